This design comes from an exercise in tuning for small area on the open sky130 flow, not from production work.
RTL that was checked went through simulation tests only; none was proved equivalent to the original.
The runs stand in the order in which they began. Some may have run side by side, so a run need not build on the results above it, and the first need not be the original design.
Not every run is shown, and edits may drop behaviour that the tests do not exercise.
For run 1, only the layout was checked, not whether the RTL still works.

**flow/config.mk**
```make
export PLATFORM = sky130hd
export DESIGN_NAME = cpu
export DESIGN_NICKNAME = cpu
export VERILOG_FILES = /design/flow/design.v
export SDC_FILE = /design/flow/constraint.sdc
export NUM_CORES = 4
export LEC_CHECK = 0
export CAP_MARGIN = 20
export CORE_MARGIN = 2
export CORE_UTILIZATION = 40
export SLEW_MARGIN = 20
```
**flow/run.sh**
```bash
#!/bin/bash
# synth_recipe.tcl (not shown) runs the flow's synth.tcl, then flattens the netlist and writes it again
# the make line also repeats each setting of config.mk as NAME=value (left out here)
make -C /OpenROAD-flow-scripts/flow DESIGN_CONFIG=/design/flow/config.mk WORK_HOME=/design/flow/orfs CLKGATE_MAP_FILE= SYNTH_SCRIPT=/design/flow/synth_recipe.tcl finish
```
**flow/constraint.sdc**
```tcl
create_clock -name core_clock -period 140.0 [get_ports {clk}]
set_input_delay 28.0000 -clock core_clock [delete_from_list [all_inputs] [get_ports {clk}]]
set_output_delay 28.0000 -clock core_clock [all_outputs]
set_load 0.01 [all_outputs]
```
**flow/design.v**
```verilog
module register (
    input wire [15:0] d,
    output reg [15:0] q,
    input wire clk, ie, rst
);
always @(posedge clk, posedge rst) begin
    if (rst)
        q <= 0;
    else if (ie)
        q <= d;
end
endmodule
module alu (
    input wire [15:0] a_in,
    input wire [15:0] b_in,
    output wire [15:0] out,
    input wire [3:0] mode,
    input wire carry_in,
    output reg [4:0] flags
);
reg [16:0] outc;
assign out = outc[15:0];
always @(*) begin
    case (mode) 
        4'b0000: outc <= a_in + b_in + carry_in;  
        4'b0001: outc <= a_in - b_in  - carry_in;  
        4'b0010: outc <= a_in & b_in;  
        4'b0011: outc <= a_in | b_in;  
        4'b0100: outc <= a_in ^ b_in;  
        4'b0101: outc <= a_in << b_in;  
        4'b0110: outc <= a_in >> b_in;  
        4'b0111: outc <= a_in * b_in;  
        4'b1000: outc <= (b_in == 16'b0) ? 17'h0FFFF : a_in / b_in;  
        4'b1001: outc <= a_in;  
        default: outc <= b_in;  
    endcase
    flags[0] <= ~(|outc[15:0]);  
    flags[1] <= (~(|mode[3:1])) & outc[16];  
    flags[2] <= outc[15];  
    flags[3] <= (((a_in[15]^b_in[15])^(~mode[0]))&((b_in[15]^outc[15])^mode[0]));  
    flags[4] <= ^outc[15:0];  
end
endmodule
module pc (
    input wire [15:0] in,
    output reg [15:0] out,
    input wire clk, inc, ie, irq, rst,
    output reg [15:0] saved_pc
);
wire [15:0] inmux;
always @(posedge clk, posedge rst) begin
    if(rst) begin
        out = 16'b0;
        saved_pc = 16'b0;
    end else begin
        if (ie)
            out = in;
        if (inc)
            out = out + 16'b1;
        if (irq & (ie | inc)) begin
            saved_pc = out;
            out = 16'b1;
        end
    end
end
endmodule
module decoder (
    input wire [15:0] instr,
    output reg pc_inc, pc_ie, reg_in_mux_ctl, alu_r_mux_ctl, alu_cin, ram_write, ram_read, alu_flags_ie, reg_sr_in, sr_ie, sr_pc_over, ram_read_done, pc_sr_ie, irq_instr,
    output reg [3:0] alu_mode, reg_l_ctl, reg_r_ctl,
    output reg [7:0] gp_reg_ie,
    input wire mem_busy, mem_ready,
    input wire [4:0] flags
);
wire [6:0] opcode = instr[6:0];
wire [2:0] tg_reg = instr[9:7];
wire [2:0] fo_reg = instr[12:10];
wire [2:0] so_reg = instr[15:13];
reg jmp_en;
always @(*) begin
    pc_inc <= 1;
    {pc_ie, reg_in_mux_ctl, alu_r_mux_ctl, alu_cin, alu_mode, reg_l_ctl, reg_r_ctl, gp_reg_ie, ram_write, ram_read, alu_flags_ie, reg_sr_in, sr_ie, sr_pc_over, pc_sr_ie, irq_instr} <= 0;
    ram_read_done <= 0;
    case (opcode)
        7'b0000001: begin  
            alu_mode            <= 4'b1001;
            gp_reg_ie[tg_reg]   <= 1'b1;
            reg_l_ctl           <= fo_reg;
        end
        7'b0000010: begin  
            if(mem_busy) begin
                pc_inc          <= 1'b0;
					 alu_mode        <= 4'b1010; 
                alu_r_mux_ctl   <= 1'b1;
            end else if (mem_ready) begin
                alu_mode        <= 4'b1010;
                alu_r_mux_ctl   <= 1'b1;
                reg_in_mux_ctl  <= 1'b1;
                gp_reg_ie[tg_reg]<= 1'b1;
                ram_read_done   <= 1'b1;
            end else begin
                alu_mode        <= 4'b1010;
                alu_r_mux_ctl   <= 1'b1;
                reg_in_mux_ctl  <= 1'b1;
                ram_read        <= 1'b1;
                pc_inc          <= 1'b0;
            end
        end
        7'b0000011: begin  
            if(mem_busy) begin
                pc_inc          <= 1'b0;
					 alu_mode        <= 4'b0000;
                reg_l_ctl       <= fo_reg;
                alu_r_mux_ctl   <= 1'b1;
            end else if (mem_ready) begin
                alu_mode        <= 4'b0000;
                reg_l_ctl       <= fo_reg;
                alu_r_mux_ctl   <= 1'b1;
                reg_in_mux_ctl  <= 1'b1;
                gp_reg_ie[tg_reg]<= 1'b1;
                ram_read_done   <= 1'b1;
            end else begin    
                alu_mode        <= 4'b0000;
                reg_l_ctl       <= fo_reg;
                alu_r_mux_ctl   <= 1'b1;
                reg_in_mux_ctl  <= 1'b1;
                ram_read        <= 1'b1;
                pc_inc          <= 1'b0;
            end
        end
        7'b0000100: begin  
            alu_mode            <= 4'b1010;
            alu_r_mux_ctl       <= 1'b1;
            gp_reg_ie[tg_reg]   <= 1'b1;
        end
        7'b0000101: begin  
            if(mem_busy) begin
                pc_inc          <= 1'b0;
					 alu_mode        <= 4'b1010;
                alu_r_mux_ctl   <= 1'b1;
                reg_r_ctl       <= fo_reg;
            end else begin
                alu_mode        <= 4'b1010;
                alu_r_mux_ctl   <= 1'b1;
                reg_r_ctl       <= fo_reg;
                ram_write       <= 1'b1;
            end
        end
        7'b0000110: begin  
            if(mem_busy) begin
                pc_inc          <= 1'b0;
                alu_r_mux_ctl   <= 1'b1;
                reg_l_ctl       <= so_reg;
                alu_mode        <= 4'b0000;
                reg_r_ctl       <= fo_reg;
            end else begin
                alu_mode        <= 4'b0000;
                alu_r_mux_ctl   <= 1'b1;
                reg_r_ctl       <= fo_reg;
                reg_l_ctl       <= so_reg;
                ram_write       <= 1'b1;           
            end
        end
        7'b0000111: begin  
            alu_mode            <= 4'b0000;
            reg_l_ctl           <= fo_reg;
            reg_r_ctl           <= so_reg;
            gp_reg_ie[tg_reg]   <= 1'b1;
            alu_flags_ie        <= 1'b1;
        end
        7'b0001000: begin  
            alu_mode            <= 4'b0000;
            reg_l_ctl           <= fo_reg;
            alu_r_mux_ctl       <= 1'b1;
            gp_reg_ie[tg_reg]   <= 1'b1;
            alu_flags_ie        <= 1'b1;
        end
        7'b0001001: begin  
            alu_mode            <= 4'b0000;
            reg_l_ctl           <= fo_reg;
            reg_r_ctl           <= so_reg;
            alu_cin             <= flags[1];
            gp_reg_ie[tg_reg]   <= 1'b1;
            alu_flags_ie        <= 1'b1;
        end
        7'b0001010: begin  
            alu_mode            <= 4'b0001;
            reg_l_ctl           <= fo_reg;
            reg_r_ctl           <= so_reg;
            gp_reg_ie[tg_reg]   <= 1'b1;
            alu_flags_ie        <= 1'b1;
        end
        7'b0001011: begin  
            alu_mode            <= 4'b0001;
            reg_l_ctl           <= fo_reg;
            reg_r_ctl           <= so_reg;
            alu_cin             <= flags[1];
            gp_reg_ie[tg_reg]   <= 1'b1;
            alu_flags_ie        <= 1'b1;
        end
        7'b0001100: begin  
            alu_mode            <= 4'b0001;
            reg_l_ctl           <= fo_reg;
            reg_r_ctl           <= so_reg;
            alu_flags_ie        <= 1'b1;
        end
        7'b0001101: begin  
            alu_mode            <= 4'b0001;
            alu_r_mux_ctl       <= 1'b1;
            reg_l_ctl           <= fo_reg;
            alu_flags_ie        <= 1'b1;
        end
        7'b0001110: begin  
            alu_mode            <= 4'b1010;
            alu_r_mux_ctl       <= 1'b1;
            pc_ie               <= jmp_en;
            pc_inc              <= ~jmp_en;
        end
        7'b0001111: begin  
            alu_mode            <= 4'b1010;
            alu_r_mux_ctl       <= 1'b1;
            pc_ie               <= 1'b1;
            pc_inc              <= 1'b0;
            reg_sr_in           <= 1'b1;
            gp_reg_ie[tg_reg]   <= 1'b1;
            sr_pc_over          <= 1'b1;
        end
        7'b0010000: begin  
            reg_sr_in           <= 1'b1;
            gp_reg_ie[tg_reg]   <= 1'b1;
        end
        7'b0010001: begin  
            alu_mode            <= 4'b1010;
            reg_r_ctl           <= fo_reg;
            sr_ie               <= 1'b1;
        end
        7'b0010010: begin  
            pc_inc              <= 1'b1;
            irq_instr           <= 1'b1;
        end
        7'b0010011: begin  
            alu_mode            <= 4'b0010;
            reg_l_ctl           <= fo_reg;
            reg_r_ctl           <= so_reg;
            gp_reg_ie[tg_reg]   <= 1'b1;
            alu_flags_ie        <= 1'b1;
        end
        7'b0010100: begin  
            alu_mode            <= 4'b0011;
            reg_l_ctl           <= fo_reg;
            reg_r_ctl           <= so_reg;
            gp_reg_ie[tg_reg]   <= 1'b1;
            alu_flags_ie        <= 1'b1;
        end
        7'b0010101: begin  
            alu_mode            <= 4'b0100;
            reg_l_ctl           <= fo_reg;
            reg_r_ctl           <= so_reg;
            gp_reg_ie[tg_reg]   <= 1'b1;
            alu_flags_ie        <= 1'b1;
        end
        7'b0010110: begin  
            alu_mode            <= 4'b0010;
            reg_l_ctl           <= fo_reg;
            alu_r_mux_ctl       <= 1'b1;
            gp_reg_ie[tg_reg]   <= 1'b1;
            alu_flags_ie        <= 1'b1;
        end
        7'b0010111: begin  
            alu_mode            <= 4'b0011;
            reg_l_ctl           <= fo_reg;
            alu_r_mux_ctl       <= 1'b1;
            gp_reg_ie[tg_reg]   <= 1'b1;
            alu_flags_ie        <= 1'b1;
        end
        7'b0011000: begin  
            alu_mode            <= 4'b0100;
            reg_l_ctl           <= fo_reg;
            alu_r_mux_ctl       <= 1'b1;
            gp_reg_ie[tg_reg]   <= 1'b1;
            alu_flags_ie        <= 1'b1;
        end
        7'b0011001: begin  
            alu_mode            <= 4'b0101;
            reg_l_ctl           <= fo_reg;
            reg_r_ctl           <= so_reg;
            gp_reg_ie[tg_reg]   <= 1'b1;
            alu_flags_ie        <= 1'b1;
        end
        7'b0011010: begin  
            alu_mode            <= 4'b0110;
            reg_l_ctl           <= fo_reg;
            reg_r_ctl           <= so_reg;
            gp_reg_ie[tg_reg]   <= 1'b1;
            alu_flags_ie        <= 1'b1;
        end
        7'b0011011: begin  
            alu_mode            <= 4'b0010;
            reg_l_ctl           <= fo_reg;
            alu_r_mux_ctl       <= 1'b1;
            alu_flags_ie        <= 1'b1;
        end
        7'b0011100: begin  
            alu_mode            <= 4'b0111;
            reg_l_ctl           <= fo_reg;
            reg_r_ctl           <= so_reg;
            gp_reg_ie[tg_reg]   <= 1'b1;
            alu_flags_ie        <= 1'b1;
        end
        7'b0011101: begin  
            alu_mode            <= 4'b1000;
            reg_l_ctl           <= fo_reg;
            reg_r_ctl           <= so_reg;
            gp_reg_ie[tg_reg]   <= 1'b1;
            alu_flags_ie        <= 1'b1;
        end
        7'b0011110: begin  
            pc_sr_ie            <= 1'b1;
            pc_ie               <= 1'b1;
            pc_inc              <= 1'b0;
        end
        default:   
            pc_inc              <= 1'b1;
    endcase
end
always @(*) begin
        case (instr[10:7])
        4'b0001:  
            jmp_en <= flags[1];
        4'b0010:  
            jmp_en <= flags[0];
        4'b0011:  
            jmp_en <= flags[2];
        4'b0100:  
            jmp_en <= ~(flags[2] | flags[0]);
        4'b0101:  
            jmp_en <= flags[0] | flags[2];
        4'b0110:  
            jmp_en <= ~flags[2];
        4'b0111:  
            jmp_en <= ~flags[0];
        4'b1000: jmp_en <= flags[3];
        4'b1001: jmp_en <= flags[3];
        default:  
            jmp_en <= 1; 
    endcase
end
endmodule
module fetch(
    input wire clk,
    input wire [15:0] pc_in,
    input wire [31:0] ram_data,
    input wire ram_busy, ram_cack, ram_data_ready,
    output reg ram_read,
    output reg [31:0] instr_out,
    output reg [15:0] ram_addr,
    output reg ram_addr_ovr,
    output reg pc_hold,
    input wire flag_boot_mode,
    input wire rst,
    input wire irq_in, irq_en,
    output reg irq_p,
    input wire [7:0] pc_page_in
);
reg [1:0] state;
reg c_acked;
reg [15:0] prev_pc;
reg [31:0] pref_instr;
reg [7:0] prev_pc_page, saved_pc_page;
reg prev_irq;
wire prefetch_ok = instr_out[6:0] != 7'h02 && instr_out[6:0] != 7'h03 && instr_out[6:0] != 7'h05 && instr_out[6:0] != 7'h06;
wire prefetch_ok_ramd = ram_data[6:0] != 7'h02 && ram_data[6:0] != 7'h03 && ram_data[6:0] != 7'h05 && ram_data[6:0] != 7'h06;
wire prefetch_ok_pref = pref_instr[6:0] != 7'h02 && pref_instr[6:0] != 7'h03 && pref_instr[6:0] != 7'h05 && pref_instr[6:0] != 7'h06;
always @(negedge clk, posedge rst) begin
    if(rst) begin
        ram_read <= 1'b0;
        instr_out <= 31'b0;
        ram_addr <= 16'b0;
        ram_addr_ovr <= 1'b0;
        pc_hold <= 1'b0;
        state <= 2'b0;
        prev_pc <= 16'hFFFF;
        c_acked <= 1'b0;
        irq_p <= 1'b0;
        prev_irq <= 1'b0;
        prev_pc_page <= 8'b0;
        saved_pc_page <= 8'b0;
    end else begin
        if(~flag_boot_mode) begin
            if(pc_in != prev_pc || pc_page_in != prev_pc_page) begin
                pc_hold <= 1'b1;
                instr_out <= 32'b0;  
            end
            case(state)
                2'b0: begin   
                    if((pc_in != prev_pc || pc_page_in != prev_pc_page || pc_hold) && ~ram_busy) begin  
                        ram_read <= 1'b1;
                        ram_addr_ovr <= 1'b1;
                        ram_addr <= pc_in;  
                        state <= 2'b1;  
                        saved_pc_page <= pc_page_in;
                    end else if(prefetch_ok) begin  
                        ram_read <= 1'b1;
                        ram_addr_ovr <= 1'b1;
                        state <= 2'b10;
                        ram_addr <= pc_in+16'b1;
                        saved_pc_page <= pc_page_in;
                    end
                end
                2'b1: begin  
                    if(~ram_cack && ~c_acked) begin  
                        ram_read <= 1'b1;
                        ram_addr_ovr <= 1'b1;
                    end else begin
                        ram_read <= 1'b0;
                        c_acked <= 1'b1;
                        if(ram_data_ready) begin  
                            ram_read <= 1'b0;
                            c_acked <= 1'b0;
                            pc_hold <= 1'b0;
                            instr_out <= ram_data;  
                            if(prefetch_ok_ramd) begin   
                                ram_read <= 1'b1;
                                ram_addr_ovr <= 1'b1;
                                state <= 2'b10;
                                ram_addr <= pc_in+16'b1;
                                saved_pc_page <= pc_page_in;
                            end else begin  
                                ram_addr_ovr <= 1'b0;
                                state <= 2'b0;
                            end
                        end else begin  
                            ram_addr_ovr <= 1'b1;
                        end
                    end
                end
                2'b10: begin  
                    if(~ram_cack && ~c_acked) begin  
                        ram_read <= 1'b1;
                        ram_addr_ovr <= 1'b1;
                        ram_read <= 1'b1;
                    end else begin
                        ram_read <= 1'b0;
                        c_acked <= 1'b1;
                        if(ram_data_ready && (pc_in != prev_pc || pc_hold || pc_page_in != prev_pc_page)) begin  
                            if(pc_in == ram_addr && pc_page_in == saved_pc_page) begin  
                                ram_addr_ovr <= 1'b0;
                                c_acked <= 1'b0;
                                pc_hold <= 1'b0; 
                                instr_out <= ram_data;
                                if(prefetch_ok_ramd) begin   
                                    ram_read <= 1'b1;
                                    ram_addr_ovr <= 1'b1;
                                    state <= 2'b10;
                                    ram_addr <= pc_in+16'b1;
                                    saved_pc_page <= pc_page_in;
                                end else begin  
                                    ram_addr_ovr <= 1'b0;
                                    state <= 2'b0;
                                end
                            end else begin  
                                c_acked <= 1'b0;
                                ram_read <= 1'b1;
                                ram_addr_ovr <= 1'b1;
                                ram_addr <= pc_in;
                                saved_pc_page <= pc_page_in;
                                state <= 2'b1;
                            end
                        end else if(ram_data_ready) begin  
                            c_acked <= 1'b0;
                            pref_instr <= ram_data;
                            state <= 2'b11;
                        end else begin  
                            ram_addr_ovr <= 1'b1;
                        end
                    end
                end
                2'b11: begin  
                    if(pc_in != prev_pc || pc_hold || pc_page_in != prev_pc_page ) begin  
                        if(pc_in == ram_addr && pc_page_in == saved_pc_page) begin  
                            c_acked <= 1'b0;
                            pc_hold <= 1'b0; 
                            instr_out <= pref_instr;
                            if(prefetch_ok_pref) begin   
                                ram_read <= 1'b1;
                                ram_addr_ovr <= 1'b1;
                                state <= 2'b10;
                                ram_addr <= pc_in+16'b1;
                                saved_pc_page <= pc_page_in;
                            end else begin  
                                ram_addr_ovr <= 1'b0;
                                state <= 2'b0;
                            end
                        end else begin  
                            ram_read <= 1'b1;
                            ram_addr_ovr <= 1'b1;
                            ram_addr <= pc_in;
                            saved_pc_page <= pc_page_in;
                            state <= 2'b1;
                        end
                    end
                end
            endcase
        end
        if(irq_in != prev_irq && irq_in == 1'b1 && irq_en)
            irq_p <= 1'b1;
        if(pc_in == 16'b1 && pc_page_in == 8'b0 && irq_p)
            irq_p <= 1'b0;
        prev_pc <= pc_in;
        prev_pc_page <= pc_page_in;
        prev_irq <= irq_in;
    end
end
endmodule
module sregs(
    input wire clk,
    input wire rst,
    input wire sr_ie,
    input wire [15:0] sr_sel, sr_in,
    input wire [6:0] instr_op,
    output reg [15:0] sr_out,
    output wire boot_mode, instr_mem_over,
    input wire irq_in, irq_instr,
    input wire [15:0] pc_in,
    output wire irq_en,
    input wire out_addr_ovr, pc_ie, pc_inc,
    input wire [4:0] alu_flags_in,
    output reg [4:0] alu_flags,
    input wire alu_flags_ie,
    input wire [15:0] saved_pc,
    input wire [15:0] addr_in,
    output reg [19:0] addr_out,
    input wire [15:0] prog_in,
    output reg [19:0] prog_out,
    output reg [7:0] prog_page_out
);
reg [3:0] rt_mode;  
reg [1:0] jtr_mode, jtr_mode_buff;  
reg [15:0] irq_pc;  
reg [3:0] irq_flags;  
reg prev_irq;
reg [15:0] virt_scratch_reg;  
reg [7:0] mem_page [15:0];  
reg [7:0] prog_page [15:0];
integer pi;
always @(posedge clk, posedge rst) begin
    if(rst) begin
        rt_mode <= 4'b0001;
        jtr_mode <= 2'b01; jtr_mode_buff <= 2'b01; 
        prev_irq <= 1'b0; irq_pc <= 16'b0;
        alu_flags <= 5'b0;
        irq_flags <= 4'b0;
        virt_scratch_reg <= 16'b0;
        for (pi = 0; pi < 16; pi = pi + 1) begin
            mem_page[pi] <= 8'b0;
            prog_page[pi] <= 8'b0;
        end
    end else begin
        if(sr_ie) begin
            case(sr_sel)
                16'b1: begin
                    if(rt_mode[0]) begin  
                        rt_mode <= sr_in[3:0];
                    end
                end
                16'b10:
                    jtr_mode_buff <= sr_in[1:0];
                16'b11:
                    irq_pc <= sr_in;
                16'b100:
                    alu_flags <= sr_in[4:0];
                16'b110:
                    virt_scratch_reg <= sr_in;
                default: begin end
            endcase
            if(sr_sel >= 16'b10000 && sr_sel <= 16'b11111 && rt_mode[0]) begin
                mem_page[sr_sel-16'b10000] <= sr_in[7:0];
            end
            if(sr_sel >= 16'b100000 && sr_sel <= 16'b101111 && rt_mode[0]) begin
                prog_page[sr_sel-16'b100000] <= sr_in[7:0];
            end
        end
        if ((instr_op == 7'b0001110 || instr_op == 7'b0001111 || instr_op == 7'b0011110 || (instr_op == 7'b0010001 && sr_sel == 16'b0)) && (pc_ie|pc_inc)) begin
            jtr_mode <= jtr_mode_buff;
        end
        if(out_addr_ovr) begin
            rt_mode[2] <= 1'b1;
        end
        if(irq_in & rt_mode[2] & (pc_ie|pc_inc)) begin
            irq_flags[3:0] <= {irq_instr, rt_mode[0], jtr_mode[1], rt_mode[3]};
            rt_mode[0] <= 1'b1;  
            rt_mode[3] <= 1'b0;
            jtr_mode[1] <= 1'b0;
            jtr_mode_buff[1] <= 1'b0;  
            rt_mode[2] <= 1'b0;
        end
        if(alu_flags_ie)
            alu_flags <= alu_flags_in;
        prev_irq <= irq_in;
    end
end
assign boot_mode = jtr_mode[0];
assign instr_mem_over = rt_mode[1];
assign irq_en = rt_mode[2];
always @(*) begin
    if(~out_addr_ovr) begin
        case (sr_sel)
            16'b1: sr_out = rt_mode;
            16'b10: sr_out = jtr_mode;
            16'b11: sr_out = saved_pc;
            16'b100: sr_out = alu_flags;
            16'b101: sr_out = irq_flags;
            16'b110: sr_out = virt_scratch_reg;
            default: sr_out = 16'b0;
        endcase
    end else begin
        sr_out = irq_pc;
    end
    if(~rt_mode[3]) 
        addr_out = {4'b0, addr_in};
    else
        addr_out = {mem_page[addr_in[15:12]], addr_in[11:0]};
    if(~jtr_mode[1])  begin
        prog_out = {4'b0, prog_in};
        prog_page_out = prog_in[15:12];
    end else begin
        prog_out = {prog_page[prog_in[15:12]], prog_in[11:0]};
        prog_page_out = prog_page[prog_in[15:12]];
    end
end
endmodule
module cpu (
    input wire clk, rst,
    output wire [19:0] e_addr_bus,
    output wire [15:0] e_prog_addr, e_data,
    input wire [15:0] e_mem_bus, 
    input wire [31:0] e_instr,
    input wire [31:0] e_sdram_instr,
    input wire e_mem_busy, e_mem_ready, e_mem_cack,
    input wire irq_in,
    output wire ram_read_out, ram_write, ram_instr_access, ram_read_done,
    output wire [7:0] e_reg_leds,
    output wire [3:0] e_pc_leds
);
wire [15:0] reg_l_bus, reg_r_bus;
wire [15:0] alu_bus, mem_bus;
wire [31:0] instr_bus;
wire [15:0] reg_in_mux;
wire [15:0] alu_r_mux;
wire [15:0] spec_reg_out_mod;
wire [4:0] alu_flags_out, alu_flags_f;
wire [7:0] prog_page;
wire [15:0] prog_addr, spec_reg_out, saved_pc;
wire [15:0] fetch_addr;
wire [19:0] alu_bus_paged, fetch_addr_paged;
wire [31:0] fetch_instr_bus;
wire pc_inc, pc_ie, reg_in_mux_ctl, alu_r_mux_ctl, alu_cin, alu_flags_ie, reg_sr_in, sr_ie, sr_pc_over, ram_read, irq_instr;
wire [3:0] alu_mode, reg_l_ctl, reg_r_ctl;
wire [7:0] gp_reg_ie;
wire fetch_ram_read, fetch_wait, fetch_addr_mux, irq_p, irq_en, pc_sr_ie;
wire flag_boot_mode, flag_instr_mem_over;
wire [15:0] gp_reg_out [7:0];
genvar i;
generate
    for (i=0; i<8; i = i+1) begin : gp_regs
        register gp_reg(reg_in_mux, gp_reg_out[i], clk, gp_reg_ie[i], rst);
    end
endgenerate
alu alu(reg_l_bus, alu_r_mux, alu_bus, alu_mode, alu_cin, alu_flags_f);
pc pc((pc_sr_ie ? spec_reg_out : alu_bus), prog_addr, clk, pc_inc & (~fetch_wait | flag_boot_mode), (pc_ie | (sr_ie & instr_bus[31:16] == 16'b0)) & (~fetch_wait | flag_boot_mode), (irq_p|irq_instr), rst, saved_pc);
decoder decoder(instr_bus[15:0], pc_inc, pc_ie, reg_in_mux_ctl, alu_r_mux_ctl, alu_cin,
    ram_write, ram_read, alu_flags_ie, reg_sr_in, sr_ie, sr_pc_over, ram_read_done, pc_sr_ie, irq_instr, alu_mode, reg_l_ctl, reg_r_ctl, gp_reg_ie,
    e_mem_busy, e_mem_ready, alu_flags_out);
fetch fetch(clk, prog_addr, e_sdram_instr, e_mem_busy, e_mem_cack, e_mem_ready, fetch_ram_read, fetch_instr_bus, fetch_addr, fetch_addr_mux, fetch_wait, flag_boot_mode, rst, irq_in, irq_en, irq_p, prog_page);
sregs sregs(clk, rst, sr_ie, instr_bus[31:16], alu_bus, instr_bus[6:0], spec_reg_out_mod, flag_boot_mode, flag_instr_mem_over, irq_p|irq_instr, irq_instr, prog_addr, irq_en, pc_sr_ie, ((pc_ie | (sr_ie & instr_bus[31:16] == 16'b0)) & (~fetch_wait | flag_boot_mode)), pc_inc & (~fetch_wait | flag_boot_mode),
    alu_flags_f, alu_flags_out, alu_flags_ie, saved_pc, alu_bus, alu_bus_paged, fetch_addr, fetch_addr_paged, prog_page);
assign reg_in_mux = (reg_in_mux_ctl | reg_sr_in ? (reg_sr_in ? spec_reg_out : mem_bus) : alu_bus);
assign alu_r_mux = (alu_r_mux_ctl ? instr_bus[31:16] : reg_r_bus);
assign reg_l_bus = gp_reg_out[reg_l_ctl];
assign reg_r_bus = gp_reg_out[reg_r_ctl];
assign spec_reg_out = (((instr_bus[31:16] == 16'b0 || sr_pc_over) && ~pc_sr_ie) ? prog_addr : spec_reg_out_mod);
assign e_addr_bus = (fetch_addr_mux ?  fetch_addr_paged : alu_bus_paged);
assign instr_bus = (flag_boot_mode ? e_instr : fetch_instr_bus);
assign e_prog_addr = prog_addr;
assign e_data = reg_r_bus;
assign mem_bus = e_mem_bus;
assign e_reg_leds = gp_reg_out[0][7:0];
assign e_pc_leds = prog_addr[3:0];
assign ram_read_out = ram_read | fetch_ram_read;
assign ram_instr_access = fetch_addr_mux | flag_instr_mem_over;
endmodule
```
==> impl_metrics.toml, run 1 <==
[timing]
clock_skew_ns = 0.08440
fin_setup_tns_ns = 0
slew_viol_final = 0
setup_violations = 0
relSlewSlack = 0.1122
whs_ns = 0.4516
hold_viol = 0
tightest_slew_ns = 1.332

[yosys]
syn-num-nets = 6342
yosys_register_bits = 585
async_reset_ff_frac = 0.9453
ys.warnings.count = 9
syn-cell-area_mm2 = 0.04806
ys_seq_area_frac = 0.3085
syn-instance-count = 5870
synth.distinct_cells = 125
synth_flop_cell = "dfrtp_1"
synth-edff-count = 32
syn_avg_cell_area_um2 = 8.187

[placement]
numPortBuffers = 153
post-dp-hpwl_um = 149100
place_area_mm2 = 0.05166
gp_routability_congestion = 1.080

[cells_and_area]
design_area_mm2 = 0.05503
layout_commonest_cell = "nand2_1"
drive_above_1_share = 0.1144
final_cell_mix = "nand2_1 (888), o21ai_0 (568), dfrtp_1 (462)"
nNetsFinal = 6485
utilization = 0.4605
largestRegisters = "gp_regs.gp_reg.q (128), sregs.mem_page (128), sregs.prog_page (128)"
area_growth_pct = 14.52
diodes = 0

[global_route]
grt_overflow = 0
grt_max_degree = 147
top_usage_layer = "met2"
use_met3 = 0.08732
track_usage = 0.3267
antenna_found_initial = 3
first_global_vias = 45490
grt_first_pass_wirelength_um = 302500
grtUsageMet1 = 0.4256
use_met2 = 0.4918

[clock_tree]
clockBufferDepth = 3
clkSlewWorstSetupHoldPaths_ns = 0.05
cts-root-buf = "clkbuf_16"
clock_sinks = 585
clock_latency_ns = 0.68
cts_max_level = 3
cts_tree = "built"
cts-buffers-inserted = 68

[critical_path]
cpMostUsedCell = "o21a_1"
slowest_stage = "clkdlybuf4s50_1"
crit_fanout = 19
slowest_delay_ns = 0.52
cp_data_required_time_ns = 112.00
end_kind = "output pin"
start_kind = "flop"
arrival_ns = 109.48
path_class = "reg2out"

[route]
routed_via_density = 6.284
vias = 48240
drt_iter0_markers = 6086
ant_nets = 0
routed_wl_um = 205900
wl_per_cell_um = 26.82
drcViolationCount = 0
dr.pass1.iters = 10

[floorplanning]
core_region_area_mm2 = 0.1195
die_area_mm2 = 0.1229
die_y_um = 350.6
start_util = 0.4022
placementRows = 127
ios = 154
die_x_um = 350.6

[flow_run]
drv_cap = 0

[hold_path]
hold_class = "reg2reg"

[status]
status = "no timing/DRC/antenna violations"
[routing by layer]
layer  part of all wire  wire (µm)
met5            0.00013         26
met2               0.43      87560
met3               0.11      22600
met4              0.065      13380
met1               0.40      82320
[metrics by stage]
stage / std cells / setup WS, ns
floorplan: 5870 / 3.037
global placement: 7444 / 0.9398
detailed placement: 7447 / -0.2580
CTS: 7618 / 0.1144
global route: 7677 / -0.1303
finish: 7677 / 2.516
[critical path, delay by kind of cell (launching register included)]
kind                       cells  cell delay, ns
AOI/OAI and AO/OA            114           22.11
and+or+nand+nor               42            7.35
adders and majority gates     15            4.50
buffers and inverters         12            2.42
muxes                          7            1.99
DFF                            1            0.47
[area by class of cell]
cell class | instances | area, µm²
well taps | 1612 | 2017
inverters | 296 | 1124
flip-flops and latches | 585 | 14830
clock inverters | 80 | 539.3
clock buffers | 90 | 1938
fillers | 11900 | 64460
multi-input cells | 4598 | 31060
repair buffers | 416 | 3526
[kinds of logic after synthesis]
group / Yosys count / synth area share
flip-flops: 585 / 0.3085
AO/OA/AOI/OAI: 1908 / 0.2666
XOR/XNOR: 151 / 0.02752
multiplexers: 160 / 0.03705
buffers and inverters: 689 / 0.05803
adder cells (fa/ha/maj): 386 / 0.1158
other: 1 / 0.00007803
AND/OR/NAND/NOR: 1990 / 0.1864
[path summary, 6_finish.rpt]
| path | startpoint | to | slack [ns] | cells after the start |
|---|---|---|---|---|
| worst max-delay path | fetch.instr_out[0]$_DFFE_NP0N_ | e_addr_bus[0] | 2.52 | 190 |
| worst min-delay path | fetch.ram_read$_DFFE_NP0P_ | fetch.ram_read$_DFFE_NP0P_ | 0.45 | 2 |
| worst max register to register | fetch.instr_out[0]$_DFFE_NP0N_ | sregs.alu_flags[4]$_DFFE_PP0P_ | 30.07 | 194 |
| worst min register to register | fetch.ram_read$_DFFE_NP0P_ | fetch.ram_read$_DFFE_NP0P_ | 0.45 | 2 |
| max in group asynchronous | rst | fetch.instr_out[22]$_DFFE_NP0N_ | 40.72 | 3 |
| min in group asynchronous | rst | pc.out[4]$_DFF_PP0_ | 28.10 | 2 |
[timing repair]
item                       in CTS  in global routing
cloned                          0                  2
hold buffers                    0                  0
resized for setup              12                 83
setup endpoints to repair       1                  2
setup buffers                   2                 55
pin swaps                       1                 16
[cell usage after synthesis (all sizes together), types with 34 or more instances]
library cell  instances  share of area
fa                   98          0.041
a21o                 57         0.0089
a31oi                72         0.0098
xor2                 84          0.015
inv                 291          0.023
a21oi               351          0.037
o21a                 96          0.015
o22ai                35         0.0047
nand3               148          0.016
a221oi               69          0.014
a21boi               36         0.0057
nor2                455          0.036
nand2b               41         0.0053
a222oi               34         0.0071
nand2               895          0.070
xnor2                67          0.012
nor4                 37         0.0056
nor3                132          0.014
a211oi               58         0.0099
o21ai               606          0.064
dfrtn                72          0.037
dfrtp               462           0.24
mux2                 80          0.019
a22oi                79          0.012
ha                  288          0.075
nand4                39         0.0053
or3                  36         0.0047
a22o                 44         0.0080
o211ai               60         0.0095
buf                 104          0.012
clkbuf              288          0.022
o221ai               45         0.0086
and3                 56         0.0073
mux2i                74          0.015
and2                 36         0.0047
Power of run 1 is not shown: default switching activity piles up to over one toggle a cycle in this logic, so the estimate is an artifact.
==> inputs of run 2 (changes only) <==
==> flow/design.v (replaced) <==
module regfile (
    input wire clk, rst,
    input wire [15:0] d,
    input wire [7:0] we,
    input wire [2:0] l_sel, r_sel,
    output wire [15:0] l_out, r_out,
    output wire [7:0] leds
);
reg [127:0] r;
genvar i;
generate
    for (i = 0; i < 8; i = i + 1) begin : gp
        always @(posedge clk)
            if (rst | we[i])
                r[16*i +: 16] <= d & {16{~rst}};
    end
endgenerate
assign l_out = r[16*l_sel +: 16] & {16{~rst}};
assign r_out = r[16*r_sel +: 16] & {16{~rst}};
assign leds = r[7:0] & {8{~rst}};
endmodule
module fadd (
    input wire a, b, c,
    output wire s, co
);
assign s  = a ^ b ^ c;
assign co = (a & b) | (c & (a ^ b));
endmodule
module alu (
    input wire [15:0] a_in,
    input wire [15:0] b_in,
    output wire [15:0] out,
    input wire c_add, c_sub, c_and, c_or, c_xor, c_shl, c_shr, c_mul, c_div, c_pa, c_pb,
    input wire carry_in,
    output wire [4:0] flags
);
wire [16:0] ac;
wire [15:0] as;
assign ac[0] = carry_in ^ c_sub;
genvar k, s;
generate
    for (k = 0; k < 16; k = k + 1) begin : addc
        fadd f(a_in[k], b_in[k] ^ c_sub, ac[k], as[k], ac[k+1]);
    end
endgenerate
wire carry_out = ac[16] ^ c_sub;
wire dv = c_div | c_shr;
wire sh = c_shl | c_shr;
wire [15:0] oh = 16'b1 << b_in[3:0];
wire big = |b_in[15:4];
wire [15:0] y = sh ? oh : b_in;
wire [255:0] rr;    
wire [255:0] sm;    
wire [271:0] cc;    
wire [15:0] q;      
wire [16:0] hz;     
assign hz[16] = 1'b1;
generate
    for (k = 15; k >= 0; k = k - 1) begin : hzc
        assign hz[k] = hz[k+1] & ~y[k];
    end
    for (s = 0; s < 16; s = s + 1) begin : st
        wire [s:0] l;
        if (s == 0) begin : l0
            assign l = dv & a_in[15];
        end else begin : ln
            assign l = {rr[16*(s-1) +: s], dv & a_in[15-s]};
        end
        assign cc[17*s] = dv;
        for (k = 0; k <= s; k = k + 1) begin : cl
            wire yy = dv ? ~y[k] : (a_in[k] & y[15-s]);
            fadd f(l[k], yy, cc[17*s+k], sm[16*s+k], cc[17*s+k+1]);
        end
        assign q[s] = cc[17*s+s+1] & hz[s+1];
        if (s < 15) begin : mx
            assign rr[16*s +: s+1] = (dv & ~q[s]) ? l : sm[16*s +: s+1];
        end
    end
endgenerate
wire [15:0] prod = sm[240 +: 16];
wire [15:0] quot;
generate
    for (k = 0; k < 16; k = k + 1) begin : qr
        assign quot[15-k] = q[k];
    end
endgenerate
wire g3 = c_and | c_or | c_pa | c_pb;
wire g2 = c_or | c_xor | c_pa;
wire g1 = c_or | c_xor | c_pb;
wire [15:0] lu = (a_in & b_in & {16{g3}}) | (a_in & ~b_in & {16{g2}}) | (~a_in & b_in & {16{g1}});
wire sel_p = c_mul | (c_shl & ~big);
wire sel_q = c_div | (c_shr & ~big);
wire sel_a = c_add | c_sub;
assign out = lu | (as & {16{sel_a}}) | (prod & {16{sel_p}}) | (quot & {16{sel_q}});
wire m0 = c_sub | c_or | c_shl | c_mul | c_pa;
assign flags[0] = ~(|out);
assign flags[1] = sel_a & carry_out;
assign flags[2] = out[15];
assign flags[3] = ((a_in[15] ^ b_in[15]) ^ ~m0) & ((b_in[15] ^ out[15]) ^ m0);
assign flags[4] = ^out;
endmodule
module pc (
    input wire [15:0] in,
    output reg [15:0] out,
    input wire clk, inc, ie, irq, rst,
    output reg [15:0] saved_pc,
    output reg chg           
);
wire [15:0] t1 = ie ? in : out;
wire [15:0] t2 = inc ? t1 + 16'b1 : t1;
wire take = irq & (ie | inc);
wire [15:0] nx = take ? 16'b1 : t2;
always @(posedge clk, posedge rst) begin
    if (rst) begin
        out <= 16'b0;
        chg <= 1'b1;
    end else begin
        out <= nx;
        chg <= nx != out;
    end
end
always @(posedge clk) begin
    if (rst)
        saved_pc <= 16'b0;
    else if (take)
        saved_pc <= t2;
end
endmodule
module decoder (
    input wire [15:0] instr,
    output wire pc_inc, pc_ie, reg_in_mux_ctl, alu_r_mux_ctl, alu_cin, ram_write, ram_read,
    output wire alu_flags_ie, reg_sr_in, sr_ie, sr_pc_over, ram_read_done, pc_sr_ie, irq_instr, jtr_op,
    output wire c_add, c_sub, c_and, c_or, c_xor, c_shl, c_shr, c_mul, c_div, c_pa, c_pb,
    output wire [2:0] reg_l_ctl, reg_r_ctl,
    output wire [7:0] gp_reg_ie,
    input wire mem_busy, mem_ready,
    input wire [4:0] flags
);
wire [6:0] op = instr[6:0];
wire [2:0] tg = instr[9:7];
wire [2:0] fo = instr[12:10];
wire [2:0] so = instr[15:13];
wire o_mov = op == 7'h01, o_ldd = op == 7'h02, o_ldo = op == 7'h03, o_ldi = op == 7'h04;
wire o_std = op == 7'h05, o_sto = op == 7'h06, o_add = op == 7'h07, o_adi = op == 7'h08;
wire o_adc = op == 7'h09, o_sub = op == 7'h0A, o_suc = op == 7'h0B, o_cmp = op == 7'h0C;
wire o_cmi = op == 7'h0D, o_jmp = op == 7'h0E, o_jal = op == 7'h0F, o_srl = op == 7'h10;
wire o_srs = op == 7'h11, o_sys = op == 7'h12, o_and = op == 7'h13, o_orr = op == 7'h14;
wire o_xor = op == 7'h15, o_ani = op == 7'h16, o_ori = op == 7'h17, o_xoi = op == 7'h18;
wire o_shl = op == 7'h19, o_shr = op == 7'h1A, o_cai = op == 7'h1B, o_mul = op == 7'h1C;
wire o_div = op == 7'h1D, o_irt = op == 7'h1E;
reg jmp_en;
always @(*) begin
    case (instr[10:7])
        4'b0001: jmp_en = flags[1];
        4'b0010: jmp_en = flags[0];
        4'b0011: jmp_en = flags[2];
        4'b0100: jmp_en = ~(flags[2] | flags[0]);
        4'b0101: jmp_en = flags[0] | flags[2];
        4'b0110: jmp_en = ~flags[2];
        4'b0111: jmp_en = ~flags[0];
        4'b1000: jmp_en = flags[3];
        4'b1001: jmp_en = flags[3];
        default: jmp_en = 1'b1;
    endcase
end
wire ld = o_ldd | o_ldo;
wire st = o_std | o_sto;
wire ld_wait = ld & ~mem_busy & ~mem_ready;
assign pc_inc = ~((ld & (mem_busy | ~mem_ready)) | (st & mem_busy) | (o_jmp & jmp_en) | o_jal | o_irt);
assign pc_ie = (o_jmp & jmp_en) | o_jal | o_irt;
assign reg_in_mux_ctl = ld & ~mem_busy;
assign ram_read_done = ld & ~mem_busy & mem_ready;
assign ram_read = ld_wait;
assign ram_write = st & ~mem_busy;
assign alu_r_mux_ctl = ld | o_ldi | st | o_adi | o_cmi | o_jmp | o_jal | o_ani | o_ori | o_xoi | o_cai;
assign alu_cin = (o_adc | o_suc) & flags[1];
assign alu_flags_ie = o_add | o_adi | o_adc | o_sub | o_suc | o_cmp | o_cmi | o_and | o_orr | o_xor
                    | o_ani | o_ori | o_xoi | o_shl | o_shr | o_cai | o_mul | o_div;
assign reg_sr_in = o_jal | o_srl;
assign sr_ie = o_srs;
assign sr_pc_over = o_jal;
assign pc_sr_ie = o_irt;
assign irq_instr = o_sys;
assign jtr_op = o_jmp | o_jal | o_irt;
assign c_sub = o_sub | o_suc | o_cmp | o_cmi;
assign c_and = o_and | o_ani | o_cai;
assign c_or  = o_orr | o_ori;
assign c_xor = o_xor | o_xoi;
assign c_shl = o_shl;
assign c_shr = o_shr;
assign c_mul = o_mul;
assign c_div = o_div;
assign c_pa  = o_mov;
assign c_pb  = o_ldd | o_ldi | o_std | o_jmp | o_jal | o_srs;
assign c_add = ~(c_sub | c_and | c_or | c_xor | c_shl | c_shr | c_mul | c_div | c_pa | c_pb);
wire l_fo = o_mov | o_ldo | o_add | o_adi | o_adc | o_sub | o_suc | o_cmp | o_cmi | o_and | o_orr | o_xor
          | o_ani | o_ori | o_xoi | o_shl | o_shr | o_cai | o_mul | o_div;
assign reg_l_ctl = l_fo ? fo : o_sto ? so : 3'b0;
wire r_so = o_add | o_adc | o_sub | o_suc | o_cmp | o_and | o_orr | o_xor | o_shl | o_shr | o_mul | o_div;
assign reg_r_ctl = r_so ? so : (o_std | o_sto | o_srs) ? fo : 3'b0;
wire we = o_mov | (ld & ~mem_busy & mem_ready) | o_ldi | o_add | o_adi | o_adc | o_sub | o_suc
        | o_jal | o_srl | o_and | o_orr | o_xor | o_ani | o_ori | o_xoi | o_shl | o_shr | o_mul | o_div;
assign gp_reg_ie = {8{we}} & (8'b1 << tg);
endmodule
module fetch (
    input wire clk,
    input wire [15:0] pc_in,
    input wire pc_chg,               
    input wire [31:0] ram_data,
    input wire ram_busy, ram_cack, ram_data_ready,
    output reg ram_read,
    output reg [31:0] instr_out,
    output wire [15:0] ram_addr,
    output reg ram_addr_ovr,
    output reg pc_hold,
    input wire flag_boot_mode,
    input wire rst,
    input wire irq_in, irq_en,
    output reg irq_p,
    input wire [7:0] pc_page_in
);
reg [1:0] state;
reg c_acked;
reg [31:0] pref_instr;
reg [7:0] prev_pc_page, saved_pc_page;
reg prev_irq;
reg [3:0] ra_hi;
reg [11:0] ra_lo;
assign ram_addr = {ra_hi, ra_lo};
function pok(input [6:0] o);
    pok = o != 7'h02 && o != 7'h03 && o != 7'h05 && o != 7'h06;
endfunction
wire chg = pc_chg | (pc_page_in != prev_pc_page);
wire hit = pc_in == ram_addr && pc_page_in == saved_pc_page;
wire [15:0] pc_nx = pc_in + 16'b1;
reg n_rd, n_ovr, n_hold, n_ack, ld_addr, ld_pref;
reg [1:0] n_state;
reg [15:0] n_addr;
reg [1:0] isel;   
always @(*) begin
    n_rd = ram_read; n_ovr = ram_addr_ovr; n_hold = pc_hold; n_ack = c_acked;
    n_state = state; ld_addr = 1'b0; n_addr = pc_in; ld_pref = 1'b0;
    isel = 2'd0;
    if (chg) begin
        n_hold = 1'b1;
        isel = 2'd1;
    end
    case (state)
        2'd0: begin
            if ((chg | pc_hold) & ~ram_busy) begin
                n_rd = 1'b1; n_ovr = 1'b1; ld_addr = 1'b1; n_addr = pc_in; n_state = 2'd1;
            end else if (pok(instr_out[6:0])) begin
                n_rd = 1'b1; n_ovr = 1'b1; ld_addr = 1'b1; n_addr = pc_nx; n_state = 2'd2;
            end
        end
        2'd1: begin
            if (~ram_cack & ~c_acked) begin
                n_rd = 1'b1; n_ovr = 1'b1;
            end else begin
                n_rd = 1'b0; n_ack = 1'b1;
                if (ram_data_ready) begin
                    n_ack = 1'b0; n_hold = 1'b0; isel = 2'd2;
                    if (pok(ram_data[6:0])) begin
                        n_rd = 1'b1; n_ovr = 1'b1; ld_addr = 1'b1; n_addr = pc_nx; n_state = 2'd2;
                    end else begin
                        n_ovr = 1'b0; n_state = 2'd0;
                    end
                end else
                    n_ovr = 1'b1;
            end
        end
        2'd2: begin
            if (~ram_cack & ~c_acked) begin
                n_rd = 1'b1; n_ovr = 1'b1;
            end else begin
                n_rd = 1'b0; n_ack = 1'b1;
                if (ram_data_ready & (chg | pc_hold)) begin
                    n_ack = 1'b0;
                    if (hit) begin
                        n_ovr = 1'b0; n_hold = 1'b0; isel = 2'd2;
                        if (pok(ram_data[6:0])) begin
                            n_rd = 1'b1; n_ovr = 1'b1; ld_addr = 1'b1; n_addr = pc_nx; n_state = 2'd2;
                        end else begin
                            n_ovr = 1'b0; n_state = 2'd0;
                        end
                    end else begin
                        n_rd = 1'b1; n_ovr = 1'b1; ld_addr = 1'b1; n_addr = pc_in; n_state = 2'd1;
                    end
                end else if (ram_data_ready) begin
                    n_ack = 1'b0; ld_pref = 1'b1; n_state = 2'd3;
                end else
                    n_ovr = 1'b1;
            end
        end
        2'd3: begin
            if (chg | pc_hold) begin
                if (hit) begin
                    n_ack = 1'b0; n_hold = 1'b0; isel = 2'd3;
                    if (pok(pref_instr[6:0])) begin
                        n_rd = 1'b1; n_ovr = 1'b1; ld_addr = 1'b1; n_addr = pc_nx; n_state = 2'd2;
                    end else begin
                        n_ovr = 1'b0; n_state = 2'd0;
                    end
                end else begin
                    n_rd = 1'b1; n_ovr = 1'b1; ld_addr = 1'b1; n_addr = pc_in; n_state = 2'd1;
                end
            end
        end
    endcase
end
wire run = ~flag_boot_mode;
always @(negedge clk, posedge rst) begin
    if (rst) begin
        ram_read <= 1'b0;
        instr_out <= 32'b0;
        ra_hi <= 4'b0;
        ram_addr_ovr <= 1'b0;
        pc_hold <= 1'b0;
        state <= 2'b0;
        c_acked <= 1'b0;
        irq_p <= 1'b0;
        prev_irq <= 1'b0;
    end else begin
        if (run) begin
            ram_read <= n_rd;
            ram_addr_ovr <= n_ovr;
            pc_hold <= n_hold;
            c_acked <= n_ack;
            state <= n_state;
            if (ld_addr)
                ra_hi <= n_addr[15:12];
            case (isel)
                2'd1: instr_out <= 32'b0;
                2'd2: instr_out <= ram_data;
                2'd3: instr_out <= pref_instr;
                default: ;
            endcase
        end
        if (pc_in == 16'b1 && pc_page_in == 8'b0 && irq_p)
            irq_p <= 1'b0;
        else if (irq_in & ~prev_irq & irq_en)
            irq_p <= 1'b1;
        prev_irq <= irq_in;
    end
end
always @(negedge clk) begin
    if (run & ld_addr) begin
        ra_lo <= n_addr[11:0];
        saved_pc_page <= pc_page_in;
    end
    if (run & ld_pref)
        pref_instr <= ram_data;
    prev_pc_page <= pc_page_in;
end
endmodule
module sregs (
    input wire clk,
    input wire rst,
    input wire sr_ie,
    input wire [15:0] sr_sel, sr_in,
    input wire jtr_op,
    output wire [15:0] sr_out,       
    output wire boot_mode, instr_mem_over,
    input wire irq_in, irq_instr,
    output wire irq_en,
    input wire out_addr_ovr, pc_move,
    input wire [4:0] alu_flags_in,
    output reg [4:0] alu_flags,
    input wire alu_flags_ie,
    input wire [15:0] saved_pc,
    output reg [15:0] irq_pc,
    input wire [15:0] addr_in,
    output wire [19:0] addr_out,
    input wire [15:0] prog_in,
    output wire [19:0] prog_out,
    output wire [7:0] prog_page_out
);
reg [3:0] rt_mode;
reg [1:0] jtr_mode, jtr_mode_buff;
reg [3:0] irq_flags;
reg [15:0] virt_scratch_reg;
reg [127:0] mem_page, prog_page;
wire hi0 = sr_sel[15:3] == 13'b0;
wire s1 = hi0 & sr_sel[2:0] == 3'd1;
wire s2 = hi0 & sr_sel[2:0] == 3'd2;
wire s3 = hi0 & sr_sel[2:0] == 3'd3;
wire s4 = hi0 & sr_sel[2:0] == 3'd4;
wire s5 = hi0 & sr_sel[2:0] == 3'd5;
wire s6 = hi0 & sr_sel[2:0] == 3'd6;
wire sel0 = hi0 & sr_sel[2:0] == 3'd0;
wire irq_take = irq_in & rt_mode[2] & pc_move;
always @(posedge clk, posedge rst) begin
    if (rst) begin
        rt_mode <= 4'b0001;
        jtr_mode <= 2'b01;
        jtr_mode_buff <= 2'b01;
        alu_flags <= 5'b0;
    end else begin
        if (sr_ie & s1 & rt_mode[0])
            rt_mode <= sr_in[3:0];
        if (sr_ie & s2)
            jtr_mode_buff <= sr_in[1:0];
        if ((jtr_op | (sr_ie & sel0)) & pc_move)
            jtr_mode <= jtr_mode_buff;
        if (out_addr_ovr)
            rt_mode[2] <= 1'b1;
        if (irq_take) begin
            rt_mode[0] <= 1'b1;
            rt_mode[3] <= 1'b0;
            jtr_mode[1] <= 1'b0;
            jtr_mode_buff[1] <= 1'b0;
            rt_mode[2] <= 1'b0;
        end
        if (alu_flags_ie)
            alu_flags <= alu_flags_in;
        else if (sr_ie & s4)
            alu_flags <= sr_in[4:0];
    end
end
always @(posedge clk) begin
    if (rst) begin
        irq_pc <= 16'b0;
        virt_scratch_reg <= 16'b0;
        irq_flags <= 4'b0;
    end else begin
        if (sr_ie & s3)
            irq_pc <= sr_in;
        if (sr_ie & s6)
            virt_scratch_reg <= sr_in;
        if (irq_take)
            irq_flags <= {irq_instr, rt_mode[0], jtr_mode[1], rt_mode[3]};
    end
end
wire mp_wr = sr_ie & rt_mode[0] & (sr_sel[15:4] == 12'd1);
wire pp_wr = sr_ie & rt_mode[0] & (sr_sel[15:4] == 12'd2);
wire [7:0] pdin = sr_in[7:0] & {8{~rst}};
genvar i;
generate
    for (i = 0; i < 16; i = i + 1) begin : pt
        always @(posedge clk)
            if (rst | (mp_wr & sr_sel[3:0] == i))
                mem_page[8*i +: 8] <= pdin;
        always @(posedge clk)
            if (rst | (pp_wr & sr_sel[3:0] == i))
                prog_page[8*i +: 8] <= pdin;
    end
endgenerate
assign boot_mode = jtr_mode[0];
assign instr_mem_over = rt_mode[1];
assign irq_en = rt_mode[2];
assign sr_out = ({16{s1}} & {12'b0, rt_mode})
              | ({16{s2}} & {14'b0, jtr_mode})
              | ({16{s3}} & saved_pc)
              | ({16{s4}} & {11'b0, alu_flags})
              | ({16{s5}} & {12'b0, irq_flags})
              | ({16{s6}} & virt_scratch_reg);
wire [7:0] mp = mem_page[8*addr_in[15:12] +: 8];
wire [7:0] pp = prog_page[8*prog_in[15:12] +: 8];
assign addr_out = rt_mode[3] ? {mp, addr_in[11:0]} : {4'b0, addr_in};
assign prog_page_out = jtr_mode[1] ? pp : {4'b0, prog_in[15:12]};
assign prog_out = {prog_page_out, prog_in[11:0]};
endmodule
module cpu (
    input wire clk, rst,
    output wire [19:0] e_addr_bus,
    output wire [15:0] e_prog_addr, e_data,
    input wire [15:0] e_mem_bus,
    input wire [31:0] e_instr,
    input wire [31:0] e_sdram_instr,
    input wire e_mem_busy, e_mem_ready, e_mem_cack,
    input wire irq_in,
    output wire ram_read_out, ram_write, ram_instr_access, ram_read_done,
    output wire [7:0] e_reg_leds,
    output wire [3:0] e_pc_leds
);
wire [15:0] reg_l_bus, reg_r_bus, alu_bus, alu_r_mux, reg_in_mux, spec_reg_out, sr_out;
wire [15:0] prog_addr, saved_pc, irq_pc, fetch_addr;
wire [31:0] instr_bus, fetch_instr_bus;
wire [19:0] alu_bus_paged, fetch_addr_paged;
wire [7:0] prog_page;
wire [4:0] alu_flags_f, alu_flags_out;
wire [2:0] reg_l_ctl, reg_r_ctl;
wire [7:0] gp_reg_ie;
wire pc_inc, pc_ie, reg_in_mux_ctl, alu_r_mux_ctl, alu_cin, alu_flags_ie, reg_sr_in, sr_ie, sr_pc_over, ram_read, irq_instr, pc_sr_ie, jtr_op;
wire c_add, c_sub, c_and, c_or, c_xor, c_shl, c_shr, c_mul, c_div, c_pa, c_pb;
wire fetch_ram_read, fetch_wait, fetch_addr_mux, irq_p, irq_en, pc_chg;
wire flag_boot_mode, flag_instr_mem_over;
wire sel0 = instr_bus[31:16] == 16'b0;
wire adv = ~fetch_wait | flag_boot_mode;
wire pc_ie_g = (pc_ie | (sr_ie & sel0)) & adv;
wire pc_inc_g = pc_inc & adv;
regfile gp(clk, rst, reg_in_mux, gp_reg_ie, reg_l_ctl, reg_r_ctl, reg_l_bus, reg_r_bus, e_reg_leds);
alu alu(reg_l_bus, alu_r_mux, alu_bus, c_add, c_sub, c_and, c_or, c_xor, c_shl, c_shr, c_mul, c_div, c_pa, c_pb,
    alu_cin, alu_flags_f);
pc pc(pc_sr_ie ? irq_pc : alu_r_mux, prog_addr, clk, pc_inc_g, pc_ie_g, irq_p | irq_instr, rst, saved_pc, pc_chg);
decoder decoder(instr_bus[15:0], pc_inc, pc_ie, reg_in_mux_ctl, alu_r_mux_ctl, alu_cin, ram_write, ram_read,
    alu_flags_ie, reg_sr_in, sr_ie, sr_pc_over, ram_read_done, pc_sr_ie, irq_instr, jtr_op,
    c_add, c_sub, c_and, c_or, c_xor, c_shl, c_shr, c_mul, c_div, c_pa, c_pb,
    reg_l_ctl, reg_r_ctl, gp_reg_ie, e_mem_busy, e_mem_ready, alu_flags_out);
fetch fetch(clk, prog_addr, pc_chg, e_sdram_instr, e_mem_busy, e_mem_cack, e_mem_ready, fetch_ram_read, fetch_instr_bus,
    fetch_addr, fetch_addr_mux, fetch_wait, flag_boot_mode, rst, irq_in, irq_en, irq_p, prog_page);
sregs sregs(clk, rst, sr_ie, instr_bus[31:16], reg_r_bus, jtr_op, sr_out, flag_boot_mode, flag_instr_mem_over,
    irq_p | irq_instr, irq_instr, irq_en, pc_sr_ie, pc_ie_g | pc_inc_g,
    alu_flags_f, alu_flags_out, alu_flags_ie, saved_pc, irq_pc,
    alu_bus, alu_bus_paged, fetch_addr, fetch_addr_paged, prog_page);
assign spec_reg_out = (sel0 | sr_pc_over) ? prog_addr : sr_out;
assign reg_in_mux = reg_sr_in ? spec_reg_out : reg_in_mux_ctl ? e_mem_bus : alu_bus;
assign alu_r_mux = alu_r_mux_ctl ? instr_bus[31:16] : reg_r_bus;
assign e_addr_bus = fetch_addr_mux ? fetch_addr_paged : alu_bus_paged;
assign instr_bus = flag_boot_mode ? e_instr : fetch_instr_bus;
assign e_prog_addr = prog_addr;
assign e_data = reg_r_bus;
assign e_pc_leds = prog_addr[3:0];
assign ram_read_out = ram_read | fetch_ram_read;
assign ram_instr_access = fetch_addr_mux | flag_instr_mem_over;
endmodule
--- a/flow/config.mk
+++ b/flow/config.mk
@@ -7,2 +7,3 @@
 export LEC_CHECK = 0
+export ABC_AREA = 1
 export CAP_MARGIN = 20
==> impl_metrics.toml, run 2 <==
[floorplanning]
die_y_um = 309.0
die_area_mm2 = 0.09547
start_util = 0.4047
ios = 154
die_x_um = 309.0
placementRows = 111
core_region_area_mm2 = 0.09194

[timing]
relSlewSlack = 0.2674
rsz0062_at_grt = "yes"
hold_viol = 0
clock_skew_ns = 0.07007
slew_viol_final = 0
setup_violations = 20
whs_ns = 0.4650
tightest_slew_ns = 1.092
worst_slack_ns = -7.280

[route]
routed_wl_um = 146700
drt_iter0_markers = 3971
drcViolationCount = 0
ant_nets = 0
dr.pass1.iters = 6
vias = 36020
wl_per_cell_um = 22.91
routed_via_density = 5.624

[global_route]
use_met3 = 0.06851
track_usage = 0.3013
top_usage_layer = "met2"
grt_max_degree = 79
first_global_vias = 33970
grtUsageMet1 = 0.4236
antenna_found_initial = 2
grt_first_pass_wirelength_um = 216100
grt_overflow = 0
use_met2 = 0.4516

[yosys]
synth_top_area_cell = "edfxtp_1"
synth_top_area_frac = 0.3519
synth_area_leaders = "edfxtp_1 (35%), nand2_1 (8.2%), fa_1 (8.1%), o21ai_0 (6.6%), nor2_1 (4.6%)"
synth_flop_cell = "edfxtp_1"
ys.warnings.count = 5
syn-instance-count = 4358
synth-edff-count = 436
synth_most_common_cell = "nand2_1"
syn-cell-area_mm2 = 0.03721
synth.distinct_cells = 80
syn_avg_cell_area_um2 = 8.537
async_reset_ff_frac = 0.1298
yosys_register_bits = 570
syn-num-nets = 4614
ys_seq_area_frac = 0.4341
synth.top_cells.by_count = "nand2_1 (817), o21ai_0 (489), nor2_1 (451), edfxtp_1 (436), inv_1 (406)"

[cells_and_area]
final_cell_mix = "nand2_1 (761), buf_4 (652), o21ai_0 (442)"
nNetsFinal = 5362
largestRegisters = "gp.r (128), sregs.mem_page (128), sregs.prog_page (128)"
drive_above_1_share = 0.2681
area_growth_pct = 31.24
layout_commonest_cell = "nand2_1"

[clock_tree]
clock_sinks = 570
cts_tree = "built"
clkSlewWorstSetupHoldPaths_ns = 0.04
cts_max_level = 2
cts-root-buf = "clkbuf_16"
cts-buffers-inserted = 61
clockBufferDepth = 3
clock_latency_ns = 0.68

[placement]
gp_routability_congestion = 0.9989
post-dp-hpwl_um = 107500
numPortBuffers = 153

[critical_path]
cpMostUsedCell = "fa_2"
r2r_slack_ns = 20.23
arrival_ns = 119.28
path_class = "reg2out"
crit_fanout = 11
cp_num_buf_inv = 66
start_kind = "flop"
critPathTopFamily = "adder cells"
end_kind = "output pin"
cp_data_required_time_ns = 112.00
slowest_delay_ns = 0.54
slowest_stage = "fa_2"

[flow_run]
drv_cap = 0

[status]
status = "finished with violations"
so_faults = "setup timing"

[hold_path]
hold_class = "reg2reg"
-- run 2: area by class of cell --
class	count	area, µm²
sequential	570	16150
fill	8670	43110
inverter	448	1739
clock buffer	74	1658
antenna	2	5.005
timing repair buffer	858	7174
tap	1243	1555
clock inverter	102	691.9
multi-input combinational	3107	19860
-- run 2: through the flow --
step | TNS, ns | util | worst slack, ns | instance area, µm² | instances
final | -105.85 | 0.5311 | -7.280 | 48830 | 6404
after global routing | -137.55 | 0.5311 | -8.936 | 48830 | 6403
after CTS | -101.50 | 0.5237 | -7.047 | 48150 | 6373
after detailed placement | -107.56 | 0.4853 | -7.371 | 44620 | 6126
after global placement | -94.75 | 0.4850 | -6.670 | 44590 | 6124
after floorplan | -70.75 | - | -5.547 | 37820 | 4358
-- run 2: what timing repair did --
action | 4_1_cts | 5_1_grt
setup buffers | 68 | 25
pin swaps | 33 | 63
gates cloned | 4 | 1
hold buffers | 0 | 0
gates resized for setup | 232 | 144
endpoints found under the setup margin | 20 | 20
-- run 2: path summary, 6_finish.rpt --
path                                                     start  depth (start not counted)                         endpoint
worst max register to register  fetch.instr_out[4]$_DFFE_NP0P_                        270   sregs.alu_flags[4]$_DFFE_PP0P_
min in group asynchronous                                  rst                          3             pc.out[13]$_DFF_PP0_
worst min register to register  fetch.pref_instr[13]$_DFFE_NP_                          2  fetch.instr_out[13]$_DFFE_NP0P_
max in group asynchronous                                  rst                          4  fetch.instr_out[11]$_DFFE_NP0P_
worst min-delay path            fetch.pref_instr[13]$_DFFE_NP_                          2  fetch.instr_out[13]$_DFFE_NP0P_
worst max-delay path            fetch.instr_out[4]$_DFFE_NP0P_                        264                   e_addr_bus[13]
-- run 2: logic make-up (layout without fill, tap and decap cells) --
| logic type | after synthesis | in the layout | share of synthesized area |
|---|---|---|---|
| buffers and inverters | 683 | 1482 | 0.07402 |
| AOI/OAI and AO/OA | 1071 | 1072 | 0.1704 |
| DFF | 570 | 570 | 0.4341 |
| adders and majority gates | 170 | 170 | 0.08764 |
| muxes | 26 | 26 | 0.007466 |
| and+or+nand+nor | 1761 | 1762 | 0.2083 |
| xor gates and xnor gates | 77 | 77 | 0.01813 |
| other | 0 | 2 | 0 |
-- run 2: worst register-to-register path, delay by kind of cell, from the launching register on --
family / cells / cell delay (ns)
buffers and inverters: 68 / 4.19
AO/OA/AOI/OAI: 20 / 2.02
adder cells (fa/ha/maj): 122 / 36.76
XOR/XNOR: 5 / 0.95
flip-flops: 1 / 0.43
AND/OR/NAND/NOR: 55 / 5.31
-- run 2: routing by layer --
layer | routed length [µm] | vias up | part of all wire
met5 | 0 | - | 0
met4 | 6411 | 0 | 0.044
met3 | 15530 | 335 | 0.11
met2 | 63800 | 1879 | 0.43
met1 | 60960 | 17330 | 0.42
li1 | - | 16480 | -
Power of run 2 is left out for the same reason.
==> inputs of run 3 (changes only) <==
--- a/flow/config.mk
+++ b/flow/config.mk
@@ -8,5 +8,6 @@
 export ABC_AREA = 1
-export CAP_MARGIN = 20
+export CAP_MARGIN = 0
 export CORE_MARGIN = 2
-export CORE_UTILIZATION = 40
-export SLEW_MARGIN = 20
+export CORE_UTILIZATION = 60
+export PLACE_DENSITY = 0.7
+export SLEW_MARGIN = 0
==> impl_metrics.toml, run 3 <==
[critical_path]
r2r_slack_ns = 20.26
crit_fanout = 11
end_kind = "output pin"
start_kind = "flop"
slowest_stage = "fa_1"
cpMostUsedCell = "fa_2"
cp_data_required_time_ns = 112.00
arrival_ns = 119.65
path_class = "reg2out"
slowest_delay_ns = 0.50

[floorplanning]
placementRows = 91
die_y_um = 253.0
die_x_um = 253.0
start_util = 0.6051
ios = 154
core_region_area_mm2 = 0.06148
die_area_mm2 = 0.06402

[yosys]
syn_avg_cell_area_um2 = 8.537
syn-num-nets = 4614
synth_top_area_cell = "edfxtp_1"
synth.distinct_cells = 80
ys.warnings.count = 5
synth-edff-count = 436
ys_seq_area_frac = 0.4341
synth.top_cells.by_count = "nand2_1 (817), o21ai_0 (489), nor2_1 (451), edfxtp_1 (436), inv_1 (406)"
synth_area_leaders = "edfxtp_1 (35%), nand2_1 (8.2%), fa_1 (8.1%), o21ai_0 (6.6%), nor2_1 (4.6%)"
synth_top_area_frac = 0.3519
yosys_register_bits = 570
synth_most_common_cell = "nand2_1"
syn-cell-area_mm2 = 0.03721
synth_flop_cell = "edfxtp_1"
async_reset_ff_frac = 0.1298
syn-instance-count = 4358

[global_route]
grt_overflow = 0
antenna_found_initial = 2
first_global_vias = 35320
track_usage = 0.4446
grt_max_degree = 89
grt_first_pass_wirelength_um = 213000

[route]
routed_wl_um = 144700
drcViolationCount = 0
drt_iter0_markers = 5535
ant_nets = 0
vias = 37340
routed_via_density = 6.334
dr.pass1.iters = 6
wl_per_cell_um = 24.55

[cells_and_area]
area_growth_pct = 27.49
drive_above_1_share = 0.2515
largestRegisters = "gp.r (128), sregs.mem_page (128), sregs.prog_page (128)"
final_cell_mix = "nand2_1 (760), buf_4 (626), o21ai_0 (460)"
diodes = 0
nNetsFinal = 5314
utilization = 0.7715
design_area_mm2 = 0.04743
register_area_mm2 = 0.01615
fill_cells = 4368
layout_commonest_cell = "nand2_1"
multi_input_area_mm2 = 0.01960

[clock_tree]
clkSlewWorstSetupHoldPaths_ns = 0.05
cts-root-buf = "clkbuf_16"
clock_latency_ns = 0.67
clock_sinks = 570
cts_tree = "built"
holdBufCountCts = 0
cts-buffers-inserted = 58
clockBufferDepth = 3
cts_max_level = 2

[timing]
tightest_slew_ns = 1.365
rsz0062_at_grt = "yes"
clock_skew_ns = 0.09485
worst_slack_ns = -7.655
slew_viol_final = 0
relSlewSlack = 0.08443
hold_viol = 0
setup_violations = 20

[flow_run]
drv_cap = 0

[placement]
place_area_mm2 = 0.04389
numPortBuffers = 153
dp_slack_ns = -7.593
post-dp-hpwl_um = 104400
gp_routability_congestion = 1.086

[status]
so_faults = "setup timing"
status = "finished with violations"

[hold_path]
hold_class = "reg2reg"
## run 3: final timing paths
kind | start | to | cells after the start
setup reg to reg | fetch.instr_out[5]$_DFFE_NP0P_ | sregs.alu_flags[4]$_DFFE_PP0P_ | 268
min in group asynchronous | rst | pc.out[10]$_DFF_PP0_ | 3
setup / recovery | fetch.instr_out[5]$_DFFE_NP0P_ | e_addr_bus[14] | 264
hold reg to reg | fetch.instr_out[18]$_DFFE_NP0P_ | fetch.instr_out[18]$_DFFE_NP0P_ | 1
max in group asynchronous | rst | fetch.instr_out[13]$_DFFE_NP0P_ | 4
hold / removal | fetch.instr_out[18]$_DFFE_NP0P_ | fetch.instr_out[18]$_DFFE_NP0P_ | 1
## run 3: critical path, delay by kind of cell (launching register included)
kind / cells / cell delay, ns
AOI/OAI and AO/OA: 22 / 2.59
xor gates and xnor gates: 1 / 0.13
adders and majority gates: 119 / 35.66
buffers and inverters: 68 / 5.06
DFF: 1 / 0.45
and+or+nand+nor: 54 / 5.14
## run 3: layout make-up
| cell class | count | share of cell area |
|---|---|---|
| inverters | 448 | 0.03667 |
| well taps | 790 | 0.02084 |
| clock buffers | 71 | 0.03250 |
| flip-flops and latches | 570 | 0.3405 |
| multi-input cells | 3107 | 0.4132 |
| repair buffers | 813 | 0.1439 |
| clock inverters | 96 | 0.01237 |
## run 3: stage by stage
| step | hold slack, ns | TNS, ns | std cells |
|---|---|---|---|
| floorplan | 0.4126 | -70.75 | 4358 |
| global placement | 0.4153 | -96.10 | 5652 |
| detailed placement | 0.4306 | -113.11 | 5652 |
| CTS | 0.4514 | -108.42 | 5862 |
| global route | 0.4644 | -146.00 | 5895 |
| finish | 0.4560 | -111.79 | 5895 |
## run 3: logic make-up after synthesis
kind of cell	synth area share
and+or+nand+nor	0.2083
buffers and inverters	0.07402
xor gates and xnor gates	0.01813
adders and majority gates	0.08764
muxes	0.007466
DFF	0.4341
AOI/OAI and AO/OA	0.1704
## run 3: routing by layer
metal	GRT usage	part of all wire	vias up	wire (µm)
met3	0.1008	0.13	578	18490
met5	0	0.000076	-	11
met4	0.2536	0.068	2	9798
met2	0.6827	0.44	2739	64380
met1	0.5834	0.36	17620	52070
li1	-	-	16400	-
## run 3: what timing repair did
action,4_1_cts,5_1_grt
pin swaps,45,51
endpoints found under the setup margin,20,20
cloned,7,2
setup buffers,37,31
resized for setup,171,111
Power of run 3 is left out for the same reason.
==> inputs of run 4 (changes only) <==
--- a/flow/design.v
+++ b/flow/design.v
@@ -39,3 +39,3 @@
 assign ac[0] = carry_in ^ c_sub;
-genvar k, s;
+genvar k;
 generate
@@ -51,6 +51,2 @@
 wire [15:0] y = sh ? oh : b_in;
-wire [255:0] rr;    
-wire [255:0] sm;    
-wire [271:0] cc;    
-wire [15:0] q;      
 wire [16:0] hz;     
@@ -61,21 +57,429 @@
     end
-    for (s = 0; s < 16; s = s + 1) begin : st
-        wire [s:0] l;
-        if (s == 0) begin : l0
-            assign l = dv & a_in[15];
-        end else begin : ln
-            assign l = {rr[16*(s-1) +: s], dv & a_in[15-s]};
-        end
-        assign cc[17*s] = dv;
-        for (k = 0; k <= s; k = k + 1) begin : cl
-            wire yy = dv ? ~y[k] : (a_in[k] & y[15-s]);
-            fadd f(l[k], yy, cc[17*s+k], sm[16*s+k], cc[17*s+k+1]);
-        end
-        assign q[s] = cc[17*s+s+1] & hz[s+1];
-        if (s < 15) begin : mx
-            assign rr[16*s +: s+1] = (dv & ~q[s]) ? l : sm[16*s +: s+1];
-        end
-    end
 endgenerate
-wire [15:0] prod = sm[240 +: 16];
+wire [15:0] q;      
+wire [0:0] l0, y0, s0, r0, g0, p0;
+wire [1:0] c0;
+assign l0 = dv & a_in[15];
+assign y0 = dv ? ~y[0:0] : (a_in[0:0] & {1{y[15]}});
+assign g0 = l0 & y0;
+assign p0 = l0 | y0;
+assign c0[0] = dv;
+fadd f0_0(l0[0], y0[0], c0[0], s0[0], c0[1]);
+assign q[0] = c0[1] & hz[1];
+assign r0 = (dv & ~q[0]) ? l0 : s0;
+wire [1:0] l1, y1, s1, r1, g1, p1;
+wire [2:0] c1;
+assign l1 = {r0[0:0], dv & a_in[14]};
+assign y1 = dv ? ~y[1:0] : (a_in[1:0] & {2{y[14]}});
+assign g1 = l1 & y1;
+assign p1 = l1 | y1;
+assign c1[0] = dv;
+wire m1_1;
+fadd f1_0(l1[0], y1[0], c1[0], s1[0], m1_1);
+fadd f1_1(l1[1], y1[1], m1_1, s1[1], c1[2]);
+assign q[1] = c1[2] & hz[2];
+assign r1 = (dv & ~q[1]) ? l1 : s1;
+wire [2:0] l2, y2, s2, r2, g2, p2;
+wire [3:0] c2;
+assign l2 = {r1[1:0], dv & a_in[13]};
+assign y2 = dv ? ~y[2:0] : (a_in[2:0] & {3{y[13]}});
+assign g2 = l2 & y2;
+assign p2 = l2 | y2;
+assign c2[0] = dv;
+wire m2_1;
+fadd f2_0(l2[0], y2[0], c2[0], s2[0], m2_1);
+wire m2_2;
+fadd f2_1(l2[1], y2[1], m2_1, s2[1], m2_2);
+fadd f2_2(l2[2], y2[2], m2_2, s2[2], c2[3]);
+assign q[2] = c2[3] & hz[3];
+assign r2 = (dv & ~q[2]) ? l2 : s2;
+wire [3:0] l3, y3, s3, r3, g3, p3;
+wire [4:0] c3;
+assign l3 = {r2[2:0], dv & a_in[12]};
+assign y3 = dv ? ~y[3:0] : (a_in[3:0] & {4{y[12]}});
+assign g3 = l3 & y3;
+assign p3 = l3 | y3;
+assign c3[0] = dv;
+wire m3_1;
+fadd f3_0(l3[0], y3[0], c3[0], s3[0], m3_1);
+wire m3_2;
+fadd f3_1(l3[1], y3[1], m3_1, s3[1], m3_2);
+wire m3_3;
+fadd f3_2(l3[2], y3[2], m3_2, s3[2], m3_3);
+fadd f3_3(l3[3], y3[3], m3_3, s3[3], c3[4]);
+assign q[3] = c3[4] & hz[4];
+assign r3 = (dv & ~q[3]) ? l3 : s3;
+wire [4:0] l4, y4, s4, r4, g4, p4;
+wire [5:0] c4;
+assign l4 = {r3[3:0], dv & a_in[11]};
+assign y4 = dv ? ~y[4:0] : (a_in[4:0] & {5{y[11]}});
+assign g4 = l4 & y4;
+assign p4 = l4 | y4;
+assign c4[0] = dv;
+wire m4_1;
+fadd f4_0(l4[0], y4[0], c4[0], s4[0], m4_1);
+wire m4_2;
+fadd f4_1(l4[1], y4[1], m4_1, s4[1], m4_2);
+wire m4_3;
+fadd f4_2(l4[2], y4[2], m4_2, s4[2], m4_3);
+fadd f4_3(l4[3], y4[3], m4_3, s4[3], c4[4]);
+fadd f4_4(l4[4], y4[4], c4[4], s4[4], c4[5]);
+assign q[4] = c4[5] & hz[5];
+assign r4 = (dv & ~q[4]) ? l4 : s4;
+wire [5:0] l5, y5, s5, r5, g5, p5;
+wire [6:0] c5;
+assign l5 = {r4[4:0], dv & a_in[10]};
+assign y5 = dv ? ~y[5:0] : (a_in[5:0] & {6{y[10]}});
+assign g5 = l5 & y5;
+assign p5 = l5 | y5;
+assign c5[0] = dv;
+wire m5_1;
+fadd f5_0(l5[0], y5[0], c5[0], s5[0], m5_1);
+wire m5_2;
+fadd f5_1(l5[1], y5[1], m5_1, s5[1], m5_2);
+wire m5_3;
+fadd f5_2(l5[2], y5[2], m5_2, s5[2], m5_3);
+fadd f5_3(l5[3], y5[3], m5_3, s5[3], c5[4]);
+wire m5_5;
+fadd f5_4(l5[4], y5[4], c5[4], s5[4], m5_5);
+fadd f5_5(l5[5], y5[5], m5_5, s5[5], c5[6]);
+assign q[5] = c5[6] & hz[6];
+assign r5 = (dv & ~q[5]) ? l5 : s5;
+wire [6:0] l6, y6, s6, r6, g6, p6;
+wire [7:0] c6;
+assign l6 = {r5[5:0], dv & a_in[9]};
+assign y6 = dv ? ~y[6:0] : (a_in[6:0] & {7{y[9]}});
+assign g6 = l6 & y6;
+assign p6 = l6 | y6;
+assign c6[0] = dv;
+wire m6_1;
+fadd f6_0(l6[0], y6[0], c6[0], s6[0], m6_1);
+wire m6_2;
+fadd f6_1(l6[1], y6[1], m6_1, s6[1], m6_2);
+wire m6_3;
+fadd f6_2(l6[2], y6[2], m6_2, s6[2], m6_3);
+fadd f6_3(l6[3], y6[3], m6_3, s6[3], c6[4]);
+wire m6_5;
+fadd f6_4(l6[4], y6[4], c6[4], s6[4], m6_5);
+wire m6_6;
+fadd f6_5(l6[5], y6[5], m6_5, s6[5], m6_6);
+fadd f6_6(l6[6], y6[6], m6_6, s6[6], c6[7]);
+assign q[6] = c6[7] & hz[7];
+assign r6 = (dv & ~q[6]) ? l6 : s6;
+wire [7:0] l7, y7, s7, r7, g7, p7;
+wire [8:0] c7;
+assign l7 = {r6[6:0], dv & a_in[8]};
+assign y7 = dv ? ~y[7:0] : (a_in[7:0] & {8{y[8]}});
+assign g7 = l7 & y7;
+assign p7 = l7 | y7;
+assign c7[0] = dv;
+wire m7_1;
+fadd f7_0(l7[0], y7[0], c7[0], s7[0], m7_1);
+wire m7_2;
+fadd f7_1(l7[1], y7[1], m7_1, s7[1], m7_2);
+wire m7_3;
+fadd f7_2(l7[2], y7[2], m7_2, s7[2], m7_3);
+wire m7_4;
+fadd f7_3(l7[3], y7[3], m7_3, s7[3], m7_4);
+assign c7[4] = (g7[0] & p7[1] & p7[2] & p7[3]) | (g7[1] & p7[2] & p7[3]) | (g7[2] & p7[3]) | (g7[3]) | (p7[0] & p7[1] & p7[2] & p7[3] & c7[0]);
+wire m7_5;
+fadd f7_4(l7[4], y7[4], c7[4], s7[4], m7_5);
+wire m7_6;
+fadd f7_5(l7[5], y7[5], m7_5, s7[5], m7_6);
+wire m7_7;
+fadd f7_6(l7[6], y7[6], m7_6, s7[6], m7_7);
+wire m7_8;
+fadd f7_7(l7[7], y7[7], m7_7, s7[7], m7_8);
+assign c7[8] = (g7[4] & p7[5] & p7[6] & p7[7]) | (g7[5] & p7[6] & p7[7]) | (g7[6] & p7[7]) | (g7[7]) | (p7[4] & p7[5] & p7[6] & p7[7] & c7[4]);
+assign q[7] = c7[8] & hz[8];
+assign r7 = (dv & ~q[7]) ? l7 : s7;
+wire [8:0] l8, y8, s8, r8, g8, p8;
+wire [9:0] c8;
+assign l8 = {r7[7:0], dv & a_in[7]};
+assign y8 = dv ? ~y[8:0] : (a_in[8:0] & {9{y[7]}});
+assign g8 = l8 & y8;
+assign p8 = l8 | y8;
+assign c8[0] = dv;
+wire m8_1;
+fadd f8_0(l8[0], y8[0], c8[0], s8[0], m8_1);
+wire m8_2;
+fadd f8_1(l8[1], y8[1], m8_1, s8[1], m8_2);
+wire m8_3;
+fadd f8_2(l8[2], y8[2], m8_2, s8[2], m8_3);
+wire m8_4;
+fadd f8_3(l8[3], y8[3], m8_3, s8[3], m8_4);
+assign c8[4] = (g8[0] & p8[1] & p8[2] & p8[3]) | (g8[1] & p8[2] & p8[3]) | (g8[2] & p8[3]) | (g8[3]) | (p8[0] & p8[1] & p8[2] & p8[3] & c8[0]);
+wire m8_5;
+fadd f8_4(l8[4], y8[4], c8[4], s8[4], m8_5);
+wire m8_6;
+fadd f8_5(l8[5], y8[5], m8_5, s8[5], m8_6);
+wire m8_7;
+fadd f8_6(l8[6], y8[6], m8_6, s8[6], m8_7);
+wire m8_8;
+fadd f8_7(l8[7], y8[7], m8_7, s8[7], m8_8);
+assign c8[8] = (g8[4] & p8[5] & p8[6] & p8[7]) | (g8[5] & p8[6] & p8[7]) | (g8[6] & p8[7]) | (g8[7]) | (p8[4] & p8[5] & p8[6] & p8[7] & c8[4]);
+fadd f8_8(l8[8], y8[8], c8[8], s8[8], c8[9]);
+assign q[8] = c8[9] & hz[9];
+assign r8 = (dv & ~q[8]) ? l8 : s8;
+wire [9:0] l9, y9, s9, r9, g9, p9;
+wire [10:0] c9;
+assign l9 = {r8[8:0], dv & a_in[6]};
+assign y9 = dv ? ~y[9:0] : (a_in[9:0] & {10{y[6]}});
+assign g9 = l9 & y9;
+assign p9 = l9 | y9;
+assign c9[0] = dv;
+wire m9_1;
+fadd f9_0(l9[0], y9[0], c9[0], s9[0], m9_1);
+wire m9_2;
+fadd f9_1(l9[1], y9[1], m9_1, s9[1], m9_2);
+wire m9_3;
+fadd f9_2(l9[2], y9[2], m9_2, s9[2], m9_3);
+wire m9_4;
+fadd f9_3(l9[3], y9[3], m9_3, s9[3], m9_4);
+assign c9[4] = (g9[0] & p9[1] & p9[2] & p9[3]) | (g9[1] & p9[2] & p9[3]) | (g9[2] & p9[3]) | (g9[3]) | (p9[0] & p9[1] & p9[2] & p9[3] & c9[0]);
+wire m9_5;
+fadd f9_4(l9[4], y9[4], c9[4], s9[4], m9_5);
+wire m9_6;
+fadd f9_5(l9[5], y9[5], m9_5, s9[5], m9_6);
+wire m9_7;
+fadd f9_6(l9[6], y9[6], m9_6, s9[6], m9_7);
+wire m9_8;
+fadd f9_7(l9[7], y9[7], m9_7, s9[7], m9_8);
+assign c9[8] = (g9[4] & p9[5] & p9[6] & p9[7]) | (g9[5] & p9[6] & p9[7]) | (g9[6] & p9[7]) | (g9[7]) | (p9[4] & p9[5] & p9[6] & p9[7] & c9[4]);
+wire m9_9;
+fadd f9_8(l9[8], y9[8], c9[8], s9[8], m9_9);
+fadd f9_9(l9[9], y9[9], m9_9, s9[9], c9[10]);
+assign q[9] = c9[10] & hz[10];
+assign r9 = (dv & ~q[9]) ? l9 : s9;
+wire [10:0] l10, y10, s10, r10, g10, p10;
+wire [11:0] c10;
+assign l10 = {r9[9:0], dv & a_in[5]};
+assign y10 = dv ? ~y[10:0] : (a_in[10:0] & {11{y[5]}});
+assign g10 = l10 & y10;
+assign p10 = l10 | y10;
+assign c10[0] = dv;
+wire m10_1;
+fadd f10_0(l10[0], y10[0], c10[0], s10[0], m10_1);
+wire m10_2;
+fadd f10_1(l10[1], y10[1], m10_1, s10[1], m10_2);
+wire m10_3;
+fadd f10_2(l10[2], y10[2], m10_2, s10[2], m10_3);
+wire m10_4;
+fadd f10_3(l10[3], y10[3], m10_3, s10[3], m10_4);
+assign c10[4] = (g10[0] & p10[1] & p10[2] & p10[3]) | (g10[1] & p10[2] & p10[3]) | (g10[2] & p10[3]) | (g10[3]) | (p10[0] & p10[1] & p10[2] & p10[3] & c10[0]);
+wire m10_5;
+fadd f10_4(l10[4], y10[4], c10[4], s10[4], m10_5);
+wire m10_6;
+fadd f10_5(l10[5], y10[5], m10_5, s10[5], m10_6);
+wire m10_7;
+fadd f10_6(l10[6], y10[6], m10_6, s10[6], m10_7);
+wire m10_8;
+fadd f10_7(l10[7], y10[7], m10_7, s10[7], m10_8);
+assign c10[8] = (g10[4] & p10[5] & p10[6] & p10[7]) | (g10[5] & p10[6] & p10[7]) | (g10[6] & p10[7]) | (g10[7]) | (p10[4] & p10[5] & p10[6] & p10[7] & c10[4]);
+wire m10_9;
+fadd f10_8(l10[8], y10[8], c10[8], s10[8], m10_9);
+wire m10_10;
+fadd f10_9(l10[9], y10[9], m10_9, s10[9], m10_10);
+fadd f10_10(l10[10], y10[10], m10_10, s10[10], c10[11]);
+assign q[10] = c10[11] & hz[11];
+assign r10 = (dv & ~q[10]) ? l10 : s10;
+wire [11:0] l11, y11, s11, r11, g11, p11;
+wire [12:0] c11;
+assign l11 = {r10[10:0], dv & a_in[4]};
+assign y11 = dv ? ~y[11:0] : (a_in[11:0] & {12{y[4]}});
+assign g11 = l11 & y11;
+assign p11 = l11 | y11;
+assign c11[0] = dv;
+wire m11_1;
+fadd f11_0(l11[0], y11[0], c11[0], s11[0], m11_1);
+wire m11_2;
+fadd f11_1(l11[1], y11[1], m11_1, s11[1], m11_2);
+wire m11_3;
+fadd f11_2(l11[2], y11[2], m11_2, s11[2], m11_3);
+wire m11_4;
+fadd f11_3(l11[3], y11[3], m11_3, s11[3], m11_4);
+assign c11[4] = (g11[0] & p11[1] & p11[2] & p11[3]) | (g11[1] & p11[2] & p11[3]) | (g11[2] & p11[3]) | (g11[3]) | (p11[0] & p11[1] & p11[2] & p11[3] & c11[0]);
+wire m11_5;
+fadd f11_4(l11[4], y11[4], c11[4], s11[4], m11_5);
+wire m11_6;
+fadd f11_5(l11[5], y11[5], m11_5, s11[5], m11_6);
+wire m11_7;
+fadd f11_6(l11[6], y11[6], m11_6, s11[6], m11_7);
+wire m11_8;
+fadd f11_7(l11[7], y11[7], m11_7, s11[7], m11_8);
+assign c11[8] = (g11[4] & p11[5] & p11[6] & p11[7]) | (g11[5] & p11[6] & p11[7]) | (g11[6] & p11[7]) | (g11[7]) | (p11[4] & p11[5] & p11[6] & p11[7] & c11[4]);
+wire m11_9;
+fadd f11_8(l11[8], y11[8], c11[8], s11[8], m11_9);
+wire m11_10;
+fadd f11_9(l11[9], y11[9], m11_9, s11[9], m11_10);
+wire m11_11;
+fadd f11_10(l11[10], y11[10], m11_10, s11[10], m11_11);
+wire m11_12;
+fadd f11_11(l11[11], y11[11], m11_11, s11[11], m11_12);
+assign c11[12] = (g11[8] & p11[9] & p11[10] & p11[11]) | (g11[9] & p11[10] & p11[11]) | (g11[10] & p11[11]) | (g11[11]) | (p11[8] & p11[9] & p11[10] & p11[11] & c11[8]);
+assign q[11] = c11[12] & hz[12];
+assign r11 = (dv & ~q[11]) ? l11 : s11;
+wire [12:0] l12, y12, s12, r12, g12, p12;
+wire [13:0] c12;
+assign l12 = {r11[11:0], dv & a_in[3]};
+assign y12 = dv ? ~y[12:0] : (a_in[12:0] & {13{y[3]}});
+assign g12 = l12 & y12;
+assign p12 = l12 | y12;
+assign c12[0] = dv;
+wire m12_1;
+fadd f12_0(l12[0], y12[0], c12[0], s12[0], m12_1);
+wire m12_2;
+fadd f12_1(l12[1], y12[1], m12_1, s12[1], m12_2);
+wire m12_3;
+fadd f12_2(l12[2], y12[2], m12_2, s12[2], m12_3);
+wire m12_4;
+fadd f12_3(l12[3], y12[3], m12_3, s12[3], m12_4);
+assign c12[4] = (g12[0] & p12[1] & p12[2] & p12[3]) | (g12[1] & p12[2] & p12[3]) | (g12[2] & p12[3]) | (g12[3]) | (p12[0] & p12[1] & p12[2] & p12[3] & c12[0]);
+wire m12_5;
+fadd f12_4(l12[4], y12[4], c12[4], s12[4], m12_5);
+wire m12_6;
+fadd f12_5(l12[5], y12[5], m12_5, s12[5], m12_6);
+wire m12_7;
+fadd f12_6(l12[6], y12[6], m12_6, s12[6], m12_7);
+wire m12_8;
+fadd f12_7(l12[7], y12[7], m12_7, s12[7], m12_8);
+assign c12[8] = (g12[4] & p12[5] & p12[6] & p12[7]) | (g12[5] & p12[6] & p12[7]) | (g12[6] & p12[7]) | (g12[7]) | (p12[4] & p12[5] & p12[6] & p12[7] & c12[4]);
+wire m12_9;
+fadd f12_8(l12[8], y12[8], c12[8], s12[8], m12_9);
+wire m12_10;
+fadd f12_9(l12[9], y12[9], m12_9, s12[9], m12_10);
+wire m12_11;
+fadd f12_10(l12[10], y12[10], m12_10, s12[10], m12_11);
+wire m12_12;
+fadd f12_11(l12[11], y12[11], m12_11, s12[11], m12_12);
+assign c12[12] = (g12[8] & p12[9] & p12[10] & p12[11]) | (g12[9] & p12[10] & p12[11]) | (g12[10] & p12[11]) | (g12[11]) | (p12[8] & p12[9] & p12[10] & p12[11] & c12[8]);
+fadd f12_12(l12[12], y12[12], c12[12], s12[12], c12[13]);
+assign q[12] = c12[13] & hz[13];
+assign r12 = (dv & ~q[12]) ? l12 : s12;
+wire [13:0] l13, y13, s13, r13, g13, p13;
+wire [14:0] c13;
+assign l13 = {r12[12:0], dv & a_in[2]};
+assign y13 = dv ? ~y[13:0] : (a_in[13:0] & {14{y[2]}});
+assign g13 = l13 & y13;
+assign p13 = l13 | y13;
+assign c13[0] = dv;
+wire m13_1;
+fadd f13_0(l13[0], y13[0], c13[0], s13[0], m13_1);
+wire m13_2;
+fadd f13_1(l13[1], y13[1], m13_1, s13[1], m13_2);
+wire m13_3;
+fadd f13_2(l13[2], y13[2], m13_2, s13[2], m13_3);
+wire m13_4;
+fadd f13_3(l13[3], y13[3], m13_3, s13[3], m13_4);
+assign c13[4] = (g13[0] & p13[1] & p13[2] & p13[3]) | (g13[1] & p13[2] & p13[3]) | (g13[2] & p13[3]) | (g13[3]) | (p13[0] & p13[1] & p13[2] & p13[3] & c13[0]);
+wire m13_5;
+fadd f13_4(l13[4], y13[4], c13[4], s13[4], m13_5);
+wire m13_6;
+fadd f13_5(l13[5], y13[5], m13_5, s13[5], m13_6);
+wire m13_7;
+fadd f13_6(l13[6], y13[6], m13_6, s13[6], m13_7);
+wire m13_8;
+fadd f13_7(l13[7], y13[7], m13_7, s13[7], m13_8);
+assign c13[8] = (g13[4] & p13[5] & p13[6] & p13[7]) | (g13[5] & p13[6] & p13[7]) | (g13[6] & p13[7]) | (g13[7]) | (p13[4] & p13[5] & p13[6] & p13[7] & c13[4]);
+wire m13_9;
+fadd f13_8(l13[8], y13[8], c13[8], s13[8], m13_9);
+wire m13_10;
+fadd f13_9(l13[9], y13[9], m13_9, s13[9], m13_10);
+wire m13_11;
+fadd f13_10(l13[10], y13[10], m13_10, s13[10], m13_11);
+wire m13_12;
+fadd f13_11(l13[11], y13[11], m13_11, s13[11], m13_12);
+assign c13[12] = (g13[8] & p13[9] & p13[10] & p13[11]) | (g13[9] & p13[10] & p13[11]) | (g13[10] & p13[11]) | (g13[11]) | (p13[8] & p13[9] & p13[10] & p13[11] & c13[8]);
+wire m13_13;
+fadd f13_12(l13[12], y13[12], c13[12], s13[12], m13_13);
+fadd f13_13(l13[13], y13[13], m13_13, s13[13], c13[14]);
+assign q[13] = c13[14] & hz[14];
+assign r13 = (dv & ~q[13]) ? l13 : s13;
+wire [14:0] l14, y14, s14, r14, g14, p14;
+wire [15:0] c14;
+assign l14 = {r13[13:0], dv & a_in[1]};
+assign y14 = dv ? ~y[14:0] : (a_in[14:0] & {15{y[1]}});
+assign g14 = l14 & y14;
+assign p14 = l14 | y14;
+assign c14[0] = dv;
+wire m14_1;
+fadd f14_0(l14[0], y14[0], c14[0], s14[0], m14_1);
+wire m14_2;
+fadd f14_1(l14[1], y14[1], m14_1, s14[1], m14_2);
+wire m14_3;
+fadd f14_2(l14[2], y14[2], m14_2, s14[2], m14_3);
+wire m14_4;
+fadd f14_3(l14[3], y14[3], m14_3, s14[3], m14_4);
+assign c14[4] = (g14[0] & p14[1] & p14[2] & p14[3]) | (g14[1] & p14[2] & p14[3]) | (g14[2] & p14[3]) | (g14[3]) | (p14[0] & p14[1] & p14[2] & p14[3] & c14[0]);
+wire m14_5;
+fadd f14_4(l14[4], y14[4], c14[4], s14[4], m14_5);
+wire m14_6;
+fadd f14_5(l14[5], y14[5], m14_5, s14[5], m14_6);
+wire m14_7;
+fadd f14_6(l14[6], y14[6], m14_6, s14[6], m14_7);
+wire m14_8;
+fadd f14_7(l14[7], y14[7], m14_7, s14[7], m14_8);
+assign c14[8] = (g14[4] & p14[5] & p14[6] & p14[7]) | (g14[5] & p14[6] & p14[7]) | (g14[6] & p14[7]) | (g14[7]) | (p14[4] & p14[5] & p14[6] & p14[7] & c14[4]);
+wire m14_9;
+fadd f14_8(l14[8], y14[8], c14[8], s14[8], m14_9);
+wire m14_10;
+fadd f14_9(l14[9], y14[9], m14_9, s14[9], m14_10);
+wire m14_11;
+fadd f14_10(l14[10], y14[10], m14_10, s14[10], m14_11);
+wire m14_12;
+fadd f14_11(l14[11], y14[11], m14_11, s14[11], m14_12);
+assign c14[12] = (g14[8] & p14[9] & p14[10] & p14[11]) | (g14[9] & p14[10] & p14[11]) | (g14[10] & p14[11]) | (g14[11]) | (p14[8] & p14[9] & p14[10] & p14[11] & c14[8]);
+wire m14_13;
+fadd f14_12(l14[12], y14[12], c14[12], s14[12], m14_13);
+wire m14_14;
+fadd f14_13(l14[13], y14[13], m14_13, s14[13], m14_14);
+fadd f14_14(l14[14], y14[14], m14_14, s14[14], c14[15]);
+assign q[14] = c14[15] & hz[15];
+assign r14 = (dv & ~q[14]) ? l14 : s14;
+wire [15:0] l15, y15, s15, r15, g15, p15;
+wire [16:0] c15;
+assign l15 = {r14[14:0], dv & a_in[0]};
+assign y15 = dv ? ~y[15:0] : (a_in[15:0] & {16{y[0]}});
+assign g15 = l15 & y15;
+assign p15 = l15 | y15;
+assign c15[0] = dv;
+wire m15_1;
+fadd f15_0(l15[0], y15[0], c15[0], s15[0], m15_1);
+wire m15_2;
+fadd f15_1(l15[1], y15[1], m15_1, s15[1], m15_2);
+wire m15_3;
+fadd f15_2(l15[2], y15[2], m15_2, s15[2], m15_3);
+wire m15_4;
+fadd f15_3(l15[3], y15[3], m15_3, s15[3], m15_4);
+assign c15[4] = (g15[0] & p15[1] & p15[2] & p15[3]) | (g15[1] & p15[2] & p15[3]) | (g15[2] & p15[3]) | (g15[3]) | (p15[0] & p15[1] & p15[2] & p15[3] & c15[0]);
+wire m15_5;
+fadd f15_4(l15[4], y15[4], c15[4], s15[4], m15_5);
+wire m15_6;
+fadd f15_5(l15[5], y15[5], m15_5, s15[5], m15_6);
+wire m15_7;
+fadd f15_6(l15[6], y15[6], m15_6, s15[6], m15_7);
+wire m15_8;
+fadd f15_7(l15[7], y15[7], m15_7, s15[7], m15_8);
+assign c15[8] = (g15[4] & p15[5] & p15[6] & p15[7]) | (g15[5] & p15[6] & p15[7]) | (g15[6] & p15[7]) | (g15[7]) | (p15[4] & p15[5] & p15[6] & p15[7] & c15[4]);
+wire m15_9;
+fadd f15_8(l15[8], y15[8], c15[8], s15[8], m15_9);
+wire m15_10;
+fadd f15_9(l15[9], y15[9], m15_9, s15[9], m15_10);
+wire m15_11;
+fadd f15_10(l15[10], y15[10], m15_10, s15[10], m15_11);
+wire m15_12;
+fadd f15_11(l15[11], y15[11], m15_11, s15[11], m15_12);
+assign c15[12] = (g15[8] & p15[9] & p15[10] & p15[11]) | (g15[9] & p15[10] & p15[11]) | (g15[10] & p15[11]) | (g15[11]) | (p15[8] & p15[9] & p15[10] & p15[11] & c15[8]);
+wire m15_13;
+fadd f15_12(l15[12], y15[12], c15[12], s15[12], m15_13);
+wire m15_14;
+fadd f15_13(l15[13], y15[13], m15_13, s15[13], m15_14);
+wire m15_15;
+fadd f15_14(l15[14], y15[14], m15_14, s15[14], m15_15);
+wire m15_16;
+fadd f15_15(l15[15], y15[15], m15_15, s15[15], m15_16);
+assign c15[16] = (g15[12] & p15[13] & p15[14] & p15[15]) | (g15[13] & p15[14] & p15[15]) | (g15[14] & p15[15]) | (g15[15]) | (p15[12] & p15[13] & p15[14] & p15[15] & c15[12]);
+assign q[15] = c15[16];
+assign r15 = s15;
+wire [15:0] prod = r15;
 wire [15:0] quot;
@@ -86,6 +490,6 @@
 endgenerate
-wire g3 = c_and | c_or | c_pa | c_pb;
-wire g2 = c_or | c_xor | c_pa;
-wire g1 = c_or | c_xor | c_pb;
-wire [15:0] lu = (a_in & b_in & {16{g3}}) | (a_in & ~b_in & {16{g2}}) | (~a_in & b_in & {16{g1}});
+wire lg3 = c_and | c_or | c_pa | c_pb;
+wire lg2 = c_or | c_xor | c_pa;
+wire lg1 = c_or | c_xor | c_pb;
+wire [15:0] lu = (a_in & b_in & {16{lg3}}) | (a_in & ~b_in & {16{lg2}}) | (~a_in & b_in & {16{lg1}});
 wire sel_p = c_mul | (c_shl & ~big);
--- a/flow/config.mk
+++ b/flow/config.mk
@@ -8,6 +8,5 @@
 export ABC_AREA = 1
-export CAP_MARGIN = 0
+export CAP_MARGIN = 20
 export CORE_MARGIN = 2
-export CORE_UTILIZATION = 60
-export PLACE_DENSITY = 0.7
-export SLEW_MARGIN = 0
+export CORE_UTILIZATION = 40
+export SLEW_MARGIN = 20
==> impl_metrics.toml, run 4 <==
[placement]
gp_routability_congestion = 0.9871
numPortBuffers = 153
post-dp-hpwl_um = 109100

[yosys]
synth.top_cells.by_count = "nand2_1 (752), inv_1 (694), o21ai_0 (618), nor2_1 (439), edfxtp_1 (436)"
synth_most_common_cell = "nand2_1"
syn_avg_cell_area_um2 = 8.292
yosys_register_bits = 570
synth_area_leaders = "edfxtp_1 (32%), o21ai_0 (7.6%), nand2_1 (7.0%), ha_1 (6.5%), inv_1 (6.4%)"
syn-cell-area_mm2 = 0.04061
synth-edff-count = 436
syn-num-nets = 5321
synth_top_area_cell = "edfxtp_1"
synth_top_area_frac = 0.3224
async_reset_ff_frac = 0.1298
ys_seq_area_frac = 0.3977
synth.distinct_cells = 78
ys.warnings.count = 5
synth_flop_cell = "edfxtp_1"
syn-instance-count = 4897

[global_route]
antenna_found_initial = 3
use_met3 = 0.03912
use_met2 = 0.4809
grt_max_degree = 109
grt_first_pass_wirelength_um = 222000
first_global_vias = 34880
grtUsageMet1 = 0.3619
grt_overflow = 0
top_usage_layer = "met2"
track_usage = 0.2834

[cells_and_area]
final_cell_mix = "inv_1 (742), nand2_1 (737), o21ai_0 (593)"
drive_above_1_share = 0.09904
largestRegisters = "gp.r (128), sregs.mem_page (128), sregs.prog_page (128)"
nNetsFinal = 5505
layout_commonest_cell = "inv_1"
area_growth_pct = 15.05

[critical_path]
arrival_ns = 108.95
cp_data_required_time_ns = 112.00
end_kind = "output pin"
slowest_stage = "clkdlybuf4s50_1"
start_kind = "flop"
slowest_delay_ns = 0.58
cp_num_buf_inv = 56
path_class = "reg2out"
critPathTopFamily = "adder cells"
crit_fanout = 45

[timing]
relSlewSlack = 0.2274
tightest_slew_ns = 1.152
whs_ns = 0.4389
setup_violations = 0
hold_viol = 0
slew_viol_final = 0
clock_skew_ns = 0.09819

[route]
routed_wl_um = 149900
wl_per_cell_um = 23.11
drt_iter0_markers = 3793
dr.pass1.iters = 6
routed_via_density = 5.578
vias = 36200
ant_nets = 0
drcViolationCount = 0

[hold_path]
hold_class = "reg2reg"

[clock_tree]
clockBufferDepth = 3
clock_latency_ns = 0.69
clock_sinks = 570
cts-root-buf = "clkbuf_16"
clkSlewWorstSetupHoldPaths_ns = 0.05
holdBufCountCts = 0
cts_tree = "built"
cts_max_level = 2
cts-buffers-inserted = 59

[floorplanning]
die_x_um = 322.6
core_region_area_mm2 = 0.1003
placementRows = 116
die_y_um = 322.6
start_util = 0.4049
ios = 154
die_area_mm2 = 0.1041

[flow_run]
drv_cap = 0

[status]
status = "no timing/DRC/antenna violations"
run 4: cell types whose count changed after synthesis, moves of 19 or more:
cell / before / now
inv_1: 406 / 694
ha_1: 19 / 211
o21ai_0: 489 / 618
nand2_1: 817 / 752
o211ai_1: 65 / 102
o311ai_0: 38 / 5
fa_1: 151 / 127
xnor2_1: 18 / 40
a31oi_1: 50 / 31
run 4: per-layer routing:
layer	vias to the layer above	share of wire
met2	1571	0.48
met4	2	0.046
li1	16870	-
met5	-	0.000087
met1	17450	0.40
met3	310	0.074
run 4: kinds of logic after synthesis:
logic type	after synthesis	share of synthesized area
and+or+nand+nor	1660	0.1775
AOI/OAI and AO/OA	1250	0.1806
buffers and inverters	974	0.09355
DFF	570	0.3977
adders and majority gates	338	0.1276
xor gates and xnor gates	95	0.02049
muxes	10	0.002465
run 4: per-stage QoR:
stage	cells	cell area, µm²	TNS [ns]	setup WS, ns	util
global placement	6291	43870	0	1.702	0.4374
detailed placement	6292	43890	0	0.9850	0.4376
CTS	6460	46090	0	0.2238	0.4596
finish	6489	46710	0	3.055	0.4658
global route	6487	46710	-0.3571	-0.1392	0.4657
floorplan	4897	40610	0	6.565	-
run 4: worst min-delay path, stage by stage, from the launching register on:
cell,delay [ns]
dfrtn_1,0.41
nand2_1,0.06
nand2_1,0.06
run 4: area by class of cell:
cell class                      count  area, µm²
Antenna cell                        3      7.507
Clock buffer                       65       1499
Clock inverter                    104      706.9
Fill cell                        9827      53580
Inverter                          735       2803
Multi-Input combinational cell   3357      21150
Sequential cell                   570      16150
Tap cell                         1357       1698
Timing Repair Buffer              298       2700
run 4: worst paths after layout:
kind	from	endpoint	slack, ns	cells after the start
min in group asynchronous	rst	sregs.jtr_mode_buff[1]$_DFFE_PP0P_	28.25	3
worst min-delay path	fetch.instr_out[18]$_DFFE_NP0P_	fetch.instr_out[18]$_DFFE_NP0P_	0.44	2
max in group asynchronous	rst	fetch.instr_out[12]$_DFFE_NP0P_	40.47	4
worst max-delay path	fetch.instr_out[4]$_DFFE_NP0P_	e_addr_bus[12]	3.05	218
worst min register to register	fetch.instr_out[18]$_DFFE_NP0P_	fetch.instr_out[18]$_DFFE_NP0P_	0.44	2
worst max register to register	fetch.instr_out[4]$_DFFE_NP0P_	gp.r[63]$_DFFE_PP_	31.32	216
run 4: repair_timing:
item | CTS | global route
gates resized for setup | 0 | 101
endpoints found under the setup margin | 0 | 20
endpoints found under the hold margin | 0 | 0
buffers inserted | 0 | 22
Power of run 4 is left out for the same reason.
==> inputs of run 5 (changes only) <==
--- a/flow/design.v
+++ b/flow/design.v
@@ -90,5 +90,4 @@
 fadd f2_0(l2[0], y2[0], c2[0], s2[0], m2_1);
-wire m2_2;
-fadd f2_1(l2[1], y2[1], m2_1, s2[1], m2_2);
-fadd f2_2(l2[2], y2[2], m2_2, s2[2], c2[3]);
+fadd f2_1(l2[1], y2[1], m2_1, s2[1], c2[2]);
+fadd f2_2(l2[2], y2[2], c2[2], s2[2], c2[3]);
 assign q[2] = c2[3] & hz[3];
@@ -106,5 +105,8 @@
 fadd f3_1(l3[1], y3[1], m3_1, s3[1], m3_2);
+assign c3[2] = (g3[0] & p3[1]) | (g3[1]) | (p3[0] & p3[1] & c3[0]);
 wire m3_3;
-fadd f3_2(l3[2], y3[2], m3_2, s3[2], m3_3);
-fadd f3_3(l3[3], y3[3], m3_3, s3[3], c3[4]);
+fadd f3_2(l3[2], y3[2], c3[2], s3[2], m3_3);
+wire m3_4;
+fadd f3_3(l3[3], y3[3], m3_3, s3[3], m3_4);
+assign c3[4] = (g3[2] & p3[3]) | (g3[3]) | (p3[2] & p3[3] & c3[2]);
 assign q[3] = c3[4] & hz[4];
@@ -122,5 +124,8 @@
 fadd f4_1(l4[1], y4[1], m4_1, s4[1], m4_2);
+assign c4[2] = (g4[0] & p4[1]) | (g4[1]) | (p4[0] & p4[1] & c4[0]);
 wire m4_3;
-fadd f4_2(l4[2], y4[2], m4_2, s4[2], m4_3);
-fadd f4_3(l4[3], y4[3], m4_3, s4[3], c4[4]);
+fadd f4_2(l4[2], y4[2], c4[2], s4[2], m4_3);
+wire m4_4;
+fadd f4_3(l4[3], y4[3], m4_3, s4[3], m4_4);
+assign c4[4] = (g4[2] & p4[3]) | (g4[3]) | (p4[2] & p4[3] & c4[2]);
 fadd f4_4(l4[4], y4[4], c4[4], s4[4], c4[5]);
@@ -139,8 +144,13 @@
 fadd f5_1(l5[1], y5[1], m5_1, s5[1], m5_2);
+assign c5[2] = (g5[0] & p5[1]) | (g5[1]) | (p5[0] & p5[1] & c5[0]);
 wire m5_3;
-fadd f5_2(l5[2], y5[2], m5_2, s5[2], m5_3);
-fadd f5_3(l5[3], y5[3], m5_3, s5[3], c5[4]);
+fadd f5_2(l5[2], y5[2], c5[2], s5[2], m5_3);
+wire m5_4;
+fadd f5_3(l5[3], y5[3], m5_3, s5[3], m5_4);
+assign c5[4] = (g5[2] & p5[3]) | (g5[3]) | (p5[2] & p5[3] & c5[2]);
 wire m5_5;
 fadd f5_4(l5[4], y5[4], c5[4], s5[4], m5_5);
-fadd f5_5(l5[5], y5[5], m5_5, s5[5], c5[6]);
+wire m5_6;
+fadd f5_5(l5[5], y5[5], m5_5, s5[5], m5_6);
+assign c5[6] = (g5[4] & p5[5]) | (g5[5]) | (p5[4] & p5[5] & c5[4]);
 assign q[5] = c5[6] & hz[6];
@@ -158,5 +168,8 @@
 fadd f6_1(l6[1], y6[1], m6_1, s6[1], m6_2);
+assign c6[2] = (g6[0] & p6[1]) | (g6[1]) | (p6[0] & p6[1] & c6[0]);
 wire m6_3;
-fadd f6_2(l6[2], y6[2], m6_2, s6[2], m6_3);
-fadd f6_3(l6[3], y6[3], m6_3, s6[3], c6[4]);
+fadd f6_2(l6[2], y6[2], c6[2], s6[2], m6_3);
+wire m6_4;
+fadd f6_3(l6[3], y6[3], m6_3, s6[3], m6_4);
+assign c6[4] = (g6[2] & p6[3]) | (g6[3]) | (p6[2] & p6[3] & c6[2]);
 wire m6_5;
@@ -165,3 +178,4 @@
 fadd f6_5(l6[5], y6[5], m6_5, s6[5], m6_6);
-fadd f6_6(l6[6], y6[6], m6_6, s6[6], c6[7]);
+assign c6[6] = (g6[4] & p6[5]) | (g6[5]) | (p6[4] & p6[5] & c6[4]);
+fadd f6_6(l6[6], y6[6], c6[6], s6[6], c6[7]);
 assign q[6] = c6[7] & hz[7];
@@ -179,7 +193,8 @@
 fadd f7_1(l7[1], y7[1], m7_1, s7[1], m7_2);
+assign c7[2] = (g7[0] & p7[1]) | (g7[1]) | (p7[0] & p7[1] & c7[0]);
 wire m7_3;
-fadd f7_2(l7[2], y7[2], m7_2, s7[2], m7_3);
+fadd f7_2(l7[2], y7[2], c7[2], s7[2], m7_3);
 wire m7_4;
 fadd f7_3(l7[3], y7[3], m7_3, s7[3], m7_4);
-assign c7[4] = (g7[0] & p7[1] & p7[2] & p7[3]) | (g7[1] & p7[2] & p7[3]) | (g7[2] & p7[3]) | (g7[3]) | (p7[0] & p7[1] & p7[2] & p7[3] & c7[0]);
+assign c7[4] = (g7[2] & p7[3]) | (g7[3]) | (p7[2] & p7[3] & c7[2]);
 wire m7_5;
@@ -188,7 +203,8 @@
 fadd f7_5(l7[5], y7[5], m7_5, s7[5], m7_6);
+assign c7[6] = (g7[4] & p7[5]) | (g7[5]) | (p7[4] & p7[5] & c7[4]);
 wire m7_7;
-fadd f7_6(l7[6], y7[6], m7_6, s7[6], m7_7);
+fadd f7_6(l7[6], y7[6], c7[6], s7[6], m7_7);
 wire m7_8;
 fadd f7_7(l7[7], y7[7], m7_7, s7[7], m7_8);
-assign c7[8] = (g7[4] & p7[5] & p7[6] & p7[7]) | (g7[5] & p7[6] & p7[7]) | (g7[6] & p7[7]) | (g7[7]) | (p7[4] & p7[5] & p7[6] & p7[7] & c7[4]);
+assign c7[8] = (g7[6] & p7[7]) | (g7[7]) | (p7[6] & p7[7] & c7[6]);
 assign q[7] = c7[8] & hz[8];
@@ -206,7 +222,8 @@
 fadd f8_1(l8[1], y8[1], m8_1, s8[1], m8_2);
+assign c8[2] = (g8[0] & p8[1]) | (g8[1]) | (p8[0] & p8[1] & c8[0]);
 wire m8_3;
-fadd f8_2(l8[2], y8[2], m8_2, s8[2], m8_3);
+fadd f8_2(l8[2], y8[2], c8[2], s8[2], m8_3);
 wire m8_4;
 fadd f8_3(l8[3], y8[3], m8_3, s8[3], m8_4);
-assign c8[4] = (g8[0] & p8[1] & p8[2] & p8[3]) | (g8[1] & p8[2] & p8[3]) | (g8[2] & p8[3]) | (g8[3]) | (p8[0] & p8[1] & p8[2] & p8[3] & c8[0]);
+assign c8[4] = (g8[2] & p8[3]) | (g8[3]) | (p8[2] & p8[3] & c8[2]);
 wire m8_5;
@@ -215,7 +232,8 @@
 fadd f8_5(l8[5], y8[5], m8_5, s8[5], m8_6);
+assign c8[6] = (g8[4] & p8[5]) | (g8[5]) | (p8[4] & p8[5] & c8[4]);
 wire m8_7;
-fadd f8_6(l8[6], y8[6], m8_6, s8[6], m8_7);
+fadd f8_6(l8[6], y8[6], c8[6], s8[6], m8_7);
 wire m8_8;
 fadd f8_7(l8[7], y8[7], m8_7, s8[7], m8_8);
-assign c8[8] = (g8[4] & p8[5] & p8[6] & p8[7]) | (g8[5] & p8[6] & p8[7]) | (g8[6] & p8[7]) | (g8[7]) | (p8[4] & p8[5] & p8[6] & p8[7] & c8[4]);
+assign c8[8] = (g8[6] & p8[7]) | (g8[7]) | (p8[6] & p8[7] & c8[6]);
 fadd f8_8(l8[8], y8[8], c8[8], s8[8], c8[9]);
@@ -234,7 +252,8 @@
 fadd f9_1(l9[1], y9[1], m9_1, s9[1], m9_2);
+assign c9[2] = (g9[0] & p9[1]) | (g9[1]) | (p9[0] & p9[1] & c9[0]);
 wire m9_3;
-fadd f9_2(l9[2], y9[2], m9_2, s9[2], m9_3);
+fadd f9_2(l9[2], y9[2], c9[2], s9[2], m9_3);
 wire m9_4;
 fadd f9_3(l9[3], y9[3], m9_3, s9[3], m9_4);
-assign c9[4] = (g9[0] & p9[1] & p9[2] & p9[3]) | (g9[1] & p9[2] & p9[3]) | (g9[2] & p9[3]) | (g9[3]) | (p9[0] & p9[1] & p9[2] & p9[3] & c9[0]);
+assign c9[4] = (g9[2] & p9[3]) | (g9[3]) | (p9[2] & p9[3] & c9[2]);
 wire m9_5;
@@ -243,10 +262,13 @@
 fadd f9_5(l9[5], y9[5], m9_5, s9[5], m9_6);
+assign c9[6] = (g9[4] & p9[5]) | (g9[5]) | (p9[4] & p9[5] & c9[4]);
 wire m9_7;
-fadd f9_6(l9[6], y9[6], m9_6, s9[6], m9_7);
+fadd f9_6(l9[6], y9[6], c9[6], s9[6], m9_7);
 wire m9_8;
 fadd f9_7(l9[7], y9[7], m9_7, s9[7], m9_8);
-assign c9[8] = (g9[4] & p9[5] & p9[6] & p9[7]) | (g9[5] & p9[6] & p9[7]) | (g9[6] & p9[7]) | (g9[7]) | (p9[4] & p9[5] & p9[6] & p9[7] & c9[4]);
+assign c9[8] = (g9[6] & p9[7]) | (g9[7]) | (p9[6] & p9[7] & c9[6]);
 wire m9_9;
 fadd f9_8(l9[8], y9[8], c9[8], s9[8], m9_9);
-fadd f9_9(l9[9], y9[9], m9_9, s9[9], c9[10]);
+wire m9_10;
+fadd f9_9(l9[9], y9[9], m9_9, s9[9], m9_10);
+assign c9[10] = (g9[8] & p9[9]) | (g9[9]) | (p9[8] & p9[9] & c9[8]);
 assign q[9] = c9[10] & hz[10];
@@ -264,7 +286,8 @@
 fadd f10_1(l10[1], y10[1], m10_1, s10[1], m10_2);
+assign c10[2] = (g10[0] & p10[1]) | (g10[1]) | (p10[0] & p10[1] & c10[0]);
 wire m10_3;
-fadd f10_2(l10[2], y10[2], m10_2, s10[2], m10_3);
+fadd f10_2(l10[2], y10[2], c10[2], s10[2], m10_3);
 wire m10_4;
 fadd f10_3(l10[3], y10[3], m10_3, s10[3], m10_4);
-assign c10[4] = (g10[0] & p10[1] & p10[2] & p10[3]) | (g10[1] & p10[2] & p10[3]) | (g10[2] & p10[3]) | (g10[3]) | (p10[0] & p10[1] & p10[2] & p10[3] & c10[0]);
+assign c10[4] = (g10[2] & p10[3]) | (g10[3]) | (p10[2] & p10[3] & c10[2]);
 wire m10_5;
@@ -273,7 +296,8 @@
 fadd f10_5(l10[5], y10[5], m10_5, s10[5], m10_6);
+assign c10[6] = (g10[4] & p10[5]) | (g10[5]) | (p10[4] & p10[5] & c10[4]);
 wire m10_7;
-fadd f10_6(l10[6], y10[6], m10_6, s10[6], m10_7);
+fadd f10_6(l10[6], y10[6], c10[6], s10[6], m10_7);
 wire m10_8;
 fadd f10_7(l10[7], y10[7], m10_7, s10[7], m10_8);
-assign c10[8] = (g10[4] & p10[5] & p10[6] & p10[7]) | (g10[5] & p10[6] & p10[7]) | (g10[6] & p10[7]) | (g10[7]) | (p10[4] & p10[5] & p10[6] & p10[7] & c10[4]);
+assign c10[8] = (g10[6] & p10[7]) | (g10[7]) | (p10[6] & p10[7] & c10[6]);
 wire m10_9;
@@ -282,3 +306,4 @@
 fadd f10_9(l10[9], y10[9], m10_9, s10[9], m10_10);
-fadd f10_10(l10[10], y10[10], m10_10, s10[10], c10[11]);
+assign c10[10] = (g10[8] & p10[9]) | (g10[9]) | (p10[8] & p10[9] & c10[8]);
+fadd f10_10(l10[10], y10[10], c10[10], s10[10], c10[11]);
 assign q[10] = c10[11] & hz[11];
@@ -296,7 +321,8 @@
 fadd f11_1(l11[1], y11[1], m11_1, s11[1], m11_2);
+assign c11[2] = (g11[0] & p11[1]) | (g11[1]) | (p11[0] & p11[1] & c11[0]);
 wire m11_3;
-fadd f11_2(l11[2], y11[2], m11_2, s11[2], m11_3);
+fadd f11_2(l11[2], y11[2], c11[2], s11[2], m11_3);
 wire m11_4;
 fadd f11_3(l11[3], y11[3], m11_3, s11[3], m11_4);
-assign c11[4] = (g11[0] & p11[1] & p11[2] & p11[3]) | (g11[1] & p11[2] & p11[3]) | (g11[2] & p11[3]) | (g11[3]) | (p11[0] & p11[1] & p11[2] & p11[3] & c11[0]);
+assign c11[4] = (g11[2] & p11[3]) | (g11[3]) | (p11[2] & p11[3] & c11[2]);
 wire m11_5;
@@ -305,7 +331,8 @@
 fadd f11_5(l11[5], y11[5], m11_5, s11[5], m11_6);
+assign c11[6] = (g11[4] & p11[5]) | (g11[5]) | (p11[4] & p11[5] & c11[4]);
 wire m11_7;
-fadd f11_6(l11[6], y11[6], m11_6, s11[6], m11_7);
+fadd f11_6(l11[6], y11[6], c11[6], s11[6], m11_7);
 wire m11_8;
 fadd f11_7(l11[7], y11[7], m11_7, s11[7], m11_8);
-assign c11[8] = (g11[4] & p11[5] & p11[6] & p11[7]) | (g11[5] & p11[6] & p11[7]) | (g11[6] & p11[7]) | (g11[7]) | (p11[4] & p11[5] & p11[6] & p11[7] & c11[4]);
+assign c11[8] = (g11[6] & p11[7]) | (g11[7]) | (p11[6] & p11[7] & c11[6]);
 wire m11_9;
@@ -314,7 +341,8 @@
 fadd f11_9(l11[9], y11[9], m11_9, s11[9], m11_10);
+assign c11[10] = (g11[8] & p11[9]) | (g11[9]) | (p11[8] & p11[9] & c11[8]);
 wire m11_11;
-fadd f11_10(l11[10], y11[10], m11_10, s11[10], m11_11);
+fadd f11_10(l11[10], y11[10], c11[10], s11[10], m11_11);
 wire m11_12;
 fadd f11_11(l11[11], y11[11], m11_11, s11[11], m11_12);
-assign c11[12] = (g11[8] & p11[9] & p11[10] & p11[11]) | (g11[9] & p11[10] & p11[11]) | (g11[10] & p11[11]) | (g11[11]) | (p11[8] & p11[9] & p11[10] & p11[11] & c11[8]);
+assign c11[12] = (g11[10] & p11[11]) | (g11[11]) | (p11[10] & p11[11] & c11[10]);
 assign q[11] = c11[12] & hz[12];
@@ -332,7 +360,8 @@
 fadd f12_1(l12[1], y12[1], m12_1, s12[1], m12_2);
+assign c12[2] = (g12[0] & p12[1]) | (g12[1]) | (p12[0] & p12[1] & c12[0]);
 wire m12_3;
-fadd f12_2(l12[2], y12[2], m12_2, s12[2], m12_3);
+fadd f12_2(l12[2], y12[2], c12[2], s12[2], m12_3);
 wire m12_4;
 fadd f12_3(l12[3], y12[3], m12_3, s12[3], m12_4);
-assign c12[4] = (g12[0] & p12[1] & p12[2] & p12[3]) | (g12[1] & p12[2] & p12[3]) | (g12[2] & p12[3]) | (g12[3]) | (p12[0] & p12[1] & p12[2] & p12[3] & c12[0]);
+assign c12[4] = (g12[2] & p12[3]) | (g12[3]) | (p12[2] & p12[3] & c12[2]);
 wire m12_5;
@@ -341,7 +370,8 @@
 fadd f12_5(l12[5], y12[5], m12_5, s12[5], m12_6);
+assign c12[6] = (g12[4] & p12[5]) | (g12[5]) | (p12[4] & p12[5] & c12[4]);
 wire m12_7;
-fadd f12_6(l12[6], y12[6], m12_6, s12[6], m12_7);
+fadd f12_6(l12[6], y12[6], c12[6], s12[6], m12_7);
 wire m12_8;
 fadd f12_7(l12[7], y12[7], m12_7, s12[7], m12_8);
-assign c12[8] = (g12[4] & p12[5] & p12[6] & p12[7]) | (g12[5] & p12[6] & p12[7]) | (g12[6] & p12[7]) | (g12[7]) | (p12[4] & p12[5] & p12[6] & p12[7] & c12[4]);
+assign c12[8] = (g12[6] & p12[7]) | (g12[7]) | (p12[6] & p12[7] & c12[6]);
 wire m12_9;
@@ -350,7 +380,8 @@
 fadd f12_9(l12[9], y12[9], m12_9, s12[9], m12_10);
+assign c12[10] = (g12[8] & p12[9]) | (g12[9]) | (p12[8] & p12[9] & c12[8]);
 wire m12_11;
-fadd f12_10(l12[10], y12[10], m12_10, s12[10], m12_11);
+fadd f12_10(l12[10], y12[10], c12[10], s12[10], m12_11);
 wire m12_12;
 fadd f12_11(l12[11], y12[11], m12_11, s12[11], m12_12);
-assign c12[12] = (g12[8] & p12[9] & p12[10] & p12[11]) | (g12[9] & p12[10] & p12[11]) | (g12[10] & p12[11]) | (g12[11]) | (p12[8] & p12[9] & p12[10] & p12[11] & c12[8]);
+assign c12[12] = (g12[10] & p12[11]) | (g12[11]) | (p12[10] & p12[11] & c12[10]);
 fadd f12_12(l12[12], y12[12], c12[12], s12[12], c12[13]);
@@ -369,7 +400,8 @@
 fadd f13_1(l13[1], y13[1], m13_1, s13[1], m13_2);
+assign c13[2] = (g13[0] & p13[1]) | (g13[1]) | (p13[0] & p13[1] & c13[0]);
 wire m13_3;
-fadd f13_2(l13[2], y13[2], m13_2, s13[2], m13_3);
+fadd f13_2(l13[2], y13[2], c13[2], s13[2], m13_3);
 wire m13_4;
 fadd f13_3(l13[3], y13[3], m13_3, s13[3], m13_4);
-assign c13[4] = (g13[0] & p13[1] & p13[2] & p13[3]) | (g13[1] & p13[2] & p13[3]) | (g13[2] & p13[3]) | (g13[3]) | (p13[0] & p13[1] & p13[2] & p13[3] & c13[0]);
+assign c13[4] = (g13[2] & p13[3]) | (g13[3]) | (p13[2] & p13[3] & c13[2]);
 wire m13_5;
@@ -378,7 +410,8 @@
 fadd f13_5(l13[5], y13[5], m13_5, s13[5], m13_6);
+assign c13[6] = (g13[4] & p13[5]) | (g13[5]) | (p13[4] & p13[5] & c13[4]);
 wire m13_7;
-fadd f13_6(l13[6], y13[6], m13_6, s13[6], m13_7);
+fadd f13_6(l13[6], y13[6], c13[6], s13[6], m13_7);
 wire m13_8;
 fadd f13_7(l13[7], y13[7], m13_7, s13[7], m13_8);
-assign c13[8] = (g13[4] & p13[5] & p13[6] & p13[7]) | (g13[5] & p13[6] & p13[7]) | (g13[6] & p13[7]) | (g13[7]) | (p13[4] & p13[5] & p13[6] & p13[7] & c13[4]);
+assign c13[8] = (g13[6] & p13[7]) | (g13[7]) | (p13[6] & p13[7] & c13[6]);
 wire m13_9;
@@ -387,10 +420,13 @@
 fadd f13_9(l13[9], y13[9], m13_9, s13[9], m13_10);
+assign c13[10] = (g13[8] & p13[9]) | (g13[9]) | (p13[8] & p13[9] & c13[8]);
 wire m13_11;
-fadd f13_10(l13[10], y13[10], m13_10, s13[10], m13_11);
+fadd f13_10(l13[10], y13[10], c13[10], s13[10], m13_11);
 wire m13_12;
 fadd f13_11(l13[11], y13[11], m13_11, s13[11], m13_12);
-assign c13[12] = (g13[8] & p13[9] & p13[10] & p13[11]) | (g13[9] & p13[10] & p13[11]) | (g13[10] & p13[11]) | (g13[11]) | (p13[8] & p13[9] & p13[10] & p13[11] & c13[8]);
+assign c13[12] = (g13[10] & p13[11]) | (g13[11]) | (p13[10] & p13[11] & c13[10]);
 wire m13_13;
 fadd f13_12(l13[12], y13[12], c13[12], s13[12], m13_13);
-fadd f13_13(l13[13], y13[13], m13_13, s13[13], c13[14]);
+wire m13_14;
+fadd f13_13(l13[13], y13[13], m13_13, s13[13], m13_14);
+assign c13[14] = (g13[12] & p13[13]) | (g13[13]) | (p13[12] & p13[13] & c13[12]);
 assign q[13] = c13[14] & hz[14];
@@ -408,7 +444,8 @@
 fadd f14_1(l14[1], y14[1], m14_1, s14[1], m14_2);
+assign c14[2] = (g14[0] & p14[1]) | (g14[1]) | (p14[0] & p14[1] & c14[0]);
 wire m14_3;
-fadd f14_2(l14[2], y14[2], m14_2, s14[2], m14_3);
+fadd f14_2(l14[2], y14[2], c14[2], s14[2], m14_3);
 wire m14_4;
 fadd f14_3(l14[3], y14[3], m14_3, s14[3], m14_4);
-assign c14[4] = (g14[0] & p14[1] & p14[2] & p14[3]) | (g14[1] & p14[2] & p14[3]) | (g14[2] & p14[3]) | (g14[3]) | (p14[0] & p14[1] & p14[2] & p14[3] & c14[0]);
+assign c14[4] = (g14[2] & p14[3]) | (g14[3]) | (p14[2] & p14[3] & c14[2]);
 wire m14_5;
@@ -417,7 +454,8 @@
 fadd f14_5(l14[5], y14[5], m14_5, s14[5], m14_6);
+assign c14[6] = (g14[4] & p14[5]) | (g14[5]) | (p14[4] & p14[5] & c14[4]);
 wire m14_7;
-fadd f14_6(l14[6], y14[6], m14_6, s14[6], m14_7);
+fadd f14_6(l14[6], y14[6], c14[6], s14[6], m14_7);
 wire m14_8;
 fadd f14_7(l14[7], y14[7], m14_7, s14[7], m14_8);
-assign c14[8] = (g14[4] & p14[5] & p14[6] & p14[7]) | (g14[5] & p14[6] & p14[7]) | (g14[6] & p14[7]) | (g14[7]) | (p14[4] & p14[5] & p14[6] & p14[7] & c14[4]);
+assign c14[8] = (g14[6] & p14[7]) | (g14[7]) | (p14[6] & p14[7] & c14[6]);
 wire m14_9;
@@ -426,7 +464,8 @@
 fadd f14_9(l14[9], y14[9], m14_9, s14[9], m14_10);
+assign c14[10] = (g14[8] & p14[9]) | (g14[9]) | (p14[8] & p14[9] & c14[8]);
 wire m14_11;
-fadd f14_10(l14[10], y14[10], m14_10, s14[10], m14_11);
+fadd f14_10(l14[10], y14[10], c14[10], s14[10], m14_11);
 wire m14_12;
 fadd f14_11(l14[11], y14[11], m14_11, s14[11], m14_12);
-assign c14[12] = (g14[8] & p14[9] & p14[10] & p14[11]) | (g14[9] & p14[10] & p14[11]) | (g14[10] & p14[11]) | (g14[11]) | (p14[8] & p14[9] & p14[10] & p14[11] & c14[8]);
+assign c14[12] = (g14[10] & p14[11]) | (g14[11]) | (p14[10] & p14[11] & c14[10]);
 wire m14_13;
@@ -435,3 +474,4 @@
 fadd f14_13(l14[13], y14[13], m14_13, s14[13], m14_14);
-fadd f14_14(l14[14], y14[14], m14_14, s14[14], c14[15]);
+assign c14[14] = (g14[12] & p14[13]) | (g14[13]) | (p14[12] & p14[13] & c14[12]);
+fadd f14_14(l14[14], y14[14], c14[14], s14[14], c14[15]);
 assign q[14] = c14[15] & hz[15];
@@ -449,7 +489,8 @@
 fadd f15_1(l15[1], y15[1], m15_1, s15[1], m15_2);
+assign c15[2] = (g15[0] & p15[1]) | (g15[1]) | (p15[0] & p15[1] & c15[0]);
 wire m15_3;
-fadd f15_2(l15[2], y15[2], m15_2, s15[2], m15_3);
+fadd f15_2(l15[2], y15[2], c15[2], s15[2], m15_3);
 wire m15_4;
 fadd f15_3(l15[3], y15[3], m15_3, s15[3], m15_4);
-assign c15[4] = (g15[0] & p15[1] & p15[2] & p15[3]) | (g15[1] & p15[2] & p15[3]) | (g15[2] & p15[3]) | (g15[3]) | (p15[0] & p15[1] & p15[2] & p15[3] & c15[0]);
+assign c15[4] = (g15[2] & p15[3]) | (g15[3]) | (p15[2] & p15[3] & c15[2]);
 wire m15_5;
@@ -458,7 +499,8 @@
 fadd f15_5(l15[5], y15[5], m15_5, s15[5], m15_6);
+assign c15[6] = (g15[4] & p15[5]) | (g15[5]) | (p15[4] & p15[5] & c15[4]);
 wire m15_7;
-fadd f15_6(l15[6], y15[6], m15_6, s15[6], m15_7);
+fadd f15_6(l15[6], y15[6], c15[6], s15[6], m15_7);
 wire m15_8;
 fadd f15_7(l15[7], y15[7], m15_7, s15[7], m15_8);
-assign c15[8] = (g15[4] & p15[5] & p15[6] & p15[7]) | (g15[5] & p15[6] & p15[7]) | (g15[6] & p15[7]) | (g15[7]) | (p15[4] & p15[5] & p15[6] & p15[7] & c15[4]);
+assign c15[8] = (g15[6] & p15[7]) | (g15[7]) | (p15[6] & p15[7] & c15[6]);
 wire m15_9;
@@ -467,7 +509,8 @@
 fadd f15_9(l15[9], y15[9], m15_9, s15[9], m15_10);
+assign c15[10] = (g15[8] & p15[9]) | (g15[9]) | (p15[8] & p15[9] & c15[8]);
 wire m15_11;
-fadd f15_10(l15[10], y15[10], m15_10, s15[10], m15_11);
+fadd f15_10(l15[10], y15[10], c15[10], s15[10], m15_11);
 wire m15_12;
 fadd f15_11(l15[11], y15[11], m15_11, s15[11], m15_12);
-assign c15[12] = (g15[8] & p15[9] & p15[10] & p15[11]) | (g15[9] & p15[10] & p15[11]) | (g15[10] & p15[11]) | (g15[11]) | (p15[8] & p15[9] & p15[10] & p15[11] & c15[8]);
+assign c15[12] = (g15[10] & p15[11]) | (g15[11]) | (p15[10] & p15[11] & c15[10]);
 wire m15_13;
@@ -476,7 +519,8 @@
 fadd f15_13(l15[13], y15[13], m15_13, s15[13], m15_14);
+assign c15[14] = (g15[12] & p15[13]) | (g15[13]) | (p15[12] & p15[13] & c15[12]);
 wire m15_15;
-fadd f15_14(l15[14], y15[14], m15_14, s15[14], m15_15);
+fadd f15_14(l15[14], y15[14], c15[14], s15[14], m15_15);
 wire m15_16;
 fadd f15_15(l15[15], y15[15], m15_15, s15[15], m15_16);
-assign c15[16] = (g15[12] & p15[13] & p15[14] & p15[15]) | (g15[13] & p15[14] & p15[15]) | (g15[14] & p15[15]) | (g15[15]) | (p15[12] & p15[13] & p15[14] & p15[15] & c15[12]);
+assign c15[16] = (g15[14] & p15[15]) | (g15[15]) | (p15[14] & p15[15] & c15[14]);
 assign q[15] = c15[16];
==> flow/flow/run.sh (new file) <==
#!/bin/bash
# Own layout flow: the standard ORFS flow, except that
#  - ABC maps the logic with an area-oriented script, then resizes for delay (flow/amap.abc),
#  - ports are buffered with the smallest buffer,
#  - CTS inserts no dummy loads,
#  - half-adder cells are not used (synthesis keeps full adders only).
# Every tool's output goes to a log in this folder (make_*.log) and under orfs/logs.
set -euo pipefail
W=$(pwd)
# synthesis script: the standard flow's, with the ABC mapping script replaced
{
  head -n 1 synth_recipe.tcl
  cat <<'T'
proc abc {args} {
  set i [lsearch -exact $args -script]
  if { $i >= 0 } { set args [lreplace $args [expr {$i+1}] [expr {$i+1}] $::env(MY_ABC_SCRIPT)] }
  yosys abc {*}$args
}
T
  tail -n +2 synth_recipe.tcl
} > my_synth.tcl
sed -e "s#SYNTH_SCRIPT=[^ ]*#SYNTH_SCRIPT=$W/my_synth.tcl#" \
    -e 's#CLKGATE_MAP_FILE= #CLKGATE_MAP_FILE= "DONT_USE_CELLS=${DU_LIST}" #' standard.sh > my_standard.sh
export MY_ABC_SCRIPT=$W/flow/amap.abc
export BUFFER_PORTS_ARGS="-buffer_cell sky130_fd_sc_hd__buf_1"
export CTS_ARGS="-sink_clustering_enable -repair_clock_nets -dont_use_dummy_load"
# the platform's don't-use cells, and the half adders
DU_LIST=$(sed -n '/^export DONT_USE_CELLS/,/^$/p' "$FLOW_HOME/platforms/$FLOW_PLATFORM/config.mk" \
  | sed -e 's/export DONT_USE_CELLS += //' -e 's/\\//' | tr -s ' \n' '  ')
export DU_LIST="$DU_LIST sky130_fd_sc_hd__ha_1 sky130_fd_sc_hd__ha_2 sky130_fd_sc_hd__ha_4"
bash my_standard.sh "${1:-finish}" > make_${1:-finish}.log 2>&1
[ -n "${1:-}" ] || test -f out/final.def
==> flow/flow/amap.abc (new file) <==
strash
dch -f
amap
topo
stime -c
buffer -c
upsize -c
dnsize -c
==> flow/standard.sh (new file) <==
#!/bin/bash
# synth_recipe.tcl (not shown) runs the flow's synth.tcl, then flattens the netlist and writes it again
# the make line also repeats each setting of config.mk as NAME=value (left out here)
make -C /OpenROAD-flow-scripts/flow DESIGN_CONFIG=/design/flow/config.mk WORK_HOME=/design/flow/orfs CLKGATE_MAP_FILE= SYNTH_SCRIPT=/design/flow/synth_recipe.tcl "${@:-finish}"
--- a/flow/config.mk
+++ b/flow/config.mk
@@ -8,2 +8,3 @@
 export ABC_AREA = 1
+export ABC_CLOCK_PERIOD_IN_PS = 36000
 export CAP_MARGIN = 20
removed: flow/run.sh
==> impl_metrics.toml, run 5 <==
[critical_path]
crit_fanout = 16
slowest_stage = "fa_1"
r2r_slack_ns = 31.09
cp.depth = 229
start_kind = "flop"
cp_data_required_time_ns = 112.00
critPathTopFamily = "compound AO/OA/AOI/OAI gates"
cpMostUsedCell = "o21ai_0"
cp_num_buf_inv = 25
r2r_end = "sregs.alu_flags[4]$_DFFE_PP0P_"
path_class = "reg2out"
arrival_ns = 109.15
slowest_delay_ns = 0.50
reg2reg_depth = 234
end_kind = "output pin"
rr_startpoint = "fetch.instr_out[2]$_DFFE_NP0P_"

[floorplanning]
ios = 154
core_region_area_mm2 = 0.08555
placementRows = 107
die_area_mm2 = 0.08899
die_y_um = 298.3
die_x_um = 298.3
start_util = 0.4050

[route]
drcViolationCount = 0
routed_wl_um = 135500
dr.pass1.iters = 7
vias = 32940
ant_nets = 0
drt_iter0_markers = 4577
wl_per_cell_um = 26.73
routed_via_density = 6.497

[global_route]
use_met3 = 0.05724
grt_max_degree = 93
use_met2 = 0.4310
grt_first_pass_wirelength_um = 197500
top_usage_layer = "met2"
antenna_found_initial = 3
grt_overflow = 0
grtUsageMet1 = 0.4213
track_usage = 0.2906
first_global_vias = 30300

[yosys]
async_reset_ff_frac = 0.1298
synth.distinct_cells = 92
synth-edff-count = 436
synth_top_area_frac = 0.3779
synth_top_area_cell = "edfxtp_1"
synth_area_leaders = "edfxtp_1 (38%), o22ai_1 (9.2%), fa_1 (5.2%), o21ai_0 (4.4%), nor2_1 (4.3%)"
syn-cell-area_mm2 = 0.03465
synth_top_family_by_area = "compound AO/OA/AOI/OAI gates"
ys.warnings.count = 5
syn_avg_cell_area_um2 = 9.534
yosys_register_bits = 570
synth.top_cells.by_count = "o22ai_1 (508), edfxtp_1 (436), nor2_1 (397), o21ai_0 (307), inv_1 (226)"
synth-simple-area-share = 0.1170
ys_seq_area_frac = 0.4661
muxShareOfSynthArea = 0
synth_most_common_cell = "o22ai_1"
synth_compound_area_frac = 0.3053
syn-instance-count = 3634
yosys.area_share.adder = 0.05200
synth_flop_cell = "edfxtp_1"
synth_xor_area_frac = 0.0007583
syn-num-nets = 3810

[clock_tree]
cts_tree = "built"
clkSlewWorstSetupHoldPaths_ns = 0.04
clockBufferDepth = 3
clock_sinks = 570
cts-root-buf = "clkbuf_16"
holdBufCountCts = 0
cts_max_level = 2
cts-buffers-inserted = 59
clock_latency_ns = 0.68

[placement]
numPortBuffers = 153
placed_cells = 4893
gp_routability_congestion = 1.013
post-dp-hpwl_um = 95340

[timing]
hold_viol = 0
tightest_slew_ns = 1.124
relSlewSlack = 0.2491
slew_viol_final = 0
clock_skew_ns = 0.1137
fin_setup_tns_ns = 0
setup_violations = 0

[cells_and_area]
layout_commonest_cell = "o22ai_1"
area_growth_pct = 15.22
final_cell_mix = "o22ai_1 (490), edfxtp_1 (436), nor2_1 (379)"
instances_no_fill = 5070
nNetsFinal = 4103
utilization = 0.4666
largestRegisters = "gp.r (128), sregs.mem_page (128), sregs.prog_page (128)"
drive_above_1_share = 0.1414

[flow_run]
drv_cap = 0

[hold_path]
whs_path_depth = 2
hold_start = "fetch.instr_out[13]$_DFFE_NP0P_"
hold_class = "reg2reg"
holdPathEnd = "fetch.instr_out[13]$_DFFE_NP0P_"

[status]
status = "no timing/DRC/antenna violations"
-- run 5: cell count changes after synthesis, sizes merged, moves of 54 or more --
| cell | previous run | this run |
|---|---|---|
| o211ai | 105 | 5 |
| o21ai | 680 | 348 |
| nand2 | 794 | 225 |
| xor2 | 55 | 1 |
| inv | 724 | 255 |
| ha | 211 | 0 |
| o22ai | 71 | 532 |
| a22oi | 14 | 86 |
| nand3 | 248 | 27 |
-- run 5: per-layer routing --
metal	part of all wire	up-vias	wire length, µm
li1	-	14650	-
met1	0.41	15980	55470
met2	0.43	1981	58850
met3	0.12	320	15600
met4	0.041	4	5569
met5	0.00015	-	21
-- run 5: cells by family (layout without fill, tap and decap cells) --
family,after synthesis,in the layout
compound gates,1576,1576
simple gates,893,893
flops,570,570
buf+inv,502,793
fa+ha+maj,90,90
xor+xnor,3,3
other cells,0,1
-- run 5: cell type report --
class                           instances  area [µm²]
Fill cell                            8163       45630
Clock inverter                         60       225.2
Inverter                              274        1076
Multi-Input combinational cell       2562       17000
Timing Repair Buffer                  400        2557
Antenna cell                            1       2.502
Clock buffer                           59        1476
Tap cell                             1144        1431
Sequential cell                       570       16150
-- run 5: repair_timing --
| action | in CTS | in global routing |
|---|---|---|
| setup endpoints to repair | 5 | 20 |
| buffers inserted | 0 | 52 |
| gates cloned | 0 | 5 |
| pin swaps | 0 | 32 |
| gates resized for setup | 7 | 94 |
-- run 5: worst max path at each step --
stage	end	startpoint
floorplan	e_addr_bus[14]	fetch.instr_out[3]$_DFFE_NP0P_
global placement	e_addr_bus[15]	fetch.instr_out[2]$_DFFE_NP0P_
detailed placement	e_addr_bus[15]	fetch.instr_out[2]$_DFFE_NP0P_
CTS	e_addr_bus[15]	fetch.instr_out[2]$_DFFE_NP0P_
global route	e_addr_bus[13]	fetch.instr_out[2]$_DFFE_NP0P_
finish	e_addr_bus[15]	fetch.instr_out[2]$_DFFE_NP0P_
-- run 5: tightest hold or removal path, delay by kind of cell (launching register included) --
| kind | cells | cell delay, ns |
|---|---|---|
| flops | 1 | 0.41 |
| compound gates | 1 | 0.06 |
| simple gates | 1 | 0.05 |
-- run 5: stage by stage --
| step | area [µm²] | hold slack [ns] | setup slack [ns] |
|---|---|---|---|
| detailed placement | 37270 | 0.4275 | -0.1441 |
| global placement | 37260 | 0.4101 | 0.6756 |
| finish | 39920 | 0.4377 | 2.848 |
| floorplan | 34650 | 0.4006 | 5.687 |
| global route | 39920 | 0.4658 | -0.3082 |
| CTS | 39000 | 0.4377 | 0.01663 |
Power of run 5 is left out for the same reason.
==> inputs of run 6 (changes only) <==
--- a/flow/design.v
+++ b/flow/design.v
@@ -770,2 +770,6 @@
         prev_irq <= 1'b0;
+        ra_lo <= 12'b0;
+        saved_pc_page <= 8'b0;
+        pref_instr <= 32'b0;
+        prev_pc_page <= 8'b0;
     end else begin
@@ -777,4 +781,9 @@
             state <= n_state;
-            if (ld_addr)
+            if (ld_addr) begin
                 ra_hi <= n_addr[15:12];
+                ra_lo <= n_addr[11:0];
+                saved_pc_page <= pc_page_in;
+            end
+            if (ld_pref)
+                pref_instr <= ram_data;
             case (isel)
@@ -791,13 +800,5 @@
         prev_irq <= irq_in;
+        prev_pc_page <= pc_page_in;
     end
 end
-always @(negedge clk) begin
-    if (run & ld_addr) begin
-        ra_lo <= n_addr[11:0];
-        saved_pc_page <= pc_page_in;
-    end
-    if (run & ld_pref)
-        pref_instr <= ram_data;
-    prev_pc_page <= pc_page_in;
-end
 endmodule
--- a/flow/flow/run.sh
+++ b/flow/flow/run.sh
@@ -4,3 +4,3 @@
 #  - ports are buffered with the smallest buffer,
-#  - CTS inserts no dummy loads,
+#  - CTS inserts no dummy loads and uses the smaller clock buffers,
 #  - half-adder cells are not used (synthesis keeps full adders only).
@@ -25,3 +25,3 @@
 export BUFFER_PORTS_ARGS="-buffer_cell sky130_fd_sc_hd__buf_1"
-export CTS_ARGS="-sink_clustering_enable -repair_clock_nets -dont_use_dummy_load"
+export CTS_ARGS="-sink_clustering_enable -repair_clock_nets -dont_use_dummy_load -buf_list {sky130_fd_sc_hd__clkbuf_4 sky130_fd_sc_hd__clkbuf_8}"
 # the platform's don't-use cells, and the half adders
--- a/flow/config.mk
+++ b/flow/config.mk
@@ -11,3 +11,3 @@
 export CORE_MARGIN = 2
-export CORE_UTILIZATION = 40
+export CORE_UTILIZATION = 55
 export SLEW_MARGIN = 20
==> impl_metrics.toml, run 6 <==
[floorplanning]
ios = 154
die_x_um = 259.5
die_y_um = 259.5
core_region_area_mm2 = 0.06446
die_area_mm2 = 0.06732
placementRows = 93
start_util = 0.5568

[placement]
dp_slack_ns = -1.325
gp_routability_congestion = 1.009
post-dp-hpwl_um = 97710
numPortBuffers = 153

[cells_and_area]
layout_commonest_cell = "o22ai_1"
drive_above_1_share = 0.1534
register_area_mm2 = 0.01593
utilization = 0.6142
area_growth_pct = 10.31
multi_input_area_mm2 = 0.01795
nNetsFinal = 4149
largestRegisters = "gp.r (128), sregs.mem_page (128), sregs.prog_page (128)"
final_cell_mix = "o22ai_1 (464), nor2_1 (401), edfxtp_1 (384)"
fill_cells = 5510

[critical_path]
slowest_stage = "fa_1"
cpMostUsedCell = "o21ai_0"
arrival_ns = 109.96
slowest_delay_ns = 0.46
crit_fanout = 32
cp_data_required_time_ns = 112.00
start_kind = "flop"
path_class = "reg2out"
end_kind = "output pin"

[yosys]
async_reset_ff_frac = 0.2351
syn-num-nets = 3961
synth.top_cells.by_count = "o22ai_1 (479), nor2_1 (414), edfxtp_1 (384), o21ai_0 (356), inv_1 (260)"
yosys_register_bits = 570
ys_seq_area_frac = 0.4438
synth_top_area_cell = "edfxtp_1"
syn_avg_cell_area_um2 = 9.484
synth_flop_cell = "edfxtp_1"
synth.distinct_cells = 114
syn-cell-area_mm2 = 0.03590
syn-instance-count = 3785
synth_top_area_frac = 0.3212
synth-edff-count = 384
synth_area_leaders = "edfxtp_1 (32%), o22ai_1 (8.3%), dfrtn_1 (7.3%), fa_1 (5.0%), o21ai_0 (5.0%)"
ys.warnings.count = 5
synth_most_common_cell = "o22ai_1"

[global_route]
track_usage = 0.3982
grt_first_pass_wirelength_um = 202400
grt_max_degree = 107
grt_overflow = 0
antenna_found_initial = 6
first_global_vias = 32240

[timing]
clock_skew_ns = 0.1864
fin_setup_tns_ns = 0
hold_viol = 0
setup_violations = 0
slew_viol_final = 0
tightest_slew_ns = 1.286
relSlewSlack = 0.1428
worst_slack_ns = 2.037

[route]
routed_wl_um = 139600
wl_per_cell_um = 28.89
routed_via_density = 7.193
ant_nets = 0
drt_iter0_markers = 5760
drcViolationCount = 0
vias = 34760
dr.pass1.iters = 6

[clock_tree]
cts_max_level = 3
cts-buffers-inserted = 93
clock_latency_ns = 0.75
clockBufferDepth = 3
cts_tree = "built"
clkSlewWorstSetupHoldPaths_ns = 0.04
cts-root-buf = "clkbuf_8"
clock_sinks = 570
holdBufCountCts = 0

[flow_run]
drv_cap = 0

[hold_path]
hold_class = "reg2reg"

[status]
status = "no timing/DRC/antenna violations"
run 6: cell count changes after synthesis, moves of 16 or more:
cell,delta
o21ai_0,+49
clkbuf_8,+17
and2b_2,+17
dfrtn_1,+60
o22ai_1,-29
o22ai_2,+16
edfxtp_1,-52
a21oi_1,+20
nor2_1,+17
o22a_1,+19
inv_1,+34
run 6: per-stage QoR:
stage          instance area (µm²)  hold slack [ns]  cells
6_report                     39600           0.4322   4833
3_3_place_gp                 37380           0.4234   4682
5_1_grt                      39590           0.4584   4831
4_1_cts                      38780           0.4316   4777
3_5_place_dp                 37410           0.4318   4683
2_1_floorplan                35900           0.4113   3785
run 6: final cells by class:
class,instances,share of cell area
sequential,570,0.4023
multi-input combinational,2666,0.4534
inverter,300,0.03122
antenna,7,0.0004424
timing repair buffer,340,0.05283
clock buffer,93,0.03233
timing repair inverter,2,0.0004424
tap,855,0.02702
run 6: cell families (layout without fill, tap and decap cells):
| family | after synthesis | in the layout | synth area share |
|---|---|---|---|
| xor+xnor | 4 | 4 | 0.0009762 |
| buf+inv | 550 | 735 | 0.07093 |
| fa+ha+maj | 90 | 90 | 0.05019 |
| simple gates | 909 | 910 | 0.1175 |
| compound gates | 1662 | 1662 | 0.3166 |
| flops | 570 | 570 | 0.4438 |
| other cells | 0 | 7 | 0 |
run 6: what timing repair did:
| item | in CTS | in global routing |
|---|---|---|
| setup buffers | 1 | 44 |
| gates cloned | 0 | 5 |
| gates resized for setup | 18 | 76 |
| setup endpoints to repair | 9 | 19 |
| pin swaps | 1 | 21 |
run 6: final timing paths:
check | startpoint | to | slack, ns | cells after the start
hold / removal | fetch.instr_out[19]$_DFFE_NP0P_ | fetch.instr_out[19]$_DFFE_NP0P_ | 0.43 | 2
setup reg to reg | fetch.instr_out[2]$_DFFE_NP0P_ | sregs.alu_flags[4]$_DFFE_PP0P_ | 29.70 | 224
max in group asynchronous | rst | fetch.pref_instr[0]$_DFFE_NP0P_ | 39.91 | 5
setup / recovery | fetch.instr_out[2]$_DFFE_NP0P_ | e_addr_bus[17] | 2.04 | 220
min in group asynchronous | rst | pc.out[1]$_DFF_PP0_ | 27.93 | 3
hold reg to reg | fetch.instr_out[19]$_DFFE_NP0P_ | fetch.instr_out[19]$_DFFE_NP0P_ | 0.43 | 2
run 6: worst max-delay path: cells and delay by family, from the launching register on:
kind | cells | cell delay, ns
compound gates | 129 | 22.22
simple gates | 49 | 7.87
buf+inv | 32 | 4.95
fa+ha+maj | 10 | 3.85
flops | 1 | 0.39
run 6: routing by layer:
layer / vias up / global-route usage / routed length (µm)
met5: - / 0 / 13
met4: 2 / 0.1746 / 7272
met3: 487 / 0.1122 / 18500
met2: 2681 / 0.5846 / 60130
met1: 16690 / 0.5514 / 53700
li1: 14900 / - / -
Power of run 6 is left out for the same reason.
==> inputs of run 7 (changes only) <==
--- a/flow/design.v
+++ b/flow/design.v
@@ -17,4 +17,15 @@
 endgenerate
-assign l_out = r[16*l_sel +: 16] & {16{~rst}};
-assign r_out = r[16*r_sel +: 16] & {16{~rst}};
+wire [7:0] ls = (8'b1 << l_sel) & {8{~rst}};
+wire [7:0] rs = (8'b1 << r_sel) & {8{~rst}};
+reg [15:0] lo, ro;
+integer j;
+always @(*) begin
+    lo = 16'b0; ro = 16'b0;
+    for (j = 0; j < 8; j = j + 1) begin
+        lo = lo | (r[16*j +: 16] & {16{ls[j]}});
+        ro = ro | (r[16*j +: 16] & {16{rs[j]}});
+    end
+end
+assign l_out = lo;
+assign r_out = ro;
 assign leds = r[7:0] & {8{~rst}};
@@ -52,8 +63,33 @@
 wire [16:0] hz;     
-assign hz[16] = 1'b1;
+wire [3:0] gz;      
+wire [16:0] hl;     
 generate
-    for (k = 15; k >= 0; k = k - 1) begin : hzc
-        assign hz[k] = hz[k+1] & ~y[k];
+    for (k = 0; k < 4; k = k + 1) begin : gzc
+        assign gz[k] = ~|y[4*k+3:4*k];
+    end
+    for (k = 15; k >= 0; k = k - 1) begin : hlc
+        if (k % 4 == 3) begin : t
+            assign hl[k] = ~y[k];
+        end else begin : c
+            assign hl[k] = hl[k+1] & ~y[k];
+        end
     end
 endgenerate
+assign hz[16] = 1'b1;
+assign hz[15] = hl[15];
+assign hz[14] = hl[14];
+assign hz[13] = hl[13];
+assign hz[12] = hl[12];
+assign hz[11] = hl[11] & gz[3];
+assign hz[10] = hl[10] & gz[3];
+assign hz[9]  = hl[9]  & gz[3];
+assign hz[8]  = hl[8]  & gz[3];
+assign hz[7]  = hl[7]  & gz[3] & gz[2];
+assign hz[6]  = hl[6]  & gz[3] & gz[2];
+assign hz[5]  = hl[5]  & gz[3] & gz[2];
+assign hz[4]  = hl[4]  & gz[3] & gz[2];
+assign hz[3]  = hl[3]  & gz[3] & gz[2] & gz[1];
+assign hz[2]  = hl[2]  & gz[3] & gz[2] & gz[1];
+assign hz[1]  = hl[1]  & gz[3] & gz[2] & gz[1];
+assign hz[0]  = hl[0]  & gz[3] & gz[2] & gz[1];
 wire [15:0] q;      
--- a/flow/config.mk
+++ b/flow/config.mk
@@ -9,5 +9,6 @@
 export ABC_CLOCK_PERIOD_IN_PS = 36000
-export CAP_MARGIN = 20
+export CAP_MARGIN = 0
 export CORE_MARGIN = 2
 export CORE_UTILIZATION = 55
-export SLEW_MARGIN = 20
+export GPL_TIMING_DRIVEN = 0
+export SLEW_MARGIN = 0
==> impl_metrics.toml, run 7 <==
[status]
status = "finished with violations"
so_faults = "capacitance limit, slew limit"

[global_route]
first_global_vias = 31170
grt_max_degree = 60
grt_overflow = 0
grt_first_pass_wirelength_um = 199500
track_usage = 0.4020
antenna_found_initial = 6

[floorplanning]
ios = 154
die_x_um = 256.8
core_region_area_mm2 = 0.06308
start_util = 0.5572
die_area_mm2 = 0.06595
placementRows = 92
die_y_um = 256.8

[cells_and_area]
design_area_mm2 = 0.03983
largestRegisters = "gp.r (128), sregs.mem_page (128), sregs.prog_page (128)"
area_growth_pct = 13.31
utilization = 0.6314
drive_above_1_share = 0.1252
fill_cells = 5628
nNetsFinal = 4352
final_cell_mix = "nor2_1 (411), edfxtp_1 (384), o22ai_1 (372)"
layout_commonest_cell = "nor2_1"

[timing]
relSlewSlack = -0.05979
tightest_slew_ns = 1.575
setup_violations = 0
slew_viol_final = 5
clock_skew_ns = 0.1230
hold_viol = 0

[yosys]
async_reset_ff_frac = 0.2351
synth_top_area_cell = "edfxtp_1"
syn-num-nets = 4023
synth.distinct_cells = 90
syn_avg_cell_area_um2 = 9.133
yosys_register_bits = 570
synth_area_leaders = "edfxtp_1 (33%), dfrtn_1 (7.4%), o22ai_1 (7.2%), fa_1 (5.0%), o21ai_0 (4.8%)"
synth_flop_cell = "edfxtp_1"
syn-cell-area_mm2 = 0.03515
synth_most_common_cell = "nor2_1"
synth-edff-count = 384
syn-instance-count = 3849
ys.warnings.count = 5
synth_top_area_frac = 0.3280
synth.top_cells.by_count = "nor2_1 (422), o22ai_1 (404), edfxtp_1 (384), inv_1 (379), o21ai_0 (337)"
ys_seq_area_frac = 0.4532

[placement]
gp_routability_congestion = 1.033
place_area_mm2 = 0.03725
post-dp-hpwl_um = 100700
numPortBuffers = 153

[clock_tree]
clockBufferDepth = 3
cts-buffers-inserted = 95
clkSlewWorstSetupHoldPaths_ns = 0.04
holdBufCountCts = 0
clock_latency_ns = 0.70
cts_max_level = 3
cts-root-buf = "clkbuf_8"
clock_sinks = 570
cts_tree = "built"

[critical_path]
end_kind = "output pin"
slowest_stage = "nor4_4"
path_class = "reg2out"
cp_data_required_time_ns = 112.00
crit_fanout = 10
critPathTopFamily = "compound AO/OA/AOI/OAI gates"
cp_num_buf_inv = 29
arrival_ns = 109.98
start_kind = "flop"
reg2reg_depth = 226
slowest_delay_ns = 0.46
cpMostUsedCell = "o22ai_2"
cp.depth = 223

[route]
routed_wl_um = 136600
drcViolationCount = 0
dr.pass1.iters = 9
ant_nets = 0
vias = 34570
drt_iter0_markers = 5291
routed_via_density = 6.877
wl_per_cell_um = 27.17

[flow_run]
drv_cap = 1

[hold_path]
hold_class = "reg2reg"
whs_path_depth = 2
run 7: cell type report:
class	count	area [µm²]	share of cell area
multi-input combinational	2615	17590	0.4416
sequential	570	15930	0.4000
inverter	419	1583	0.03974
clock buffer	95	1308	0.03283
timing repair buffer	233	1290	0.03239
tap	846	1059	0.02658
buffer	244	1057	0.02655
antenna	5	12.51	0.0003141
run 7: cells by family (layout without fill, tap and decap cells):
group                      after synthesis  in the layout  share of synthesized area
AOI/OAI and AO/OA                     1548           1548                     0.2948
xor gates and xnor gates                 3              3                  0.0007476
adders and majority gates               88             88                    0.05012
buffers and inverters                  664            991                    0.07311
DFF                                    570            570                     0.4532
other                                    0              5                          0
and+or+nand+nor                        976            976                     0.1280
run 7: metrics by stage:
stage	std cells	hold slack, ns	worst slack, ns	TNS [ns]
2_1_floorplan	3849	0.4107	8.118	0
3_3_place_gp	4848	0.4240	-3.507	-38.96
3_5_place_dp	4881	0.4301	-3.578	-34.59
4_1_cts	4985	0.4319	0.01121	0
5_1_grt	5025	0.4420	-0.2512	-1.647
6_report	5027	0.4287	2.020	0
run 7: what timing repair did:
action / CTS / global route
resized for setup: 78 / 144
hold endpoints to repair: 0 / 0
setup buffers: 9 / 36
endpoints found under the setup margin: 20 / 20
pin swaps: 6 / 27
run 7: path summary, 6_finish.rpt:
check                      slack [ns]                                  to                             from
max in group asynchronous       40.69          fetch.ra_hi[2]$_DFFE_NP0P_                              rst
hold / removal                   0.43     fetch.instr_out[15]$_DFFE_NP0P_  fetch.instr_out[15]$_DFFE_NP0P_
min in group asynchronous       28.63  sregs.jtr_mode_buff[1]$_DFFE_PP0P_                              rst
setup reg to reg                30.21      sregs.alu_flags[4]$_DFFE_PP0P_   fetch.instr_out[0]$_DFFE_NP0P_
hold reg to reg                  0.43     fetch.instr_out[15]$_DFFE_NP0P_  fetch.instr_out[15]$_DFFE_NP0P_
setup / recovery                 2.02                      e_addr_bus[14]   fetch.instr_out[0]$_DFFE_NP0P_
run 7: worst reg2reg max path: cells and delay by family (launching register included):
family / cells / cell delay [ns]
DFF: 1 / 0.41
buffers and inverters: 26 / 4.09
adders and majority gates: 8 / 2.78
AOI/OAI and AO/OA: 121 / 21.12
and+or+nand+nor: 70 / 11.04
xor gates and xnor gates: 1 / 0.19
run 7: per-layer routing:
| metal | global-route usage | vias up | wire [µm] |
|---|---|---|---|
| met4 | 0.1563 | 0 | 5961 |
| met2 | 0.5697 | 2654 | 57150 |
| met1 | 0.5863 | 16390 | 53850 |
| li1 | - | 15120 | - |
| met5 | 0 | - | 0 |
| met3 | 0.1076 | 405 | 19630 |
Power of run 7 is left out for the same reason.
==> inputs of run 8 (changes only) <==
--- a/flow/design.v
+++ b/flow/design.v
@@ -17,15 +17,4 @@
 endgenerate
-wire [7:0] ls = (8'b1 << l_sel) & {8{~rst}};
-wire [7:0] rs = (8'b1 << r_sel) & {8{~rst}};
-reg [15:0] lo, ro;
-integer j;
-always @(*) begin
-    lo = 16'b0; ro = 16'b0;
-    for (j = 0; j < 8; j = j + 1) begin
-        lo = lo | (r[16*j +: 16] & {16{ls[j]}});
-        ro = ro | (r[16*j +: 16] & {16{rs[j]}});
-    end
-end
-assign l_out = lo;
-assign r_out = ro;
+assign l_out = r[16*l_sel +: 16] & {16{~rst}};
+assign r_out = r[16*r_sel +: 16] & {16{~rst}};
 assign leds = r[7:0] & {8{~rst}};
@@ -806,6 +795,2 @@
         prev_irq <= 1'b0;
-        ra_lo <= 12'b0;
-        saved_pc_page <= 8'b0;
-        pref_instr <= 32'b0;
-        prev_pc_page <= 8'b0;
     end else begin
@@ -817,9 +802,4 @@
             state <= n_state;
-            if (ld_addr) begin
+            if (ld_addr)
                 ra_hi <= n_addr[15:12];
-                ra_lo <= n_addr[11:0];
-                saved_pc_page <= pc_page_in;
-            end
-            if (ld_pref)
-                pref_instr <= ram_data;
             case (isel)
@@ -836,5 +816,13 @@
         prev_irq <= irq_in;
-        prev_pc_page <= pc_page_in;
     end
 end
+always @(negedge clk) begin
+    if (run & ld_addr) begin
+        ra_lo <= n_addr[11:0];
+        saved_pc_page <= pc_page_in;
+    end
+    if (run & ld_pref)
+        pref_instr <= ram_data;
+    prev_pc_page <= pc_page_in;
+end
 endmodule
--- a/flow/config.mk
+++ b/flow/config.mk
@@ -9,6 +9,5 @@
 export ABC_CLOCK_PERIOD_IN_PS = 36000
-export CAP_MARGIN = 0
+export CAP_MARGIN = 20
 export CORE_MARGIN = 2
 export CORE_UTILIZATION = 55
-export GPL_TIMING_DRIVEN = 0
-export SLEW_MARGIN = 0
+export SLEW_MARGIN = 20
==> impl_metrics.toml, run 8 <==
[route]
vias = 33620
routed_via_density = 7.098
dr.pass1.iters = 7
wl_per_cell_um = 27.62
drt_iter0_markers = 4713
drcViolationCount = 0
dr_wl_met2_um = 56830
highest_layer = "met4"
routed_wl_um = 130800
wl_met3_um = 16430
ant_nets = 0
wl_met1_um = 50690

[critical_path]
crit_fanout = 64
reg2reg_depth = 229
slowest_stage = "dfrtn_1"
slowest_delay_ns = 0.52
cpMostUsedCell = "o22ai_2"
crit_start = "fetch.instr_out[2]$_DFFE_NP0P_"
rr_startpoint = "fetch.instr_out[2]$_DFFE_NP0P_"
end_kind = "output pin"
crit_path_end = "e_addr_bus[16]"
r2r_slack_ns = 30.70
path_class = "reg2out"
arrival_ns = 109.63
cp_data_required_time_ns = 112.00
start_kind = "flop"
r2r_end = "sregs.alu_flags[4]$_DFFE_PP0P_"

[cells_and_area]
instances_no_fill = 4737
largestRegisters = "gp.r (128), sregs.mem_page (128), sregs.prog_page (128)"
fill_cells = 5258
area_growth_pct = 11.79
drive_above_1_share = 0.1278
final_cell_mix = "o22ai_1 (486), edfxtp_1 (436), nor2_1 (398)"
multi_input_area_mm2 = 0.01694
layout_commonest_cell = "o22ai_1"
nNetsFinal = 4073
register_area_mm2 = 0.01615

[flow_run]
drv_cap = 0

[hold_path]
hold_class = "reg2reg"
whs_path_depth = 2
hold_start = "fetch.instr_out[15]$_DFFE_NP0P_"

[yosys]
syn-instance-count = 3657
synth.distinct_cells = 93
synth_area_leaders = "edfxtp_1 (38%), o22ai_1 (9.1%), fa_1 (5.1%), o21ai_0 (4.5%), nor2_1 (4.5%)"
synth.top_cells.by_count = "o22ai_1 (503), edfxtp_1 (436), nor2_1 (413), o21ai_0 (313), inv_1 (232)"
muxShareOfSynthArea = 0
ys.warnings.count = 5
yosys.area_share.adder = 0.05091
synth_xor_area_frac = 0.0005062
synth-simple-area-share = 0.1208
syn-num-nets = 3831
synth_compound_area_frac = 0.3021
syn-cell-area_mm2 = 0.03460
syn_avg_cell_area_um2 = 9.463
synth_flop_cell = "edfxtp_1"
synth_most_common_cell = "o22ai_1"
async_reset_ff_frac = 0.1298
synth_top_area_cell = "edfxtp_1"
yosys_register_bits = 570
synth-edff-count = 436
ys_seq_area_frac = 0.4667
synth_top_area_frac = 0.3783
synth_top_family_by_area = "compound AO/OA/AOI/OAI gates"

[timing]
clock_skew_ns = 0.1376
tightest_slew_ns = 1.119
whs_ns = 0.4304
slew_viol_final = 0
hold_viol = 0
relSlewSlack = 0.2485
setup_violations = 0
fin_setup_tns_ns = 0

[placement]
numPortBuffers = 153
post-dp-hpwl_um = 91330
placed_cells = 4541
gp_routability_congestion = 1.005

[global_route]
grt_overflow = 0
grt_max_degree = 79
first_global_vias = 31570
grt_first_pass_wirelength_um = 191900
track_usage = 0.3931
antenna_found_initial = 1

[floorplanning]
die_x_um = 254.8
start_util = 0.5587
ios = 154
placementRows = 91
core_region_area_mm2 = 0.06194
die_y_um = 254.8
die_area_mm2 = 0.06494

[clock_tree]
holdBufCountCts = 0
clockBufferDepth = 3
clock_latency_ns = 0.71
cts_tree = "built"
cts-root-buf = "clkbuf_8"
clock_sinks = 570
clkSlewWorstSetupHoldPaths_ns = 0.04
cts_max_level = 3
cts-buffers-inserted = 94

[status]
status = "no timing/DRC/antenna violations"
[run 8: cell type report]
| cell class | instances | area share |
|---|---|---|
| Sequential cell | 570 | 0.4175 |
| Timing Repair Buffer | 318 | 0.04991 |
| Antenna cell | 3 | 0.0001941 |
| Clock buffer | 94 | 0.03344 |
| Multi-Input combinational cell | 2579 | 0.4379 |
| Inverter | 276 | 0.02820 |
| Tap cell | 837 | 0.02707 |
| Clock inverter | 60 | 0.005822 |
[run 8: logic make-up (layout without fill, tap and decap cells)]
family | Yosys count | after routing
compound gates | 1566 | 1566
simple gates | 922 | 923
flops | 570 | 570
buf+inv | 509 | 748
fa+ha+maj | 88 | 88
xor+xnor | 2 | 2
other cells | 0 | 3
[run 8: timing repair]
action	in CTS	in global routing
resized for setup	5	101
hold endpoints to repair	0	0
endpoints found under the setup margin	8	20
gates cloned	0	2
pin swaps	0	21
buffers inserted	0	37
[run 8: worst min path at each step]
stage / slack [ns] / end
finish: 0.43 / fetch.instr_out[15]$_DFFE_NP0P_
global route: 0.45 / fetch.instr_out[20]$_DFFE_NP0P_
CTS: 0.43 / fetch.instr_out[15]$_DFFE_NP0P_
detailed placement: 0.43 / fetch.instr_out[29]$_DFFE_NP0P_
global placement: 0.41 / fetch.instr_out[28]$_DFFE_NP0P_
floorplan: 0.40 / fetch.instr_out[22]$_DFFE_NP0P_
[run 8: stage by stage]
stage               utilization  instance area (µm²)  worst slack (ns)
finish                   0.6246                38680             2.375
global route             0.6245                38680           -0.3581
CTS                      0.6111                37850           0.06598
detailed placement       0.5864                36320           -0.2659
global placement         0.5860                36290             1.617
floorplan                     -                34600             7.812
[run 8: critical path: cells and delay by family, from the launching register on]
kind                     cells  cell delay (ns)
AO/OA/AOI/OAI              126            21.22
adder cells (fa/ha/maj)      8             2.60
flip-flops                   1             0.52
AND/OR/NAND/NOR             62             9.95
buffers and inverters       30             4.63
[run 8: layer usage]
layer  GRT usage  vias up
li1            -    14590
met1      0.5400    16150
met2      0.5846     2400
met3      0.1015      473
met4      0.1840        0
met5           0        -
Power of run 8 is left out for the same reason.
==> inputs of run 9 (changes only) <==
--- a/flow/flow/run.sh
+++ b/flow/flow/run.sh
@@ -25,3 +25,3 @@
 export BUFFER_PORTS_ARGS="-buffer_cell sky130_fd_sc_hd__buf_1"
-export CTS_ARGS="-sink_clustering_enable -repair_clock_nets -dont_use_dummy_load -buf_list {sky130_fd_sc_hd__clkbuf_4 sky130_fd_sc_hd__clkbuf_8}"
+export CTS_ARGS="-sink_clustering_enable -repair_clock_nets -dont_use_dummy_load -buf_list {sky130_fd_sc_hd__clkbuf_4}"
 # the platform's don't-use cells, and the half adders
--- a/flow/config.mk
+++ b/flow/config.mk
@@ -11,3 +11,3 @@
 export CORE_MARGIN = 2
-export CORE_UTILIZATION = 55
+export CORE_UTILIZATION = 65
 export SLEW_MARGIN = 20
==> impl_metrics.toml, run 9 <==
[floorplanning]
die_area_mm2 = 0.05510
die_x_um = 234.7
die_y_um = 234.7
core_region_area_mm2 = 0.05255
start_util = 0.6585
placementRows = 84
ios = 154

[global_route]
track_usage = 0.4525
grt_max_degree = 83
grt_first_pass_wirelength_um = 192300
first_global_vias = 33000
grt_overflow = 0
antenna_found_initial = 2

[placement]
numPortBuffers = 153
post-dp-hpwl_um = 89020
gp_routability_congestion = 1.056
dp_slack_ns = -0.7100

[clock_tree]
clockBufferDepth = 3
clkSlewWorstSetupHoldPaths_ns = 0.04
cts_max_level = 4
clock_sinks = 570
cts-buffers-inserted = 146
cts-root-buf = "clkbuf_4"
holdBufCountCts = 0
clock_latency_ns = 0.99
cts_tree = "built"

[yosys]
synth.top_cells.by_count = "o22ai_1 (503), edfxtp_1 (436), nor2_1 (413), o21ai_0 (313), inv_1 (232)"
syn-num-nets = 3831
ys_seq_area_frac = 0.4667
syn-instance-count = 3657
syn_avg_cell_area_um2 = 9.463
yosys_register_bits = 570
ys.warnings.count = 5
async_reset_ff_frac = 0.1298
synth_area_leaders = "edfxtp_1 (38%), o22ai_1 (9.1%), fa_1 (5.1%), o21ai_0 (4.5%), nor2_1 (4.5%)"
syn-cell-area_mm2 = 0.03460
synth_flop_cell = "edfxtp_1"
synth-edff-count = 436
synth_most_common_cell = "o22ai_1"
synth_top_area_frac = 0.3783
synth_top_area_cell = "edfxtp_1"
synth.distinct_cells = 93

[critical_path]
r2r_slack_ns = 30.36
slowest_delay_ns = 0.53
reg2reg_depth = 226
crit_path_end = "e_addr_bus[13]"
cpMostUsedCell = "o22ai_1"
rr_startpoint = "fetch.instr_out[2]$_DFFE_NP0P_"
arrival_ns = 109.99
slowest_stage = "dfrtn_1"
path_class = "reg2out"
crit_start = "fetch.instr_out[2]$_DFFE_NP0P_"
crit_fanout = 51
end_kind = "output pin"
r2r_end = "sregs.alu_flags[4]$_DFFE_PP0P_"
start_kind = "flop"
cp_data_required_time_ns = 112.00

[timing]
worst_slack_ns = 2.013
slew_viol_final = 0
tightest_slew_ns = 1.224
whs_ns = 0.4319
hold_viol = 0
fin_setup_tns_ns = 0
clock_skew_ns = 0.2226
setup_violations = 0
relSlewSlack = 0.1779

[cells_and_area]
area_growth_pct = 11.04
final_cell_mix = "o22ai_1 (485), edfxtp_1 (436), nor2_1 (394)"
layout_commonest_cell = "o22ai_1"
drive_above_1_share = 0.1445
largestRegisters = "gp.r (128), sregs.mem_page (128), sregs.prog_page (128)"
utilization = 0.7312
nNetsFinal = 4134

[route]
routed_wl_um = 130700
dr.pass1.iters = 10
ant_nets = 0
drcViolationCount = 0
routed_via_density = 7.577
wl_per_cell_um = 28.11
drt_iter0_markers = 6431
vias = 35220

[status]
status = "no timing/DRC/antenna violations"

[flow_run]
drv_cap = 0

[hold_path]
hold_class = "reg2reg"
[run 9: cell counts after synthesis]
Identical to the previous run, type by type.
[run 9: worst min-delay path by stage]
stage | cells after the start | to | slack [ns] | from
after detailed placement | 2 | fetch.instr_out[25]$_DFFE_NP0P_ | 0.42 | fetch.pref_instr[25]$_DFFE_NP_
final | 2 | fetch.instr_out[10]$_DFFE_NP0P_ | 0.43 | fetch.instr_out[10]$_DFFE_NP0P_
after global placement | 2 | fetch.instr_out[18]$_DFFE_NP0P_ | 0.42 | fetch.pref_instr[18]$_DFFE_NP_
after floorplan | 2 | fetch.instr_out[22]$_DFFE_NP0P_ | 0.40 | fetch.pref_instr[22]$_DFFE_NP_
after CTS | 2 | fetch.instr_out[19]$_DFFE_NP0P_ | 0.43 | fetch.instr_out[19]$_DFFE_NP0P_
after global routing | 2 | fetch.instr_out[21]$_DFFE_NP0P_ | 0.46 | fetch.instr_out[21]$_DFFE_NP0P_
[run 9: metal layers]
layer | track usage | share of wire
met2 | 0.6682 | 0.43
met3 | 0.1494 | 0.16
met4 | 0.2424 | 0.065
met1 | 0.5945 | 0.35
met5 | 0 | 0.00014
[run 9: cells by family after synthesis]
kind of cell / count (synthesis) / synth area share
XOR/XNOR: 2 / 0.0005063
flip-flops: 570 / 0.4667
buffers and inverters: 509 / 0.05894
AO/OA/AOI/OAI: 1566 / 0.3021
AND/OR/NAND/NOR: 922 / 0.1208
adder cells (fa/ha/maj): 88 / 0.05091
[run 9: per-stage QoR]
| step | std cells | area (µm²) |
|---|---|---|
| CTS | 4591 | 37470 |
| floorplan | 3657 | 34600 |
| detailed placement | 4384 | 36060 |
| finish | 4648 | 38420 |
| global route | 4647 | 38420 |
| global placement | 4382 | 36040 |
[run 9: final cells by class]
class | count | area [µm²]
Antenna cell | 2 | 5.005
Clock buffer | 146 | 1096
Clock inverter | 60 | 225.2
Fill cell | 3799 | 14130
Inverter | 276 | 1089
Multi-Input combinational cell | 2579 | 17040
Sequential cell | 570 | 16150
Tap cell | 688 | 860.8
Timing Repair Buffer | 324 | 1938
Timing Repair inverter | 3 | 20.02
[run 9: critical path, delay by kind of cell, from the launching register on]
kind,cells,cell delay [ns]
compound gates,118,20.83
fa+ha+maj,8,2.36
simple gates,63,10.44
buf+inv,32,4.88
flops,1,0.53
[run 9: repair_timing]
action	CTS	global route
endpoints found under the setup margin	8	20
pin swaps	0	26
setup buffers	0	52
cloned	2	3
gates resized for setup	18	108
Power of run 9 is left out for the same reason.
==> inputs of run 10 (changes only) <==
--- a/flow/flow/run.sh
+++ b/flow/flow/run.sh
@@ -25,3 +25,3 @@
 export BUFFER_PORTS_ARGS="-buffer_cell sky130_fd_sc_hd__buf_1"
-export CTS_ARGS="-sink_clustering_enable -repair_clock_nets -dont_use_dummy_load -buf_list {sky130_fd_sc_hd__clkbuf_4}"
+export CTS_ARGS="-sink_clustering_enable -repair_clock_nets -dont_use_dummy_load -buf_list {sky130_fd_sc_hd__clkbuf_4 sky130_fd_sc_hd__clkbuf_8}"
 # the platform's don't-use cells, and the half adders
--- a/flow/config.mk
+++ b/flow/config.mk
@@ -11,3 +11,4 @@
 export CORE_MARGIN = 2
-export CORE_UTILIZATION = 65
+export CORE_UTILIZATION = 55
+export PLACE_DENSITY = 0.75
 export SLEW_MARGIN = 20
==> impl_metrics.toml, run 10 <==
[status]
status = "no timing/DRC/antenna violations"

[cells_and_area]
largestRegisters = "gp.r (128), sregs.mem_page (128), sregs.prog_page (128)"
final_cell_mix = "o22ai_1 (481), edfxtp_1 (436), nor2_1 (399)"
area_growth_pct = 11.34
layout_commonest_cell = "o22ai_1"
instances_no_fill = 4720
nNetsFinal = 4056
fill_cells = 5252
drive_above_1_share = 0.1237

[yosys]
synth.top_cells.by_count = "o22ai_1 (503), edfxtp_1 (436), nor2_1 (413), o21ai_0 (313), inv_1 (232)"
async_reset_ff_frac = 0.1298
synth_flop_cell = "edfxtp_1"
synth-edff-count = 436
ys_seq_area_frac = 0.4667
syn_avg_cell_area_um2 = 9.463
syn-instance-count = 3657
syn-num-nets = 3831
synth.distinct_cells = 93
ys.warnings.count = 5
syn-cell-area_mm2 = 0.03460
yosys_register_bits = 570
synth_top_area_cell = "edfxtp_1"
synth_top_area_frac = 0.3783
synth_most_common_cell = "o22ai_1"
synth_area_leaders = "edfxtp_1 (38%), o22ai_1 (9.1%), fa_1 (5.1%), o21ai_0 (4.5%), nor2_1 (4.5%)"

[critical_path]
r2r_end = "sregs.alu_flags[4]$_DFFE_PP0P_"
crit_path_end = "e_addr_bus[12]"
crit_start = "fetch.instr_out[2]$_DFFE_NP0P_"
crit_fanout = 49
cp_data_required_time_ns = 112.00
slowest_delay_ns = 0.59
reg2reg_depth = 220
r2r_slack_ns = 30.90
arrival_ns = 109.49
path_class = "reg2out"
end_kind = "output pin"
cp.depth = 216
cp_num_buf_inv = 29
start_kind = "flop"
rr_startpoint = "fetch.instr_out[2]$_DFFE_NP0P_"
cpMostUsedCell = "o22ai_1"
critPathTopFamily = "compound AO/OA/AOI/OAI gates"
slowest_stage = "fa_2"

[floorplanning]
die_x_um = 254.8
ios = 154
die_y_um = 254.8
die_area_mm2 = 0.06494
start_util = 0.5587
placementRows = 91
core_region_area_mm2 = 0.06194

[placement]
gp_routability_congestion = 1.091
placed_cells = 4525
numPortBuffers = 153
post-dp-hpwl_um = 87800

[timing]
relSlewSlack = 0.2091
clock_skew_ns = 0.1055
tightest_slew_ns = 1.177
setup_violations = 0
fin_setup_tns_ns = 0
slew_viol_final = 0
hold_viol = 0

[global_route]
grt_max_degree = 122
grt_first_pass_wirelength_um = 187000
track_usage = 0.3830
grt_overflow = 0
antenna_found_initial = 5
first_global_vias = 30740

[hold_path]
hold_class = "reg2reg"

[clock_tree]
clockBufferDepth = 3
cts-buffers-inserted = 92
cts_max_level = 3
clock_sinks = 570
clkSlewWorstSetupHoldPaths_ns = 0.04
clock_latency_ns = 0.70
cts_tree = "built"
cts-root-buf = "clkbuf_8"

[route]
dr.pass1.iters = 9
drt_iter0_markers = 5409
wl_per_cell_um = 26.95
ant_nets = 0
vias = 33360
drcViolationCount = 0
routed_via_density = 7.068
routed_wl_um = 127200

[flow_run]
drv_cap = 0
[run 10: cell families after synthesis]
family	after synthesis	share of synthesized area
compound gates	1566	0.3021
simple gates	922	0.1208
flops	570	0.4667
buf+inv	509	0.05894
fa+ha+maj	88	0.05091
xor+xnor	2	0.0005063
[run 10: timing repair]
action                                  4_1_cts  5_1_grt
gates resized for setup                       7       90
cloned                                        1        1
endpoints found under the setup margin        8       20
buffers inserted                              0       38
hold buffers                                  0        0
pin swaps                                     1       19
[run 10: per-layer routing]
metal | track usage | part of all wire | up-vias
met3 | 0.09621 | 0.13 | 507
met2 | 0.5616 | 0.43 | 2462
met1 | 0.5223 | 0.38 | 15810
met5 | 0 | 0.00022 | -
met4 | 0.2114 | 0.061 | 4
li1 | - | - | 14580
[run 10: worst min-delay path, delay by kind of cell, from the launching register on]
| family | cells | cell delay, ns |
|---|---|---|
| AO/OA/AOI/OAI | 1 | 0.06 |
| AND/OR/NAND/NOR | 1 | 0.05 |
| flip-flops | 1 | 0.40 |
[run 10: worst min-delay path by stage]
stage | slack, ns | depth (start not counted) | startpoint | endpoint
floorplan | 0.40 | 2 | fetch.pref_instr[22]$_DFFE_NP_ | fetch.instr_out[22]$_DFFE_NP0P_
global placement | 0.41 | 2 | fetch.pref_instr[23]$_DFFE_NP_ | fetch.instr_out[23]$_DFFE_NP0P_
detailed placement | 0.42 | 2 | fetch.pref_instr[25]$_DFFE_NP_ | fetch.instr_out[25]$_DFFE_NP0P_
CTS | 0.44 | 2 | fetch.instr_out[10]$_DFFE_NP0P_ | fetch.instr_out[10]$_DFFE_NP0P_
global route | 0.45 | 2 | fetch.instr_out[10]$_DFFE_NP0P_ | fetch.instr_out[10]$_DFFE_NP0P_
finish | 0.43 | 2 | fetch.instr_out[10]$_DFFE_NP0P_ | fetch.instr_out[10]$_DFFE_NP0P_
[run 10: metrics by stage]
| stage | utilization | setup WS, ns | cell area [µm²] | hold slack (ns) |
|---|---|---|---|---|
| floorplan | - | 7.812 | 34600 | 0.4006 |
| global placement | 0.5843 | 1.539 | 36190 | 0.4092 |
| detailed placement | 0.5845 | 0.08252 | 36200 | 0.4211 |
| CTS | 0.6092 | 0.1451 | 37740 | 0.4354 |
| global route | 0.6219 | -0.3859 | 38520 | 0.4453 |
| finish | 0.6220 | 2.512 | 38530 | 0.4349 |
[run 10: final cells by class]
type / instances / area [µm²] / share of cell area
antenna: 3 / 7.507 / 0.0001949
clock buffer: 92 / 1266 / 0.03287
clock inverter: 60 / 225.2 / 0.005846
inverter: 276 / 1077 / 0.02796
multi-input combinational: 2580 / 17010 / 0.4415
sequential: 570 / 16150 / 0.4192
tap: 837 / 1047 / 0.02718
timing repair buffer: 302 / 1743 / 0.04524
Power of run 10 is left out for the same reason.
==> inputs of run 11 (changes only) <==
--- a/flow/flow/run.sh
+++ b/flow/flow/run.sh
@@ -5,3 +5,4 @@
 #  - CTS inserts no dummy loads and uses the smaller clock buffers,
-#  - half-adder cells are not used (synthesis keeps full adders only).
+#  - half-adder cells are not used (synthesis keeps full adders only),
+#  - after global routing, cells off the critical paths are downsized (RECOVER_POWER).
 # Every tool's output goes to a log in this folder (make_*.log) and under orfs/logs.
@@ -22,6 +23,6 @@
 sed -e "s#SYNTH_SCRIPT=[^ ]*#SYNTH_SCRIPT=$W/my_synth.tcl#" \
-    -e 's#CLKGATE_MAP_FILE= #CLKGATE_MAP_FILE= "DONT_USE_CELLS=${DU_LIST}" #' standard.sh > my_standard.sh
+    -e 's#CLKGATE_MAP_FILE= #CLKGATE_MAP_FILE= "DONT_USE_CELLS=${DU_LIST}" RECOVER_POWER=100 #' standard.sh > my_standard.sh
 export MY_ABC_SCRIPT=$W/flow/amap.abc
 export BUFFER_PORTS_ARGS="-buffer_cell sky130_fd_sc_hd__buf_1"
-export CTS_ARGS="-sink_clustering_enable -repair_clock_nets -dont_use_dummy_load -buf_list {sky130_fd_sc_hd__clkbuf_4 sky130_fd_sc_hd__clkbuf_8}"
+export CTS_ARGS="-sink_clustering_enable -repair_clock_nets -dont_use_dummy_load -buf_list {sky130_fd_sc_hd__clkbuf_4}"
 # the platform's don't-use cells, and the half adders
--- a/flow/config.mk
+++ b/flow/config.mk
@@ -11,4 +11,3 @@
 export CORE_MARGIN = 2
-export CORE_UTILIZATION = 55
-export PLACE_DENSITY = 0.75
+export CORE_UTILIZATION = 65
 export SLEW_MARGIN = 20
==> impl_metrics.toml, run 11 <==
[status]
status = "finished with violations"
so_faults = "capacitance limit, slew limit"

[cells_and_area]
multi_input_area_mm2 = 0.01704
drive_above_1_share = 0.1352
nNetsFinal = 4134
design_area_mm2 = 0.03829
utilization = 0.7286
fill_cells = 3846
area_growth_pct = 10.64
register_area_mm2 = 0.01615
layout_commonest_cell = "o22ai_1"
final_cell_mix = "o22ai_1 (485), edfxtp_1 (436), nor2_1 (394)"
largestRegisters = "gp.r (128), sregs.mem_page (128), sregs.prog_page (128)"

[clock_tree]
clock_sinks = 570
cts-buffers-inserted = 146
clockBufferDepth = 3
cts_max_level = 4
cts_tree = "built"
clkSlewWorstSetupHoldPaths_ns = 0.04
clock_latency_ns = 0.98
cts-root-buf = "clkbuf_4"

[timing]
tightest_slew_ns = 3.395
setup_violations = 0
fin_setup_tns_ns = 0
clock_skew_ns = 0.2114
hold_viol = 0
slew_viol_final = 147
relSlewSlack = -1.264

[route]
routed_via_density = 7.563
dr.pass1.iters = 9
drcViolationCount = 0
vias = 35150
wl_per_cell_um = 28.12
drt_iter0_markers = 6514
ant_nets = 0
routed_wl_um = 130700

[global_route]
grt_overflow = 0
track_usage = 0.4525
grt_max_degree = 83
grt_first_pass_wirelength_um = 192300
antenna_found_initial = 2
first_global_vias = 33000

[yosys]
synth_top_area_cell = "edfxtp_1"
ys.warnings.count = 5
synth_flop_cell = "edfxtp_1"
synth_area_leaders = "edfxtp_1 (38%), o22ai_1 (9.1%), fa_1 (5.1%), o21ai_0 (4.5%), nor2_1 (4.5%)"
synth-edff-count = 436
synth_most_common_cell = "o22ai_1"
syn_avg_cell_area_um2 = 9.463
syn-num-nets = 3831
synth_top_area_frac = 0.3783
syn-instance-count = 3657
yosys_register_bits = 570
ys_seq_area_frac = 0.4667
synth.distinct_cells = 93
synth.top_cells.by_count = "o22ai_1 (503), edfxtp_1 (436), nor2_1 (413), o21ai_0 (313), inv_1 (232)"
async_reset_ff_frac = 0.1298
syn-cell-area_mm2 = 0.03460

[placement]
numPortBuffers = 153
gp_routability_congestion = 1.056
place_area_mm2 = 0.03606
post-dp-hpwl_um = 89020

[floorplanning]
core_region_area_mm2 = 0.05255
die_area_mm2 = 0.05510
die_x_um = 234.7
start_util = 0.6585
ios = 154
placementRows = 84
die_y_um = 234.7

[critical_path]
arrival_ns = 110.00
start_kind = "flop"
slowest_delay_ns = 0.53
cpMostUsedCell = "o21ai_0"
cp_data_required_time_ns = 112.00
crit_fanout = 21
end_kind = "output pin"
path_class = "reg2out"
slowest_stage = "dfrtn_1"

[hold_path]
hold_class = "reg2reg"

[flow_run]
drv_cap = 2
[run 11: cell type report]
| type | count | area share |
|---|---|---|
| clock inverter | 60 | 0.005882 |
| timing repair buffer | 324 | 0.04706 |
| clock buffer | 146 | 0.02863 |
| sequential | 570 | 0.4218 |
| tap | 688 | 0.02248 |
| timing repair inverter | 3 | 0.0005229 |
| antenna | 2 | 0.0001307 |
| multi-input combinational | 2579 | 0.4450 |
| inverter | 276 | 0.02843 |
[run 11: repair_timing]
| action | 4_1_cts | 5_1_grt |
|---|---|---|
| setup buffers | 0 | 52 |
| cloned | 2 | 3 |
| resized for setup | 18 | 108 |
| endpoints found under the setup margin | 8 | 20 |
| pin swaps | 0 | 26 |
| hold buffers | 0 | 0 |
[run 11: final timing paths]
check / startpoint / endpoint / slack (ns) / depth (start not counted)
worst max-delay path: fetch.instr_out[2]$_DFFE_NP0P_ / e_addr_bus[18] / 2.00 / 224
worst min-delay path: fetch.instr_out[10]$_DFFE_NP0P_ / fetch.instr_out[10]$_DFFE_NP0P_ / 0.43 / 2
worst max register to register: fetch.instr_out[2]$_DFFE_NP0P_ / sregs.alu_flags[4]$_DFFE_PP0P_ / 30.34 / 226
worst min register to register: fetch.instr_out[10]$_DFFE_NP0P_ / fetch.instr_out[10]$_DFFE_NP0P_ / 0.43 / 2
max in group asynchronous: rst / fetch.irq_p$_DFFE_NP0P_ / 36.91 / 4
min in group asynchronous: rst / pc.out[12]$_DFF_PP0_ / 28.67 / 3
[run 11: through the flow]
step	cells	setup WS [ns]	hold slack, ns
6_report	4648	1.997	0.4302
5_1_grt	4647	-0.5664	0.4593
4_1_cts	4591	0.01885	0.4317
3_5_place_dp	4384	-0.7100	0.4207
3_3_place_gp	4382	1.303	0.4162
2_1_floorplan	3657	7.812	0.4006
[run 11: logic make-up after synthesis]
group	count (synthesis)	share of synthesized area
compound gates	1566	0.3021
buf+inv	509	0.05894
flops	570	0.4667
xor+xnor	2	0.0005063
fa+ha+maj	88	0.05091
simple gates	922	0.1208
[run 11: worst max-delay path, delay by kind of cell, from the launching register on]
kind / cells / cell delay, ns
fa+ha+maj: 8 / 2.57
compound gates: 121 / 21.11
buf+inv: 32 / 4.72
simple gates: 63 / 10.13
flops: 1 / 0.53
[run 11: routing by layer]
metal,global-route usage,part of all wire,vias to the layer above
li1,-,-,14770
met4,0.2424,0.068,0
met5,0,0,-
met2,0.6682,0.43,3313
met1,0.5945,0.34,16300
met3,0.1494,0.16,770
Power of run 11 is left out for the same reason.
==> inputs of run 12 (changes only) <==
--- a/flow/flow/run.sh
+++ b/flow/flow/run.sh
@@ -5,4 +5,3 @@
 #  - CTS inserts no dummy loads and uses the smaller clock buffers,
-#  - half-adder cells are not used (synthesis keeps full adders only),
-#  - after global routing, cells off the critical paths are downsized (RECOVER_POWER).
+#  - half-adder cells are not used (synthesis keeps full adders only).
 # Every tool's output goes to a log in this folder (make_*.log) and under orfs/logs.
@@ -23,3 +22,3 @@
 sed -e "s#SYNTH_SCRIPT=[^ ]*#SYNTH_SCRIPT=$W/my_synth.tcl#" \
-    -e 's#CLKGATE_MAP_FILE= #CLKGATE_MAP_FILE= "DONT_USE_CELLS=${DU_LIST}" RECOVER_POWER=100 #' standard.sh > my_standard.sh
+    -e 's#CLKGATE_MAP_FILE= #CLKGATE_MAP_FILE= "DONT_USE_CELLS=${DU_LIST}" #' standard.sh > my_standard.sh
 export MY_ABC_SCRIPT=$W/flow/amap.abc
--- a/flow/config.mk
+++ b/flow/config.mk
@@ -11,3 +11,4 @@
 export CORE_MARGIN = 2
-export CORE_UTILIZATION = 65
+export CORE_UTILIZATION = 55
+export PLACE_DENSITY = 0.75
 export SLEW_MARGIN = 20
==> impl_metrics.toml, run 12 <==
[status]
status = "no timing/DRC/antenna violations"

[global_route]
grt_max_degree = 122
track_usage = 0.3859
grt_overflow = 0
first_global_vias = 31230
antenna_found_initial = 6
grt_first_pass_wirelength_um = 187800

[yosys]
synth-edff-count = 436
ys_seq_area_frac = 0.4667
syn-cell-area_mm2 = 0.03460
syn-instance-count = 3657
ys.warnings.count = 5
syn-num-nets = 3831
synth_top_area_frac = 0.3783
yosys_register_bits = 570
synth_area_leaders = "edfxtp_1 (38%), o22ai_1 (9.1%), fa_1 (5.1%), o21ai_0 (4.5%), nor2_1 (4.5%)"
syn_avg_cell_area_um2 = 9.463
synth.top_cells.by_count = "o22ai_1 (503), edfxtp_1 (436), nor2_1 (413), o21ai_0 (313), inv_1 (232)"
synth.distinct_cells = 93
synth_top_area_cell = "edfxtp_1"
synth_most_common_cell = "o22ai_1"
async_reset_ff_frac = 0.1298
synth_flop_cell = "edfxtp_1"

[route]
wl_met3_um = 17320
routed_wl_um = 127800
highest_layer = "met5"
vias = 33720
routed_via_density = 7.057
ant_nets = 0
drcViolationCount = 0
dr_wl_met2_um = 55140
wl_per_cell_um = 26.75
drt_iter0_markers = 5481
wl_met1_um = 47720
dr.pass1.iters = 9

[clock_tree]
cts_max_level = 4
cts-root-buf = "clkbuf_4"
cts-buffers-inserted = 147
cts_tree = "built"
clockBufferDepth = 3
clock_latency_ns = 0.98
clkSlewWorstSetupHoldPaths_ns = 0.05
clock_sinks = 570

[critical_path]
start_kind = "flop"
cpMostUsedCell = "o22ai_1"
cp_num_buf_inv = 27
path_class = "reg2out"
slowest_stage = "fa_2"
critPathTopFamily = "compound AO/OA/AOI/OAI gates"
arrival_ns = 109.59
end_kind = "output pin"
crit_fanout = 49
slowest_delay_ns = 0.58
cp_data_required_time_ns = 112.00
r2r_slack_ns = 31.14

[timing]
hold_viol = 0
setup_violations = 0
whs_ns = 0.4305
slew_viol_final = 0
tightest_slew_ns = 1.185
clock_skew_ns = 0.1916
relSlewSlack = 0.2037

[placement]
post-dp-hpwl_um = 87800
numPortBuffers = 153
gp_routability_congestion = 1.091

[floorplanning]
die_y_um = 254.8
die_x_um = 254.8
die_area_mm2 = 0.06494
ios = 154
core_region_area_mm2 = 0.06194
start_util = 0.5587
placementRows = 91

[cells_and_area]
utilization = 0.6194
drive_above_1_share = 0.1355
largestRegisters = "gp.r (128), sregs.mem_page (128), sregs.prog_page (128)"
fill_cells = 5326
layout_commonest_cell = "o22ai_1"
final_cell_mix = "o22ai_1 (483), edfxtp_1 (436), nor2_1 (398)"
area_growth_pct = 10.88
nNetsFinal = 4110

[hold_path]
hold_class = "reg2reg"

[flow_run]
drv_cap = 0
-- run 12: changes by cell type in the layout (fill, tap and decap cells not counted), moves of 4 or more --
cell and delta:
clkinvlp_4 -4, o21ai_1 +6, nor2_2 -5, buf_4 +17, nor2_1 +4, diode_2 +5, clkbuf_1 -37, o21ai_0 -9
-- run 12: kinds of logic after synthesis --
group / count (synthesis) / synth area share
compound gates: 1566 / 0.3021
xor+xnor: 2 / 0.0005063
fa+ha+maj: 88 / 0.05091
buf+inv: 509 / 0.05894
flops: 570 / 0.4667
simple gates: 922 / 0.1208
-- run 12: area by class of cell --
class / instances / area [µm²] / share of cell area
clock buffer: 147 / 1104 / 0.02876
sequential: 570 / 16150 / 0.4209
clock inverter: 60 / 225.2 / 0.005870
multi-input combinational: 2579 / 16990 / 0.4427
inverter: 276 / 1077 / 0.02808
timing repair buffer: 302 / 1762 / 0.04592
tap: 837 / 1047 / 0.02729
antenna: 7 / 17.52 / 0.0004565
-- run 12: metrics by stage --
| step | worst slack, ns | instances | TNS (ns) | cell area [µm²] |
|---|---|---|---|---|
| 2_1_floorplan | 7.812 | 3657 | 0 | 34600 |
| 3_3_place_gp | 1.539 | 4524 | 0 | 36190 |
| 3_5_place_dp | 0.08252 | 4525 | 0 | 36200 |
| 4_1_cts | 0.1414 | 4732 | 0 | 37580 |
| 5_1_grt | -0.3967 | 4774 | -1.835 | 38360 |
| 6_report | 2.409 | 4778 | 0 | 38370 |
-- run 12: final timing paths --
check | from | to | depth (start not counted)
min in group asynchronous | rst | pc.out[0]$_DFF_PP0_ | 2
worst max register to register | fetch.instr_out[3]$_DFFE_NP0P_ | sregs.alu_flags[4]$_DFFE_PP0P_ | 223
worst min-delay path | fetch.instr_out[10]$_DFFE_NP0P_ | fetch.instr_out[10]$_DFFE_NP0P_ | 2
worst max-delay path | fetch.instr_out[3]$_DFFE_NP0P_ | e_addr_bus[13] | 218
max in group asynchronous | rst | fetch.instr_out[12]$_DFFE_NP0P_ | 3
worst min register to register | fetch.instr_out[10]$_DFFE_NP0P_ | fetch.instr_out[10]$_DFFE_NP0P_ | 2
-- run 12: timing repair --
item / in CTS / in global routing
hold buffers: 0 / 0
gates cloned: 1 / 0
buffers inserted: 0 / 37
setup endpoints to repair: 8 / 20
gates resized for setup: 8 / 91
pin swaps: 1 / 21
-- run 12: metal layers --
layer | track usage | vias up
li1 | - | 14700
met1 | 0.5162 | 15910
met2 | 0.5648 | 2613
met3 | 0.1084 | 494
met4 | 0.2216 | 4
met5 | 0 | -
-- run 12: worst register-to-register path: cells and delay by family, from the launching register on --
| kind | cells | cell delay [ns] |
|---|---|---|
| and+or+nand+nor | 65 | 10.78 |
| adders and majority gates | 8 | 2.59 |
| buffers and inverters | 24 | 3.78 |
| DFF | 1 | 0.46 |
| AOI/OAI and AO/OA | 126 | 21.19 |
Power of run 12 is left out for the same reason.
==> inputs of run 13 (changes only) <==
--- a/flow/flow/run.sh
+++ b/flow/flow/run.sh
@@ -25,3 +25,3 @@
 export BUFFER_PORTS_ARGS="-buffer_cell sky130_fd_sc_hd__buf_1"
-export CTS_ARGS="-sink_clustering_enable -repair_clock_nets -dont_use_dummy_load -buf_list {sky130_fd_sc_hd__clkbuf_4}"
+export CTS_ARGS="-sink_clustering_enable -repair_clock_nets -dont_use_dummy_load -buf_list {sky130_fd_sc_hd__clkbuf_8} -sink_clustering_size 12 -sink_clustering_max_diameter 80"
 # the platform's don't-use cells, and the half adders
==> impl_metrics.toml, run 13 <==
[floorplanning]
die_x_um = 254.8
die_y_um = 254.8
core_region_area_mm2 = 0.06194
die_area_mm2 = 0.06494
start_util = 0.5587
placementRows = 91
ios = 154

[global_route]
first_global_vias = 30390
grt_overflow = 0
antenna_found_initial = 4
track_usage = 0.3796
grt_max_degree = 122
grt_first_pass_wirelength_um = 186000

[yosys]
syn-num-nets = 3831
synth_top_area_frac = 0.3783
synth.distinct_cells = 93
synth-edff-count = 436
ys.warnings.count = 5
synth_area_leaders = "edfxtp_1 (38%), o22ai_1 (9.1%), fa_1 (5.1%), o21ai_0 (4.5%), nor2_1 (4.5%)"
synth.top_cells.by_count = "o22ai_1 (503), edfxtp_1 (436), nor2_1 (413), o21ai_0 (313), inv_1 (232)"
synth_most_common_cell = "o22ai_1"
yosys_register_bits = 570
syn_avg_cell_area_um2 = 9.463
ys_seq_area_frac = 0.4667
syn-cell-area_mm2 = 0.03460
async_reset_ff_frac = 0.1298
syn-instance-count = 3657
synth_flop_cell = "edfxtp_1"
synth_top_area_cell = "edfxtp_1"

[clock_tree]
cts_max_level = 2
holdBufCountCts = 0
cts-root-buf = "clkbuf_8"
clock_latency_ns = 0.70
cts_tree = "built"
clock_sinks = 570
cts-buffers-inserted = 54
clkSlewWorstSetupHoldPaths_ns = 0.05
clockBufferDepth = 3

[cells_and_area]
layout_commonest_cell = "o22ai_1"
fill_cells = 5338
multi_input_area_mm2 = 0.01696
area_growth_pct = 9.748
largestRegisters = "gp.r (128), sregs.mem_page (128), sregs.prog_page (128)"
final_cell_mix = "o22ai_1 (486), edfxtp_1 (436), nor2_1 (397)"
utilization = 0.6131
drive_above_1_share = 0.1147
register_area_mm2 = 0.01615
nNetsFinal = 4020

[critical_path]
critPathTopFamily = "compound AO/OA/AOI/OAI gates"
arrival_ns = 109.30
cp_num_buf_inv = 27
slowest_delay_ns = 0.57
start_kind = "flop"
cpMostUsedCell = "o22ai_1"
crit_fanout = 64
end_kind = "output pin"
cp_data_required_time_ns = 112.00
slowest_stage = "fa_2"
path_class = "reg2out"
cp.depth = 215
reg2reg_depth = 220

[timing]
setup_violations = 0
slew_viol_final = 0
tightest_slew_ns = 1.200
relSlewSlack = 0.1941
clock_skew_ns = 0.1029
hold_viol = 0

[hold_path]
whs_path_depth = 2
hold_class = "reg2reg"

[route]
dr.pass1.iters = 9
routed_via_density = 7.089
wl_per_cell_um = 27.04
vias = 33200
routed_wl_um = 126600
drt_iter0_markers = 5277
ant_nets = 0
drcViolationCount = 0

[placement]
post-dp-hpwl_um = 87800
numPortBuffers = 153
gp_routability_congestion = 1.091

[status]
status = "no timing/DRC/antenna violations"

[flow_run]
drv_cap = 0
[run 13: cell counts after synthesis]
Identical to the previous run, type by type.
[run 13: path summary, 6_finish.rpt]
| kind | from | endpoint | slack (ns) |
|---|---|---|---|
| max reg2reg | fetch.instr_out[3]$_DFFE_NP0P_ | sregs.alu_flags[4]$_DFFE_PP0P_ | 31.29 |
| max in group asynchronous | rst | fetch.instr_out[29]$_DFFE_NP0P_ | 41.17 |
| min in group asynchronous | rst | pc.out[5]$_DFF_PP0_ | 27.52 |
| max | fetch.instr_out[3]$_DFFE_NP0P_ | e_addr_bus[13] | 2.70 |
| min reg2reg | fetch.instr_out[10]$_DFFE_NP0P_ | fetch.instr_out[10]$_DFFE_NP0P_ | 0.43 |
| min | fetch.instr_out[10]$_DFFE_NP0P_ | fetch.instr_out[10]$_DFFE_NP0P_ | 0.43 |
[run 13: final cells by class]
cell class                      count  area share
Timing Repair Buffer              305     0.04659
Tap cell                          837     0.02758
Sequential cell                   570      0.4253
Multi-Input combinational cell   2579      0.4466
Clock buffer                       54     0.01957
Inverter                          276     0.02830
Clock inverter                     60    0.005930
Antenna cell                        2   0.0001318
[run 13: worst min-delay path: stages, from the launching register on]
cell     delay, ns
dfrtn_1       0.41
nand2_1       0.05
o21ai_0       0.06
[run 13: repair_timing]
action,4_1_cts,5_1_grt
pin swaps,1,19
cloned,1,0
buffers inserted,0,41
endpoints found under the setup margin,8,20
resized for setup,3,91
[run 13: metal layers]
layer,track usage,share of wire
met5,0,0
met3,0.08726,0.13
met4,0.1970,0.062
met2,0.5644,0.43
met1,0.5214,0.38
[run 13: metrics by stage]
| step | hold WS [ns] | cells | TNS [ns] | cell area (µm²) | setup WS, ns |
|---|---|---|---|---|---|
| 6_report | 0.4311 | 4683 | 0 | 37980 | 2.695 |
| 2_1_floorplan | 0.4006 | 3657 | 0 | 34600 | 7.812 |
| 5_1_grt | 0.4458 | 4682 | -1.384 | 37980 | -0.2230 |
| 3_5_place_dp | 0.4211 | 4525 | 0 | 36200 | 0.08252 |
| 4_1_cts | 0.4358 | 4639 | 0 | 37190 | 0.02863 |
| 3_3_place_gp | 0.4092 | 4524 | 0 | 36190 | 1.539 |
[run 13: logic make-up (layout without fill, tap and decap cells)]
| family | Yosys count | in the layout | share of synthesized area |
|---|---|---|---|
| AOI/OAI and AO/OA | 1566 | 1567 | 0.3021 |
| adders and majority gates | 88 | 88 | 0.05091 |
| buffers and inverters | 509 | 695 | 0.05894 |
| xor gates and xnor gates | 2 | 2 | 0.0005063 |
| other | 0 | 2 | 0 |
| DFF | 570 | 570 | 0.4667 |
| and+or+nand+nor | 922 | 922 | 0.1208 |
Power of run 13 is left out for the same reason.
==> inputs of run 14 (changes only) <==
--- a/flow/config.mk
+++ b/flow/config.mk
@@ -12,3 +12,3 @@
 export CORE_UTILIZATION = 55
-export PLACE_DENSITY = 0.75
+export PLACE_DENSITY = 0.85
 export SLEW_MARGIN = 20
==> impl_metrics.toml, run 14 <==
[global_route]
grt_max_degree = 78
track_usage = 0.3720
grt_first_pass_wirelength_um = 183900
first_global_vias = 31020
antenna_found_initial = 3
grt_overflow = 0

[route]
drcViolationCount = 0
vias = 33550
drt_iter0_markers = 5917
ant_nets = 0
routed_wl_um = 124100
routed_via_density = 7.194
wl_per_cell_um = 26.61
dr.pass1.iters = 9

[critical_path]
arrival_ns = 109.55
slowest_stage = "nor4_1"
r2r_slack_ns = 30.79
cp_data_required_time_ns = 112.00
end_kind = "output pin"
cpMostUsedCell = "o22ai_1"
start_kind = "flop"
cp_num_buf_inv = 30
slowest_delay_ns = 0.86
path_class = "reg2out"
critPathTopFamily = "compound AO/OA/AOI/OAI gates"
crit_fanout = 53

[clock_tree]
clockBufferDepth = 3
cts-root-buf = "clkbuf_8"
cts-buffers-inserted = 54
cts_tree = "built"
clock_sinks = 570
clock_latency_ns = 0.69
clkSlewWorstSetupHoldPaths_ns = 0.06
cts_max_level = 2

[floorplanning]
start_util = 0.5587
die_area_mm2 = 0.06494
ios = 154
placementRows = 91
die_y_um = 254.8
core_region_area_mm2 = 0.06194
die_x_um = 254.8

[timing]
clock_skew_ns = 0.1015
whs_ns = 0.4343
relSlewSlack = 0.1548
hold_viol = 0
slew_viol_final = 0
setup_violations = 0
tightest_slew_ns = 1.263

[cells_and_area]
design_area_mm2 = 0.03782
utilization = 0.6106
layout_commonest_cell = "o22ai_1"
area_growth_pct = 9.285
largestRegisters = "gp.r (128), sregs.mem_page (128), sregs.prog_page (128)"
drive_above_1_share = 0.1103
nNetsFinal = 4002
final_cell_mix = "o22ai_1 (487), edfxtp_1 (436), nor2_1 (394)"

[yosys]
syn-num-nets = 3831
synth_area_leaders = "edfxtp_1 (38%), o22ai_1 (9.1%), fa_1 (5.1%), o21ai_0 (4.5%), nor2_1 (4.5%)"
synth-edff-count = 436
syn-instance-count = 3657
ys_seq_area_frac = 0.4667
synth.distinct_cells = 93
async_reset_ff_frac = 0.1298
synth_most_common_cell = "o22ai_1"
syn_avg_cell_area_um2 = 9.463
ys.warnings.count = 5
synth_flop_cell = "edfxtp_1"
synth_top_area_frac = 0.3783
synth_top_area_cell = "edfxtp_1"
synth.top_cells.by_count = "o22ai_1 (503), edfxtp_1 (436), nor2_1 (413), o21ai_0 (313), inv_1 (232)"
syn-cell-area_mm2 = 0.03460
yosys_register_bits = 570

[hold_path]
hold_class = "reg2reg"

[status]
status = "no timing/DRC/antenna violations"

[flow_run]
drv_cap = 0

[placement]
place_area_mm2 = 0.03614
numPortBuffers = 153
gp_routability_congestion = 1.080
post-dp-hpwl_um = 86970
[run 14: final cells by class]
type,count,area [µm²]
Sequential cell,570,16150
Fill cell,5126,24120
Antenna cell,1,2.502
Clock buffer,54,743.2
Multi-Input combinational cell,2578,16920
Tap cell,837,1047
Timing Repair inverter,2,10.01
Timing Repair Buffer,286,1630
Clock inverter,60,225.2
Inverter,276,1085
[run 14: worst register-to-register path: cells and delay by family, from the launching register on]
kind	cells	cell delay (ns)
adders and majority gates	9	3.04
and+or+nand+nor	59	9.17
buffers and inverters	26	5.11
DFF	1	0.51
AOI/OAI and AO/OA	128	21.36
[run 14: path summary, 6_finish.rpt]
path | startpoint | end | depth (start not counted)
worst max-delay path | fetch.instr_out[5]$_DFFE_NP0P_ | e_addr_bus[14] | 217
worst min-delay path | fetch.instr_out[9]$_DFFE_NP0P_ | fetch.instr_out[9]$_DFFE_NP0P_ | 2
worst max register to register | fetch.instr_out[5]$_DFFE_NP0P_ | sregs.alu_flags[4]$_DFFE_PP0P_ | 222
worst min register to register | fetch.instr_out[9]$_DFFE_NP0P_ | fetch.instr_out[9]$_DFFE_NP0P_ | 2
max in group asynchronous | rst | fetch.ra_hi[1]$_DFFE_NP0P_ | 4
min in group asynchronous | rst | pc.out[12]$_DFF_PP0_ | 3
[run 14: logic make-up after synthesis]
family	Yosys count	share of synthesized area
AO/OA/AOI/OAI	1566	0.3021
AND/OR/NAND/NOR	922	0.1208
flip-flops	570	0.4667
buffers and inverters	509	0.05894
adder cells (fa/ha/maj)	88	0.05091
XOR/XNOR	2	0.0005063
[run 14: per-stage QoR]
stage	instances	setup WS [ns]	setup TNS, ns
after floorplan	3657	7.812	0
after global placement	4519	1.216	0
after detailed placement	4519	-0.2594	-0.7982
after CTS	4632	0.009337	0
after global routing	4664	-0.2261	-1.272
final	4664	2.447	0
[run 14: metal layers]
metal	vias to the layer above	GRT usage	routed length (µm)
met4	4	0.1967	7352
met2	2853	0.5609	53880
met1	15740	0.4954	44690
met3	516	0.09733	18180
met5	-	0	22
li1	14440	-	-
[run 14: repair_timing]
| item | 4_1_cts | 5_1_grt |
|---|---|---|
| setup endpoints to repair | 8 | 20 |
| buffers inserted | 0 | 29 |
| hold buffers | 0 | 0 |
| pin swaps | 0 | 13 |
| resized for setup | 4 | 94 |
| gates cloned | 0 | 2 |
Power of run 14 is left out for the same reason.
==> inputs of run 15 (changes only) <==
--- a/flow/design.v
+++ b/flow/design.v
@@ -684,3 +684,3 @@
     output reg ram_read,
-    output reg [31:0] instr_out,
+    output wire [31:0] instr_out,    
     output wire [15:0] ram_addr,
@@ -694,5 +694,10 @@
 );
+function [4:0] opcode(input [6:0] o);
+    opcode = (o[6:5] == 2'b00 && o[4:0] != 5'h1F) ? o[4:0] : 5'h00;
+endfunction
 reg [1:0] state;
 reg c_acked;
-reg [31:0] pref_instr;
+reg [29:0] instr_q, pref_instr;
+assign instr_out = {instr_q[29:5], 2'b00, instr_q[4:0]};
+wire [29:0] ram_word = {ram_data[31:7], opcode(ram_data[6:0])};
 reg [7:0] prev_pc_page, saved_pc_page;
@@ -702,4 +707,4 @@
 assign ram_addr = {ra_hi, ra_lo};
-function pok(input [6:0] o);
-    pok = o != 7'h02 && o != 7'h03 && o != 7'h05 && o != 7'h06;
+function pok(input [4:0] o);
+    pok = o != 5'h02 && o != 5'h03 && o != 5'h05 && o != 5'h06;
 endfunction
@@ -724,3 +729,3 @@
                 n_rd = 1'b1; n_ovr = 1'b1; ld_addr = 1'b1; n_addr = pc_in; n_state = 2'd1;
-            end else if (pok(instr_out[6:0])) begin
+            end else if (pok(instr_q[4:0])) begin
                 n_rd = 1'b1; n_ovr = 1'b1; ld_addr = 1'b1; n_addr = pc_nx; n_state = 2'd2;
@@ -735,3 +740,3 @@
                     n_ack = 1'b0; n_hold = 1'b0; isel = 2'd2;
-                    if (pok(ram_data[6:0])) begin
+                    if (pok(ram_word[4:0])) begin
                         n_rd = 1'b1; n_ovr = 1'b1; ld_addr = 1'b1; n_addr = pc_nx; n_state = 2'd2;
@@ -753,3 +758,3 @@
                         n_ovr = 1'b0; n_hold = 1'b0; isel = 2'd2;
-                        if (pok(ram_data[6:0])) begin
+                        if (pok(ram_word[4:0])) begin
                             n_rd = 1'b1; n_ovr = 1'b1; ld_addr = 1'b1; n_addr = pc_nx; n_state = 2'd2;
@@ -771,3 +776,3 @@
                     n_ack = 1'b0; n_hold = 1'b0; isel = 2'd3;
-                    if (pok(pref_instr[6:0])) begin
+                    if (pok(pref_instr[4:0])) begin
                         n_rd = 1'b1; n_ovr = 1'b1; ld_addr = 1'b1; n_addr = pc_nx; n_state = 2'd2;
@@ -787,3 +792,3 @@
         ram_read <= 1'b0;
-        instr_out <= 32'b0;
+        instr_q <= 30'b0;
         ra_hi <= 4'b0;
@@ -805,5 +810,5 @@
             case (isel)
-                2'd1: instr_out <= 32'b0;
-                2'd2: instr_out <= ram_data;
-                2'd3: instr_out <= pref_instr;
+                2'd1: instr_q <= 30'b0;
+                2'd2: instr_q <= ram_word;
+                2'd3: instr_q <= pref_instr;
                 default: ;
@@ -824,3 +829,3 @@
     if (run & ld_pref)
-        pref_instr <= ram_data;
+        pref_instr <= ram_word;
     prev_pc_page <= pc_page_in;
@@ -948,2 +953,5 @@
 );
+function [4:0] opcode(input [6:0] o);
+    opcode = (o[6:5] == 2'b00 && o[4:0] != 5'h1F) ? o[4:0] : 5'h00;
+endfunction
 wire [15:0] reg_l_bus, reg_r_bus, alu_bus, alu_r_mux, reg_in_mux, spec_reg_out, sr_out;
@@ -982,3 +990,3 @@
 assign e_addr_bus = fetch_addr_mux ? fetch_addr_paged : alu_bus_paged;
-assign instr_bus = flag_boot_mode ? e_instr : fetch_instr_bus;
+assign instr_bus = flag_boot_mode ? {e_instr[31:7], 2'b00, opcode(e_instr[6:0])} : fetch_instr_bus;
 assign e_prog_addr = prog_addr;
--- a/flow/config.mk
+++ b/flow/config.mk
@@ -12,3 +12,3 @@
 export CORE_UTILIZATION = 55
-export PLACE_DENSITY = 0.85
+export PLACE_DENSITY = 0.75
 export SLEW_MARGIN = 20
==> impl_metrics.toml, run 15 <==
[route]
wl_per_cell_um = 26.84
routed_wl_um = 125600
routed_via_density = 7.068
dr.pass1.iters = 10
drt_iter0_markers = 5463
vias = 33080
drcViolationCount = 0
ant_nets = 0

[critical_path]
arrival_ns = 109.27
end_kind = "output pin"
cp_data_required_time_ns = 112.00
slowest_stage = "o221ai_2"
path_class = "reg2out"
critPathTopFamily = "compound AO/OA/AOI/OAI gates"
cp_num_buf_inv = 28
slowest_delay_ns = 0.46
start_kind = "flop"
crit_fanout = 17
cpMostUsedCell = "o21ai_0"

[floorplanning]
die_y_um = 254.9
die_area_mm2 = 0.06499
placementRows = 91
ios = 154
die_x_um = 254.9
core_region_area_mm2 = 0.06194
start_util = 0.5591

[global_route]
grt_max_degree = 71
grtUsageMet1 = 0.5383
grt_overflow = 0
grt_first_pass_wirelength_um = 184300
use_met2 = 0.5395
first_global_vias = 29940
use_met3 = 0.08207
track_usage = 0.3762
top_usage_layer = "met2"
antenna_found_initial = 2

[yosys]
synth_area_leaders = "edfxtp_1 (38%), o22ai_1 (8.5%), fa_1 (5.1%), o21ai_0 (5.1%), nor2_1 (4.2%)"
synth-edff-count = 434
synth_flop_cell = "edfxtp_1"
yosys_register_bits = 566
ys_seq_area_frac = 0.4632
syn-instance-count = 3658
ys.warnings.count = 6
synth_top_area_cell = "edfxtp_1"
synth_most_common_cell = "o22ai_1"
synth.distinct_cells = 101
async_reset_ff_frac = 0.1272
syn-cell-area_mm2 = 0.03463
synth_top_area_frac = 0.3763
syn_avg_cell_area_um2 = 9.467
synth.top_cells.by_count = "o22ai_1 (468), edfxtp_1 (434), nor2_1 (383), o21ai_0 (350), inv_1 (239)"
syn-num-nets = 3832

[clock_tree]
cts_tree = "built"
holdBufCountCts = 0
cts-buffers-inserted = 54
cts_max_level = 2
clock_sinks = 566
clock_latency_ns = 0.74
clockBufferDepth = 3
clkSlewWorstSetupHoldPaths_ns = 0.06
cts-root-buf = "clkbuf_8"

[cells_and_area]
layout_commonest_cell = "o22ai_1"
drive_above_1_share = 0.1177
nNetsFinal = 4017
area_growth_pct = 9.722
final_cell_mix = "o22ai_1 (455), edfxtp_1 (434), nor2_1 (372)"
largestRegisters = "gp.r (128), sregs.mem_page (128), sregs.prog_page (128)"
utilization = 0.6135

[placement]
gp_routability_congestion = 1.016
dp_slack_ns = 0.08110
post-dp-hpwl_um = 88300
numPortBuffers = 153

[timing]
setup_violations = 0
slew_viol_final = 0
worst_slack_ns = 2.731
relSlewSlack = 0.1641
clock_skew_ns = 0.1504
tightest_slew_ns = 1.246
hold_viol = 0

[flow_run]
drv_cap = 0

[status]
status = "no timing/DRC/antenna violations"

[hold_path]
hold_class = "reg2reg"
-- run 15: cell types whose count changed in the layout (fill, tap and decap cells not counted), moves of 12 or more --
cell,change
a21oi_1,+29
a221oi_1,-19
buf_4,+12
nor2_1,-22
nor2b_1,+13
o21ai_0,+38
o21ai_1,-16
o221ai_1,+13
o22ai_1,-32
-- run 15: what timing repair did --
item	4_1_cts	5_1_grt
resized for setup	4	77
cloned	0	2
setup endpoints to repair	8	20
hold endpoints to repair	0	0
pin swaps	0	11
setup buffers	0	24
-- run 15: area by class of cell --
cell class / count / area, µm²
multi-input combinational: 2576 / 17070
timing repair inverter: 1 / 8.758
clock buffer: 54 / 743.2
timing repair buffer: 300 / 1748
clock inverter: 58 / 217.7
antenna: 2 / 5.005
fill: 5252 / 23940
sequential: 566 / 16040
tap: 837 / 1047
inverter: 286 / 1119
-- run 15: worst paths after layout --
check,from,endpoint,slack [ns],cells after the start
worst max-delay path,fetch.instr_q[0]$_DFFE_NP0P_,e_addr_bus[13],2.73,216
worst min-delay path,fetch.instr_q[20]$_DFFE_NP0P_,fetch.instr_q[20]$_DFFE_NP0P_,0.43,2
worst max register to register,fetch.instr_q[0]$_DFFE_NP0P_,sregs.alu_flags[4]$_DFFE_PP0P_,30.66,223
worst min register to register,fetch.instr_q[20]$_DFFE_NP0P_,fetch.instr_q[20]$_DFFE_NP0P_,0.43,2
max in group asynchronous,rst,fetch.instr_q[1]$_DFFE_NP0P_,41.05,4
min in group asynchronous,rst,pc.out[10]$_DFF_PP0_,27.69,3
-- run 15: cell families after synthesis --
kind of cell	Yosys count	share of synthesized area
AO/OA/AOI/OAI	1592	0.3090
XOR/XNOR	3	0.0007588
AND/OR/NAND/NOR	892	0.1173
flip-flops	566	0.4632
adder cells (fa/ha/maj)	88	0.05087
buffers and inverters	517	0.05882
-- run 15: routing by layer --
metal	part of all wire	wire (µm)
met1	0.39	49400
met2	0.42	53090
met3	0.13	15930
met4	0.057	7181
met5	0	0
-- run 15: through the flow --
step	area, µm²	setup TNS [ns]	cells	hold WS (ns)
2_1_floorplan	34630	0	3658	0.3826
3_3_place_gp	36370	0	4538	0.3940
3_5_place_dp	36390	0	4539	0.4058
4_1_cts	37360	0	4650	0.4317
5_1_grt	38000	-0.6981	4680	0.4632
6_report	38000	0	4680	0.4273
-- run 15: worst reg2reg max path: cells and delay by family, from the launching register on --
| family | cells | cell delay (ns) |
|---|---|---|
| compound gates | 118 | 21.60 |
| fa+ha+maj | 8 | 2.63 |
| simple gates | 71 | 10.05 |
| buf+inv | 26 | 4.62 |
| flops | 1 | 0.40 |
Power of run 15 is left out for the same reason.
==> inputs of run 16 (changes only) <==
==> flow/design.v: back to that of run 8 <==
--- a/flow/config.mk
+++ b/flow/config.mk
@@ -12,3 +12,3 @@
 export CORE_UTILIZATION = 55
-export PLACE_DENSITY = 0.75
+export PLACE_DENSITY = 0.95
 export SLEW_MARGIN = 20
==> impl_metrics.toml, run 16 <==
[critical_path]
start_kind = "flop"
crit_fanout = 39
cp_data_required_time_ns = 112.00
arrival_ns = 109.62
slowest_delay_ns = 0.77
slowest_stage = "o22ai_1"
end_kind = "output pin"
cpMostUsedCell = "o22ai_1"
path_class = "reg2out"

[yosys]
syn_avg_cell_area_um2 = 9.463
synth.top_cells.by_count = "o22ai_1 (503), edfxtp_1 (436), nor2_1 (413), o21ai_0 (313), inv_1 (232)"
async_reset_ff_frac = 0.1298
yosys_register_bits = 570
synth_top_family_by_area = "compound AO/OA/AOI/OAI gates"
synth_top_area_cell = "edfxtp_1"
synth_most_common_cell = "o22ai_1"
synth_compound_area_frac = 0.3021
synth_area_leaders = "edfxtp_1 (38%), o22ai_1 (9.1%), fa_1 (5.1%), o21ai_0 (4.5%), nor2_1 (4.5%)"
synth_flop_cell = "edfxtp_1"
syn-instance-count = 3657
synth.distinct_cells = 93
synth-edff-count = 436
yosys.area_share.adder = 0.05091
syn-cell-area_mm2 = 0.03460
muxShareOfSynthArea = 0
ys.warnings.count = 5
synth_xor_area_frac = 0.0005062
ys_seq_area_frac = 0.4667
synth-simple-area-share = 0.1208
syn-num-nets = 3831
synth_top_area_frac = 0.3783

[placement]
numPortBuffers = 153
post-dp-hpwl_um = 84470
gp_routability_congestion = 1.074

[cells_and_area]
fill_cells = 4901
nNetsFinal = 4024
utilization = 0.6118
drive_above_1_share = 0.1130
largestRegisters = "gp.r (128), sregs.mem_page (128), sregs.prog_page (128)"
layout_commonest_cell = "o22ai_1"
final_cell_mix = "o22ai_1 (491), edfxtp_1 (436), nor2_1 (398)"
area_growth_pct = 9.509

[clock_tree]
holdBufCountCts = 0
cts_tree = "built"
cts-buffers-inserted = 53
cts_max_level = 2
cts-root-buf = "clkbuf_8"
clock_sinks = 570
clock_latency_ns = 0.68
clkSlewWorstSetupHoldPaths_ns = 0.06
clockBufferDepth = 3

[hold_path]
hold_class = "reg2reg"

[floorplanning]
die_x_um = 254.8
core_region_area_mm2 = 0.06194
ios = 154
die_y_um = 254.8
die_area_mm2 = 0.06494
placementRows = 91
start_util = 0.5587

[timing]
tightest_slew_ns = 1.258
hold_viol = 0
clock_skew_ns = 0.1071
setup_violations = 0
relSlewSlack = 0.1610
slew_viol_final = 0

[global_route]
track_usage = 0.3661
grt_first_pass_wirelength_um = 182800
grt_overflow = 0
grt_max_degree = 98
antenna_found_initial = 6
first_global_vias = 31320

[route]
dr.pass1.iters = 10
drt_iter0_markers = 7255
routed_wl_um = 124300
vias = 34460
drcViolationCount = 0
wl_per_cell_um = 26.52
ant_nets = 0
routed_via_density = 7.350

[flow_run]
drv_cap = 0

[status]
status = "no timing/DRC/antenna violations"
## run 16: layout make-up
cell class | count | area, µm² | share of cell area
Sequential cell | 570 | 16150 | 0.4262
Timing Repair Buffer | 310 | 1808 | 0.04771
Clock inverter | 60 | 225.2 | 0.005943
Tap cell | 837 | 1047 | 0.02764
Inverter | 276 | 1080 | 0.02849
Clock buffer | 53 | 729.5 | 0.01925
Multi-Input combinational cell | 2579 | 16850 | 0.4446
Antenna cell | 3 | 7.507 | 0.0001981
## run 16: timing repair
| item | in CTS | in global routing |
|---|---|---|
| pin swaps | 0 | 21 |
| gates cloned | 0 | 2 |
| gates resized for setup | 2 | 76 |
| setup endpoints to repair | 4 | 20 |
| setup buffers | 0 | 54 |
## run 16: worst paths after layout
path / cells after the start / slack, ns / endpoint / startpoint
worst max-delay path: 218 / 2.38 / e_addr_bus[13] / fetch.instr_out[2]$_DFFE_NP0P_
worst min-delay path: 2 / 0.44 / fetch.instr_out[9]$_DFFE_NP0P_ / fetch.instr_out[9]$_DFFE_NP0P_
worst max register to register: 223 / 30.69 / sregs.alu_flags[4]$_DFFE_PP0P_ / fetch.instr_out[2]$_DFFE_NP0P_
worst min register to register: 2 / 0.44 / fetch.instr_out[9]$_DFFE_NP0P_ / fetch.instr_out[9]$_DFFE_NP0P_
max in group asynchronous: 4 / 40.73 / fetch.ram_addr_ovr$_DFFE_NP0P_ / rst
min in group asynchronous: 3 / 27.98 / pc.out[9]$_DFF_PP0_ / rst
## run 16: logic make-up after synthesis
logic type | after synthesis
AOI/OAI and AO/OA | 1566
xor gates and xnor gates | 2
adders and majority gates | 88
buffers and inverters | 509
DFF | 570
and+or+nand+nor | 922
## run 16: worst max-delay path: cells and delay by family, from the launching register on
kind	cells	cell delay (ns)
and+or+nand+nor	62	10.21
buffers and inverters	24	3.93
AOI/OAI and AO/OA	124	21.85
DFF	1	0.50
adders and majority gates	8	2.55
## run 16: layer usage
metal / wire [µm] / global-route usage / up-vias
li1: - / - / 14500
met1: 42000 / 0.4741 / 15830
met4: 9015 / 0.1948 / 6
met3: 20820 / 0.1197 / 758
met5: 54 / 0.003759 / -
met2: 52440 / 0.5477 / 3370
## run 16: per-stage QoR
step	setup TNS [ns]	std cells	setup WS (ns)	cell area, µm²	hold WS (ns)
2_1_floorplan	0	3657	7.812	34600	0.4006
3_3_place_gp	0	4515	1.700	36110	0.4084
3_5_place_dp	0	4516	0.3299	36110	0.4244
4_1_cts	0	4628	0.2844	37070	0.4409
5_1_grt	-5.962	4686	-0.8035	37890	0.4682
6_report	0	4688	2.383	37900	0.4399
Power of run 16 is left out for the same reason.
==> inputs of run 17 (changes only) <==
--- a/flow/config.mk
+++ b/flow/config.mk
@@ -11,4 +11,4 @@
 export CORE_MARGIN = 2
-export CORE_UTILIZATION = 55
-export PLACE_DENSITY = 0.95
+export CORE_UTILIZATION = 62
+export PLACE_DENSITY = 0.85
 export SLEW_MARGIN = 20
==> impl_metrics.toml, run 17 <==
[status]
status = "no timing/DRC/antenna violations"

[global_route]
grt_first_pass_wirelength_um = 180800
track_usage = 0.4147
grt_max_degree = 77
antenna_found_initial = 3
first_global_vias = 30730
grt_overflow = 0

[cells_and_area]
nNetsFinal = 4007
layout_commonest_cell = "o22ai_1"
multi_input_area_mm2 = 0.01699
drive_above_1_share = 0.1141
fill_cells = 4281
register_area_mm2 = 0.01615
final_cell_mix = "o22ai_1 (487), edfxtp_1 (436), nor2_1 (396)"
area_growth_pct = 9.387
largestRegisters = "gp.r (128), sregs.mem_page (128), sregs.prog_page (128)"

[route]
drt_iter0_markers = 5658
dr.pass1.iters = 9
wl_per_cell_um = 26.68
drcViolationCount = 0
routed_via_density = 7.290
ant_nets = 0
routed_wl_um = 122200
vias = 33390

[timing]
tightest_slew_ns = 1.300
hold_viol = 0
slew_viol_final = 0
setup_violations = 0
relSlewSlack = 0.1265
clock_skew_ns = 0.09719
fin_setup_tns_ns = 0

[yosys]
synth.distinct_cells = 93
synth_top_area_cell = "edfxtp_1"
synth_most_common_cell = "o22ai_1"
synth_area_leaders = "edfxtp_1 (38%), o22ai_1 (9.1%), fa_1 (5.1%), o21ai_0 (4.5%), nor2_1 (4.5%)"
yosys_register_bits = 570
synth.top_cells.by_count = "o22ai_1 (503), edfxtp_1 (436), nor2_1 (413), o21ai_0 (313), inv_1 (232)"
syn_avg_cell_area_um2 = 9.463
ys.warnings.count = 5
ys_seq_area_frac = 0.4667
synth_top_area_frac = 0.3783
syn-instance-count = 3657
async_reset_ff_frac = 0.1298
synth_flop_cell = "edfxtp_1"
syn-num-nets = 3831
syn-cell-area_mm2 = 0.03460
synth-edff-count = 436

[critical_path]
slowest_stage = "a221oi_2"
cp_data_required_time_ns = 112.00
arrival_ns = 109.39
crit_fanout = 66
start_kind = "flop"
end_kind = "output pin"
slowest_delay_ns = 0.59
path_class = "reg2out"

[clock_tree]
clkSlewWorstSetupHoldPaths_ns = 0.06
cts_max_level = 2
clockBufferDepth = 3
clock_sinks = 570
cts-root-buf = "clkbuf_8"
clock_latency_ns = 0.70
holdBufCountCts = 0
cts_tree = "built"
cts-buffers-inserted = 54

[floorplanning]
die_y_um = 240.3
placementRows = 86
core_region_area_mm2 = 0.05509
ios = 154
die_x_um = 240.3
start_util = 0.6281
die_area_mm2 = 0.05772

[hold_path]
hold_class = "reg2reg"

[placement]
gp_routability_congestion = 1.077
numPortBuffers = 153
post-dp-hpwl_um = 84430

[flow_run]
drv_cap = 0
-- run 17: changes by cell type in the layout (fill, tap and decap cells not counted), moves of 4 or more --
cell and change:
buf_4 -20, o21ai_0 +4, o22ai_1 -4, nor3_2 +5
o21ai_1 -6, nor3_1 -5
-- run 17: layout make-up --
cell class	instances	share of cell area
antenna	1	0.00006611
clock buffer	54	0.01963
clock inverter	60	0.005950
inverter	276	0.02866
multi-input combinational	2579	0.4488
sequential	570	0.4267
tap	748	0.02472
timing repair buffer	291	0.04532
timing repair inverter	1	0.0001322
-- run 17: critical path: cells and delay by family, from the launching register on --
family                     cells  cell delay, ns
AOI/OAI and AO/OA            120           20.96
and+or+nand+nor               61            9.18
buffers and inverters         26            4.97
adders and majority gates      9            3.11
DFF                            1            0.40
-- run 17: logic make-up (layout without fill, tap and decap cells) --
family | after synthesis | count (layout) | share of synthesized area
simple gates | 922 | 922 | 0.1208
other cells | 0 | 1 | 0
flops | 570 | 570 | 0.4667
buf+inv | 509 | 682 | 0.05894
xor+xnor | 2 | 2 | 0.0005063
fa+ha+maj | 88 | 88 | 0.05091
compound gates | 1566 | 1567 | 0.3021
-- run 17: final timing paths --
kind	slack, ns	cells after the start	from	end
min in group asynchronous	28.62	4	rst	pc.out[4]$_DFF_PP0_
min	0.43	2	fetch.instr_out[20]$_DFFE_NP0P_	fetch.instr_out[20]$_DFFE_NP0P_
max in group asynchronous	40.85	4	rst	fetch.ra_hi[3]$_DFFE_NP0P_
max reg2reg	30.90	222	fetch.instr_out[2]$_DFFE_NP0P_	sregs.alu_flags[4]$_DFFE_PP0P_
min reg2reg	0.43	2	fetch.instr_out[20]$_DFFE_NP0P_	fetch.instr_out[20]$_DFFE_NP0P_
max	2.61	216	fetch.instr_out[2]$_DFFE_NP0P_	e_addr_bus[17]
-- run 17: timing repair --
action / in CTS / in global routing
endpoints found under the setup margin: 8 / 20
pin swaps: 1 / 16
buffers inserted: 0 / 29
gates cloned: 1 / 3
gates resized for setup: 11 / 98
-- run 17: stage by stage --
step	std cells	utilization	instance area (µm²)	hold WS [ns]	worst slack, ns
3_3_place_gp	4433	0.6547	36070	0.4076	0.9700
5_1_grt	4580	0.6871	37850	0.4686	-0.07662
2_1_floorplan	3657	-	34600	0.4006	7.812
6_report	4580	0.6871	37850	0.4294	2.606
3_5_place_dp	4433	0.6548	36070	0.4233	-0.6731
4_1_cts	4547	0.6734	37100	0.4322	0.007354
-- run 17: layer usage --
| layer | routed length [µm] | GRT usage | vias to the layer above |
|---|---|---|---|
| li1 | - | - | 14440 |
| met1 | 43330 | 0.5563 | 15550 |
| met2 | 52280 | 0.6068 | 2891 |
| met3 | 18540 | 0.1152 | 508 |
| met4 | 8027 | 0.2390 | 0 |
| met5 | 0 | 0 | - |
Power of run 17 is left out for the same reason.
==> inputs of run 18 (changes only) <==
--- a/flow/flow/run.sh
+++ b/flow/flow/run.sh
@@ -25,3 +25,3 @@
 export BUFFER_PORTS_ARGS="-buffer_cell sky130_fd_sc_hd__buf_1"
-export CTS_ARGS="-sink_clustering_enable -repair_clock_nets -dont_use_dummy_load -buf_list {sky130_fd_sc_hd__clkbuf_8} -sink_clustering_size 12 -sink_clustering_max_diameter 80"
+export CTS_ARGS="-sink_clustering_enable -repair_clock_nets -dont_use_dummy_load -buf_list {sky130_fd_sc_hd__clkbuf_8} -sink_clustering_size 14 -sink_clustering_max_diameter 90"
 # the platform's don't-use cells, and the half adders
--- a/flow/config.mk
+++ b/flow/config.mk
@@ -11,3 +11,3 @@
 export CORE_MARGIN = 2
-export CORE_UTILIZATION = 62
+export CORE_UTILIZATION = 55
 export PLACE_DENSITY = 0.85
==> impl_metrics.toml, run 18 <==
[status]
status = "no timing/DRC/antenna violations"

[floorplanning]
ios = 154
die_x_um = 254.8
die_y_um = 254.8
start_util = 0.5587
placementRows = 91
core_region_area_mm2 = 0.06194
die_area_mm2 = 0.06494

[yosys]
ys.warnings.count = 5
synth-edff-count = 436
synth_top_area_frac = 0.3783
synth.top_cells.by_count = "o22ai_1 (503), edfxtp_1 (436), nor2_1 (413), o21ai_0 (313), inv_1 (232)"
synth_flop_cell = "edfxtp_1"
ys_seq_area_frac = 0.4667
yosys_register_bits = 570
synth.distinct_cells = 93
synth_top_area_cell = "edfxtp_1"
syn-cell-area_mm2 = 0.03460
async_reset_ff_frac = 0.1298
syn-instance-count = 3657
syn_avg_cell_area_um2 = 9.463
synth_area_leaders = "edfxtp_1 (38%), o22ai_1 (9.1%), fa_1 (5.1%), o21ai_0 (4.5%), nor2_1 (4.5%)"
synth_most_common_cell = "o22ai_1"
syn-num-nets = 3831

[critical_path]
r2r_slack_ns = 30.88
end_kind = "output pin"
crit_fanout = 53
r2r_end = "sregs.alu_flags[4]$_DFFE_PP0P_"
reg2reg_depth = 222
start_kind = "flop"
cp_data_required_time_ns = 112.00
slowest_delay_ns = 0.84
rr_startpoint = "fetch.instr_out[5]$_DFFE_NP0P_"
cpMostUsedCell = "o22ai_1"
arrival_ns = 109.49
path_class = "reg2out"
slowest_stage = "nor4_1"

[global_route]
track_usage = 0.3725
first_global_vias = 30800
grt_max_degree = 78
antenna_found_initial = 5
grt_first_pass_wirelength_um = 184200
grt_overflow = 0

[clock_tree]
clockBufferDepth = 3
clock_latency_ns = 0.69
cts_max_level = 2
clock_sinks = 570
cts-root-buf = "clkbuf_8"
holdBufCountCts = 0
cts-buffers-inserted = 46
clkSlewWorstSetupHoldPaths_ns = 0.06
cts_tree = "built"

[placement]
placed_cells = 4519
numPortBuffers = 153
place_area_mm2 = 0.03614
post-dp-hpwl_um = 86970
gp_routability_congestion = 1.080

[timing]
slew_viol_final = 0
tightest_slew_ns = 1.219
setup_violations = 0
relSlewSlack = 0.1844
hold_viol = 0
whs_ns = 0.4355
clock_skew_ns = 0.09666

[cells_and_area]
area_growth_pct = 8.887
multi_input_area_mm2 = 0.01690
fill_cells = 5146
drive_above_1_share = 0.1074
instances_no_fill = 4658
design_area_mm2 = 0.03768
final_cell_mix = "o22ai_1 (488), edfxtp_1 (436), nor2_1 (395)"
largestRegisters = "gp.r (128), sregs.mem_page (128), sregs.prog_page (128)"
nNetsFinal = 3993
utilization = 0.6083
register_area_mm2 = 0.01615
layout_commonest_cell = "o22ai_1"

[route]
drcViolationCount = 0
wl_per_cell_um = 26.57
routed_via_density = 7.187
ant_nets = 0
dr.pass1.iters = 8
routed_wl_um = 123800
vias = 33480
drt_iter0_markers = 5590

[hold_path]
holdPathEnd = "fetch.instr_out[16]$_DFFE_NP0P_"
whs_path_depth = 2
hold_class = "reg2reg"
hold_start = "fetch.instr_out[16]$_DFFE_NP0P_"

[flow_run]
drv_cap = 0
-- run 18: area by class of cell --
type | instances | share of cell area
diodes | 4 | 0.0002656
clock buffers | 46 | 0.01680
clock inverters | 60 | 0.005977
inverters | 276 | 0.02886
multi-input cells | 2578 | 0.4485
flip-flops and latches | 570 | 0.4286
well taps | 837 | 0.02779
repair buffers | 286 | 0.04307
repair inverters | 1 | 0.0001328
-- run 18: layer usage --
metal / up-vias / track usage / wire length (µm)
met5: - / 0 / 17
met4: 4 / 0.1926 / 7359
met3: 489 / 0.08888 / 17420
met2: 2812 / 0.5626 / 53830
met1: 15780 / 0.5027 / 45150
li1: 14400 / - / -
-- run 18: worst max path at each step --
stage,start,to,slack [ns],cells after the start
after floorplan,fetch.instr_out[5]$_DFFE_NP0P_,e_addr_bus[14],7.81,216
after global placement,fetch.instr_out[5]$_DFFE_NP0P_,e_addr_bus[14],1.22,209
after detailed placement,fetch.instr_out[5]$_DFFE_NP0P_,e_addr_bus[14],-0.26,219
after CTS,fetch.instr_out[3]$_DFFE_NP0P_,e_addr_bus[14],0.02,219
after global routing,fetch.instr_out[5]$_DFFE_NP0P_,e_addr_bus[12],-0.38,220
final,fetch.instr_out[5]$_DFFE_NP0P_,e_addr_bus[14],2.51,217
-- run 18: kinds of logic after synthesis --
family | after synthesis | synth area share
and+or+nand+nor | 922 | 0.1208
DFF | 570 | 0.4667
xor gates and xnor gates | 2 | 0.0005063
adders and majority gates | 88 | 0.05091
buffers and inverters | 509 | 0.05894
AOI/OAI and AO/OA | 1566 | 0.3021
-- run 18: worst max-delay path, delay by kind of cell (launching register included) --
kind	cells	cell delay, ns
adder cells (fa/ha/maj)	9	2.97
flip-flops	1	0.47
AO/OA/AOI/OAI	120	20.63
buffers and inverters	31	5.88
AND/OR/NAND/NOR	57	8.82
-- run 18: repair_timing --
item | in CTS | in global routing
gates resized for setup | 4 | 91
gates cloned | 0 | 1
buffers inserted | 0 | 28
endpoints found under the setup margin | 8 | 20
pin swaps | 0 | 12
-- run 18: through the flow --
step	worst slack [ns]	TNS, ns
floorplan	7.812	0
global placement	1.216	0
detailed placement	-0.2594	-0.7982
CTS	0.01550	0
global route	-0.3832	-2.470
finish	2.508	0
Power of run 18 is left out for the same reason.
==> inputs of run 19 (changes only) <==
--- a/flow/flow/run.sh
+++ b/flow/flow/run.sh
@@ -25,3 +25,3 @@
 export BUFFER_PORTS_ARGS="-buffer_cell sky130_fd_sc_hd__buf_1"
-export CTS_ARGS="-sink_clustering_enable -repair_clock_nets -dont_use_dummy_load -buf_list {sky130_fd_sc_hd__clkbuf_8} -sink_clustering_size 14 -sink_clustering_max_diameter 90"
+export CTS_ARGS="-sink_clustering_enable -repair_clock_nets -dont_use_dummy_load -buf_list {sky130_fd_sc_hd__clkbuf_8} -sink_clustering_size 12 -sink_clustering_max_diameter 80"
 # the platform's don't-use cells, and the half adders
--- a/flow/config.mk
+++ b/flow/config.mk
@@ -9,3 +9,3 @@
 export ABC_CLOCK_PERIOD_IN_PS = 36000
-export CAP_MARGIN = 20
+export CAP_MARGIN = 10
 export CORE_MARGIN = 2
@@ -13,2 +13,2 @@
 export PLACE_DENSITY = 0.85
-export SLEW_MARGIN = 20
+export SLEW_MARGIN = 10
==> impl_metrics.toml, run 19 <==
[floorplanning]
die_y_um = 254.8
ios = 154
die_x_um = 254.8
die_area_mm2 = 0.06494
core_region_area_mm2 = 0.06194
start_util = 0.5587
placementRows = 91

[global_route]
grt_first_pass_wirelength_um = 183400
first_global_vias = 30740
grt_max_degree = 78
antenna_found_initial = 4
track_usage = 0.3711
grt_overflow = 0

[critical_path]
cpMostUsedCell = "o22ai_1"
start_kind = "flop"
path_class = "reg2out"
end_kind = "output pin"
slowest_stage = "nor4_1"
reg2reg_depth = 221
crit_fanout = 33
slowest_delay_ns = 0.87
arrival_ns = 109.71
cp_data_required_time_ns = 112.00

[timing]
fin_setup_tns_ns = 0
hold_viol = 0
clock_skew_ns = 0.09849
tightest_slew_ns = 1.208
relSlewSlack = 0.1916
slew_viol_final = 0
setup_violations = 0

[yosys]
synth_flop_cell = "edfxtp_1"
synth.distinct_cells = 93
async_reset_ff_frac = 0.1298
synth_top_area_cell = "edfxtp_1"
ys_seq_area_frac = 0.4667
synth.top_cells.by_count = "o22ai_1 (503), edfxtp_1 (436), nor2_1 (413), o21ai_0 (313), inv_1 (232)"
ys.warnings.count = 5
syn-num-nets = 3831
syn-cell-area_mm2 = 0.03460
syn_avg_cell_area_um2 = 9.463
syn-instance-count = 3657
synth_area_leaders = "edfxtp_1 (38%), o22ai_1 (9.1%), fa_1 (5.1%), o21ai_0 (4.5%), nor2_1 (4.5%)"
synth-edff-count = 436
synth_top_area_frac = 0.3783
synth_most_common_cell = "o22ai_1"
yosys_register_bits = 570

[cells_and_area]
area_growth_pct = 9.404
fill_cells = 5129
final_cell_mix = "o22ai_1 (488), edfxtp_1 (436), nor2_1 (395)"
drive_above_1_share = 0.1090
multi_input_area_mm2 = 0.01694
register_area_mm2 = 0.01615
nNetsFinal = 4003
layout_commonest_cell = "o22ai_1"
largestRegisters = "gp.r (128), sregs.mem_page (128), sregs.prog_page (128)"

[placement]
numPortBuffers = 153
gp_routability_congestion = 1.080
post-dp-hpwl_um = 87050

[clock_tree]
clock_sinks = 570
holdBufCountCts = 0
cts-buffers-inserted = 55
cts-root-buf = "clkbuf_8"
cts_max_level = 2
clkSlewWorstSetupHoldPaths_ns = 0.05
clockBufferDepth = 3
clock_latency_ns = 0.68
cts_tree = "built"

[route]
routed_wl_um = 124400
wl_per_cell_um = 26.66
vias = 33470
drcViolationCount = 0
drt_iter0_markers = 5662
dr.pass1.iters = 9
routed_via_density = 7.171
ant_nets = 0

[hold_path]
whs_path_depth = 2
hold_class = "reg2reg"

[flow_run]
drv_cap = 0

[status]
status = "no timing/DRC/antenna violations"
-- run 19: routing by layer --
layer	global-route usage	up-vias	wire length, µm
met5	0	-	20
met4	0.1923	4	7165
met3	0.09285	472	17730
met2	0.5574	2765	54150
met1	0.5003	15750	45380
li1	-	14480	-
-- run 19: what timing repair did --
| action | in CTS | in global routing |
|---|---|---|
| pin swaps | 0 | 15 |
| endpoints found under the setup margin | 8 | 20 |
| resized for setup | 5 | 91 |
| hold endpoints to repair | 0 | 0 |
| setup buffers | 0 | 26 |
| gates cloned | 0 | 4 |
-- run 19: final timing paths --
path	from	to	slack, ns
max	fetch.instr_out[5]$_DFFE_NP0P_	e_addr_bus[16]	2.29
min	fetch.instr_out[16]$_DFFE_NP0P_	fetch.instr_out[16]$_DFFE_NP0P_	0.43
max reg2reg	fetch.instr_out[5]$_DFFE_NP0P_	sregs.alu_flags[4]$_DFFE_PP0P_	30.61
min reg2reg	fetch.instr_out[16]$_DFFE_NP0P_	fetch.instr_out[16]$_DFFE_NP0P_	0.43
max in group asynchronous	rst	fetch.ra_hi[0]$_DFFE_NP0P_	40.88
min in group asynchronous	rst	pc.out[10]$_DFF_PP0_	27.80
-- run 19: cells by family after synthesis --
| family | Yosys count | share of synthesized area |
|---|---|---|
| AO/OA/AOI/OAI | 1566 | 0.3021 |
| XOR/XNOR | 2 | 0.0005063 |
| flip-flops | 570 | 0.4667 |
| adder cells (fa/ha/maj) | 88 | 0.05091 |
| buffers and inverters | 509 | 0.05894 |
| AND/OR/NAND/NOR | 922 | 0.1208 |
-- run 19: metrics by stage --
step                  util  cell area, µm²  worst slack [ns]  hold slack, ns  cells
floorplan                -           34600             7.812          0.4006   3657
global placement    0.5835           36140             1.216          0.4113   4519
detailed placement  0.5835           36140           -0.3516          0.4260   4519
CTS                 0.5996           37140          0.002451          0.4391   4633
global route        0.6111           37850           -0.2663          0.4576   4665
finish              0.6112           37860             2.294          0.4338   4667
-- run 19: cell type report --
| type | instances | share of cell area |
|---|---|---|
| tap | 837 | 0.02766 |
| clock inverter | 60 | 0.005949 |
| antenna | 3 | 0.0001983 |
| multi-input combinational | 2581 | 0.4474 |
| clock buffer | 55 | 0.01999 |
| inverter | 276 | 0.02865 |
| timing repair buffer | 285 | 0.04359 |
| sequential | 570 | 0.4266 |
-- run 19: worst max-delay path, delay by kind of cell (launching register included) --
kind / cells / cell delay, ns
adders and majority gates: 9 / 2.86
DFF: 1 / 0.46
and+or+nand+nor: 57 / 8.34
AOI/OAI and AO/OA: 125 / 21.53
buffers and inverters: 30 / 5.78
Power of run 19 is left out for the same reason.
